This is an optimization exercise on Yosys and OpenROAD, whose aim is small area, not a production implementation. Where RTL was checked, it was by simulation tests only, not by an equivalence proof against the original. The runs stand in the order in which they began. Some may have run side by side, so a run need not build on the results above it, and the first need not be the original design. The series may have gaps, and a smaller design here may also do less where the tests do not look. The RTL of runs 3 to 13 was laid out without a check of its function. The clock cells of runs 16 to 23 come from the design's own scripts or RTL, not from TritonCTS. The clock input has no modelled driver; a real chip could not lean on it and would need a root buffer or a full tree. No activity file was given, so power comes from the tool's default toggle rates.

===== config.mk =====
export PLATFORM = sky130hd
export DESIGN_NAME = RainbowRGB
export DESIGN_NICKNAME = RainbowRGB
export VERILOG_FILES = /design/flow/design.v
export SDC_FILE = /design/flow/constraint.sdc
export NUM_CORES = 4
export LEC_CHECK = 0
export CAP_MARGIN = 20
export CORE_MARGIN = 2
export CORE_UTILIZATION = 40
export SLEW_MARGIN = 20

===== constraint.sdc =====
create_clock -name core_clock -period 10.0 [get_ports {CLK}]
set_input_delay 2.0000 -clock core_clock [delete_from_list [all_inputs] [get_ports {CLK}]]
set_output_delay 2.0000 -clock core_clock [all_outputs]
set_load 0.01 [all_outputs]

===== design.v =====
module PWM
(input CLK
,input RST 
,input FLAG 
,output STT 
,output STR 
,output PWM
);
reg[12:0]cnt1;
reg[12:0]cnt2;
parameter[12:0]freq=13'd300; 
reg stt;
always@(posedge CLK)
	if(RST)
		stt<=1'b0;
	else if(cnt2==freq-1'b1)
		stt<=1'b1;
	else
		stt<=1'b0;
assign STT=stt;
assign STR=(cnt2==freq-1'b1)&&!stt;
always@(posedge CLK)
	if(RST)
		cnt1<=1'b0;
	else if(cnt1>=freq-1'b1)
		cnt1<=1'b0;
	else
		cnt1<=cnt1+1'b1;
always@(posedge CLK)
	if(RST)
		cnt2<=1'b0;
	else if(cnt1==freq-1'b1)
		if(FLAG)
			if(cnt2>=freq-1'b1)
				cnt2<=1'b0;
			else
				cnt2<=cnt2+1'b1;
		else
			if(cnt2<=0)
				cnt2<=freq-1'b1;
			else
				cnt2<=cnt2-1'b1;
	else
		cnt2<=cnt2;
assign PWM=(cnt1<cnt2)?1'b0:1'b1;
endmodule
module DBC
(input CLK
,input RST 
,input KEY 
,output KP 
,output KR 
);
reg[18:0]cnt_h; 
reg[18:0]cnt_l; 
reg kp;
always @(posedge CLK)
	if(RST)
		cnt_l<=0;
	else if(!KEY)
		cnt_l<=cnt_l+1'b1;
	else
		cnt_l<=0;
always@(posedge CLK)
	if(RST)
		cnt_h<=0;
	else if(KEY)
		cnt_h<=cnt_h+1'b1;
	else
		cnt_h<= 0;
always@(posedge CLK)
	if(RST)
		kp<=0;
	else if(cnt_h==19'h00bb8)
		kp<=1;
	else if(cnt_l==19'h00bb8)
		kp<=0;
	else
		kp<=kp;
assign KP=kp;
assign KR=(cnt_h==19'h00bb8)&&!kp;
endmodule
module LED(input CLK,input RST,input[2:0]FLAG,output LED);
wire UP;
wire DW;
wire STT0;
wire STT1;
wire STR0;
wire STR1;
PWM up(CLK,RST,1'b1,STT0,STR0,UP);
PWM dw(CLK,RST,1'b0,STT1,STR1,DW);
reg[2:0]flag;
reg E;
always@(posedge CLK)
	if(RST)begin
		flag<=FLAG;
		E<=1'b0;
	end
	else if(STR0)
		if(!E)begin
			flag<=FLAG;
			E<=1'b1;
		end
		else if(flag==3'b111)
			flag<=1'b0;
		else
			flag<=flag+1'b1;
assign LED=(flag==3'b000)?UP:((flag==3'b001)?DW:1'b1);
endmodule
module RGB(input CLK,input RST,input[1:0]FLAG,output LED);
wire UP;
wire DW;
wire STT0;
wire STT1;
wire STR0;
wire STR1;
PWM up(CLK,RST,1'b1,STT0,STR0,UP);
PWM dw(CLK,RST,1'b0,STT1,STR1,DW);
reg[1:0]flag;
reg E;
always@(posedge CLK)
	if(RST)begin
		flag<=FLAG;
		E<=1'b0;
	end
	else if(STR0)
		if(!E)begin
			flag<=FLAG;
			E<=1'b1;
		end
		else if(flag==2'b10)
			flag<=1'b0;
		else
			flag<=flag+1'b1;
assign LED=(flag==2'b00)?UP:((flag==2'b01)?DW:1'b1);
endmodule
module RainbowRGB
(input CLK
,input RST
,input BTN
,output[7:0]LED
,output[2:0]RGB
);
wire BP;
wire BR;
DBC i0(CLK,RST,BTN,BP,BR);
reg E;
always@(posedge CLK)
	if(RST)
		E<=1'b0;
	else if(BR)
		E<=~E;
wire[7:0]led;
LED i1(CLK,RST,3'b000,led[0]);
LED i2(CLK,RST,3'b001,led[1]);
LED i3(CLK,RST,3'b010,led[2]);
LED i4(CLK,RST,3'b011,led[3]);
LED i5(CLK,RST,3'b100,led[4]);
LED i6(CLK,RST,3'b101,led[5]);
LED i7(CLK,RST,3'b110,led[6]);
LED i8(CLK,RST,3'b111,led[7]);
assign LED=(E==1)?led:8'b1111_1111;
wire[2:0]rgb;
RGB i9(CLK,RST,2'b00,rgb[0]);
RGB i10(CLK,RST,2'b01,rgb[1]);
RGB i11(CLK,RST,2'b10,rgb[2]);
assign RGB=(E==0)?rgb:3'b111;
endmodule

===== run.sh =====
#!/bin/bash
# synth_recipe.tcl (not shown) runs the flow's synth.tcl, then flattens the netlist and writes it again
# the make line also repeats each setting of config.mk as NAME=value (left out here)
make -C /OpenROAD-flow-scripts/flow DESIGN_CONFIG=/design/flow/config.mk WORK_HOME=/design/flow/orfs CLKGATE_MAP_FILE= SYNTH_SCRIPT=/design/flow/synth_recipe.tcl finish

==> results of run 1 <==
report_power, final:
group          total [mW]  switching (mW)  internal (mW)
Sequential           2.68          0.0142           2.67
Combinational       0.112          0.0764         0.0361
Clock                3.05            1.16           1.89
Total                5.84            1.25           4.59
cell usage in the layout (no fill, tap or decap), types with 20 or more instances in the layout:
| cell | instances |
|---|---|
| dfxtp_1 | 663 |
| nor2_1 | 511 |
| ha_1 | 344 |
| inv_1 | 339 |
| a21oi_1 | 249 |
| nand2_1 | 240 |
| nand3_1 | 218 |
| xnor2_1 | 160 |
| o21ai_0 | 147 |
| nor3_1 | 118 |
| nand4_1 | 99 |
| conb_1 | 88 |
| and3_1 | 84 |
| clkbuf_16 | 81 |
| xor2_1 | 76 |
| nor4_1 | 64 |
| or4_1 | 63 |
| a211oi_1 | 38 |
| or3_1 | 36 |
| o31ai_1 | 36 |
| nand2b_1 | 33 |
| a31oi_1 | 33 |
| nor4bb_1 | 28 |
| o211ai_1 | 25 |
| nor2b_1 | 23 |
| a21o_1 | 23 |
| o22ai_1 | 21 |
| a211o_1 | 20 |
| clkbuf_8 | 20 |
through the flow:
step / instance area (um2) / utilization, % / setup WS (ps) / hold slack [ps]
finish: 39100 / 45.7 / 4770 / 456
global route: 39100 / 45.7 / 4650 / 472
CTS: 39100 / 45.7 / 4670 / 458
detailed placement: 36300 / 42.4 / 5320 / 445
global placement: 36300 / 42.4 / 5310 / 440
floorplan: 35000 / - / 6340 / 421
critical path, stage by stage (launching register included):
cell             delay (ps)
dfxtp_1                 420
inv_1                   120
ha_1                    310
a21o_1                  110
a31oi_1                  40
o21ai_0                 300
nand3_1                 180
a211oi_1                500
clkdlybuf4s50_1         640
worst min path at each step:
stage / end / slack (ps) / depth (start not counted)
after floorplan: i4.up.cnt1[0]$_SDFF_PP0_ / 420 / 1
after global placement: i0.cnt_h[0]$_SDFF_PP0_ / 440 / 1
after detailed placement: i0.cnt_h[0]$_SDFF_PP0_ / 450 / 1
after CTS: i0.cnt_h[0]$_SDFF_PP0_ / 460 / 1
after global routing: i0.cnt_h[0]$_SDFF_PP0_ / 470 / 1
final: i4.up.cnt1[0]$_SDFF_PP0_ / 460 / 1
per-layer routing:
layer | wire, um | track usage [%] | share of wire [%]
met1 | 36100 | 21.9 | 51
met2 | 31300 | 25.3 | 44
met3 | 2230 | 2.60 | 3.1
met4 | 1410 | 3.92 | 2.0
met5 | 0 | 0 | 0
area by class of cell:
type                    count  area, um2  area share, %
clock buffers             110       2330           5.95
clock inverters            30        465           1.19
inverters                 340       1280           3.26
multi-input cells        3063      20100           51.4
flip-flops and latches    664      13300           34.0
well taps                1144       1430           3.66
repair buffers             23        209          0.534
kinds of logic (layout without fill, tap and decap cells):
| family | Yosys count | after routing | synth area share, % |
|---|---|---|---|
| AND/OR/NAND/NOR | 1650 | 1650 | 24.9 |
| multiplexers | 19 | 19 | 0.563 |
| buffers and inverters | 420 | 503 | 4.64 |
| XOR/XNOR | 236 | 236 | 5.96 |
| other | 1 | 88 | 0.0108 |
| adder cells (fa/ha/maj) | 344 | 344 | 12.4 |
| flip-flops | 664 | 664 | 38.3 |
| AO/OA/AOI/OAI | 726 | 726 | 13.1 |
==> impl_metrics.json, run 1 <==
{
  "ys_warn_count": 5,
  "syn_area_per_cell_um2": 8.54,
  "rsz0062_at_grt": "false",
  "drt_iter0_markers": 1384,
  "final_cells": 5374,
  "synthToLayoutAreaGrowth_pct": 12.8,
  "cts.sinks": 664,
  "crit_required_ps": 8000,
  "cts_setup_buffers": 0,
  "fin_crit_sh_pct": 52.3,
  "synth-edff-count": 0,
  "r2r_slack_ps": 7160,
  "antenna_found_initial": 0,
  "ys.flop_type": "dfxtp_1",
  "yosysSeqAreaShare_pct": 38.3,
  "cts.clk_slew.worst_paths_ps": 60,
  "synth_top_area_share_pct": 38.3,
  "r2r-start": "i8.dw.cnt1[10]$_SDFF_PP0_",
  "maxSlewViolCount": 0,
  "reg2reg_depth": 5,
  "total_power_mw": 5.84,
  "first_global_vias": 26100,
  "nets": 4518,
  "fp.dieArea_um2": 89000,
  "insertion_delay_ps": 640,
  "leakage_nw": 14.8,
  "hold_class": "flop to flop",
  "drc_errors": 0,
  "grt_pass1_wl_um": 123000,
  "synth_area_um2": 34700,
  "numPortBuffers": 13,
  "cts_tree": "built",
  "firstDrtPassIters": 5,
  "fp.dieW_um": 298,
  "hpwl_um": 49900,
  "fin_tns_setup_ps": 0,
  "via_per_inst": 5.24,
  "crit_start": "i11.up.cnt2[2]$_SDFFE_PP0P_",
  "endpoint": "RGB[2]",
  "grt_max_degree": 71,
  "synth_common_cells": "dfxtp_1 (664), nor2_1 (511), ha_1 (344)",
  "slew_headroom_pct": 28.5,
  "grt_overflow": 0,
  "drtAntennaViolNets": 0,
  "report.final.setup_viol": 0,
  "drive_gt1_share_pct": 4.63,
  "tightestPinTransition_ps": 1060,
  "arrival_ps": 3230,
  "async_flop_share_pct": 0,
  "dieHeight_um": 298,
  "synth.most_common_cell": "dfxtp_1",
  "coreArea_um2": 85500,
  "hold_violations": 0,
  "cts_buffer_depth": 3,
  "largestRegisters": "i0.cnt_h x19, i0.cnt_l x19",
  "place_inst": 5234,
  "num_vias": 28200,
  "synthTopCellsByArea": "dfxtp_1 (38%), ha_1 (12%), nor2_1 (5.5%), xnor2_1 (4.0%), inv_1 (3.7%)",
  "powerDensity_nw_per_um2": 149,
  "end_kind": "output pin",
  "cts_resized": 0,
  "worstSetupStartpointType": "flop",
  "synthDistinctLibCells": 92,
  "grt_use_total_pct": 15.8,
  "hp-start": "i4.up.cnt1[0]$_SDFF_PP0_",
  "skew_ps": 25.0,
  "avgRoutedWirePerCell_um": 13.2,
  "yosys.area.top_type": "dfxtp_1",
  "cap_viol_max_count": 0,
  "vdd_drop_max_mv": 0.113,
  "routabilityCongestion": 0.808,
  "h-tree-depth": 3,
  "critPathMaxFanout": 6,
  "criticalPathCategory": "flop to output pin",
  "totalWireLength_um": 71100,
  "period_minus_slack_ps": 5230,
  "cts-buffers-inserted": 79,
  "start_util_pct": 40.5,
  "fmax_mhz": 191,
  "netlist_instances": 4060,
  "n_fill_cell": 8324,
  "fp-row-count": 107,
  "num_antenna_cells": 0,
  "ctsHoldBuffers": 0,
  "r2r-end": "i8.dw.cnt2[2]$_SDFFE_PP0P_",
  "clock-root-buffer": "clkbuf_16",
  "status": "complete, no violations",
  "io_pins": 14,
  "ys_seq_elements": 664
}
==> run 2: changes to the inputs <==
==> design.v (replaced) <==
module RainbowRGB
(input CLK
,input RST
,input BTN
,output[7:0]LED
,output[2:0]RGB
);
reg[8:0]c;    
reg[8:0]u;    
wire cw=c[8]&c[5]&c[3]&c[1]&c[0];    
wire uw=u[8]&u[5]&u[3]&u[1]&u[0];    
always@(posedge CLK)
	if(RST)
		c<=9'd0;
	else if(cw)
		c<=9'd0;
	else
		c<=c+1'b1;
always@(posedge CLK)
	if(RST)
		u<=9'd0;
	else if(cw)
		u<=uw?9'd0:u+1'b1;
wire up_low=c<u;
wire dw_low=(u!=9'd0)&&({1'b0,c}+{1'b0,u}<10'd300);
wire ramp=uw&&(c==9'd0);    
reg[2:0]k8;   
reg[1:0]k3;   
always@(posedge CLK)
	if(RST)begin
		k8<=3'd0;
		k3<=2'd3;
	end
	else if(ramp)begin
		if(k3==2'd3)
			k3<=2'd0;
		else begin
			k8<=k8+1'b1;
			k3<=(k3==2'd2)?2'd0:k3+1'b1;
		end
	end
reg b;           
reg[11:0]s;      
reg kp;          
reg sel;         
wire D=s[11]&s[10];    
always@(posedge CLK)
	b<=BTN;
always@(posedge CLK)
	if(RST)
		s<=12'd72;
	else if(BTN!=b)
		s<=12'd73;
	else
		s<=s+1'b1;
always@(posedge CLK)
	if(RST)
		kp<=1'b0;
	else if(D)
		kp<=b;
always@(posedge CLK)
	if(RST)
		sel<=1'b0;
	else if(D&&b&&!kp)
		sel<=~sel;
wire[2:0]k3e={1'b0,(k3==2'd3)?2'd0:k3};
genvar i;
generate
for(i=0;i<8;i=i+1)begin:gl
	wire[2:0]ph=k8+i;
	assign LED[i]=~(sel&&((ph==3'd0&&up_low)||(ph==3'd1&&dw_low)));
end
for(i=0;i<3;i=i+1)begin:gr
	wire[2:0]ph=(k3e+i>=3)?k3e+i-3:k3e+i;
	assign RGB[i]=~(!sel&&((ph==3'd0&&up_low)||(ph==3'd1&&dw_low)));
end
endgenerate
endmodule
==> impl_metrics.json, run 2 <==
{
  "cts.clk_slew.worst_paths_ps": 80,
  "totalWireLength_um": 5010,
  "cts_tree": "built",
  "num_antenna_cells": 0,
  "synthToLayoutAreaGrowth_pct": 11.6,
  "ctsHoldBuffers": 0,
  "cts_setup_buffers": 0,
  "avgRoutedWirePerCell_um": 12.4,
  "synthDistinctLibCells": 49,
  "end_kind": "output pin",
  "tightestPinTransition_ps": 737,
  "rsz0062_at_grt": "false",
  "fin_area_um2": 2870,
  "crit_required_ps": 8000,
  "synthTopCellsByArea": "dfxtp_1 (30%), ha_1 (16%), nor2_1 (6.9%), xnor2_1 (6.8%), xor2_1 (4.8%)",
  "mostFrequentLayoutCells": "nor2_1 (47), dfxtp_1 (38), ha_1 (32), inv_1 (26), xnor2_1 (20)",
  "arrival_ps": 3420,
  "final_common_cell": "nor2_1",
  "grt_pass1_wl_um": 8770,
  "numPortBuffers": 13,
  "hold_class": "flop to flop",
  "first_global_vias": 1916,
  "vdd_drop_max_mv": 0.0742,
  "largest_reg_flops": 12,
  "fmax_mhz": 185,
  "num_vias": 2064,
  "ys_seq_elements": 38,
  "grt_overflow": 0,
  "drc_errors": 0,
  "nets": 361,
  "synth_top_area_share_pct": 29.5,
  "cts_resized": 0,
  "firstDrtPassIters": 5,
  "place_area_um2": 2780,
  "io_pins": 14,
  "fp-row-count": 29,
  "worstSetupStartpointType": "flop",
  "powerDensity_nw_per_um2": 98.3,
  "maxSlewViolCount": 0,
  "criticalPathCategory": "flop to output pin",
  "cap_viol_max_count": 0,
  "yosysSeqAreaShare_pct": 29.5,
  "h-tree-depth": 2,
  "synth_common_cells": "nor2_1 (47), dfxtp_1 (38), ha_1 (32)",
  "largestRegisters": "s x12, c x9, u x9",
  "fp.dieW_um": 84.2,
  "leakage_nw": 1.10,
  "dieHeight_um": 84.2,
  "yosys.area.top_type": "dfxtp_1",
  "start_util_pct": 41.0,
  "grt_use_total_pct": 14.9,
  "hold_violations": 0,
  "ys_warn_count": 1,
  "fin_tns_setup_ps": 0,
  "drt_iter0_markers": 69,
  "clock-root-buffer": "clkbuf_8",
  "skew_ps": 3.98,
  "insertion_delay_ps": 290,
  "report.final.setup_viol": 0,
  "drtAntennaViolNets": 0,
  "fp.dieArea_um2": 7100,
  "routabilityCongestion": 0.863,
  "grt_max_degree": 15,
  "netlist_instances": 312,
  "via_per_inst": 5.11,
  "synth_area_um2": 2570,
  "async_flop_share_pct": 0,
  "hpwl_um": 3840,
  "period_minus_slack_ps": 5420,
  "syn_area_per_cell_um2": 8.25,
  "antenna_found_initial": 0,
  "drive_gt1_share_pct": 5.20,
  "coreArea_um2": 6280,
  "critPathMaxFanout": 7,
  "cts.sinks": 38,
  "cts-buffers-inserted": 5,
  "slew_headroom_pct": 50.5,
  "status": "complete, no violations",
  "ys.flop_type": "dfxtp_1",
  "regMostFlops": "s",
  "synth.most_common_cell": "nor2_1",
  "cts_buffer_depth": 2,
  "fin_crit_sh_pct": 54.2,
  "synth-edff-count": 0
}
## run 2: cell count changes in the layout (fill, tap and decap cells not counted), moves of 81 or more
cell / previous run / this run
a21oi_1: 249 / 6
clkbuf_16: 81 / 0
conb_1: 88 / 0
dfxtp_1: 663 / 38
ha_1: 344 / 32
inv_1: 339 / 26
nand2_1: 240 / 18
nand3_1: 218 / 14
nand4_1: 99 / 3
nor2_1: 511 / 47
nor3_1: 118 / 5
o21ai_0: 147 / 14
xnor2_1: 160 / 20
## run 2: path summary, 6_finish.rpt
check / slack, ps / to / from / depth (start not counted)
hold / removal: 470 / kp$_SDFFE_PP0P_ / kp$_SDFFE_PP0P_ / 2
setup / recovery: 4580 / LED[0] / u[2]$_SDFFE_PP0P_ / 9
hold reg to reg: 470 / kp$_SDFFE_PP0P_ / kp$_SDFFE_PP0P_ / 2
setup reg to reg: 8090 / k8[2]$_SDFFE_PP0P_ / c[0]$_SDFF_PP0_ / 8
## run 2: stage by stage
stage,std cells,utilization [%],hold slack (ps),setup WS (ps),power [mW]
global placement,396,44.2,439,5000,0.176
global route,404,45.8,504,4290,0.296
floorplan,312,-,431,5750,0.171
finish,404,45.8,468,4580,0.282
CTS,404,45.8,469,4510,0.287
detailed placement,396,44.2,455,4840,0.177
## run 2: kinds of logic (layout without fill, tap and decap cells)
kind of cell,count (synthesis),in the layout,share of synthesized area [%]
AO/OA/AOI/OAI,53,53,13.8
XOR/XNOR,34,34,11.6
adder cells (fa/ha/maj),32,32,15.5
buffers and inverters,32,47,4.71
flip-flops,38,38,29.5
multiplexers,2,2,0.777
AND/OR/NAND/NOR,121,121,24.0
## run 2: cell type report
| type | count | area, um2 |
|---|---|---|
| clock buffers | 6 | 82.6 |
| well taps | 77 | 96.3 |
| flip-flops and latches | 38 | 761 |
| repair buffers | 13 | 130 |
| fillers | 632 | 3400 |
| inverters | 26 | 97.6 |
| multi-input cells | 242 | 1690 |
| clock inverters | 2 | 12.5 |
## run 2: power by group
part           total (mW)  switching [mW]  internal [mW]
Clock               0.110          0.0541         0.0554
Combinational      0.0165         0.00962        0.00689
Sequential          0.156         0.00320          0.153
## run 2: layer usage
metal	track usage, %	wire length (um)	vias to the layer above
li1	-	-	1099
met1	20.2	2600	938
met2	23.4	2220	22
met3	2.85	118	5
met4	5.87	69	0
met5	0	0	-
## run 2: critical path: stages, from the launching register on
cell and delay, ps:
dfxtp_1 400, inv_1 100, ha_1 350, and4bb_1 320
o31ai_2 80, nor3b_2 190, o31ai_1 610, o21ai_0 260
o211ai_1 250, clkdlybuf4s50_1 570
==> run 3: changes to the inputs <==
==> design.v (replaced) <==
module RainbowRGB
(input CLK
,input RST
,input BTN
,output[7:0]LED
,output[2:0]RGB
);
reg[8:0]x;
reg[8:0]v;
wire xw=x[8]&x[7]&x[4]&x[2]&x[0];          
wire vw=v[8]&v[7]&v[4]&v[2]&v[0];          
wire x0=~(x[8]|x[7]|x[4]|x[2]|x[0]);       
wire v0=~(v[8]|v[7]|v[4]|v[2]|v[0]);       
always@(posedge CLK)
	if(RST|xw)
		x<=9'd106;
	else
		x<=x+1'b1;
always@(posedge CLK)
	if(RST)
		v<=9'd106;
	else if(xw)
		v<=vw?9'd106:v+1'b1;
wire up_low=x<v;
wire dw_low=!v0&&!(~x<v);
wire ramp=vw&&x0;    
reg[2:0]a;    
reg[1:0]q;    
always@(posedge CLK)
	if(RST)begin
		a<=3'd0;
		q<=2'd0;
	end
	else if(ramp)begin
		q<={q[1]^q[0],q[1]|~q[0]};
		if(q!=2'd0)
			a<=a-1'b1;
	end
reg b;           
reg[11:0]s;
reg kp;          
reg sel;         
wire D=s[11]&s[10]&!s[9]&!s[7]&s[6]&!s[5]&!s[4]&s[3]&!s[1];
always@(posedge CLK)
	b<=BTN;
always@(posedge CLK)
	if(RST)
		s<=12'h100;
	else if(BTN!=b)
		s<=12'h200;
	else
		s<={s[10:0],s[11]^s[10]};
always@(posedge CLK)
	if(RST)
		kp<=1'b0;
	else if(D)
		kp<=b;
always@(posedge CLK)
	if(RST)
		sel<=1'b0;
	else if(D&&b&&!kp)
		sel<=~sel;
wire U=up_low&&sel;
wire W=dw_low&&sel;
genvar i;
generate
for(i=0;i<8;i=i+1)begin:gl
	assign LED[i]=~((a==i&&U)||(a==((i+7)&7)&&W));
end
endgenerate
wire Ur=up_low&&!sel;
wire Wr=dw_low&&!sel;
assign RGB[0]=~((!q[1]&&Ur)||(q[1]&&!q[0]&&Wr));
assign RGB[1]=~((q[1]&&q[0]&&Ur)||(!q[1]&&Wr));
assign RGB[2]=~((q[1]&&!q[0]&&Ur)||(q[1]&&q[0]&&Wr));
endmodule
--- a/config.mk
+++ b/config.mk
@@ -5,6 +5,7 @@
 export SDC_FILE = /design/flow/constraint.sdc
 export NUM_CORES = 4
 export LEC_CHECK = 0
+export ABC_AREA = 1
 export CAP_MARGIN = 20
 export CORE_MARGIN = 2
 export CORE_UTILIZATION = 40
==> impl_metrics.json, run 3 <==
{
  "fp.dieW_um": 80.5,
  "cts.clk_slew.worst_paths_ps": 80,
  "drt_iter0_markers": 80,
  "fp.dieArea_um2": 6470,
  "synth.most_common_cell": "nor2_1",
  "skew_ps": 9.92,
  "ys_warn_count": 1,
  "dieHeight_um": 80.5,
  "maxSlewViolCount": 0,
  "grt_use_total_pct": 15.9,
  "vdd_drop_max_mv": 0.0690,
  "crit_start": "x[4]$_SDFF_PP0_",
  "fp-row-count": 27,
  "grt_pass1_wl_um": 8060,
  "ctsHoldBuffers": 0,
  "tightestPinTransition_ps": 358,
  "num_vias": 1953,
  "routabilityCongestion": 0.789,
  "largestRegisters": "s x12, v x9, x x9",
  "ys_seq_elements": 38,
  "end_kind": "output pin",
  "hp-start": "s[2]$_SDFF_PP0_",
  "hold_violations": 0,
  "num_antenna_cells": 0,
  "final_common_cell": "nor2_1",
  "grt_overflow": 0,
  "hpwl_um": 3640,
  "drc_errors": 0,
  "place_area_um2": 2550,
  "critPathMaxFanout": 8,
  "cts_tree": "built",
  "r2r-start": "v[0]$_SDFFE_PP0P_",
  "cts.sinks": 38,
  "period_minus_slack_ps": 4630,
  "first_global_vias": 1846,
  "avgRoutedWirePerCell_um": 10.8,
  "powerDensity_nw_per_um2": 126,
  "slew_headroom_pct": 76.1,
  "worstSetupStartpointType": "flop",
  "synthDistinctLibCells": 31,
  "drive_gt1_share_pct": 8.91,
  "fmax_mhz": 216,
  "synthToLayoutAreaGrowth_pct": 15.1,
  "arrival_ps": 2630,
  "report.final.setup_viol": 0,
  "drtAntennaViolNets": 0,
  "nets": 378,
  "cts-buffers-inserted": 5,
  "post-route-util_pct": 48.3,
  "cts_resized": 0,
  "synth-edff-count": 0,
  "synthTopCellsByArea": "dfxtp_1 (33%), ha_1 (15%), nor2_1 (9.8%), nand2_1 (9.1%), inv_1 (8.8%)",
  "yosys.area.top_type": "dfxtp_1",
  "clock-root-buffer": "clkbuf_8",
  "fin_tns_setup_ps": 0,
  "status": "complete, no violations",
  "totalWireLength_um": 4540,
  "regMostFlops": "s",
  "netlist_instances": 328,
  "io_pins": 14,
  "antenna_found_initial": 0,
  "yosysSeqAreaShare_pct": 32.5,
  "insertion_delay_ps": 290,
  "grt_max_degree": 14,
  "fin_crit_sh_pct": 46.3,
  "firstDrtPassIters": 4,
  "h-tree-depth": 2,
  "criticalPathCategory": "flop to output pin",
  "synth_top_area_share_pct": 32.5,
  "start_util_pct": 42.0,
  "numPortBuffers": 13,
  "hold_class": "flop to flop",
  "largest_reg_flops": 12,
  "hold_ws_ps": 412,
  "cap_viol_max_count": 0,
  "cts_setup_buffers": 0,
  "cts_buffer_depth": 2,
  "rsz0062_at_grt": "false",
  "synth_common_cells": "nor2_1 (61), nand2_1 (57), inv_1 (55)",
  "via_per_inst": 4.65,
  "syn_area_per_cell_um2": 7.13,
  "coreArea_um2": 5570,
  "synth_area_um2": 2340,
  "mostFrequentLayoutCells": "nor2_1 (61), nand2_1 (57), inv_1 (55), dfxtp_1 (38), ha_1 (28)",
  "ys.flop_type": "dfxtp_1",
  "crit_required_ps": 8000,
  "async_flop_share_pct": 0,
  "leakage_nw": 1.16,
  "fin_area_um2": 2690
}
run 3: cell types whose count changed after synthesis, sizes merged, moves of 5 or more:
cell / change
o211ai: -10
nor2: +19
nand3: +7
a21oi: +11
a211o: -5
inv: +32
xor2: -12
nand2: +41
nand2b: -6
xnor2: -20
run 3: power breakdown:
part | internal (mW) | leakage, nW | switching [mW]
sequential | 0.154 | 0.309 | 0.00314
clock | 0.100 | 0.0683 | 0.0579
combinational | 0.00947 | 0.784 | 0.0154
total | 0.263 | 1.16 | 0.0764
run 3: final timing paths:
kind,slack [ps],cells past startpoint,endpoint
worst max-delay path,5370,10,LED[3]
worst min-delay path,410,2,s[3]$_SDFF_PP0_
worst max register to register,8450,6,v[8]$_SDFFE_PP0P_
worst min register to register,410,2,s[3]$_SDFF_PP0_
run 3: critical path: stages, from the launching register on:
cell and delay, ps:
dfxtp_1 510, inv_1 110, ha_1 350, a21oi_1 190, nand2_1 80, nand2_1 50, nand3_1 90, nand3_1 250
nor2_1 70, nor2_1 90, clkdlybuf4s50_1 550
run 3: cells by family (layout without fill, tap and decap cells):
logic type               after synthesis  count (layout)  synth area share [%]
AO/OA/AOI/OAI                         34              34                  8.45
buffers and inverters                 60              80                  9.63
adder cells (fa/ha/maj)               28              28                  15.0
AND/OR/NAND/NOR                      166             166                  33.7
XOR/XNOR                               2               2                 0.749
flip-flops                            38              38                  32.5
run 3: through the flow:
| stage | worst slack (ps) | power (mW) | instances |
|---|---|---|---|
| floorplan | 6420 | 0.178 | 328 |
| global placement | 5710 | 0.185 | 412 |
| detailed placement | 5660 | 0.186 | 412 |
| CTS | 5330 | 0.345 | 420 |
| global route | 5130 | 0.355 | 420 |
| finish | 5370 | 0.340 | 420 |
run 3: layout make-up:
type / instances / area [um2]
fillers: 585 / 2880
inverters: 59 / 221
clock inverters: 3 / 68.8
multi-input cells: 230 / 1350
clock buffers: 5 / 68.8
well taps: 72 / 90.1
flip-flops and latches: 38 / 761
repair buffers: 13 / 130
run 3: routing by layer:
metal	global-route usage [%]	up-vias	routed length [um]
met3	3.60	5	137
met1	20.3	863	2280
met2	26.3	20	2090
met5	0	-	0
li1	-	1065	-
met4	5.42	0	36
==> run 4: changes to the inputs <==
--- a/config.mk
+++ b/config.mk
@@ -5,7 +5,6 @@
 export SDC_FILE = /design/flow/constraint.sdc
 export NUM_CORES = 4
 export LEC_CHECK = 0
-export ABC_AREA = 1
 export CAP_MARGIN = 20
 export CORE_MARGIN = 2
 export CORE_UTILIZATION = 40
==> impl_metrics.json, run 4 <==
{
  "maxSlewViolCount": 0,
  "totalWireLength_um": 4100,
  "largestRegisters": "s x12, v x9, x x9",
  "hold_violations": 0,
  "fp.dieArea_um2": 6080,
  "synth-edff-count": 0,
  "num_antenna_cells": 0,
  "fin_tns_setup_ps": 0,
  "fp-row-count": 26,
  "critPathMaxFanout": 11,
  "cts_buffer_depth": 2,
  "cts-buffers-inserted": 5,
  "post-route-util_pct": 47.6,
  "numPortBuffers": 13,
  "via_per_inst": 5.13,
  "report.final.setup_viol": 0,
  "fmax_mhz": 199,
  "synthTopCellsByArea": "dfxtp_1 (35%), ha_1 (16%), xnor2_1 (6.4%), nor2_1 (4.6%), a32oi_1 (4.4%)",
  "firstDrtPassIters": 5,
  "grt_max_degree": 19,
  "powerDensity_nw_per_um2": 127,
  "coreArea_um2": 5200,
  "num_vias": 1674,
  "grt_pass1_wl_um": 7090,
  "yosys.area.top_type": "dfxtp_1",
  "grt_overflow": 0,
  "cts.clk_slew.worst_paths_ps": 70,
  "synthToLayoutAreaGrowth_pct": 13.2,
  "cts_resized": 0,
  "regMostFlops": "s",
  "final_common_cell": "dfxtp_1",
  "drt_iter0_markers": 105,
  "cts_setup_buffers": 0,
  "status": "complete, no violations",
  "fin_area_um2": 2480,
  "hold_class": "flop to flop",
  "h-tree-depth": 2,
  "synth_common_cells": "dfxtp_1 (38), ha_1 (28), nor2_1 (27)",
  "clock-root-buffer": "clkbuf_8",
  "crit_required_ps": 8000,
  "leakage_nw": 1.03,
  "skew_ps": 4.21,
  "ctsHoldBuffers": 0,
  "worstSetupStartpointType": "flop",
  "avgRoutedWirePerCell_um": 12.6,
  "insertion_delay_ps": 290,
  "fin_crit_sh_pct": 50.3,
  "criticalPathCategory": "flop to output pin",
  "synthDistinctLibCells": 42,
  "nets": 287,
  "cts.sinks": 38,
  "fp.dieW_um": 78.0,
  "dieHeight_um": 78.0,
  "netlist_instances": 244,
  "arrival_ps": 3030,
  "syn_area_per_cell_um2": 8.97,
  "antenna_found_initial": 0,
  "tightestPinTransition_ps": 803,
  "grt_use_total_pct": 14.7,
  "ys_seq_elements": 38,
  "period_minus_slack_ps": 5030,
  "synth.most_common_cell": "dfxtp_1",
  "vdd_drop_max_mv": 0.0782,
  "slew_headroom_pct": 46.3,
  "io_pins": 14,
  "largest_reg_flops": 12,
  "hpwl_um": 3140,
  "place_area_um2": 2370,
  "drc_errors": 0,
  "mostFrequentLayoutCells": "dfxtp_1 (38), ha_1 (28), nor2_1 (27), inv_1 (23), xnor2_1 (16)",
  "drive_gt1_share_pct": 5.47,
  "rsz0062_at_grt": "false",
  "cts_tree": "built",
  "drtAntennaViolNets": 0,
  "ys.flop_type": "dfxtp_1",
  "routabilityCongestion": 0.841,
  "synth_top_area_share_pct": 34.7,
  "ys_warn_count": 1,
  "end_kind": "output pin",
  "first_global_vias": 1580,
  "synth_area_um2": 2190,
  "cap_viol_max_count": 0,
  "start_util_pct": 42.1,
  "yosysSeqAreaShare_pct": 34.7,
  "async_flop_share_pct": 0
}
[run 4: per-stage QoR]
stage               cells  hold slack (ps)  power (mW)  setup WS [ps]
finish                326              430       0.315           4970
global route          326              462       0.330           4710
CTS                   326              434       0.322           4840
detailed placement    319              416       0.187           5210
global placement      319              408       0.187           5270
floorplan             244              406       0.182           6090
[run 4: critical path, cell delays in order (launching register included)]
cell and delay (ps):
dfxtp_1 430, inv_1 90, ha_1 290, or2b_2 290
a31oi_1 160, o21bai_1 100, a311oi_2 660, a32oi_1 210
clkdlybuf4s50_1 520
[run 4: cells by family after synthesis]
group,Yosys count,share of synthesized area [%]
DFF,38,34.7
AOI/OAI and AO/OA,31,11.3
buffers and inverters,31,5.83
and+or+nand+nor,96,24.0
adders and majority gates,28,16.0
xor gates and xnor gates,18,7.20
muxes,2,0.914
[run 4: area by class of cell]
cell class	count	area (um2)
clock buffers	6	82.6
clock inverters	1	30.0
fillers	522	2730
inverters	23	86.3
multi-input cells	175	1300
flip-flops and latches	38	761
well taps	70	87.6
repair buffers	13	130
[run 4: worst paths after layout]
kind | slack (ps) | start | depth (start not counted) | end
setup / recovery | 4970 | v[1]$_SDFFE_PP1P_ | 8 | LED[1]
hold / removal | 430 | s[2]$_SDFF_PP0_ | 1 | s[3]$_SDFF_PP0_
setup reg to reg | 8150 | x[2]$_SDFF_PP0_ | 5 | v[5]$_SDFFE_PP1P_
hold reg to reg | 430 | s[2]$_SDFF_PP0_ | 1 | s[3]$_SDFF_PP0_
[run 4: routing by layer]
layer  part of all wire, %  vias to the layer above  GRT usage [%]  routed length [um]
met3                   3.9                        4           3.60                 161
met2                    45                       35           23.4                1840
met5                     0                        -              0                   0
met1                    50                      777           18.7                2030
li1                      -                      858              -                   -
met4                   1.6                        0           7.19                  67
[run 4: where the power goes]
part | leakage [nW] | internal (mW) | total, mW | switching, mW
clock | 0.0573 | 0.0798 | 0.132 | 0.0523
sequential | 0.309 | 0.154 | 0.158 | 0.00353
combinational | 0.667 | 0.0115 | 0.0255 | 0.0140
total | 1.03 | 0.246 | 0.315 | 0.0698
==> run 5: changes to the inputs <==
--- a/design.v
+++ b/design.v
@@ -5,24 +5,45 @@
 ,output[7:0]LED
 ,output[2:0]RGB
 );
-reg[8:0]x;
-reg[8:0]v;
-wire xw=x[8]&x[7]&x[4]&x[2]&x[0];          
-wire vw=v[8]&v[7]&v[4]&v[2]&v[0];          
-wire x0=~(x[8]|x[7]|x[4]|x[2]|x[0]);       
-wire v0=~(v[8]|v[7]|v[4]|v[2]|v[0]);       
-always@(posedge CLK)
-	if(RST|xw)
-		x<=9'd106;
-	else
-		x<=x+1'b1;
+function[9:0]nx;
+	input[9:0]s;
+	begin
+		nx={s[8:0],s[9]^~((s[0]&s[2])^(~s[6]&~s[8])^(s[4]?s[1]:~s[7]))};
+	end
+endfunction
+reg[9:0]x;
+reg[9:0]v;
+reg up_low;
+reg dw_low;
+wire xw=(x&10'h0d5)==10'h091;      
+wire x0=(x&10'h1aa)==10'h122;      
+wire vw=(v&10'h156)==10'h044;      
+wire[9:0]vm={~v[0],~v[1],~v[2],~v[3],~v[4],~v[5],~v[6],~v[7],~v[8],~v[9]};
 always@(posedge CLK)
 	if(RST)
-		v<=9'd106;
+		x<=10'h333;
+	else
+		x<=nx(x);
+always@(posedge CLK)
+	if(RST)
+		v<=10'h199;
 	else if(xw)
-		v<=vw?9'd106:v+1'b1;
-wire up_low=x<v;
-wire dw_low=!v0&&!(~x<v);
+		v<=nx(v);
+always@(posedge CLK)
+	if(RST)begin
+		up_low<=1'b0;
+		dw_low<=1'b0;
+	end
+	else if(xw)begin
+		up_low<=!vw;
+		dw_low<=!vw;
+	end
+	else begin
+		if(x==v)
+			up_low<=1'b0;
+		if(x==vm)
+			dw_low<=1'b0;
+	end
 wire ramp=vw&&x0;    
 reg[2:0]a;    
 reg[1:0]q;    
==> flow/run.sh (new file) <==
#!/bin/bash
bash standard.sh ADDER_MAP_FILE= finish > standard.log 2>&1
==> standard.sh (new file) <==
#!/bin/bash
# synth_recipe.tcl (not shown) runs the flow's synth.tcl, then flattens the netlist and writes it again
# the make line also repeats each setting of config.mk as NAME=value (left out here)
make -C /OpenROAD-flow-scripts/flow DESIGN_CONFIG=/design/flow/config.mk WORK_HOME=/design/flow/orfs CLKGATE_MAP_FILE= SYNTH_SCRIPT=/design/flow/synth_recipe.tcl "${@:-finish}"
removed: run.sh
==> impl_metrics.json, run 5 <==
{
  "status": "complete, no violations",
  "n_fill_cell": 476,
  "netlist_instances": 226,
  "final_cells": 297,
  "grt_use_total_pct": 14.8,
  "fmax_mhz": 256,
  "io_pins": 14,
  "r2r-start": "v[2]$_SDFFE_PP0P_",
  "largest_reg_flops": 12,
  "synth_common_cells": "dfxtp_1 (42), nand2_1 (27), nor2_1 (14), xor2_1 (14)",
  "synth_top_area_share_pct": 42.4,
  "tightestPinTransition_ps": 801,
  "antenna_found_initial": 0,
  "syn_area_per_cell_um2": 8.77,
  "yosys.area.top_type": "dfxtp_1",
  "synth-edff-count": 0,
  "drc_errors": 0,
  "slew_headroom_pct": 46.5,
  "fin_crit_sh_pct": 39.1,
  "fp.dieArea_um2": 5530,
  "nets": 232,
  "maxSlewViolCount": 0,
  "powerDensity_nw_per_um2": 149,
  "largestRegisters": "s x12, v x10, x x10",
  "crit_required_ps": 8000,
  "cts.clk_slew.worst_paths_ps": 90,
  "avgRoutedWirePerCell_um": 12.1,
  "place_area_um2": 2120,
  "cts-buffers-inserted": 5,
  "period_minus_slack_ps": 3910,
  "r2r_slack_ps": 7750,
  "drt_iter0_markers": 101,
  "cts_resized": 0,
  "post-route-util_pct": 46.5,
  "cts_buffer_depth": 2,
  "ys_seq_elements": 42,
  "synthToLayoutAreaGrowth_pct": 11.6,
  "worstSetupStartpointType": "flop",
  "routabilityCongestion": 0.767,
  "skew_ps": 7.89,
  "criticalPathCategory": "flop to output pin",
  "total_power_mw": 0.329,
  "cts_tree": "built",
  "regMostFlops": "s",
  "worst_slack_ps": 6090,
  "totalWireLength_um": 3590,
  "vdd_drop_max_mv": 0.0549,
  "clock-root-buffer": "clkbuf_8",
  "num_antenna_cells": 0,
  "leakage_nw": 0.792,
  "ys.flop_type": "dfxtp_1",
  "synthDistinctLibCells": 43,
  "drive_gt1_share_pct": 8.26,
  "synth_area_um2": 1980,
  "numPortBuffers": 13,
  "hold_class": "flop to flop",
  "hpwl_um": 2480,
  "rsz0062_at_grt": "false",
  "cts.sinks": 42,
  "arrival_ps": 1910,
  "via_per_inst": 4.89,
  "synthTopCellsByArea": "dfxtp_1 (42%), xor2_1 (6.2%), nand2_1 (5.1%), xnor2_1 (4.4%), nand3b_1 (3.8%)",
  "fp-row-count": 25,
  "dieHeight_um": 74.4,
  "yosysSeqAreaShare_pct": 42.4,
  "report.final.setup_viol": 0,
  "grt_overflow": 0,
  "grt_max_degree": 39,
  "coreArea_um2": 4750,
  "drtAntennaViolNets": 0,
  "synth.most_common_cell": "dfxtp_1",
  "critPathMaxFanout": 9,
  "fp.dieW_um": 74.4,
  "num_vias": 1451,
  "insertion_delay_ps": 300,
  "multi_input_area_um2": 1050,
  "endpoint": "LED[7]",
  "final_common_cell": "dfxtp_1",
  "hold_ws_ps": 439,
  "mostFrequentLayoutCells": "dfxtp_1 (42), nand2_1 (27), nor2_1 (14), xor2_1 (14), clkdlybuf4s50_1 (13)",
  "reg2reg_depth": 4,
  "first_global_vias": 1300,
  "fin_tns_setup_ps": 0,
  "cap_viol_max_count": 0,
  "cts_setup_buffers": 0,
  "grt_pass1_wl_um": 6150,
  "dp_slack_ps": 6420,
  "seq_area_um2": 841,
  "h-tree-depth": 2,
  "async_flop_share_pct": 0,
  "hold_violations": 0,
  "ctsHoldBuffers": 0,
  "fin_area_um2": 2210,
  "firstDrtPassIters": 4,
  "crit_start": "a[0]$_SDFFE_PP0P_",
  "start_util_pct": 41.7,
  "end_kind": "output pin",
  "place_inst": 289,
  "r2r-end": "a[2]$_SDFFE_PP0P_",
  "ys_warn_count": 1
}
## run 5: where the power goes
part	leakage, nW	internal [mW]	total (mW)	switching (mW)
clock network	0.0495	0.0519	0.118	0.0662
logic	0.400	0.0156	0.0274	0.0118
registers	0.343	0.174	0.184	0.00991
## run 5: worst min path at each step
stage                                from         endpoint  cells past startpoint
after floorplan           s[0]$_SDFF_PP0_  s[1]$_SDFF_PP0_                      1
after global placement    s[0]$_SDFF_PP0_  s[1]$_SDFF_PP0_                      1
after detailed placement  s[2]$_SDFF_PP0_  s[3]$_SDFF_PP0_                      1
after CTS                 s[2]$_SDFF_PP0_  s[3]$_SDFF_PP0_                      1
after global routing      s[2]$_SDFF_PP0_  s[3]$_SDFF_PP0_                      1
final                     s[2]$_SDFF_PP0_  s[3]$_SDFF_PP0_                      1
## run 5: worst max-delay path, cell delays in order, from the launching register on
cell and delay (ps):
dfxtp_1 470, mux2_2 370, and2_1 170, nand3_1 70, clkdlybuf4s50_1 530
## run 5: layout make-up
class | count | area share, %
Inverter | 2 | 0.340
Timing Repair Buffer | 14 | 6.23
Sequential cell | 42 | 38.0
Clock buffer | 5 | 3.11
Clock inverter | 3 | 1.19
Multi-Input combinational cell | 164 | 47.3
Tap cell | 67 | 3.79
## run 5: logic make-up after synthesis
| family | Yosys count | share of synthesized area [%] |
|---|---|---|
| multiplexers | 5 | 2.90 |
| AND/OR/NAND/NOR | 109 | 30.4 |
| AO/OA/AOI/OAI | 25 | 7.77 |
| flip-flops | 42 | 42.4 |
| XOR/XNOR | 25 | 11.7 |
| buffers and inverters | 20 | 4.80 |
## run 5: layer usage
layer	wire length (um)	vias up	track usage (%)
met4	57	0	5.36
met2	1540	26	22.1
met1	1850	655	19.9
met3	144	7	4.88
li1	-	763	-
met5	0	-	0
==> run 6: changes to the inputs <==
--- a/design.v
+++ b/design.v
@@ -5,45 +5,24 @@
 ,output[7:0]LED
 ,output[2:0]RGB
 );
-function[9:0]nx;
-	input[9:0]s;
-	begin
-		nx={s[8:0],s[9]^~((s[0]&s[2])^(~s[6]&~s[8])^(s[4]?s[1]:~s[7]))};
-	end
-endfunction
-reg[9:0]x;
-reg[9:0]v;
-reg up_low;
-reg dw_low;
-wire xw=(x&10'h0d5)==10'h091;      
-wire x0=(x&10'h1aa)==10'h122;      
-wire vw=(v&10'h156)==10'h044;      
-wire[9:0]vm={~v[0],~v[1],~v[2],~v[3],~v[4],~v[5],~v[6],~v[7],~v[8],~v[9]};
+reg[8:0]x;
+reg[8:0]v;
+wire xw=x[8]&x[7]&x[4]&x[2]&x[0];          
+wire vw=v[8]&v[7]&v[4]&v[2]&v[0];          
+wire x0=~(x[8]|x[7]|x[4]|x[2]|x[0]);       
+wire v0=~(v[8]|v[7]|v[4]|v[2]|v[0]);       
+always@(posedge CLK)
+	if(RST|xw)
+		x<=9'd106;
+	else
+		x<=x+1'b1;
 always@(posedge CLK)
 	if(RST)
-		x<=10'h333;
-	else
-		x<=nx(x);
-always@(posedge CLK)
-	if(RST)
-		v<=10'h199;
+		v<=9'd106;
 	else if(xw)
-		v<=nx(v);
-always@(posedge CLK)
-	if(RST)begin
-		up_low<=1'b0;
-		dw_low<=1'b0;
-	end
-	else if(xw)begin
-		up_low<=!vw;
-		dw_low<=!vw;
-	end
-	else begin
-		if(x==v)
-			up_low<=1'b0;
-		if(x==vm)
-			dw_low<=1'b0;
-	end
+		v<=vw?9'd106:v+1'b1;
+wire up_low=x<v;
+wire dw_low=!v0&&!(~x<v);
 wire ramp=vw&&x0;    
 reg[2:0]a;    
 reg[1:0]q;    
==> impl_metrics.json, run 6 <==
{
  "cts.clk_slew.worst_paths_ps": 80,
  "worst_slack_ps": 5170,
  "seq_area_um2": 761,
  "critPathMaxFanout": 11,
  "coreArea_um2": 5010,
  "cp_slowest_stage_delay_ps": 610,
  "maxSlewViolCount": 0,
  "h-tree-depth": 2,
  "yosysSeqAreaShare_pct": 37.3,
  "grt_pass1_wl_um": 5780,
  "synth_area_um2": 2040,
  "synth_top_area_share_pct": 37.3,
  "ys.flop_type": "dfxtp_1",
  "slew_headroom_pct": 46.8,
  "grt_max_degree": 20,
  "antenna_found_initial": 0,
  "fp.dieW_um": 75.5,
  "numPortBuffers": 13,
  "rsz0062_at_grt": "false",
  "insertion_delay_ps": 280,
  "powerDensity_nw_per_um2": 138,
  "num_antenna_cells": 0,
  "hold_class": "flop to flop",
  "wl_met1_um": 1830,
  "path_common_cell": "maj3_2",
  "top_layer": "met4",
  "totalWireLength_um": 3520,
  "largestRegisters": "s x12, v x9, x x9",
  "drc_errors": 0,
  "skew_ps": 4.64,
  "status": "complete, no violations",
  "cts_tree": "built",
  "synth_common_cells": "dfxtp_1 (38), nor2_1 (32), nand2_1 (17)",
  "wl_met3_um": 139,
  "p_sw_share_pct": 22.1,
  "async_flop_share_pct": 0,
  "crit_path_top_delay_cell": "a221oi_2",
  "report.final.setup_viol": 0,
  "fin_tns_setup_ps": 0,
  "dp_slack_ps": 5490,
  "arrival_ps": 2830,
  "cp_top_family": "compound AO/OA/AOI/OAI gates",
  "dieHeight_um": 75.5,
  "hold_ws_ps": 431,
  "syn_area_per_cell_um2": 8.69,
  "drt_iter0_markers": 101,
  "end_kind": "output pin",
  "avgRoutedWirePerCell_um": 11.4,
  "n_fill_cell": 529,
  "leakage_nw": 0.772,
  "crit_required_ps": 8000,
  "grt_use_total_pct": 13.1,
  "nets": 239,
  "multi_input_area_um2": 1070,
  "criticalPathCategory": "flop to output pin",
  "regMostFlops": "s",
  "hold_violations": 0,
  "hpwl_um": 2550,
  "fmax_mhz": 207,
  "drive_gt1_share_pct": 6.75,
  "ctsHoldBuffers": 0,
  "ys_warn_count": 1,
  "vdd_drop_max_mv": 0.0676,
  "power_frac_clock_pct": 42.1,
  "largest_reg_flops": 12,
  "io_pins": 14,
  "crit_buf_inv": 1,
  "cts_buffer_depth": 2,
  "clock-root-buffer": "clkbuf_8",
  "cts-buffers-inserted": 5,
  "period_minus_slack_ps": 4830,
  "wl_met2_um": 1500,
  "tightestPinTransition_ps": 791,
  "p_seq_share_pct": 52.2,
  "via_per_inst": 4.95,
  "yosys.area.top_type": "dfxtp_1",
  "num_vias": 1521,
  "synth-edff-count": 0,
  "final_common_cell": "dfxtp_1",
  "netlist_instances": 235,
  "routabilityCongestion": 0.799,
  "path_cells": "nand2b_1 -> maj3_2 -> maj3_2 -> a221oi_2 -> a22oi_1 -> clkdlybuf4s50_1",
  "fp-row-count": 26,
  "synthDistinctLibCells": 52,
  "firstDrtPassIters": 4,
  "fp.dieArea_um2": 5690,
  "fin_crit_sh_pct": 48.3,
  "p_int_mw": 0.237,
  "ys_seq_elements": 38,
  "power_frac_comb_pct": 5.7,
  "start_util_pct": 40.8,
  "cts_resized": 0,
  "synthToLayoutAreaGrowth_pct": 7.54,
  "netSwitchingPower_mw": 0.0670,
  "grt_overflow": 0,
  "synth.most_common_cell": "dfxtp_1",
  "drtAntennaViolNets": 0,
  "first_global_vias": 1268,
  "worstSetupStartpointType": "flop",
  "cts_setup_buffers": 0,
  "cap_viol_max_count": 0,
  "cts.sinks": 38,
  "synthTopCellsByArea": "dfxtp_1 (37%), nor2_1 (5.9%), buf_6 (5.5%), xor2_1 (4.7%), a22oi_1 (4.4%)",
  "mostFrequentLayoutCells": "dfxtp_1 (38), nor2_1 (32), nand2_1 (17), clkdlybuf4s50_1 (13), a22oi_1 (12)"
}
[run 6: cell count changes in the layout (fill, tap and decap cells not counted), sizes merged, moves of 4 or more]
cell and change:
nand3b -8, a21oi -4, a22oi +12, nand2 -10, maj3 +6, dfxtp -4, nor2b -4, or2b +4
nor2 +18, or2 -5
[run 6: metal layers]
layer	vias to the layer above	global-route usage, %
li1	805	-
met1	684	18.8
met2	28	19.0
met3	4	3.57
met4	0	4.09
met5	-	0
[run 6: path summary, 6_finish.rpt]
path | slack [ps] | end | start | cells after the start
max | 5170 | RGB[2] | v[2]$_SDFFE_PP0P_ | 6
min | 430 | s[3]$_SDFF_PP0_ | s[2]$_SDFF_PP0_ | 1
max reg2reg | 7950 | v[7]$_SDFFE_PP0P_ | x[7]$_SDFF_PP0_ | 5
min reg2reg | 430 | s[3]$_SDFF_PP0_ | s[2]$_SDFF_PP0_ | 1
[run 6: logic make-up after synthesis]
family / synth area share [%]
AOI/OAI and AO/OA: 14.5
xor gates and xnor gates: 8.58
adders and majority gates: 3.19
buffers and inverters: 10.2
DFF: 37.3
muxes: 0.490
and+or+nand+nor: 25.8
[run 6: cell type report]
type	count	area share (%)
clock buffer	5	3.13
clock inverter	3	2.05
inverter	8	1.37
multi-input combinational	170	48.9
sequential	38	34.6
tap	70	3.99
timing repair buffer	13	5.93
[run 6: through the flow]
stage / power [mW] / util [%] / cell area (um2) / std cells
floorplan: 0.178 / - / 2040 / 235
global placement: 0.180 / 41.6 / 2080 / 299
detailed placement: 0.180 / 41.6 / 2080 / 299
CTS: 0.309 / 43.8 / 2200 / 307
global route: 0.318 / 43.8 / 2200 / 307
finish: 0.304 / 43.8 / 2200 / 307
[run 6: power groups by stage]
| stage | registers [mW] | clock network [mW] | logic (mW) |
|---|---|---|---|
| global route | 0.159 | 0.139 | 0.0192 |
| detailed placement | 0.162 | 0 | 0.0173 |
| CTS | 0.159 | 0.133 | 0.0174 |
| global placement | 0.162 | 0 | 0.0175 |
| floorplan | 0.159 | 0 | 0.0191 |
| finish | 0.159 | 0.128 | 0.0173 |
==> run 7: changes to the inputs <==
==> flow/run.sh (replaced) <==
#!/bin/bash
bash standard.sh 'ADDER_MAP_FILE=' 'BUFFER_PORTS_ARGS=-buffer_cell sky130_fd_sc_hd__buf_1' finish > standard.log 2>&1
==> impl_metrics.json, run 7 <==
{
  "hold_class": "flop to flop",
  "total_power_mw": 0.284,
  "hold_ws_ps": 433,
  "h-tree-depth": 2,
  "ys_seq_elements": 38,
  "drt_iter0_markers": 124,
  "yosysSeqAreaShare_pct": 37.3,
  "cts_resized": 0,
  "fin_crit_sh_pct": 45.0,
  "grt_overflow": 0,
  "hpwl_um": 2630,
  "synth_area_um2": 2040,
  "place_area_um2": 2000,
  "dieHeight_um": 75.5,
  "hp-start": "s[2]$_SDFF_PP0_",
  "crit_required_ps": 8000,
  "maxSlewViolCount": 0,
  "numPortBuffers": 13,
  "cts_setup_buffers": 0,
  "insertion_delay_ps": 290,
  "tightestPinTransition_ps": 777,
  "synth_common_cells": "dfxtp_1 (38), nor2_1 (32), nand2_1 (17)",
  "leakage_nw": 0.728,
  "status": "complete, no violations",
  "routabilityCongestion": 0.784,
  "clock-root-buffer": "clkbuf_8",
  "vdd_drop_max_mv": 0.0694,
  "worst_slack_ps": 5500,
  "worstSetupStartpointType": "flop",
  "via_per_inst": 4.98,
  "fmax_mhz": 222,
  "mostFrequentLayoutCells": "dfxtp_1 (38), nor2_1 (32), nand2_1 (17), buf_1 (13), a22oi_1 (12)",
  "largestRegisters": "s x12, v x9, x x9",
  "crit_start": "v[2]$_SDFFE_PP0P_",
  "critPathMaxFanout": 11,
  "powerDensity_nw_per_um2": 135,
  "antenna_found_initial": 0,
  "criticalPathCategory": "flop to output pin",
  "rsz0062_at_grt": "false",
  "dp_slack_ps": 5830,
  "fp.dieW_um": 75.5,
  "fp.dieArea_um2": 5690,
  "fp-row-count": 26,
  "ctsHoldBuffers": 0,
  "fin_area_um2": 2100,
  "nets": 239,
  "drc_errors": 0,
  "grt_pass1_wl_um": 5830,
  "largest_reg_flops": 12,
  "report.final.setup_viol": 0,
  "totalWireLength_um": 3640,
  "regMostFlops": "s",
  "arrival_ps": 2500,
  "cts_buffer_depth": 2,
  "cts_tree": "built",
  "cts.sinks": 38,
  "num_vias": 1530,
  "io_pins": 14,
  "synth.most_common_cell": "dfxtp_1",
  "coreArea_um2": 5010,
  "slew_headroom_pct": 48.2,
  "fin_tns_setup_ps": 0,
  "final_cells": 307,
  "synth_top_area_share_pct": 37.3,
  "hold_violations": 0,
  "synthDistinctLibCells": 52,
  "avgRoutedWirePerCell_um": 11.8,
  "synthTopCellsByArea": "dfxtp_1 (37%), nor2_1 (5.9%), buf_6 (5.5%), xor2_1 (4.7%), a22oi_1 (4.4%)",
  "grt_use_total_pct": 13.4,
  "period_minus_slack_ps": 4500,
  "firstDrtPassIters": 4,
  "cts-buffers-inserted": 5,
  "synth-edff-count": 0,
  "num_antenna_cells": 0,
  "async_flop_share_pct": 0,
  "drive_gt1_share_pct": 6.75,
  "yosys.area.top_type": "dfxtp_1",
  "drtAntennaViolNets": 0,
  "syn_area_per_cell_um2": 8.69,
  "synthToLayoutAreaGrowth_pct": 2.63,
  "cap_viol_max_count": 0,
  "grt_max_degree": 20,
  "ys_warn_count": 1,
  "start_util_pct": 40.8,
  "r2r-start": "x[7]$_SDFF_PP0_",
  "skew_ps": 10.1,
  "final_common_cell": "dfxtp_1",
  "post-route-util_pct": 41.8,
  "netlist_instances": 235,
  "ys.flop_type": "dfxtp_1",
  "cts.clk_slew.worst_paths_ps": 80,
  "end_kind": "output pin",
  "place_inst": 299,
  "first_global_vias": 1295
}
run 7: cell counts after synthesis:
Identical to the previous run, type by type.
run 7: worst paths after layout:
| kind | endpoint | slack (ps) | cells after the start |
|---|---|---|---|
| setup reg to reg | v[7]$_SDFFE_PP0P_ | 7950 | 5 |
| hold / removal | s[3]$_SDFF_PP0_ | 430 | 1 |
| setup / recovery | RGB[2] | 5500 | 6 |
| hold reg to reg | s[3]$_SDFF_PP0_ | 430 | 1 |
run 7: cell type report:
cell class                      count  area (um2)
Tap cell                           70        87.6
Timing Repair Buffer               13        48.8
Multi-Input combinational cell    170        1070
Fill cell                         534        2910
Clock inverter                      2        12.5
Clock buffer                        6        82.6
Inverter                            8        30.0
Sequential cell                    38         761
run 7: critical path, stage by stage, from the launching register on:
cell and delay [ps]:
dfxtp_1 500, nand2b_1 100, maj3_2 310, maj3_2 310
a221oi_2 600, a22oi_1 210, buf_1 170
run 7: kinds of logic (layout without fill, tap and decap cells):
logic type / count (synthesis) / count (layout) / synth area share [%]
xor gates and xnor gates: 20 / 20 / 8.58
AOI/OAI and AO/OA: 42 / 42 / 14.5
buffers and inverters: 27 / 29 / 10.2
adders and majority gates: 6 / 6 / 3.19
muxes: 1 / 1 / 0.490
and+or+nand+nor: 101 / 101 / 25.8
DFF: 38 / 38 / 37.3
run 7: metal layers:
layer | global-route usage, % | wire length, um
met1 | 17.7 | 1850
met2 | 21.0 | 1600
met3 | 3.17 | 142
met4 | 5.26 | 44
met5 | 0 | 0
run 7: report_power, final:
part,internal (mW),switching (mW),leakage [nW]
clock network,0.0554,0.0538,0.0472
logic,0.00696,0.00904,0.372
registers,0.154,0.00441,0.309
==> run 8: changes to the inputs <==
==> flow/run.sh (replaced) <==
#!/bin/bash
bash standard.sh 'ADDER_MAP_FILE=' 'BUFFER_PORTS_ARGS=-buffer_cell sky130_fd_sc_hd__buf_1' 'CTS_ARGS=-sink_clustering_enable -repair_clock_nets -sink_clustering_size 40 -sink_clustering_max_diameter 200 -buf_list sky130_fd_sc_hd__clkbuf_4 sky130_fd_sc_hd__clkbuf_8 -dont_use_dummy_load' finish > standard.log 2>&1
==> impl_metrics.json, run 8 <==
{
  "synth_top_area_share_pct": 37.3,
  "place_inst": 299,
  "status": "did not finish",
  "synthTopCellsByArea": "dfxtp_1 (37%), nor2_1 (5.9%), buf_6 (5.5%), xor2_1 (4.7%), a22oi_1 (4.4%)",
  "fp-row-count": 26,
  "yosysSeqAreaShare_pct": 37.3,
  "synth.most_common_cell": "dfxtp_1",
  "dieHeight_um": 75.5,
  "ys_warn_count": 1,
  "yosys.area.top_type": "dfxtp_1",
  "hpwl_um": 2630,
  "io_pins": 14,
  "numPortBuffers": 13,
  "synth_common_cells": "dfxtp_1 (38), nor2_1 (32), nand2_1 (17)",
  "netlist_instances": 235,
  "syn_area_per_cell_um2": 8.69,
  "failing_step": "4_1_cts",
  "synth_area_um2": 2040,
  "async_flop_share_pct": 0,
  "ys.flop_type": "dfxtp_1",
  "fp.dieW_um": 75.5,
  "synthDistinctLibCells": 52,
  "start_util_pct": 40.8,
  "routabilityCongestion": 0.784,
  "synth-edff-count": 0,
  "ys_seq_elements": 38,
  "firstError": "[ERROR STA-0564] clock_tree_synthesis positional arguments not supported."
}
run 8: cells by family after synthesis:
group	synth area share, %
flops	37.3
mux	0.490
buf+inv	10.2
fa+ha+maj	3.19
simple gates	25.8
compound gates	14.5
xor+xnor	8.58
run 8: power groups by stage:
stage	logic (mW)	clock network (mW)	registers, mW
after floorplan	0.0191	0	0.159
after global placement	0.0159	0	0.162
after detailed placement	0.0161	0	0.162
run 8: worst max path at each step:
stage	from	endpoint	slack, ps	depth (start not counted)
3_5_place_dp	v[2]$_SDFFE_PP0P_	RGB[2]	5830	6
3_3_place_gp	v[2]$_SDFFE_PP0P_	RGB[2]	5890	6
2_1_floorplan	v[2]$_SDFFE_PP0P_	LED[1]	6250	7
run 8: through the flow:
stage,instance area (um2),power [mW],worst slack (ps)
3_5_place_dp,2000,0.178,5830
2_1_floorplan,2040,0.178,6250
3_3_place_gp,2000,0.178,5890
==> run 9: changes to the inputs <==
==> flow/run.sh (replaced) <==
#!/bin/bash
D=$(pwd)
bash standard.sh "SYNTH_SCRIPT=$D/flow/synth.tcl" 'ADDER_MAP_FILE=' 'BUFFER_PORTS_ARGS=-buffer_cell sky130_fd_sc_hd__buf_1' finish > standard.log 2>&1
==> flow/synth.tcl (new file) <==
proc synth {args} { yosys synth -nofsm -noshare {*}$args }
# The standard synthesis (synth_recipe.tcl), with abc given a different script.
proc abc {args} {
  set out {}
  set skip 0
  foreach a $args {
    if {$skip} { set skip 0; lappend out {+strash;dc2;dch -f;map -a;topo}; continue }
    if {$a eq "-script"} { set skip 1 }
    lappend out $a
  }
  yosys abc {*}$out
}
source $::env(SCRIPTS_DIR)/synth.tcl
# left out here: clear keep_hierarchy, flatten, clean up, hide names made inside functions, write 1_2_yosys.v
==> impl_metrics.json, run 9 <==
{
  "antenna_found_initial": 0,
  "regMostFlops": "s",
  "arrival_ps": 2440,
  "synthToLayoutAreaGrowth_pct": 14.7,
  "totalWireLength_um": 3580,
  "cts_resized": 0,
  "netlist_instances": 250,
  "start_util_pct": 42.3,
  "synthDistinctLibCells": 20,
  "ys_warn_count": 1,
  "total_power_mw": 0.333,
  "mostFrequentLayoutCells": "nor2_1 (67), clkinv_1 (44), dfxtp_1 (38), nand2_1 (20), o21ai_0 (18)",
  "skew_ps": 7.68,
  "drtAntennaViolNets": 0,
  "powerDensity_nw_per_um2": 168,
  "path_common_cell": "o21ai_0",
  "critPathMaxFanout": 8,
  "hold_class": "flop to flop",
  "fp.dieArea_um2": 4860,
  "grt_overflow": 0,
  "grt_max_degree": 13,
  "drc_errors": 0,
  "power_frac_comb_pct": 4.2,
  "maxSlewViolCount": 0,
  "async_flop_share_pct": 0,
  "vdd_drop_max_mv": 0.0838,
  "crit_required_ps": 8000,
  "syn_area_per_cell_um2": 6.91,
  "path_cells": "clkinv_1 -> nor2_1 -> o21ai_0 -> o21ai_0 -> a21oi_1 -> o21ai_0 -> a2111oi_0 -> or2_2 -> nor2_1 -> a32oi_1 -> buf_1",
  "fin_crit_sh_pct": 44.4,
  "largest_reg_flops": 12,
  "p_int_mw": 0.265,
  "end_kind": "output pin",
  "grt_pass1_wl_um": 6230,
  "place_inst": 313,
  "grt_use_total_pct": 15.7,
  "fin_tns_setup_ps": 0,
  "cts_tree": "built",
  "clock-root-buffer": "clkbuf_8",
  "fp-row-count": 23,
  "p_sw_share_pct": 20.3,
  "num_antenna_cells": 0,
  "cts_buffer_depth": 2,
  "coreArea_um2": 4090,
  "avgRoutedWirePerCell_um": 11.1,
  "io_pins": 14,
  "num_vias": 1601,
  "hp-start": "s[0]$_SDFF_PP0_",
  "yosys.area.top_type": "dfxtp_1",
  "hpwl_um": 2700,
  "synth_common_cells": "nor2_1 (67), clkinv_1 (44), dfxtp_1 (38)",
  "synth-edff-count": 0,
  "via_per_inst": 4.99,
  "tightestPinTransition_ps": 543,
  "insertion_delay_ps": 290,
  "period_minus_slack_ps": 4440,
  "criticalPathCategory": "flop to output pin",
  "final_common_cell": "nor2_1",
  "drt_iter0_markers": 58,
  "p_seq_share_pct": 47.0,
  "r2r-end": "v[8]$_SDFFE_PP0P_",
  "ys_seq_elements": 38,
  "yosysSeqAreaShare_pct": 44.0,
  "cap_viol_max_count": 0,
  "cts.sinks": 38,
  "cp_slowest_stage_delay_ps": 400,
  "nets": 273,
  "leakage_nw": 0.690,
  "r2r-start": "x[2]$_SDFF_PP0_",
  "h-tree-depth": 2,
  "seq_area_um2": 761,
  "synthTopCellsByArea": "dfxtp_1 (44%), nor2_1 (15%), clkinv_1 (9.6%), a22oi_1 (5.6%), o21ai_0 (5.2%)",
  "cts-buffers-inserted": 5,
  "firstDrtPassIters": 4,
  "crit_path_top_delay_cell": "dfxtp_1",
  "rsz0062_at_grt": "false",
  "place_area_um2": 1840,
  "fin_area_um2": 1980,
  "first_global_vias": 1405,
  "grt_busiest_layer": "met2",
  "netSwitchingPower_mw": 0.0677,
  "slew_headroom_pct": 63.8,
  "numPortBuffers": 13,
  "whs_path_depth": 2,
  "met3_usage_pct": 3.78,
  "drive_gt1_share_pct": 3.32,
  "min_to": "s[1]$_SDFF_PP0_",
  "grtUsageMet1_pct": 22.1,
  "r2r_slack_ps": 7880,
  "dieHeight_um": 69.7,
  "power_frac_clock_pct": 48.8,
  "final_cells": 321,
  "fmax_mhz": 225,
  "routabilityCongestion": 0.896,
  "hold_violations": 0,
  "multi_input_area_um2": 802,
  "largestRegisters": "s x12, v x9, x x9",
  "status": "complete, no violations",
  "report.final.setup_viol": 0,
  "n_fill_cell": 422,
  "synth_top_area_share_pct": 44.0,
  "synth.most_common_cell": "nor2_1",
  "ctsHoldBuffers": 0,
  "fp.dieW_um": 69.7,
  "cts.clk_slew.worst_paths_ps": 80,
  "worstSetupStartpointType": "flop",
  "use_met2_pct": 23.6,
  "reg2reg_depth": 12,
  "synth_area_um2": 1730,
  "cts_setup_buffers": 0,
  "ys.flop_type": "dfxtp_1"
}
[run 9: power by group through the flow]
stage | Combinational [mW] | Sequential (mW) | Clock [mW]
global route | 0.0163 | 0.157 | 0.172
CTS | 0.0140 | 0.156 | 0.165
detailed placement | 0.0138 | 0.160 | 0
floorplan | 0.0102 | 0.159 | 0
global placement | 0.0139 | 0.160 | 0
finish | 0.0140 | 0.156 | 0.162
[run 9: cell families after synthesis]
kind of cell	count (synthesis)	synth area share (%)
DFF	38	44.0
buffers and inverters	44	9.56
and+or+nand+nor	111	26.3
AOI/OAI and AO/OA	56	19.6
xor gates and xnor gates	1	0.507
[run 9: per-layer routing]
layer / share of wire, % / routed length (um)
met1: 53 / 1880
met2: 42 / 1500
met3: 4.9 / 177
met4: 0.56 / 20
met5: 0 / 0
[run 9: final cells by class]
class                   instances  share of cell area [%]
clock buffers                   6                    4.17
clock inverters                 2                    3.03
inverters                      44                    8.33
multi-input cells             168                    40.5
flip-flops and latches         38                    38.4
well taps                      50                    3.16
repair buffers                 13                    2.46
[run 9: worst max-delay path, delay by kind of cell, from the launching register on]
kind            cells  cell delay [ps]
flops               1              400
simple gates        3              790
compound gates      6              690
buf+inv             2              270
[run 9: worst max path at each step]
stage                      start  endpoint  slack [ps]  cells past startpoint
2_1_floorplan  v[0]$_SDFFE_PP0P_    LED[0]        6240                     10
3_3_place_gp   v[0]$_SDFFE_PP0P_    LED[0]        5950                     11
3_5_place_dp   v[0]$_SDFFE_PP0P_    LED[0]        5930                     11
4_1_cts        v[0]$_SDFFE_PP0P_    LED[0]        5580                     11
5_1_grt        v[0]$_SDFFE_PP0P_    LED[0]        5330                     11
6_report       v[0]$_SDFFE_PP0P_    LED[0]        5560                     11
[run 9: through the flow]
stage	util, %	hold WS (ps)	setup slack [ps]
after floorplan	-	388	6240
after global placement	45.0	391	5950
after detailed placement	45.0	396	5930
after CTS	48.5	407	5580
after global routing	48.5	427	5330
final	48.5	404	5560
==> run 10: changes to the inputs <==
==> flow/run.sh (replaced) <==
#!/bin/bash
D=$(pwd)
bash standard.sh "SYNTH_SCRIPT=$D/flow/synth.tcl" 'ADDER_MAP_FILE=' 'BUFFER_PORTS_ARGS=-buffer_cell sky130_fd_sc_hd__buf_1' 'CTS_ARGS=-sink_clustering_enable -repair_clock_nets -sink_clustering_size 40 -sink_clustering_max_diameter 200 -buf_list {sky130_fd_sc_hd__clkbuf_4 sky130_fd_sc_hd__clkbuf_8} -dont_use_dummy_load' finish > standard.log 2>&1
==> impl_metrics.json, run 10 <==
{
  "drtAntennaViolNets": 0,
  "grt_use_total_pct": 15.7,
  "insertion_delay_ps": 280,
  "clock-root-buffer": "clkbuf_8",
  "report.final.setup_viol": 0,
  "end_kind": "output pin",
  "hold_violations": 0,
  "cts.sinks": 38,
  "drive_gt1_share_pct": 2.24,
  "synthToLayoutAreaGrowth_pct": 10.4,
  "fin_crit_sh_pct": 43.9,
  "first_global_vias": 1392,
  "place_area_um2": 1840,
  "grt_max_degree": 13,
  "hold_class": "flop to flop",
  "largestRegisters": "s x12, v x9, x x9",
  "ctsHoldBuffers": 0,
  "powerDensity_nw_per_um2": 138,
  "tightestPinTransition_ps": 545,
  "yosys.area.top_type": "dfxtp_1",
  "multi_input_area_um2": 802,
  "hpwl_um": 2700,
  "n_fill_cell": 436,
  "firstDrtPassIters": 4,
  "total_power_mw": 0.263,
  "period_minus_slack_ps": 4390,
  "largest_reg_flops": 12,
  "cts_tree": "built",
  "cts-buffers-inserted": 5,
  "synthDistinctLibCells": 20,
  "antenna_found_initial": 0,
  "fp-row-count": 23,
  "mostFrequentLayoutCells": "nor2_1 (67), clkinv_1 (44), dfxtp_1 (38), nand2_1 (20), o21ai_0 (18)",
  "drc_errors": 0,
  "cap_viol_max_count": 0,
  "rsz0062_at_grt": "false",
  "skew_ps": 12.0,
  "grt_pass1_wl_um": 6220,
  "post-route-util_pct": 46.7,
  "nets": 273,
  "synth_common_cells": "nor2_1 (67), clkinv_1 (44), dfxtp_1 (38)",
  "numPortBuffers": 13,
  "totalWireLength_um": 3530,
  "avgRoutedWirePerCell_um": 11.1,
  "num_antenna_cells": 0,
  "seq_area_um2": 761,
  "start_util_pct": 42.3,
  "synth.most_common_cell": "nor2_1",
  "fmax_mhz": 228,
  "fin_area_um2": 1910,
  "criticalPathCategory": "flop to output pin",
  "leakage_nw": 0.654,
  "critPathMaxFanout": 8,
  "grt_overflow": 0,
  "slew_headroom_pct": 63.6,
  "fp.dieArea_um2": 4860,
  "via_per_inst": 5.08,
  "async_flop_share_pct": 0,
  "ys_warn_count": 1,
  "hold_ws_ps": 403,
  "fp.dieW_um": 69.7,
  "ys.flop_type": "dfxtp_1",
  "io_pins": 14,
  "final_common_cell": "nor2_1",
  "dieHeight_um": 69.7,
  "regMostFlops": "s",
  "status": "complete, no violations",
  "syn_area_per_cell_um2": 6.91,
  "drt_iter0_markers": 75,
  "num_vias": 1615,
  "vdd_drop_max_mv": 0.0749,
  "cts.clk_slew.worst_paths_ps": 70,
  "worstSetupStartpointType": "flop",
  "h-tree-depth": 2,
  "fin_tns_setup_ps": 0,
  "maxSlewViolCount": 0,
  "netlist_instances": 250,
  "cts_resized": 0,
  "crit_required_ps": 8000,
  "cts_setup_buffers": 0,
  "yosysSeqAreaShare_pct": 44.0,
  "cts_buffer_depth": 2,
  "synth_area_um2": 1730,
  "synth_top_area_share_pct": 44.0,
  "routabilityCongestion": 0.896,
  "coreArea_um2": 4090,
  "arrival_ps": 2390,
  "synthTopCellsByArea": "dfxtp_1 (44%), nor2_1 (15%), clkinv_1 (9.6%), a22oi_1 (5.6%), o21ai_0 (5.2%)",
  "ys_seq_elements": 38,
  "synth-edff-count": 0
}
## run 10: cell type report
type,instances,area share (%)
multi-input combinational,168,42.0
clock buffer,5,3.61
tap,50,3.28
inverter,44,8.66
sequential,38,39.9
timing repair buffer,13,2.56
## run 10: logic make-up after synthesis
group           count (synthesis)  synth area share, %
compound gates                 56                 19.6
xor+xnor                        1                0.507
buf+inv                        44                 9.56
flops                          38                 44.0
simple gates                  111                 26.3
## run 10: power by group
group | internal (mW) | switching (mW) | total (mW)
Clock | 0.0449 | 0.0480 | 0.0929
Combinational | 0.00486 | 0.00898 | 0.0138
Sequential | 0.154 | 0.00276 | 0.157
Total | 0.204 | 0.0598 | 0.263
## run 10: stage by stage
step	std cells	setup WS, ps
floorplan	250	6240
global placement	313	5950
detailed placement	313	5930
CTS	318	5610
global route	318	5360
finish	318	5610
## run 10: final timing paths
| check | startpoint | endpoint | slack, ps | cells past startpoint |
|---|---|---|---|---|
| hold reg to reg | s[2]$_SDFF_PP0_ | s[3]$_SDFF_PP0_ | 400 | 2 |
| setup / recovery | v[0]$_SDFFE_PP0P_ | LED[0] | 5610 | 11 |
| hold / removal | s[2]$_SDFF_PP0_ | s[3]$_SDFF_PP0_ | 400 | 2 |
| setup reg to reg | x[2]$_SDFF_PP0_ | v[7]$_SDFFE_PP0P_ | 7880 | 11 |
## run 10: worst max-delay path, stage by stage (launching register included)
cell	delay, ps
dfxtp_1	390
clkinv_1	110
nor2_1	120
o21ai_0	90
o21ai_0	80
a21oi_1	80
o21ai_0	140
a2111oi_0	120
or2_2	300
nor2_1	370
a32oi_1	160
buf_1	160
## run 10: layer usage
metal  wire length, um  GRT usage, %  share of wire, %  vias to the layer above
met5                 0             0                 0                        -
met1              1780          22.1                50                      702
li1                  -             -                 -                      873
met2              1510          23.1                43                       38
met3               234          5.52               6.6                        2
met4                 8          3.85              0.23                        0
==> run 11: changes to the inputs <==
==> flow/run.sh (replaced) <==
#!/bin/bash
D=$(pwd)
bash standard.sh "SYNTH_SCRIPT=$D/flow/synth.tcl" 'ADDER_MAP_FILE=' 'BUFFER_PORTS_ARGS=-buffer_cell sky130_fd_sc_hd__buf_1' 'CTS_ARGS=-repair_clock_nets -buf_list {sky130_fd_sc_hd__clkbuf_16} -root_buf sky130_fd_sc_hd__clkbuf_16 -dont_use_dummy_load' finish > standard.log 2>&1
==> impl_metrics.json, run 11 <==
{
  "post-route-util_pct": 48.1,
  "grt_max_degree": 13,
  "h-tree-depth": 2,
  "largestRegisters": "s x12, v x9, x x9",
  "routabilityCongestion": 0.896,
  "rsz0062_at_grt": "false",
  "reg2reg_depth": 12,
  "num_antenna_cells": 0,
  "wl_met3_um": 206,
  "syn_area_per_cell_um2": 6.91,
  "period_minus_slack_ps": 4410,
  "io_pins": 14,
  "wl_met1_um": 1850,
  "synth_common_cells": "nor2_1 (67), clkinv_1 (44), dfxtp_1 (38)",
  "nets": 273,
  "report.final.setup_viol": 0,
  "clock-root-buffer": "clkbuf_16",
  "status": "complete, no violations",
  "worstSetupStartpointType": "flop",
  "critPathMaxFanout": 8,
  "yosys.area.top_type": "dfxtp_1",
  "hold_class": "flop to flop",
  "muxShareOfSynthArea_pct": 0,
  "firstDrtPassIters": 4,
  "place_inst": 313,
  "fin_tns_setup_ps": 0,
  "hpwl_um": 2700,
  "fp.dieArea_um2": 4860,
  "numPortBuffers": 13,
  "wl_met2_um": 1480,
  "synthTopCellsByArea": "dfxtp_1 (44%), nor2_1 (15%), clkinv_1 (9.6%), a22oi_1 (5.6%), o21ai_0 (5.2%)",
  "maxSlewViolCount": 0,
  "r2r_slack_ps": 7870,
  "synth_area_um2": 1730,
  "worst_slack_ps": 5590,
  "top_layer": "met4",
  "synth_top_area_share_pct": 44.0,
  "via_per_inst": 5.06,
  "crit_required_ps": 8000,
  "final_common_cell": "nor2_1",
  "fp-row-count": 23,
  "synth.most_common_cell": "nor2_1",
  "avgRoutedWirePerCell_um": 11.2,
  "drc_errors": 0,
  "mostFrequentLayoutCells": "nor2_1 (67), clkinv_1 (44), dfxtp_1 (38), nand2_1 (20), o21ai_0 (18)",
  "cts_resized": 0,
  "async_flop_share_pct": 0,
  "grt_pass1_wl_um": 6250,
  "dieHeight_um": 69.7,
  "totalWireLength_um": 3570,
  "endpoint": "LED[0]",
  "hold_violations": 0,
  "synth_compound_area_share_pct": 19.6,
  "slew_headroom_pct": 63.3,
  "vdd_drop_max_mv": 0.0873,
  "synthToLayoutAreaGrowth_pct": 13.7,
  "start_util_pct": 42.3,
  "cts_setup_buffers": 0,
  "fmax_mhz": 227,
  "cts-buffers-inserted": 5,
  "drtAntennaViolNets": 0,
  "ys_warn_count": 1,
  "total_power_mw": 0.314,
  "arrival_ps": 2410,
  "ys_seq_elements": 38,
  "hold_ws_ps": 401,
  "fin_crit_sh_pct": 44.1,
  "cts.sinks": 38,
  "cap_viol_max_count": 0,
  "antenna_found_initial": 0,
  "yosys.area_share.adder_pct": 0,
  "grt_overflow": 0,
  "criticalPathCategory": "flop to output pin",
  "synth_top_family_by_area": "simple AND/OR/NAND/NOR gates",
  "num_vias": 1610,
  "fp.dieW_um": 69.7,
  "regMostFlops": "s",
  "synth_xor_area_share_pct": 0.507,
  "drive_gt1_share_pct": 2.24,
  "n_fill_cell": 429,
  "grt_use_total_pct": 15.7,
  "crit_start": "v[0]$_SDFFE_PP0P_",
  "ctsHoldBuffers": 0,
  "yosys.area_share.simple_pct": 26.3,
  "cts.clk_slew.worst_paths_ps": 60,
  "leakage_nw": 0.680,
  "dp_slack_ps": 5930,
  "synth-edff-count": 0,
  "coreArea_um2": 4090,
  "powerDensity_nw_per_um2": 160,
  "netlist_instances": 250,
  "skew_ps": 7.27,
  "synthDistinctLibCells": 20,
  "place_area_um2": 1840,
  "insertion_delay_ps": 270,
  "ys.flop_type": "dfxtp_1",
  "fin_area_um2": 1960,
  "cts_tree": "built",
  "first_global_vias": 1407,
  "end_kind": "output pin",
  "r2r-start": "x[2]$_SDFF_PP0_",
  "drt_iter0_markers": 79,
  "r2r-end": "v[8]$_SDFFE_PP0P_",
  "tightestPinTransition_ps": 550,
  "cts_buffer_depth": 2,
  "yosysSeqAreaShare_pct": 44.0,
  "final_cells": 318,
  "largest_reg_flops": 12
}
## run 11: cell type report
cell class                      instances  area [um2]  area share [%]
Timing Repair Buffer                   13        48.8            2.48
Clock buffer                            5         125            6.37
Tap cell                               50        62.6            3.18
Sequential cell                        38         761            38.7
Multi-Input combinational cell        168         802            40.8
Inverter                               44         165            8.41
## run 11: critical path, stage by stage (launching register included)
cell and delay [ps]:
dfxtp_1 390, clkinv_1 110, nor2_1 120, o21ai_0 90, o21ai_0 80, a21oi_1 80
o21ai_0 150, a2111oi_0 130, or2_2 300, nor2_1 380, a32oi_1 160, buf_1 160
## run 11: kinds of logic after synthesis
kind of cell	after synthesis
simple gates	111
compound gates	56
buf+inv	44
flops	38
xor+xnor	1
## run 11: routing by layer
metal | up-vias | global-route usage, %
met2 | 36 | 23.7
li1 | 880 | -
met4 | 0 | 3.85
met1 | 690 | 22.3
met5 | - | 0
met3 | 4 | 4.22
## run 11: worst min path at each step
stage                     cells after the start              end             from  slack [ps]
after floorplan                               2  s[1]$_SDFF_PP0_  s[0]$_SDFF_PP0_         390
after global placement                        2  s[3]$_SDFF_PP0_  s[2]$_SDFF_PP0_         390
after detailed placement                      2  s[1]$_SDFF_PP0_  s[0]$_SDFF_PP0_         400
after CTS                                     2  s[1]$_SDFF_PP0_  s[0]$_SDFF_PP0_         400
after global routing                          2  s[1]$_SDFF_PP0_  s[0]$_SDFF_PP0_         420
final                                         2  s[1]$_SDFF_PP0_  s[0]$_SDFF_PP0_         400
## run 11: power by group
group	switching (mW)	leakage (nW)	internal, mW
sequential	0.00277	0.309	0.154
clock	0.0549	0.0616	0.0880
combinational	0.00918	0.310	0.00486
total	0.0669	0.680	0.247
==> run 12: changes to the inputs <==
==> flow/run.sh (replaced) <==
#!/bin/bash
D=$(pwd)
bash standard.sh "SYNTH_SCRIPT=$D/flow/synth.tcl" 'ADDER_MAP_FILE=' 'BUFFER_PORTS_ARGS=-buffer_cell sky130_fd_sc_hd__buf_1' 'CTS_ARGS=-sink_clustering_enable -repair_clock_nets -sink_clustering_size 50 -sink_clustering_max_diameter 1000 -sink_buffer_max_cap_derate 1.0 -buf_list {sky130_fd_sc_hd__clkbuf_8 sky130_fd_sc_hd__clkbuf_16} -root_buf sky130_fd_sc_hd__clkbuf_8 -dont_use_dummy_load' finish > standard.log 2>&1
==> impl_metrics.json, run 12 <==
{
  "netSwitchingPower_mw": 0.0598,
  "grt_overflow": 0,
  "criticalPathCategory": "flop to output pin",
  "num_vias": 1615,
  "powerDensity_nw_per_um2": 138,
  "place_inst": 313,
  "synthDistinctLibCells": 20,
  "num_antenna_cells": 0,
  "antenna_found_initial": 0,
  "maxSlewViolCount": 0,
  "coreArea_um2": 4090,
  "fp.dieArea_um2": 4860,
  "slew_headroom_pct": 63.6,
  "post-route-util_pct": 46.7,
  "fin_crit_sh_pct": 43.9,
  "firstDrtPassIters": 4,
  "drc_errors": 0,
  "grt_max_degree": 13,
  "power_frac_comb_pct": 5.3,
  "fmax_mhz": 228,
  "cts_resized": 0,
  "h-tree-depth": 2,
  "power_frac_clock_pct": 35.3,
  "hold_class": "flop to flop",
  "yosys.area.top_type": "dfxtp_1",
  "fin_tns_setup_ps": 0,
  "grt_pass1_wl_um": 6220,
  "leakage_nw": 0.654,
  "crit_required_ps": 8000,
  "netlist_instances": 250,
  "critPathMaxFanout": 8,
  "start_util_pct": 42.3,
  "cts-buffers-inserted": 5,
  "largestRegisters": "s x12, v x9, x x9",
  "p_int_mw": 0.204,
  "numPortBuffers": 13,
  "cts.sinks": 38,
  "synth.most_common_cell": "nor2_1",
  "mostFrequentLayoutCells": "nor2_1 (67), clkinv_1 (44), dfxtp_1 (38), nand2_1 (20), o21ai_0 (18)",
  "ys_warn_count": 1,
  "cts_tree": "built",
  "final_cells": 318,
  "io_pins": 14,
  "first_global_vias": 1392,
  "arrival_ps": 2390,
  "ys_seq_elements": 38,
  "drive_gt1_share_pct": 2.24,
  "skew_ps": 12.0,
  "grt_use_total_pct": 15.7,
  "syn_area_per_cell_um2": 6.91,
  "synthToLayoutAreaGrowth_pct": 10.4,
  "synth_top_area_share_pct": 44.0,
  "dieHeight_um": 69.7,
  "cts_buffer_depth": 2,
  "hpwl_um": 2700,
  "fp.dieW_um": 69.7,
  "async_flop_share_pct": 0,
  "cts_setup_buffers": 0,
  "clock-root-buffer": "clkbuf_8",
  "synth-edff-count": 0,
  "synth_common_cells": "nor2_1 (67), clkinv_1 (44), dfxtp_1 (38)",
  "cap_viol_max_count": 0,
  "period_minus_slack_ps": 4390,
  "status": "complete, no violations",
  "ctsHoldBuffers": 0,
  "hold_ws_ps": 403,
  "report.final.setup_viol": 0,
  "ys.flop_type": "dfxtp_1",
  "final_common_cell": "nor2_1",
  "end_kind": "output pin",
  "p_seq_share_pct": 59.5,
  "via_per_inst": 5.08,
  "synth_area_um2": 1730,
  "drtAntennaViolNets": 0,
  "tightestPinTransition_ps": 545,
  "nets": 273,
  "largest_reg_flops": 12,
  "rsz0062_at_grt": "false",
  "p_sw_share_pct": 22.7,
  "yosysSeqAreaShare_pct": 44.0,
  "worstSetupStartpointType": "flop",
  "fin_area_um2": 1910,
  "routabilityCongestion": 0.896,
  "place_area_um2": 1840,
  "totalWireLength_um": 3530,
  "insertion_delay_ps": 280,
  "hold_violations": 0,
  "vdd_drop_max_mv": 0.0749,
  "synthTopCellsByArea": "dfxtp_1 (44%), nor2_1 (15%), clkinv_1 (9.6%), a22oi_1 (5.6%), o21ai_0 (5.2%)",
  "regMostFlops": "s",
  "avgRoutedWirePerCell_um": 11.1,
  "cts.clk_slew.worst_paths_ps": 70,
  "drt_iter0_markers": 75,
  "fp-row-count": 23
}
==> run 12: cell counts after synthesis <==
Identical to the previous run, type by type.
==> run 12: area by class of cell <==
type | count | area, um2
inverters | 44 | 165
fillers | 436 | 2180
well taps | 50 | 62.6
repair buffers | 13 | 48.8
flip-flops and latches | 38 | 761
clock buffers | 5 | 68.8
multi-input cells | 168 | 802
==> run 12: power groups by stage <==
stage	clock network, mW	logic, mW	registers [mW]
global route	0.105	0.0162	0.157
floorplan	0	0.0102	0.159
global placement	0	0.0139	0.160
finish	0.0929	0.0138	0.157
detailed placement	0	0.0138	0.160
CTS	0.0977	0.0139	0.156
==> run 12: kinds of logic after synthesis <==
logic type / count (synthesis) / share of synthesized area [%]
buf+inv: 44 / 9.56
xor+xnor: 1 / 0.507
flops: 38 / 44.0
simple gates: 111 / 26.3
compound gates: 56 / 19.6
==> run 12: stage by stage <==
stage | total power [mW] | setup slack [ps]
after floorplan | 0.169 | 6240
after global placement | 0.174 | 5950
after detailed placement | 0.174 | 5930
after CTS | 0.268 | 5610
after global routing | 0.278 | 5360
final | 0.263 | 5610
==> run 12: final timing paths <==
check	start	to	slack, ps	cells past startpoint
hold reg to reg	s[2]$_SDFF_PP0_	s[3]$_SDFF_PP0_	400	2
hold / removal	s[2]$_SDFF_PP0_	s[3]$_SDFF_PP0_	400	2
setup reg to reg	x[2]$_SDFF_PP0_	v[7]$_SDFFE_PP0P_	7880	11
setup / recovery	v[0]$_SDFFE_PP0P_	LED[0]	5610	11
==> run 12: critical path: stages, from the launching register on <==
cell	delay, ps
dfxtp_1	390
clkinv_1	110
nor2_1	120
o21ai_0	90
o21ai_0	80
a21oi_1	80
o21ai_0	140
a2111oi_0	120
or2_2	300
nor2_1	370
a32oi_1	160
buf_1	160
==> run 12: routing by layer <==
layer	vias to the layer above	global-route usage [%]	routed length (um)
met5	-	0	0
met4	0	3.85	8
met3	2	5.52	234
met2	38	23.1	1510
met1	702	22.1	1780
li1	873	-	-
==> run 13: changes to the inputs <==
==> flow/run.sh (replaced) <==
#!/bin/bash
D=$(pwd)
bash standard.sh "SYNTH_SCRIPT=$D/flow/synth.tcl" 'ADDER_MAP_FILE=' 'BUFFER_PORTS_ARGS=-buffer_cell sky130_fd_sc_hd__buf_1' 'CTS_ARGS=-sink_clustering_enable -repair_clock_nets -buf_list {sky130_fd_sc_hd__clkbuf_4} -root_buf sky130_fd_sc_hd__clkbuf_4 -dont_use_dummy_load' finish > standard.log 2>&1
==> impl_metrics.json, run 13 <==
{
  "firstDrtPassIters": 4,
  "synth_area_um2": 1730,
  "synth-edff-count": 0,
  "path_cells": "clkinv_1 -> nor2_1 -> o21ai_0 -> o21ai_0 -> a21oi_1 -> o21ai_0 -> a2111oi_0 -> or2_2 -> nor2_1 -> a32oi_1 -> buf_1",
  "via_per_inst": 5.02,
  "largestRegisters": "s x12, v x9, x x9",
  "synth_top_area_share_pct": 44.0,
  "yosys.area.top_type": "dfxtp_1",
  "drt_iter0_markers": 84,
  "cts_tree": "built",
  "critPathMaxFanout": 8,
  "largest_reg_flops": 12,
  "ys_warn_count": 1,
  "fin_tns_setup_ps": 0,
  "crit_required_ps": 8000,
  "cts_buffer_depth": 2,
  "cts_setup_buffers": 0,
  "final_cells": 318,
  "ctsHoldBuffers": 0,
  "leakage_nw": 0.641,
  "grt_pass1_wl_um": 6200,
  "drtAntennaViolNets": 0,
  "dieHeight_um": 69.7,
  "cp_slowest_stage_delay_ps": 410,
  "fp-row-count": 23,
  "vdd_drop_max_mv": 0.0700,
  "fmax_mhz": 224,
  "io_pins": 14,
  "cts-buffers-inserted": 5,
  "synthDistinctLibCells": 20,
  "criticalPathCategory": "flop to output pin",
  "routabilityCongestion": 0.896,
  "num_vias": 1596,
  "hold_violations": 0,
  "path_common_cell": "o21ai_0",
  "start_util_pct": 42.3,
  "yosys.area_share.adder_pct": 0,
  "ys.flop_type": "dfxtp_1",
  "place_inst": 313,
  "h-tree-depth": 2,
  "cts_resized": 0,
  "cts.clk_slew.worst_paths_ps": 110,
  "crit_path_top_delay_cell": "dfxtp_1",
  "grt_max_degree": 13,
  "regMostFlops": "s",
  "status": "complete, no violations",
  "num_antenna_cells": 0,
  "synth_top_family_by_area": "simple AND/OR/NAND/NOR gates",
  "grt_use_total_pct": 15.8,
  "muxShareOfSynthArea_pct": 0,
  "async_flop_share_pct": 0,
  "arrival_ps": 2460,
  "synth.most_common_cell": "nor2_1",
  "synthTopCellsByArea": "dfxtp_1 (44%), nor2_1 (15%), clkinv_1 (9.6%), a22oi_1 (5.6%), o21ai_0 (5.2%)",
  "synth_xor_area_share_pct": 0.507,
  "cap_viol_max_count": 0,
  "tightestPinTransition_ps": 544,
  "coreArea_um2": 4090,
  "hpwl_um": 2700,
  "synth_common_cells": "nor2_1 (67), clkinv_1 (44), dfxtp_1 (38)",
  "report.final.setup_viol": 0,
  "end_kind": "output pin",
  "synth_compound_area_share_pct": 19.6,
  "avgRoutedWirePerCell_um": 11.2,
  "fin_crit_sh_pct": 44.6,
  "total_power_mw": 0.241,
  "slew_headroom_pct": 63.7,
  "final_common_cell": "nor2_1",
  "maxSlewViolCount": 0,
  "hold_class": "flop to flop",
  "clock-root-buffer": "clkbuf_4",
  "rsz0062_at_grt": "false",
  "yosysSeqAreaShare_pct": 44.0,
  "first_global_vias": 1414,
  "synthToLayoutAreaGrowth_pct": 8.62,
  "nets": 273,
  "ys_seq_elements": 38,
  "numPortBuffers": 13,
  "period_minus_slack_ps": 4460,
  "totalWireLength_um": 3550,
  "drive_gt1_share_pct": 2.24,
  "syn_area_per_cell_um2": 6.91,
  "fp.dieArea_um2": 4860,
  "netlist_instances": 250,
  "hold_ws_ps": 409,
  "drc_errors": 0,
  "cts.sinks": 38,
  "post-route-util_pct": 45.9,
  "mostFrequentLayoutCells": "nor2_1 (67), clkinv_1 (44), dfxtp_1 (38), nand2_1 (20), o21ai_0 (18)",
  "grt_overflow": 0,
  "skew_ps": 18.0,
  "antenna_found_initial": 0,
  "powerDensity_nw_per_um2": 128,
  "worstSetupStartpointType": "flop",
  "fp.dieW_um": 69.7,
  "insertion_delay_ps": 340,
  "yosys.area_share.simple_pct": 26.3
}
## run 13: cells by family (layout without fill, tap and decap cells)
| kind of cell | count (synthesis) | count (layout) |
|---|---|---|
| DFF | 38 | 38 |
| xor gates and xnor gates | 1 | 1 |
| AOI/OAI and AO/OA | 56 | 56 |
| buffers and inverters | 44 | 62 |
| and+or+nand+nor | 111 | 111 |
## run 13: power breakdown
group / switching [mW] / internal, mW / total [mW]
combinational: 0.00901 / 0.00486 / 0.0139
clock: 0.0465 / 0.0236 / 0.0701
sequential: 0.00279 / 0.154 / 0.157
total: 0.0583 / 0.182 / 0.241
## run 13: path summary, 6_finish.rpt
path                      from           endpoint  slack [ps]  depth (start not counted)
min reg2reg    s[2]$_SDFF_PP0_    s[3]$_SDFF_PP0_         410                          2
max reg2reg    x[2]$_SDFF_PP0_  v[8]$_SDFFE_PP0P_        7860                         12
min            s[2]$_SDFF_PP0_    s[3]$_SDFF_PP0_         410                          2
max          v[0]$_SDFFE_PP0P_             LED[0]        5540                         11
## run 13: cell type report
cell class	count	area, um2
clock buffer	5	37.5
tap	50	62.6
fill	438	2210
multi-input combinational	168	802
inverter	44	165
timing repair buffer	13	48.8
sequential	38	761
## run 13: layer usage
layer / track usage, % / up-vias / share of wire (%)
met5: 0 / - / 0
met4: 7.05 / 0 / 0.51
met3: 3.78 / 2 / 5.1
met2: 23.0 / 37 / 42
met1: 22.0 / 683 / 53
li1: - / 874 / -
## run 13: critical path, delay by kind of cell (launching register included)
family | cells | cell delay, ps
and+or+nand+nor | 3 | 790
AOI/OAI and AO/OA | 6 | 670
DFF | 1 | 410
buffers and inverters | 2 | 270
## run 13: per-stage QoR
step,cell area [um2],setup slack [ps]
after floorplan,1730,6240
after global placement,1840,5950
after detailed placement,1840,5930
after CTS,1880,5540
after global routing,1880,5300
final,1880,5540
==> run 14: changes to the inputs <==
--- a/design.v
+++ b/design.v
@@ -37,7 +37,8 @@
 			a<=a-1'b1;
 	end
 reg b;           
-reg[11:0]s;
+reg[11:0]sr;     
+wire[11:0]s=sr^12'haaa;
 reg kp;          
 reg sel;         
 wire D=s[11]&s[10]&!s[9]&!s[7]&s[6]&!s[5]&!s[4]&s[3]&!s[1];
@@ -45,11 +46,11 @@
 	b<=BTN;
 always@(posedge CLK)
 	if(RST)
-		s<=12'h100;
+		sr<=12'h100^12'haaa;
 	else if(BTN!=b)
-		s<=12'h200;
+		sr<=12'h200^12'haaa;
 	else
-		s<={s[10:0],s[11]^s[10]};
+		sr<={s[10:0],s[11]^s[10]}^12'haaa;
 always@(posedge CLK)
 	if(RST)
 		kp<=1'b0;
@@ -62,10 +63,15 @@
 		sel<=~sel;
 wire U=up_low&&sel;
 wire W=dw_low&&sel;
-genvar i;
+wire U0=U&&!a[0];
+wire W1=W&&a[0];
+wire M=a[0]?U:W;
+wire[3:0]d={a[2:1]==2'd3,a[2:1]==2'd2,a[2:1]==2'd1,a[2:1]==2'd0};
+genvar j;
 generate
-for(i=0;i<8;i=i+1)begin:gl
-	assign LED[i]=~((a==i&&U)||(a==((i+7)&7)&&W));
+for(j=0;j<4;j=j+1)begin:gl
+	assign LED[2*j]=~((d[j]&&U0)||(d[(j+3)%4]&&W1));
+	assign LED[2*j+1]=~(d[j]&&M);
 end
 endgenerate
 wire Ur=up_low&&!sel;
==> impl_metrics.json, run 14 <==
{
  "yosys.area.top_type": "dfxtp_1",
  "yosysSeqAreaShare_pct": 45.4,
  "cts-buffers-inserted": 5,
  "cts_tree": "built",
  "grt_pass1_wl_um": 5490,
  "cap_viol_max_count": 0,
  "num_antenna_cells": 0,
  "antenna_found_initial": 0,
  "crit_path_top_delay_cell": "dfxtp_1",
  "worstSetupStartpointType": "flop",
  "min_to": "sr[3]$_SDFF_PP1_",
  "place_inst": 299,
  "drive_gt1_share_pct": 3.94,
  "firstDrtPassIters": 4,
  "synth_common_cells": "nor2_1 (47), clkinv_1 (40), dfxtp_1 (38)",
  "regMostFlops": "sr",
  "arrival_ps": 2320,
  "r2r-end": "v[8]$_SDFFE_PP0P_",
  "critPathMaxFanout": 4,
  "cp_top_family": "compound AO/OA/AOI/OAI gates",
  "io_pins": 14,
  "tightestPinTransition_ps": 482,
  "hold_class": "flop to flop",
  "first_global_vias": 1238,
  "powerDensity_nw_per_um2": 130,
  "dieHeight_um": 68.7,
  "path_common_cell": "o221ai_1",
  "synth_top_area_share_pct": 45.4,
  "totalWireLength_um": 3370,
  "largestRegisters": "sr x12, v x9, x x9",
  "ys_warn_count": 1,
  "ctsHoldBuffers": 0,
  "avgRoutedWirePerCell_um": 11.1,
  "maxSlewViolCount": 0,
  "grt_max_degree": 14,
  "clock-root-buffer": "clkbuf_4",
  "end_kind": "output pin",
  "routabilityCongestion": 0.948,
  "final_cells": 304,
  "cts_setup_buffers": 0,
  "r2r-start": "x[4]$_SDFF_PP0_",
  "synthDistinctLibCells": 19,
  "criticalPathCategory": "flop to output pin",
  "coreArea_um2": 4030,
  "via_per_inst": 5.16,
  "report.final.setup_viol": 0,
  "fp-row-count": 23,
  "whs_path_depth": 1,
  "grt_use_total_pct": 15.7,
  "multi_input_area_um2": 764,
  "mostFrequentLayoutCells": "nor2_1 (47), clkinv_1 (40), dfxtp_1 (38), nand2_1 (36), o21ai_0 (25)",
  "cts_buffer_depth": 2,
  "drc_errors": 0,
  "largest_reg_flops": 12,
  "syn_area_per_cell_um2": 7.10,
  "skew_ps": 35.1,
  "hpwl_um": 2520,
  "final_common_cell": "nor2_1",
  "h-tree-depth": 2,
  "insertion_delay_ps": 350,
  "dp_slack_ps": 6030,
  "seq_area_um2": 761,
  "drt_iter0_markers": 91,
  "fp.dieArea_um2": 4720,
  "numPortBuffers": 13,
  "crit_buf_inv": 2,
  "synth_area_um2": 1680,
  "hold_violations": 0,
  "fmax_mhz": 232,
  "slew_headroom_pct": 67.7,
  "cts.clk_slew.worst_paths_ps": 120,
  "crit_required_ps": 8000,
  "period_minus_slack_ps": 4320,
  "netlist_instances": 236,
  "cts_resized": 0,
  "drtAntennaViolNets": 0,
  "r2r_slack_ps": 7770,
  "synth-edff-count": 0,
  "synth.most_common_cell": "nor2_1",
  "fin_crit_sh_pct": 43.2,
  "status": "complete, no violations",
  "start_util_pct": 41.6,
  "cts.sinks": 38,
  "n_fill_cell": 401,
  "synthTopCellsByArea": "dfxtp_1 (45%), nor2_1 (11%), clkinv_1 (9.0%), nand2_1 (8.1%), o21ai_0 (7.5%)",
  "hp-start": "sr[2]$_SDFF_PP0_",
  "synthToLayoutAreaGrowth_pct": 8.89,
  "vdd_drop_max_mv": 0.0662,
  "reg2reg_depth": 14,
  "fin_tns_setup_ps": 0,
  "fp.dieW_um": 68.7,
  "path_cells": "clkinv_1 -> o21ai_0 -> o221ai_1 -> o221ai_1 -> o221ai_1 -> a21oi_1 -> o221ai_1 -> o21ai_0 -> nor2_1 -> nand2_1 -> o22a_2 -> buf_1",
  "leakage_nw": 0.637,
  "async_flop_share_pct": 0,
  "rsz0062_at_grt": "false",
  "ys_seq_elements": 38,
  "nets": 259,
  "ys.flop_type": "dfxtp_1",
  "num_vias": 1568,
  "cp_slowest_stage_delay_ps": 400,
  "worst_slack_ps": 5680,
  "grt_overflow": 0
}
-- run 14: cell types whose count changed after synthesis, moves of 4 or more --
cell,previous run,this run
a22oi_1,13,7
clkinv_1,44,40
nand2_1,20,36
nor2_1,67,47
nor3_1,15,5
o21ai_0,18,25
o221ai_1,0,4
o22a_2,0,4
-- run 14: area by class of cell --
cell class / count / area share, %
inverters: 40 / 8.23
clock buffers: 5 / 2.06
repair buffers: 13 / 2.67
well taps: 50 / 3.43
flip-flops and latches: 38 / 41.7
multi-input cells: 158 / 41.9
-- run 14: worst max-delay path by stage --
stage / start / endpoint / slack [ps] / cells after the start
global route: v[0]$_SDFFE_PP0P_ / LED[1] / 5420 / 13
finish: x[0]$_SDFF_PP0_ / LED[0] / 5680 / 12
global placement: v[0]$_SDFFE_PP0P_ / LED[4] / 6060 / 12
floorplan: x[0]$_SDFF_PP0_ / RGB[0] / 6400 / 10
CTS: x[0]$_SDFF_PP0_ / LED[0] / 5660 / 12
detailed placement: x[0]$_SDFF_PP0_ / LED[0] / 6030 / 12
-- run 14: per-stage QoR --
step                instance area [um2]  power, mW  utilization (%)  hold WS (ps)
finish                             1820      0.238             45.3           383
global route                       1820      0.249             45.3           399
CTS                                1820      0.241             45.3           386
detailed placement                 1790      0.173             44.3           356
global placement                   1790      0.173             44.3           354
floorplan                          1680      0.169                -           352
-- run 14: logic make-up after synthesis --
| family | count (synthesis) | synth area share, % |
|---|---|---|
| and+or+nand+nor | 98 | 23.5 |
| AOI/OAI and AO/OA | 59 | 21.6 |
| xor gates and xnor gates | 1 | 0.523 |
| buffers and inverters | 40 | 8.96 |
| DFF | 38 | 45.4 |
-- run 14: metal layers --
| layer | vias up | GRT usage [%] | wire length [um] |
|---|---|---|---|
| li1 | 824 | - | - |
| met1 | 697 | 20.9 | 1690 |
| met2 | 38 | 23.3 | 1420 |
| met3 | 9 | 5.84 | 199 |
| met4 | 0 | 5.39 | 64 |
| met5 | - | 0 | 0 |
-- run 14: power by group --
| group | total, mW | internal (mW) | switching, mW |
|---|---|---|---|
| logic | 0.0129 | 0.00444 | 0.00848 |
| clock network | 0.0682 | 0.0235 | 0.0447 |
| registers | 0.156 | 0.154 | 0.00258 |
| total | 0.238 | 0.182 | 0.0557 |
==> run 15: changes to the inputs <==
--- a/flow/synth.tcl
+++ b/flow/synth.tcl
@@ -4,7 +4,7 @@
   set out {}
   set skip 0
   foreach a $args {
-    if {$skip} { set skip 0; lappend out {+strash;dc2;dch -f;map -a;topo}; continue }
+    if {$skip} { set skip 0; lappend out {+strash;dc2;dch -f;map -a;strash;dc2;dch -f;map -a;strash;dc2;dch -f;map -a;strash;dc2;dch -f;map -a;topo}; continue }
     if {$a eq "-script"} { set skip 1 }
     lappend out $a
   }
==> impl_metrics.json, run 15 <==
{
  "fin_crit_sh_pct": 47.1,
  "drc_errors": 0,
  "n_fill_cell": 428,
  "synth_common_cells": "nor2_1 (50), dfxtp_1 (38), clkinv_1 (36)",
  "report.final.setup_viol": 0,
  "place_inst": 292,
  "ys_warn_count": 1,
  "yosys.area.top_type": "dfxtp_1",
  "fp-row-count": 23,
  "cts.sinks": 38,
  "cts_setup_buffers": 0,
  "grt_use_total_pct": 16.5,
  "slew_headroom_pct": 69.4,
  "muxShareOfSynthArea_pct": 0,
  "cts_tree": "built",
  "skew_ps": 14.0,
  "cts_buffer_depth": 2,
  "grt_max_degree": 13,
  "critPathMaxFanout": 4,
  "synth_top_family_by_area": "simple AND/OR/NAND/NOR gates",
  "yosys.area_share.adder_pct": 0.612,
  "avgRoutedWirePerCell_um": 11.4,
  "grt_overflow": 0,
  "final_common_cell": "nor2_1",
  "synthToLayoutAreaGrowth_pct": 9.10,
  "fp.dieArea_um2": 4620,
  "drive_gt1_share_pct": 2.43,
  "cap_viol_max_count": 0,
  "leakage_nw": 0.623,
  "ys.flop_type": "dfxtp_1",
  "hold_class": "flop to flop",
  "powerDensity_nw_per_um2": 134,
  "rsz0062_at_grt": "false",
  "synthTopCellsByArea": "dfxtp_1 (47%), nor2_1 (11%), clkinv_1 (8.3%), o21ai_0 (7.0%), nand2_1 (6.7%)",
  "status": "complete, no violations",
  "ys_seq_elements": 38,
  "crit_required_ps": 8000,
  "largestRegisters": "sr x12, v x9, x x9",
  "h-tree-depth": 2,
  "drt_iter0_markers": 124,
  "tightestPinTransition_ps": 458,
  "maxSlewViolCount": 0,
  "criticalPathCategory": "flop to output pin",
  "io_pins": 14,
  "totalWireLength_um": 3380,
  "place_area_um2": 1750,
  "insertion_delay_ps": 340,
  "arrival_ps": 2710,
  "synth_compound_area_share_pct": 20.7,
  "post-route-util_pct": 44.9,
  "syn_area_per_cell_um2": 7.14,
  "end_kind": "output pin",
  "ctsHoldBuffers": 0,
  "largest_reg_flops": 12,
  "grt_pass1_wl_um": 5660,
  "start_util_pct": 41.2,
  "period_minus_slack_ps": 4710,
  "numPortBuffers": 13,
  "hpwl_um": 2570,
  "fp.dieW_um": 67.9,
  "hold_violations": 0,
  "cts_resized": 0,
  "path_cells": "clkinv_1 -> a22oi_1 -> a221oi_1 -> a221oi_1 -> o22ai_1 -> maj3_1 -> a21oi_1 -> o21ai_0 -> o21ai_0 -> or2_2 -> nor2_1 -> nand2_1 -> o21ai_0 -> nand2_1 -> buf_1",
  "worstSetupStartpointType": "flop",
  "synth-edff-count": 0,
  "async_flop_share_pct": 0,
  "cts-buffers-inserted": 5,
  "synth_xor_area_share_pct": 0.536,
  "mostFrequentLayoutCells": "nor2_1 (50), dfxtp_1 (38), clkinv_1 (36), nand2_1 (29), o21ai_0 (23)",
  "routabilityCongestion": 0.886,
  "fin_area_um2": 1780,
  "dieHeight_um": 67.9,
  "fmax_mhz": 212,
  "clock-root-buffer": "clkbuf_4",
  "synthDistinctLibCells": 18,
  "vdd_drop_max_mv": 0.0486,
  "netlist_instances": 229,
  "path_common_cell": "o21ai_0",
  "cp_slowest_stage_delay_ps": 390,
  "fin_tns_setup_ps": 0,
  "firstDrtPassIters": 4,
  "final_cells": 297,
  "synth_top_area_share_pct": 46.5,
  "num_antenna_cells": 0,
  "yosysSeqAreaShare_pct": 46.5,
  "cts.clk_slew.worst_paths_ps": 110,
  "coreArea_um2": 3970,
  "via_per_inst": 5.09,
  "synth_area_um2": 1640,
  "first_global_vias": 1287,
  "synth.most_common_cell": "nor2_1",
  "nets": 252,
  "num_vias": 1513,
  "regMostFlops": "sr",
  "antenna_found_initial": 0,
  "crit_path_top_delay_cell": "dfxtp_1",
  "yosys.area_share.simple_pct": 23.4,
  "drtAntennaViolNets": 0
}
[run 15: cell types whose count changed after synthesis, moves of 2 or more]
cell | previous run | this run
o22a_2 | 4 | 0
nor2_1 | 47 | 50
o21ai_0 | 25 | 23
nor3_1 | 5 | 7
clkinv_1 | 40 | 36
a221oi_1 | 1 | 3
o221ai_1 | 4 | 0
a31oi_1 | 0 | 2
o22ai_1 | 3 | 6
nand2_1 | 36 | 29
[run 15: final timing paths]
kind | from | to | slack [ps] | cells after the start
setup / recovery | x[0]$_SDFF_PP0_ | LED[2] | 5290 | 15
hold / removal | sr[2]$_SDFF_PP0_ | sr[3]$_SDFF_PP1_ | 380 | 1
setup reg to reg | x[4]$_SDFF_PP0_ | v[7]$_SDFFE_PP0P_ | 7940 | 14
hold reg to reg | sr[2]$_SDFF_PP0_ | sr[3]$_SDFF_PP1_ | 380 | 1
[run 15: cells by family after synthesis]
group	after synthesis
xor gates and xnor gates	1
adders and majority gates	1
and+or+nand+nor	95
AOI/OAI and AO/OA	58
DFF	38
buffers and inverters	36
[run 15: worst max-delay path: cells and delay by family, from the launching register on]
family | cells | cell delay (ps)
buffers and inverters | 2 | 290
AOI/OAI and AO/OA | 8 | 1000
and+or+nand+nor | 4 | 370
adders and majority gates | 1 | 330
DFF | 1 | 390
[run 15: routing by layer]
metal	track usage, %	share of wire (%)
met1	21.9	51
met2	24.9	41
met3	4.44	6.3
met4	7.50	1.9
met5	0	0
[run 15: report_power, final]
part | leakage (nW) | internal (mW) | switching (mW) | total [mW]
clock network | 0.0230 | 0.0235 | 0.0454 | 0.0689
logic | 0.292 | 0.00470 | 0.00880 | 0.0135
registers | 0.309 | 0.154 | 0.00245 | 0.156
total | 0.623 | 0.182 | 0.0567 | 0.239
[run 15: layout make-up]
class                   count  area, um2  area share [%]
repair buffers             13       48.8            2.73
flip-flops and latches     38        761            42.6
inverters                  36        135            7.57
well taps                  50       62.6            3.51
clock buffers               5       37.5            2.10
multi-input cells         155        739            41.4
[run 15: per-stage QoR]
step / hold slack [ps] / power (mW) / setup slack [ps]
2_1_floorplan: 352 / 0.169 / 6000
3_3_place_gp: 353 / 0.173 / 5690
3_5_place_dp: 364 / 0.173 / 5690
4_1_cts: 387 / 0.242 / 5300
5_1_grt: 419 / 0.251 / 4960
6_report: 384 / 0.239 / 5290
==> run 16: changes to the inputs <==
==> flow/run.sh (replaced) <==
#!/bin/bash
D=$(pwd)
export CTS_SINGLE_BUF=sky130_fd_sc_hd__clkbuf_8
export CTS_NBUF=2
export POST_CTS_TCL=$D/flow/cts_post.tcl
bash standard.sh "SYNTH_SCRIPT=$D/flow/synth.tcl" "POST_CTS_TCL=$D/flow/cts_post.tcl" 'ADDER_MAP_FILE=' 'BUFFER_PORTS_ARGS=-buffer_cell sky130_fd_sc_hd__buf_1' 'CTS_ARGS=-sink_clustering_enable -repair_clock_nets -buf_list {sky130_fd_sc_hd__clkbuf_4} -root_buf sky130_fd_sc_hd__clkbuf_4 -dont_use_dummy_load' finish > standard.log 2>&1
==> flow/cts_post.tcl (new file) <==
# POST_CTS hook: replace the clock tree that CTS built with CTS_NBUF clock
# buffers of type CTS_SINGLE_BUF, all driven by the CLK port, each driving
# an equal share of the register clock pins (split by position).
set db [ord::get_db]
set block [ord::get_db_block]
set master [$db findMaster $::env(CTS_SINGLE_BUF)]
set nbuf $::env(CTS_NBUF)
set port_net [[$block findBTerm CLK] getNet]
set tree_insts {}
set tree_nets {}
set sinks {}
set todo [list $port_net]
while { [llength $todo] } {
  set net [lindex $todo 0]
  set todo [lrange $todo 1 end]
  foreach it [$net getITerms] {
    if { [$it getIoType] ne "INPUT" } { continue }
    set inst [$it getInst]
    set mname [[$inst getMaster] getName]
    if { [string match "*__clkbuf_*" $mname] || [string match "*__buf_*" $mname] } {
      lappend tree_insts $inst
      foreach o [$inst getITerms] {
        if { [$o getIoType] eq "OUTPUT" && [$o getNet] ne "NULL" } {
          lappend tree_nets [$o getNet]
          lappend todo [$o getNet]
        }
      }
    } else {
      set b [$inst getBBox]
      lappend sinks [list [expr {([$b xMin] + [$b xMax]) / 2}] [expr {([$b yMin] + [$b yMax]) / 2}] $it]
    }
  }
}
puts "cts_post: [llength $tree_insts] tree cells, [llength $sinks] sinks, $nbuf new buffers"
foreach s $sinks { [lindex $s 2] disconnect }
foreach inst $tree_insts { odb::dbInst_destroy $inst }
foreach net $tree_nets { odb::dbNet_destroy $net }
# split along the longer side of the sink region
set xs [lmap s $sinks {lindex $s 0}]
set ys [lmap s $sinks {lindex $s 1}]
set w [expr {[tcl::mathfunc::max {*}$xs] - [tcl::mathfunc::min {*}$xs]}]
set h [expr {[tcl::mathfunc::max {*}$ys] - [tcl::mathfunc::min {*}$ys]}]
set key [expr {$w >= $h ? 0 : 1}]
set sinks [lsort -integer -index $key $sinks]
set n [llength $sinks]
for {set k 0} {$k < $nbuf} {incr k} {
  set lo [expr {$k * $n / $nbuf}]
  set hi [expr {($k + 1) * $n / $nbuf - 1}]
  set grp [lrange $sinks $lo $hi]
  set buf [odb::dbInst_create $block $master clkbuf_root_$k]
  set cnet [odb::dbNet_create $block clknet_root_$k]
  $cnet setSigType CLOCK
  [$buf findITerm A] connect $port_net
  [$buf findITerm X] connect $cnet
  set sx 0; set sy 0
  foreach s $grp {
    [lindex $s 2] connect $cnet
    set sx [expr {$sx + [lindex $s 0]}]
    set sy [expr {$sy + [lindex $s 1]}]
  }
  $buf setLocation [expr {$sx / [llength $grp]}] [expr {$sy / [llength $grp]}]
  $buf setPlacementStatus PLACED
}
detailed_placement
check_placement -verbose
estimate_parasitics -placement
report_clock_skew
report_check_types -max_slew -max_capacitance
==> impl_metrics.json, run 16 <==
{
  "coreArea_um2": 3970,
  "hold_class": "flop to flop",
  "synth_top_area_share_pct": 46.5,
  "drtAntennaViolNets": 0,
  "hold_violations": 0,
  "synth.most_common_cell": "nor2_1",
  "regMostFlops": "sr",
  "skew_ps": 4.29,
  "crit_required_ps": 8000,
  "yosysSeqAreaShare_pct": 46.5,
  "largestRegisters": "sr x12, v x9, x x9",
  "async_flop_share_pct": 0,
  "r2r_slack_ps": 7930,
  "vdd_drop_max_mv": 0.0654,
  "path_common_cell": "o21ai_0",
  "final_cells": 294,
  "netlist_instances": 229,
  "largest_reg_flops": 12,
  "first_global_vias": 1253,
  "via_per_inst": 5.00,
  "fin_crit_sh_pct": 45.2,
  "grt_pass1_wl_um": 5550,
  "synth-edff-count": 0,
  "num_antenna_cells": 0,
  "maxSlewViolCount": 0,
  "place_area_um2": 1750,
  "synthToLayoutAreaGrowth_pct": 8.49,
  "end_kind": "output pin",
  "drive_gt1_share_pct": 1.23,
  "leakage_nw": 0.615,
  "fp.dieArea_um2": 4620,
  "fmax_mhz": 221,
  "synthTopCellsByArea": "dfxtp_1 (47%), nor2_1 (11%), clkinv_1 (8.3%), o21ai_0 (7.0%), nand2_1 (6.7%)",
  "powerDensity_nw_per_um2": 128,
  "status": "complete, no violations",
  "synth_area_um2": 1640,
  "totalWireLength_um": 3300,
  "grt_max_degree": 20,
  "numPortBuffers": 13,
  "yosys.area.top_type": "dfxtp_1",
  "mostFrequentLayoutCells": "nor2_1 (50), dfxtp_1 (38), clkinv_1 (36), nand2_1 (29), o21ai_0 (23)",
  "drt_iter0_markers": 114,
  "fin_tns_setup_ps": 0,
  "endpoint": "LED[2]",
  "hpwl_um": 2570,
  "final_common_cell": "nor2_1",
  "cts.sinks": 38,
  "antenna_found_initial": 0,
  "cp_slowest_stage_delay_ps": 400,
  "synth_common_cells": "nor2_1 (50), dfxtp_1 (38), clkinv_1 (36)",
  "start_util_pct": 41.2,
  "ys.flop_type": "dfxtp_1",
  "num_vias": 1469,
  "routabilityCongestion": 0.886,
  "ys_warn_count": 1,
  "seq_area_um2": 761,
  "grt_use_total_pct": 15.7,
  "arrival_ps": 2520,
  "multi_input_area_um2": 739,
  "avgRoutedWirePerCell_um": 11.2,
  "nets": 249,
  "cap_viol_max_count": 0,
  "synthDistinctLibCells": 18,
  "syn_area_per_cell_um2": 7.14,
  "ys_seq_elements": 38,
  "period_minus_slack_ps": 4520,
  "dieHeight_um": 67.9,
  "rsz0062_at_grt": "false",
  "path_cells": "clkinv_1 -> a22oi_1 -> a221oi_1 -> a221oi_1 -> o22ai_1 -> maj3_1 -> a21oi_1 -> o21ai_0 -> o21ai_0 -> or2_2 -> nor2_1 -> nand2_1 -> o21ai_0 -> nand2_1 -> buf_1",
  "fin_area_um2": 1770,
  "worstSetupStartpointType": "flop",
  "criticalPathCategory": "flop to output pin",
  "cts.clk_slew.worst_paths_ps": 110,
  "place_inst": 292,
  "firstDrtPassIters": 4,
  "io_pins": 14,
  "insertion_delay_ps": 170,
  "grt_overflow": 0,
  "r2r-start": "x[4]$_SDFF_PP0_",
  "n_fill_cell": 428,
  "fp.dieW_um": 67.9,
  "drc_errors": 0,
  "report.final.setup_viol": 0,
  "crit_start": "x[0]$_SDFF_PP0_",
  "fp-row-count": 23,
  "reg2reg_depth": 14,
  "tightestPinTransition_ps": 468,
  "crit_path_top_delay_cell": "dfxtp_1",
  "critPathMaxFanout": 4,
  "r2r-end": "v[7]$_SDFFE_PP0P_",
  "slew_headroom_pct": 68.7
}
## run 16: cell counts after synthesis
Identical to the previous run, type by type.
## run 16: metrics by stage
stage	power (mW)	hold slack [ps]	utilization (%)	setup WS, ps
after floorplan	0.169	352	-	6000
after global placement	0.173	353	44.0	5690
after detailed placement	0.173	364	44.0	5690
after global routing	0.237	419	44.7	5120
final	0.226	385	44.7	5480
## run 16: routing by layer
| layer | share of wire (%) | GRT usage, % |
|---|---|---|
| met1 | 52 | 22.3 |
| met2 | 41 | 24.0 |
| met3 | 5.6 | 2.47 |
| met4 | 1.3 | 5.25 |
| met5 | 0 | 0 |
## run 16: layout make-up
cell class | count | share of cell area [%]
multi-input combinational | 155 | 41.7
inverter | 36 | 7.62
timing repair buffer | 13 | 2.75
tap | 50 | 3.53
sequential | 38 | 42.9
buffer | 2 | 1.55
## run 16: worst min path at each step
stage               cells past startpoint  slack, ps                to        startpoint
global route                            1        420  sr[3]$_SDFF_PP1_  sr[2]$_SDFF_PP0_
floorplan                               1        350  sr[1]$_SDFF_PP1_  sr[0]$_SDFF_PP0_
detailed placement                      1        360  sr[3]$_SDFF_PP1_  sr[2]$_SDFF_PP0_
global placement                        1        350  sr[3]$_SDFF_PP1_  sr[2]$_SDFF_PP0_
finish                                  1        380  sr[3]$_SDFF_PP1_  sr[2]$_SDFF_PP0_
## run 16: power by group
group / leakage (nW) / internal (mW) / switching [mW]
Clock: 0.0144 / 0.0187 / 0.0379
Sequential: 0.309 / 0.154 / 0.00245
Combinational: 0.292 / 0.00470 / 0.00877
Total: 0.615 / 0.177 / 0.0491
## run 16: cells by family (layout without fill, tap and decap cells)
group	count (synthesis)	in the layout	share of synthesized area, %
flip-flops	38	38	46.5
XOR/XNOR	1	1	0.536
AO/OA/AOI/OAI	58	58	20.7
AND/OR/NAND/NOR	95	95	23.4
buffers and inverters	36	51	8.26
adder cells (fa/ha/maj)	1	1	0.612
## run 16: critical path: cells and delay by family (launching register included)
kind | cells | cell delay (ps)
buf+inv | 2 | 290
fa+ha+maj | 1 | 330
simple gates | 4 | 370
compound gates | 8 | 980
flops | 1 | 400
==> run 17: changes to the inputs <==
==> flow/run.sh (replaced) <==
#!/bin/bash
D=$(pwd)
export CTS_SINGLE_BUF=sky130_fd_sc_hd__clkbuf_4
export CTS_NBUF=3
export POST_CTS_TCL=$D/flow/cts_post.tcl
bash standard.sh "SYNTH_SCRIPT=$D/flow/synth.tcl" "POST_CTS_TCL=$D/flow/cts_post.tcl" 'ADDER_MAP_FILE=' 'BUFFER_PORTS_ARGS=-buffer_cell sky130_fd_sc_hd__buf_1' 'CTS_ARGS=-sink_clustering_enable -repair_clock_nets -buf_list {sky130_fd_sc_hd__clkbuf_4} -root_buf sky130_fd_sc_hd__clkbuf_4 -dont_use_dummy_load' finish > standard.log 2>&1
--- a/flow/cts_post.tcl
+++ b/flow/cts_post.tcl
@@ -35,7 +35,7 @@
 foreach s $sinks { [lindex $s 2] disconnect }
 foreach inst $tree_insts { odb::dbInst_destroy $inst }
 foreach net $tree_nets { odb::dbNet_destroy $net }
-# split along the longer side of the sink region
+# k-means on sink positions, started from strips along the longer side
 set xs [lmap s $sinks {lindex $s 0}]
 set ys [lmap s $sinks {lindex $s 1}]
 set w [expr {[tcl::mathfunc::max {*}$xs] - [tcl::mathfunc::min {*}$xs]}]
@@ -43,10 +43,36 @@
 set key [expr {$w >= $h ? 0 : 1}]
 set sinks [lsort -integer -index $key $sinks]
 set n [llength $sinks]
+set assign {}
+for {set i 0} {$i < $n} {incr i} { lappend assign [expr {$i * $nbuf / $n}] }
+for {set iter 0} {$iter < 20} {incr iter} {
+  set cx {}; set cy {}
+  for {set k 0} {$k < $nbuf} {incr k} {
+    set sx 0.0; set sy 0.0; set c 0
+    foreach s $sinks g $assign { if {$g == $k} { set sx [expr {$sx + [lindex $s 0]}]; set sy [expr {$sy + [lindex $s 1]}]; incr c } }
+    if {$c == 0} { set c 1 }
+    lappend cx [expr {$sx / $c}]; lappend cy [expr {$sy / $c}]
+  }
+  set new {}
+  foreach s $sinks {
+    set best 0; set bd 1e30
+    for {set k 0} {$k < $nbuf} {incr k} {
+      set d [expr {abs([lindex $s 0] - [lindex $cx $k]) + abs([lindex $s 1] - [lindex $cy $k])}]
+      if {$d < $bd} { set bd $d; set best $k }
+    }
+    lappend new $best
+  }
+  set assign $new
+}
+set groups {}
 for {set k 0} {$k < $nbuf} {incr k} {
-  set lo [expr {$k * $n / $nbuf}]
-  set hi [expr {($k + 1) * $n / $nbuf - 1}]
-  set grp [lrange $sinks $lo $hi]
+  set g {}
+  foreach s $sinks a $assign { if {$a == $k} { lappend g $s } }
+  lappend groups $g
+  puts "cts_post: group $k has [llength $g] sinks"
+}
+for {set k 0} {$k < $nbuf} {incr k} {
+  set grp [lindex $groups $k]
   set buf [odb::dbInst_create $block $master clkbuf_root_$k]
   set cnet [odb::dbNet_create $block clknet_root_$k]
   $cnet setSigType CLOCK
--- a/flow/synth.tcl
+++ b/flow/synth.tcl
@@ -4,7 +4,7 @@
   set out {}
   set skip 0
   foreach a $args {
-    if {$skip} { set skip 0; lappend out {+strash;dc2;dch -f;map -a;strash;dc2;dch -f;map -a;strash;dc2;dch -f;map -a;strash;dc2;dch -f;map -a;topo}; continue }
+    if {$skip} { set skip 0; lappend out {+strash;dc2;dch -f;map -a;strash;dc2;dch -f;map -a;strash;&get -n;&if -K 4 -a;&put;mfs;strash;dc2;dch -f;map -a;topo}; continue }
     if {$a eq "-script"} { set skip 1 }
     lappend out $a
   }
==> impl_metrics.json, run 17 <==
{
  "n_fill_cell": 429,
  "drt_iter0_markers": 61,
  "maxSlewViolCount": 0,
  "first_global_vias": 1235,
  "firstDrtPassIters": 4,
  "coreArea_um2": 3970,
  "powerDensity_nw_per_um2": 125,
  "status": "complete, no violations",
  "report.final.setup_viol": 0,
  "yosys.area.top_type": "dfxtp_1",
  "async_flop_share_pct": 0,
  "dieHeight_um": 67.8,
  "worst_slack_ps": 5420,
  "totalWireLength_um": 3240,
  "io_pins": 14,
  "insertion_delay_ps": 180,
  "slew_headroom_pct": 70.2,
  "largest_reg_flops": 12,
  "crit_path_top_delay_cell": "dfxtp_1",
  "fp.dieArea_um2": 4600,
  "worstSetupStartpointType": "flop",
  "synthTopCellsByArea": "dfxtp_1 (47%), nor2_1 (11%), clkinv_1 (8.3%), o21ai_0 (6.8%), nand2_1 (6.4%)",
  "critPathMaxFanout": 5,
  "synthDistinctLibCells": 19,
  "final_common_cell": "nor2_1",
  "grt_max_degree": 14,
  "period_minus_slack_ps": 4580,
  "synthToLayoutAreaGrowth_pct": 8.21,
  "hold_violations": 0,
  "tightestPinTransition_ps": 446,
  "cts.sinks": 38,
  "synth-edff-count": 0,
  "syn_area_per_cell_um2": 7.18,
  "power_frac_clock_pct": 23.2,
  "p_seq_share_pct": 70.9,
  "vdd_drop_max_mv": 0.0450,
  "leakage_nw": 0.611,
  "ys_seq_elements": 38,
  "netSwitchingPower_mw": 0.0483,
  "criticalPathCategory": "flop to output pin",
  "ys_warn_count": 1,
  "drc_errors": 0,
  "start_util_pct": 41.1,
  "hold_class": "flop to flop",
  "grt_use_total_pct": 15.4,
  "path_cells": "clkinv_1 -> a22oi_1 -> a21oi_1 -> a221oi_1 -> a221oi_1 -> o22ai_1 -> o21ai_0 -> nand2_1 -> o21ai_0 -> or2_2 -> nor2_1 -> nand2_1 -> o21ai_0 -> nand2_1 -> buf_1",
  "cap_viol_max_count": 0,
  "arrival_ps": 2580,
  "fp-row-count": 23,
  "grt_pass1_wl_um": 5340,
  "rsz0062_at_grt": "false",
  "cp_slowest_stage_delay_ps": 400,
  "p_int_mw": 0.173,
  "synth.most_common_cell": "nor2_1",
  "yosysSeqAreaShare_pct": 46.7,
  "netlist_instances": 227,
  "grt_overflow": 0,
  "cts.clk_slew.worst_paths_ps": 130,
  "end_kind": "output pin",
  "dp_slack_ps": 5650,
  "crit_required_ps": 8000,
  "numPortBuffers": 13,
  "antenna_found_initial": 0,
  "mostFrequentLayoutCells": "nor2_1 (48), dfxtp_1 (38), clkinv_1 (36), nand2_1 (28), o21ai_0 (22)",
  "synth_area_um2": 1630,
  "fin_tns_setup_ps": 0,
  "r2r_slack_ps": 7820,
  "fmax_mhz": 219,
  "synth_common_cells": "nor2_1 (48), dfxtp_1 (38), clkinv_1 (36)",
  "num_vias": 1489,
  "drtAntennaViolNets": 0,
  "hold_ws_ps": 382,
  "fp.dieW_um": 67.8,
  "num_antenna_cells": 0,
  "nets": 248,
  "power_frac_comb_pct": 5.9,
  "routabilityCongestion": 0.887,
  "avgRoutedWirePerCell_um": 11.1,
  "via_per_inst": 5.08,
  "hpwl_um": 2560,
  "largestRegisters": "sr x12, v x9, x x9",
  "ys.flop_type": "dfxtp_1",
  "skew_ps": 6.02,
  "drive_gt1_share_pct": 1.65,
  "synth_top_area_share_pct": 46.7,
  "p_sw_share_pct": 21.8,
  "regMostFlops": "sr",
  "fin_crit_sh_pct": 45.8
}
==> run 17: cell families after synthesis <==
kind of cell              count (synthesis)  synth area share [%]
buffers and inverters                    36                  8.29
xor gates and xnor gates                  1                 0.537
AOI/OAI and AO/OA                        59                  21.3
and+or+nand+nor                          93                  23.3
DFF                                      38                  46.7
==> run 17: power groups by stage <==
stage	clock, mW	sequential, mW	combinational (mW)
6_report	0.0513	0.157	0.0130
3_5_place_dp	0	0.160	0.0131
3_3_place_gp	0	0.160	0.0131
2_1_floorplan	0	0.159	0.00955
5_1_grt	0.0597	0.158	0.0151
==> run 17: worst max-delay path: cells and delay by family, from the launching register on <==
kind            cells  cell delay (ps)
flops               1              400
buf+inv             2              290
simple gates        5              670
compound gates      8             1030
==> run 17: stage by stage <==
step	total power [mW]	std cells	area [um2]	util, %
after floorplan	0.169	227	1630	-
after global placement	0.173	290	1740	43.9
after detailed placement	0.173	290	1740	43.9
after global routing	0.232	293	1760	44.4
final	0.221	293	1760	44.4
==> run 17: area by class of cell <==
class	count	area [um2]	area share, %
inverters	36	135	7.66
multi-input cells	153	734	41.6
repair buffers	13	48.8	2.77
well taps	50	62.6	3.55
flip-flops and latches	38	761	43.1
plain buffers	3	22.5	1.28
==> run 17: worst paths after layout <==
| path | startpoint | depth (start not counted) | to |
|---|---|---|---|
| worst min-delay path | sr[2]$_SDFF_PP0_ | 1 | sr[3]$_SDFF_PP1_ |
| worst max-delay path | v[2]$_SDFFE_PP0P_ | 15 | LED[2] |
| worst max register to register | x[0]$_SDFF_PP0_ | 13 | v[7]$_SDFFE_PP0P_ |
| worst min register to register | sr[2]$_SDFF_PP0_ | 1 | sr[3]$_SDFF_PP1_ |
==> run 17: layer usage <==
metal / vias up / part of all wire (%) / global-route usage, %
li1: 807 / - / -
met1: 652 / 52 / 20.4
met2: 27 / 43 / 24.4
met3: 3 / 3.9 / 3.45
met4: 0 / 1.4 / 5.75
met5: - / 0 / 0
==> run 18: changes to the inputs <==
==> flow/run.sh (replaced) <==
#!/bin/bash
D=$(pwd)
export CTS_SINGLE_BUF=sky130_fd_sc_hd__clkbuf_8
export CTS_NBUF=2
export POST_CTS_TCL=$D/flow/cts_post.tcl
bash standard.sh "SYNTH_SCRIPT=$D/flow/synth.tcl" "POST_CTS_TCL=$D/flow/cts_post.tcl" 'ADDER_MAP_FILE=' 'BUFFER_PORTS_ARGS=-buffer_cell sky130_fd_sc_hd__buf_1' 'CTS_ARGS=-sink_clustering_enable -repair_clock_nets -buf_list {sky130_fd_sc_hd__clkbuf_4} -root_buf sky130_fd_sc_hd__clkbuf_4 -dont_use_dummy_load' finish > standard.log 2>&1
--- a/flow/cts_post.tcl
+++ b/flow/cts_post.tcl
@@ -35,7 +35,7 @@
 foreach s $sinks { [lindex $s 2] disconnect }
 foreach inst $tree_insts { odb::dbInst_destroy $inst }
 foreach net $tree_nets { odb::dbNet_destroy $net }
-# k-means on sink positions, started from strips along the longer side
+# split along the longer side of the sink region
 set xs [lmap s $sinks {lindex $s 0}]
 set ys [lmap s $sinks {lindex $s 1}]
 set w [expr {[tcl::mathfunc::max {*}$xs] - [tcl::mathfunc::min {*}$xs]}]
@@ -43,36 +43,10 @@
 set key [expr {$w >= $h ? 0 : 1}]
 set sinks [lsort -integer -index $key $sinks]
 set n [llength $sinks]
-set assign {}
-for {set i 0} {$i < $n} {incr i} { lappend assign [expr {$i * $nbuf / $n}] }
-for {set iter 0} {$iter < 20} {incr iter} {
-  set cx {}; set cy {}
-  for {set k 0} {$k < $nbuf} {incr k} {
-    set sx 0.0; set sy 0.0; set c 0
-    foreach s $sinks g $assign { if {$g == $k} { set sx [expr {$sx + [lindex $s 0]}]; set sy [expr {$sy + [lindex $s 1]}]; incr c } }
-    if {$c == 0} { set c 1 }
-    lappend cx [expr {$sx / $c}]; lappend cy [expr {$sy / $c}]
-  }
-  set new {}
-  foreach s $sinks {
-    set best 0; set bd 1e30
-    for {set k 0} {$k < $nbuf} {incr k} {
-      set d [expr {abs([lindex $s 0] - [lindex $cx $k]) + abs([lindex $s 1] - [lindex $cy $k])}]
-      if {$d < $bd} { set bd $d; set best $k }
-    }
-    lappend new $best
-  }
-  set assign $new
-}
-set groups {}
 for {set k 0} {$k < $nbuf} {incr k} {
-  set g {}
-  foreach s $sinks a $assign { if {$a == $k} { lappend g $s } }
-  lappend groups $g
-  puts "cts_post: group $k has [llength $g] sinks"
-}
-for {set k 0} {$k < $nbuf} {incr k} {
-  set grp [lindex $groups $k]
+  set lo [expr {$k * $n / $nbuf}]
+  set hi [expr {($k + 1) * $n / $nbuf - 1}]
+  set grp [lrange $sinks $lo $hi]
   set buf [odb::dbInst_create $block $master clkbuf_root_$k]
   set cnet [odb::dbNet_create $block clknet_root_$k]
   $cnet setSigType CLOCK
==> impl_metrics.json, run 18 <==
{
  "status": "complete, no violations",
  "nets": 247,
  "grt_overflow": 0,
  "ys_seq_elements": 38,
  "grt_max_degree": 20,
  "yosysSeqAreaShare_pct": 46.7,
  "hold_violations": 0,
  "place_area_um2": 1740,
  "dp_slack_ps": 5650,
  "start_util_pct": 41.1,
  "synth_common_cells": "nor2_1 (48), dfxtp_1 (38), clkinv_1 (36)",
  "largest_reg_flops": 12,
  "via_per_inst": 5.09,
  "drt_iter0_markers": 109,
  "avgRoutedWirePerCell_um": 11.2,
  "period_minus_slack_ps": 4580,
  "critPathMaxFanout": 5,
  "routabilityCongestion": 0.887,
  "fin_crit_sh_pct": 45.8,
  "r2r_slack_ps": 7830,
  "leakage_nw": 0.611,
  "vdd_drop_max_mv": 0.0512,
  "largestRegisters": "sr x12, v x9, x x9",
  "rsz0062_at_grt": "false",
  "path_cells": "clkinv_1 -> a22oi_1 -> a21oi_1 -> a221oi_1 -> a221oi_1 -> o22ai_1 -> o21ai_0 -> nand2_1 -> o21ai_0 -> or2_2 -> nor2_1 -> nand2_1 -> o21ai_0 -> nand2_1 -> buf_1",
  "whs_path_depth": 1,
  "hold_class": "flop to flop",
  "insertion_delay_ps": 170,
  "ys_warn_count": 1,
  "num_vias": 1485,
  "end_kind": "output pin",
  "io_pins": 14,
  "maxSlewViolCount": 0,
  "synth_area_um2": 1630,
  "coreArea_um2": 3970,
  "synth_top_area_share_pct": 46.7,
  "totalWireLength_um": 3260,
  "r2r-start": "x[4]$_SDFF_PP0_",
  "cts.clk_slew.worst_paths_ps": 110,
  "dieHeight_um": 67.8,
  "synth.most_common_cell": "nor2_1",
  "cts.sinks": 38,
  "final_cells": 292,
  "netlist_instances": 227,
  "hp-start": "sr[2]$_SDFF_PP0_",
  "min_to": "sr[3]$_SDFF_PP1_",
  "reg2reg_depth": 13,
  "final_common_cell": "nor2_1",
  "synthToLayoutAreaGrowth_pct": 8.52,
  "arrival_ps": 2580,
  "criticalPathCategory": "flop to output pin",
  "drc_errors": 0,
  "slew_headroom_pct": 69.2,
  "cp_slowest_stage_delay_ps": 400,
  "numPortBuffers": 13,
  "worstSetupStartpointType": "flop",
  "tightestPinTransition_ps": 463,
  "cap_viol_max_count": 0,
  "fin_tns_setup_ps": 0,
  "fp.dieArea_um2": 4600,
  "fmax_mhz": 218,
  "report.final.setup_viol": 0,
  "drtAntennaViolNets": 0,
  "mostFrequentLayoutCells": "nor2_1 (48), dfxtp_1 (38), clkinv_1 (36), nand2_1 (28), o21ai_0 (22)",
  "synth-edff-count": 0,
  "syn_area_per_cell_um2": 7.18,
  "crit_required_ps": 8000,
  "synthDistinctLibCells": 19,
  "first_global_vias": 1222,
  "worst_slack_ps": 5420,
  "antenna_found_initial": 0,
  "regMostFlops": "sr",
  "r2r-end": "v[7]$_SDFFE_PP0P_",
  "fp-row-count": 23,
  "fin_area_um2": 1770,
  "hold_ws_ps": 380,
  "powerDensity_nw_per_um2": 128,
  "fp.dieW_um": 67.8,
  "grt_use_total_pct": 15.2,
  "crit_path_top_delay_cell": "dfxtp_1",
  "hpwl_um": 2560,
  "ys.flop_type": "dfxtp_1",
  "place_inst": 290,
  "drive_gt1_share_pct": 1.24,
  "skew_ps": 4.05,
  "grt_pass1_wl_um": 5370,
  "yosys.area.top_type": "dfxtp_1",
  "num_antenna_cells": 0,
  "async_flop_share_pct": 0,
  "firstDrtPassIters": 4,
  "synthTopCellsByArea": "dfxtp_1 (47%), nor2_1 (11%), clkinv_1 (8.3%), o21ai_0 (6.8%), nand2_1 (6.4%)"
}
-- run 18: cell counts after synthesis --
Identical to the previous run, type by type.
-- run 18: cell type report --
cell class | instances | area [um2]
Timing Repair Buffer | 13 | 48.8
Sequential cell | 38 | 761
Inverter | 36 | 135
Buffer | 2 | 27.5
Tap cell | 50 | 62.6
Multi-Input combinational cell | 153 | 734
Fill cell | 423 | 2200
-- run 18: per-stage QoR --
step                      total power, mW  util [%]
after floorplan                     0.169         -
after global placement              0.173      43.9
after detailed placement            0.173      43.9
after global routing                0.237      44.5
final                               0.227      44.5
-- run 18: how the worst max path moves through the flow --
stage / start / endpoint / depth (start not counted)
after floorplan: v[2]$_SDFFE_PP0P_ / LED[2] / 14
after global placement: v[2]$_SDFFE_PP0P_ / LED[6] / 15
after detailed placement: v[2]$_SDFFE_PP0P_ / LED[2] / 15
after global routing: v[2]$_SDFFE_PP0P_ / LED[6] / 15
final: v[2]$_SDFFE_PP0P_ / LED[2] / 15
-- run 18: logic make-up after synthesis --
kind of cell	after synthesis	synth area share (%)
AO/OA/AOI/OAI	59	21.3
XOR/XNOR	1	0.537
buffers and inverters	36	8.29
flip-flops	38	46.7
AND/OR/NAND/NOR	93	23.3
-- run 18: worst max-delay path, delay by kind of cell (launching register included) --
family	cells	cell delay [ps]
simple gates	5	680
flops	1	400
compound gates	8	1040
buf+inv	2	290
-- run 18: power by group --
part	switching, mW	internal, mW
Clock	0.0384	0.0187
Sequential	0.00295	0.154
Combinational	0.00862	0.00452
-- run 18: routing by layer --
layer	vias to the layer above	share of wire, %	routed length (um)	track usage [%]
met5	-	0	0	0
met4	0	1.2	38	5.00
met3	2	3.5	115	2.47
met2	28	44	1420	24.3
met1	657	52	1680	20.9
li1	798	-	-	-
==> run 19: changes to the inputs <==
--- a/design.v
+++ b/design.v
@@ -61,12 +61,10 @@
 		sel<=1'b0;
 	else if(D&&b&&!kp)
 		sel<=~sel;
-wire U=up_low&&sel;
-wire W=dw_low&&sel;
-wire U0=U&&!a[0];
-wire W1=W&&a[0];
-wire M=a[0]?U:W;
-wire[3:0]d={a[2:1]==2'd3,a[2:1]==2'd2,a[2:1]==2'd1,a[2:1]==2'd0};
+wire U0=up_low&&!a[0];
+wire W1=dw_low&&a[0];
+wire M=a[0]?up_low:dw_low;
+wire[3:0]d={sel&&a[2:1]==2'd3,sel&&a[2:1]==2'd2,sel&&a[2:1]==2'd1,sel&&a[2:1]==2'd0};
 genvar j;
 generate
 for(j=0;j<4;j=j+1)begin:gl
--- a/flow/synth.tcl
+++ b/flow/synth.tcl
@@ -4,7 +4,7 @@
   set out {}
   set skip 0
   foreach a $args {
-    if {$skip} { set skip 0; lappend out {+strash;dc2;dch -f;map -a;strash;dc2;dch -f;map -a;strash;&get -n;&if -K 4 -a;&put;mfs;strash;dc2;dch -f;map -a;topo}; continue }
+    if {$skip} { set skip 0; lappend out {+strash;dc2;dch -f;map -a;strash;dc2;dch -f;map -a;strash;dc2;dch -f;map -a;topo}; continue }
     if {$a eq "-script"} { set skip 1 }
     lappend out $a
   }
==> impl_metrics.json, run 19 <==
{
  "status": "complete, no violations",
  "synth_area_um2": 1630,
  "r2r-start": "x[7]$_SDFF_PP0_",
  "firstDrtPassIters": 4,
  "num_antenna_cells": 0,
  "nets": 247,
  "place_inst": 290,
  "period_minus_slack_ps": 4380,
  "mostFrequentLayoutCells": "nor2_1 (50), clkinv_1 (39), dfxtp_1 (38), nand2_1 (27), o21ai_0 (18)",
  "grt_overflow": 0,
  "slew_headroom_pct": 70.7,
  "vdd_drop_max_mv": 0.0638,
  "powerDensity_nw_per_um2": 129,
  "report.final.setup_viol": 0,
  "path_cells": "clkinv_1 -> nor2_1 -> a21oi_1 -> a221oi_1 -> a221oi_1 -> a221oi_1 -> a221oi_1 -> nor2_1 -> a21oi_1 -> a21oi_1 -> o22ai_1 -> mux2i_1 -> nand2_1 -> buf_1",
  "async_flop_share_pct": 0,
  "path_common_cell": "a221oi_1",
  "synth_common_cells": "nor2_1 (50), clkinv_1 (39), dfxtp_1 (38)",
  "num_vias": 1459,
  "synthDistinctLibCells": 17,
  "crit_start": "v[0]$_SDFFE_PP0P_",
  "hp-start": "sr[0]$_SDFF_PP0_",
  "synth_top_area_share_pct": 46.8,
  "final_common_cell": "nor2_1",
  "dieHeight_um": 67.8,
  "tightestPinTransition_ps": 439,
  "synth.most_common_cell": "nor2_1",
  "rsz0062_at_grt": "false",
  "end_kind": "output pin",
  "n_fill_cell": 409,
  "antenna_found_initial": 0,
  "routabilityCongestion": 0.793,
  "fp.dieW_um": 67.8,
  "insertion_delay_ps": 170,
  "yosysSeqAreaShare_pct": 46.8,
  "coreArea_um2": 3940,
  "netlist_instances": 227,
  "ys.flop_type": "dfxtp_1",
  "ys_warn_count": 1,
  "via_per_inst": 5.00,
  "post-route-util_pct": 44.8,
  "start_util_pct": 41.3,
  "syn_area_per_cell_um2": 7.17,
  "leakage_nw": 0.609,
  "largestRegisters": "sr x12, v x9, x x9",
  "cts.sinks": 38,
  "hold_violations": 0,
  "totalWireLength_um": 3140,
  "worstSetupStartpointType": "flop",
  "cap_viol_max_count": 0,
  "synthTopCellsByArea": "dfxtp_1 (47%), nor2_1 (12%), clkinv_1 (9.0%), nand2_1 (6.2%), o21ai_0 (5.5%)",
  "crit_required_ps": 8000,
  "drt_iter0_markers": 68,
  "grt_max_degree": 20,
  "cp_top_family": "compound AO/OA/AOI/OAI gates",
  "largest_reg_flops": 12,
  "fp.dieArea_um2": 4590,
  "critPathMaxFanout": 5,
  "ys_seq_elements": 38,
  "arrival_ps": 2380,
  "maxSlewViolCount": 0,
  "fin_area_um2": 1770,
  "crit_buf_inv": 2,
  "regMostFlops": "sr",
  "drive_gt1_share_pct": 0.826,
  "crit_path_top_delay_cell": "dfxtp_1",
  "fin_crit_sh_pct": 43.8,
  "synthToLayoutAreaGrowth_pct": 8.54,
  "synth-edff-count": 0,
  "criticalPathCategory": "flop to output pin",
  "fin_tns_setup_ps": 0,
  "fmax_mhz": 228,
  "hpwl_um": 2480,
  "io_pins": 14,
  "numPortBuffers": 13,
  "first_global_vias": 1161,
  "skew_ps": 8.18,
  "cp_slowest_stage_delay_ps": 350,
  "final_cells": 292,
  "drc_errors": 0,
  "avgRoutedWirePerCell_um": 10.8,
  "yosys.area.top_type": "dfxtp_1",
  "grt_use_total_pct": 14.5,
  "drtAntennaViolNets": 0,
  "fp-row-count": 23,
  "place_area_um2": 1740,
  "cts.clk_slew.worst_paths_ps": 120,
  "hold_class": "flop to flop",
  "grt_pass1_wl_um": 5100
}
-- run 19: power breakdown --
| part | switching, mW | internal, mW | total, mW |
|---|---|---|---|
| Sequential | 0.00262 | 0.154 | 0.157 |
| Clock | 0.0384 | 0.0187 | 0.0572 |
| Combinational | 0.00924 | 0.00482 | 0.0141 |
-- run 19: cell families after synthesis --
family          count (synthesis)  synth area share [%]
simple gates                   94                  23.3
compound gates                 54                  19.8
buf+inv                        39                  9.00
flops                          38                  46.8
xor+xnor                        1                 0.539
mux                             1                 0.615
-- run 19: worst paths after layout --
check | endpoint | slack, ps | cells after the start
worst max-delay path | LED[7] | 5620 | 14
worst min-delay path | sr[1]$_SDFF_PP1_ | 380 | 1
worst max register to register | v[8]$_SDFFE_PP0P_ | 7720 | 12
worst min register to register | sr[1]$_SDFF_PP1_ | 380 | 1
-- run 19: through the flow --
stage	setup slack [ps]	total power, mW	hold slack (ps)
2_1_floorplan	6180	0.170	352
3_3_place_gp	5880	0.174	358
3_5_place_dp	5830	0.174	361
5_1_grt	5270	0.238	402
6_report	5620	0.228	383
-- run 19: area by class of cell --
cell class | instances | area, um2 | share of cell area [%]
Tap cell | 50 | 62.6 | 3.54
Buffer | 2 | 27.5 | 1.56
Sequential cell | 38 | 761 | 43.1
Inverter | 39 | 146 | 8.29
Multi-Input combinational cell | 150 | 719 | 40.8
Timing Repair Buffer | 13 | 48.8 | 2.76
-- run 19: layer usage --
layer  track usage, %  part of all wire, %  vias up
met1             21.2                   52      634
li1                 -                    -      794
met2             22.3                   42       29
met5                0                    0        -
met3             2.00                  5.1        2
met4             3.75                 0.96        0
-- run 19: worst reg2reg max path, delay by kind of cell (launching register included) --
kind | cells | cell delay, ps
AND/OR/NAND/NOR | 11 | 1560
flip-flops | 1 | 480
buffers and inverters | 1 | 190
==> run 20: changes to the inputs <==
--- a/flow/synth.tcl
+++ b/flow/synth.tcl
@@ -4,7 +4,7 @@
   set out {}
   set skip 0
   foreach a $args {
-    if {$skip} { set skip 0; lappend out {+strash;dc2;dch -f;map -a;strash;dc2;dch -f;map -a;strash;dc2;dch -f;map -a;topo}; continue }
+    if {$skip} { set skip 0; lappend out {+strash;dc2;dch -f;map -a;strash;dc2;dch -f;map -a;strash;&get -n;&if -K 4 -a;&put;mfs;strash;dc2;dch -f;map -a;topo}; continue }
     if {$a eq "-script"} { set skip 1 }
     lappend out $a
   }
==> impl_metrics.json, run 20 <==
{
  "vdd_drop_max_mv": 0.0511,
  "mostFrequentLayoutCells": "nor2_1 (52), clkinv_1 (39), dfxtp_1 (38), nand2_1 (26), o21ai_0 (17)",
  "drive_gt1_share_pct": 0.826,
  "dp_slack_ps": 5790,
  "final_common_cell": "nor2_1",
  "coreArea_um2": 3970,
  "tightestPinTransition_ps": 457,
  "fin_crit_sh_pct": 44.9,
  "total_power_mw": 0.228,
  "synth_common_cells": "nor2_1 (52), clkinv_1 (39), dfxtp_1 (38)",
  "min_to": "sr[3]$_SDFF_PP1_",
  "powerDensity_nw_per_um2": 129,
  "reg2reg_depth": 12,
  "grt_overflow": 0,
  "worst_slack_ps": 5510,
  "leakage_nw": 0.603,
  "drt_iter0_markers": 49,
  "ys_seq_elements": 38,
  "synthToLayoutAreaGrowth_pct": 8.53,
  "async_flop_share_pct": 0,
  "largest_reg_flops": 12,
  "cts.sinks": 38,
  "fp.dieW_um": 67.8,
  "largestRegisters": "sr x12, v x9, x x9",
  "fin_tns_setup_ps": 0,
  "synth_area_um2": 1630,
  "whs_path_depth": 1,
  "status": "complete, no violations",
  "netSwitchingPower_mw": 0.0505,
  "ys.flop_type": "dfxtp_1",
  "synthTopCellsByArea": "dfxtp_1 (47%), nor2_1 (12%), clkinv_1 (9.0%), nand2_1 (6.0%), o21ai_0 (5.2%)",
  "skew_ps": 16.4,
  "maxSlewViolCount": 0,
  "worstSetupStartpointType": "flop",
  "yosys.area.top_type": "dfxtp_1",
  "hpwl_um": 2430,
  "rsz0062_at_grt": "false",
  "synth-edff-count": 0,
  "synthDistinctLibCells": 19,
  "routabilityCongestion": 0.853,
  "hp-start": "sr[2]$_SDFF_PP0_",
  "grt_max_degree": 20,
  "cts.clk_slew.worst_paths_ps": 120,
  "num_vias": 1458,
  "cap_viol_max_count": 0,
  "antenna_found_initial": 0,
  "r2r-start": "x[7]$_SDFF_PP0_",
  "fmax_mhz": 223,
  "fp.dieArea_um2": 4600,
  "synth_top_area_share_pct": 46.7,
  "slew_headroom_pct": 69.6,
  "dieHeight_um": 67.8,
  "ys_warn_count": 1,
  "r2r_slack_ps": 7770,
  "fin_area_um2": 1770,
  "drc_errors": 0,
  "numPortBuffers": 13,
  "grt_use_total_pct": 15.2,
  "place_area_um2": 1740,
  "totalWireLength_um": 3200,
  "drtAntennaViolNets": 0,
  "end_kind": "output pin",
  "first_global_vias": 1221,
  "hold_class": "flop to flop",
  "p_seq_share_pct": 68.8,
  "power_frac_comb_pct": 6.1,
  "via_per_inst": 4.99,
  "io_pins": 14,
  "hold_ws_ps": 381,
  "critPathMaxFanout": 5,
  "criticalPathCategory": "flop to output pin",
  "regMostFlops": "sr",
  "avgRoutedWirePerCell_um": 11.0,
  "fp-row-count": 23,
  "hold_violations": 0,
  "netlist_instances": 227,
  "num_antenna_cells": 0,
  "crit_required_ps": 8000,
  "power_frac_clock_pct": 25.1,
  "report.final.setup_viol": 0,
  "period_minus_slack_ps": 4490,
  "yosysSeqAreaShare_pct": 46.7,
  "firstDrtPassIters": 5,
  "syn_area_per_cell_um2": 7.17,
  "p_int_mw": 0.177,
  "insertion_delay_ps": 180,
  "grt_pass1_wl_um": 5330,
  "p_sw_share_pct": 22.2,
  "synth.most_common_cell": "nor2_1",
  "start_util_pct": 41.0,
  "r2r-end": "v[8]$_SDFFE_PP0P_",
  "nets": 247,
  "arrival_ps": 2490
}
[run 20: changes by cell type after synthesis]
cell / change
o21ai_0: -1
a211oi_1: +1
nor2_1: +2
o221ai_1: +1
nand2_1: -1
o22ai_1: -1
a22oi_1: -1
[run 20: layout make-up]
cell class | count | area, um2
inverters | 39 | 146
repair buffers | 13 | 48.8
multi-input cells | 150 | 721
plain buffers | 2 | 27.5
well taps | 50 | 62.6
fillers | 413 | 2200
flip-flops and latches | 38 | 761
[run 20: worst max path at each step]
stage | from | endpoint | slack [ps] | cells past startpoint
floorplan | v[0]$_SDFFE_PP0P_ | LED[1] | 6180 | 13
global placement | v[0]$_SDFFE_PP0P_ | LED[5] | 5760 | 14
detailed placement | v[0]$_SDFFE_PP0P_ | LED[1] | 5790 | 14
global route | v[0]$_SDFFE_PP0P_ | LED[7] | 5160 | 14
finish | v[0]$_SDFFE_PP0P_ | LED[5] | 5510 | 14
[run 20: cell families after synthesis]
family	count (synthesis)	synth area share, %
xor+xnor	1	0.538
mux	1	0.615
flops	38	46.7
buf+inv	39	8.99
compound gates	53	19.6
simple gates	95	23.5
[run 20: worst max-delay path, stage by stage (launching register included)]
cell and delay, ps:
dfxtp_1 360, clkinv_1 140, nor2_1 170, a21oi_1 70
a221oi_1 270, a211oi_1 80, a221oi_1 240, a221oi_1 80
nor2_1 110, a21oi_1 50, a21oi_1 130, o22ai_1 110
mux2i_1 290, nand2_1 80, buf_1 140
[run 20: metrics by stage]
stage | utilization, % | instances
after floorplan | - | 227
after global placement | 43.8 | 290
after detailed placement | 43.8 | 290
after global routing | 44.5 | 292
final | 44.5 | 292
[run 20: power groups by stage]
stage	Clock [mW]	Sequential (mW)	Combinational, mW
2_1_floorplan	0	0.159	0.0104
3_3_place_gp	0	0.160	0.0139
6_report	0.0572	0.157	0.0140
5_1_grt	0.0653	0.157	0.0162
3_5_place_dp	0	0.160	0.0138
[run 20: per-layer routing]
metal,share of wire [%],track usage [%],routed length (um),up-vias
li1,-,-,-,794
met1,51,20.5,1640,616
met2,42,24.9,1350,40
met3,4.9,2.33,158,8
met4,1.7,4.75,55,0
met5,0,0,0,-
==> run 21: changes to the inputs <==
--- a/flow/cts_post.tcl
+++ b/flow/cts_post.tcl
@@ -35,7 +35,7 @@
 foreach s $sinks { [lindex $s 2] disconnect }
 foreach inst $tree_insts { odb::dbInst_destroy $inst }
 foreach net $tree_nets { odb::dbNet_destroy $net }
-# split along the longer side of the sink region
+# k-means on sink positions, started from strips along the longer side
 set xs [lmap s $sinks {lindex $s 0}]
 set ys [lmap s $sinks {lindex $s 1}]
 set w [expr {[tcl::mathfunc::max {*}$xs] - [tcl::mathfunc::min {*}$xs]}]
@@ -43,10 +43,36 @@
 set key [expr {$w >= $h ? 0 : 1}]
 set sinks [lsort -integer -index $key $sinks]
 set n [llength $sinks]
+set assign {}
+for {set i 0} {$i < $n} {incr i} { lappend assign [expr {$i * $nbuf / $n}] }
+for {set iter 0} {$iter < 20} {incr iter} {
+  set cx {}; set cy {}
+  for {set k 0} {$k < $nbuf} {incr k} {
+    set sx 0.0; set sy 0.0; set c 0
+    foreach s $sinks g $assign { if {$g == $k} { set sx [expr {$sx + [lindex $s 0]}]; set sy [expr {$sy + [lindex $s 1]}]; incr c } }
+    if {$c == 0} { set c 1 }
+    lappend cx [expr {$sx / $c}]; lappend cy [expr {$sy / $c}]
+  }
+  set new {}
+  foreach s $sinks {
+    set best 0; set bd 1e30
+    for {set k 0} {$k < $nbuf} {incr k} {
+      set d [expr {abs([lindex $s 0] - [lindex $cx $k]) + abs([lindex $s 1] - [lindex $cy $k])}]
+      if {$d < $bd} { set bd $d; set best $k }
+    }
+    lappend new $best
+  }
+  set assign $new
+}
+set groups {}
 for {set k 0} {$k < $nbuf} {incr k} {
-  set lo [expr {$k * $n / $nbuf}]
-  set hi [expr {($k + 1) * $n / $nbuf - 1}]
-  set grp [lrange $sinks $lo $hi]
+  set g {}
+  foreach s $sinks a $assign { if {$a == $k} { lappend g $s } }
+  lappend groups $g
+  puts "cts_post: group $k has [llength $g] sinks"
+}
+for {set k 0} {$k < $nbuf} {incr k} {
+  set grp [lindex $groups $k]
   set buf [odb::dbInst_create $block $master clkbuf_root_$k]
   set cnet [odb::dbNet_create $block clknet_root_$k]
   $cnet setSigType CLOCK
==> impl_metrics.json, run 21 <==
{
  "status": "complete, no violations",
  "num_vias": 1432,
  "via_per_inst": 4.90,
  "io_pins": 14,
  "synthDistinctLibCells": 19,
  "synth_area_um2": 1630,
  "cts.clk_slew.worst_paths_ps": 130,
  "antenna_found_initial": 0,
  "start_util_pct": 41.0,
  "totalWireLength_um": 3190,
  "cts.sinks": 38,
  "synth-edff-count": 0,
  "min_to": "sr[3]$_SDFF_PP1_",
  "vdd_drop_max_mv": 0.0528,
  "r2r-start": "x[7]$_SDFF_PP0_",
  "syn_area_per_cell_um2": 7.17,
  "hp-start": "sr[2]$_SDFF_PP0_",
  "largest_reg_flops": 12,
  "drive_gt1_share_pct": 0.826,
  "hpwl_um": 2430,
  "grt_use_total_pct": 15.1,
  "criticalPathCategory": "flop to output pin",
  "reg2reg_depth": 11,
  "fmax_mhz": 224,
  "synth_common_cells": "nor2_1 (52), clkinv_1 (39), dfxtp_1 (38)",
  "netlist_instances": 227,
  "largestRegisters": "sr x12, v x9, x x9",
  "ys_warn_count": 1,
  "ys_seq_elements": 38,
  "worst_slack_ps": 5530,
  "drt_iter0_markers": 46,
  "cp_top_family": "compound AO/OA/AOI/OAI gates",
  "n_fill_cell": 415,
  "coreArea_um2": 3970,
  "crit_required_ps": 8000,
  "dieHeight_um": 67.8,
  "dp_slack_ps": 5790,
  "synth_top_area_share_pct": 46.7,
  "powerDensity_nw_per_um2": 129,
  "fin_crit_sh_pct": 44.7,
  "insertion_delay_ps": 180,
  "avgRoutedWirePerCell_um": 10.9,
  "routabilityCongestion": 0.853,
  "crit_buf_inv": 2,
  "ys.flop_type": "dfxtp_1",
  "mostFrequentLayoutCells": "nor2_1 (52), clkinv_1 (39), dfxtp_1 (38), nand2_1 (26), o21ai_0 (17)",
  "cap_viol_max_count": 0,
  "rsz0062_at_grt": "false",
  "whs_path_depth": 1,
  "end_kind": "output pin",
  "fp-row-count": 23,
  "leakage_nw": 0.603,
  "critPathMaxFanout": 5,
  "hold_ws_ps": 386,
  "r2r-end": "v[7]$_SDFFE_PP0P_",
  "worstSetupStartpointType": "flop",
  "firstDrtPassIters": 4,
  "crit_start": "v[0]$_SDFFE_PP0P_",
  "regMostFlops": "sr",
  "tightestPinTransition_ps": 443,
  "synthTopCellsByArea": "dfxtp_1 (47%), nor2_1 (12%), clkinv_1 (9.0%), nand2_1 (6.0%), o21ai_0 (5.2%)",
  "fp.dieArea_um2": 4600,
  "grt_max_degree": 23,
  "fin_tns_setup_ps": 0,
  "slew_headroom_pct": 70.5,
  "first_global_vias": 1220,
  "path_cells": "clkinv_1 -> nor2_1 -> a21oi_1 -> a221oi_1 -> a211oi_1 -> a221oi_1 -> a221oi_1 -> nor2_1 -> a21oi_1 -> a21oi_1 -> o22ai_1 -> mux2i_1 -> nand2_1 -> buf_1",
  "report.final.setup_viol": 0,
  "grt_overflow": 0,
  "yosysSeqAreaShare_pct": 46.7,
  "cp_slowest_stage_delay_ps": 350,
  "yosys.area.top_type": "dfxtp_1",
  "synth.most_common_cell": "nor2_1",
  "r2r_slack_ps": 7750,
  "arrival_ps": 2470,
  "synthToLayoutAreaGrowth_pct": 8.53,
  "numPortBuffers": 13,
  "drtAntennaViolNets": 0,
  "hold_violations": 0,
  "maxSlewViolCount": 0,
  "num_antenna_cells": 0,
  "cp_num_cells": 14,
  "fp.dieW_um": 67.8,
  "hold_class": "flop to flop",
  "async_flop_share_pct": 0,
  "grt_pass1_wl_um": 5260,
  "nets": 247,
  "crit_path_top_delay_cell": "dfxtp_1",
  "skew_ps": 18.7,
  "period_minus_slack_ps": 4470,
  "drc_errors": 0,
  "final_common_cell": "nor2_1"
}
run 21: cell counts after synthesis:
Identical to the previous run, type by type.
run 21: logic make-up (layout without fill, tap and decap cells):
kind of cell	count (synthesis)	count (layout)	synth area share [%]
xor gates and xnor gates	1	1	0.538
muxes	1	1	0.615
and+or+nand+nor	95	95	23.5
AOI/OAI and AO/OA	53	53	19.6
DFF	38	38	46.7
buffers and inverters	39	54	8.99
run 21: layout make-up:
| type | instances | area (um2) | area share (%) |
|---|---|---|---|
| multi-input cells | 150 | 721 | 40.8 |
| well taps | 50 | 62.6 | 3.54 |
| flip-flops and latches | 38 | 761 | 43.1 |
| inverters | 39 | 146 | 8.29 |
| plain buffers | 2 | 27.5 | 1.56 |
| repair buffers | 13 | 48.8 | 2.76 |
run 21: power breakdown:
part / total [mW] / switching [mW] / internal, mW
clock: 0.0581 / 0.0394 / 0.0188
sequential: 0.157 / 0.00270 / 0.154
combinational: 0.0140 / 0.00929 / 0.00468
total: 0.229 / 0.0513 / 0.177
run 21: how the worst max path moves through the flow:
stage	to	slack [ps]
after floorplan	LED[1]	6180
after global placement	LED[5]	5760
after detailed placement	LED[1]	5790
after global routing	LED[7]	5180
final	LED[5]	5530
run 21: metal layers:
metal / vias to the layer above / wire (um) / part of all wire (%) / global-route usage, %
met5: - / 0 / 0 / 0
met4: 0 / 61 / 1.9 / 4.75
met3: 7 / 98 / 3.1 / 2.83
met2: 22 / 1310 / 41 / 24.6
met1: 604 / 1720 / 54 / 20.1
li1: 799 / - / - / -
run 21: stage by stage:
step	area [um2]	cells	util, %	total power [mW]
2_1_floorplan	1630	227	-	0.170
3_5_place_dp	1740	290	43.8	0.174
3_3_place_gp	1740	290	43.8	0.174
5_1_grt	1770	292	44.5	0.237
6_report	1770	292	44.5	0.229
run 21: worst reg2reg max path, delay by kind of cell (launching register included):
| kind | cells | cell delay, ps |
|---|---|---|
| flops | 1 | 460 |
| buf+inv | 1 | 160 |
| simple gates | 10 | 1540 |
==> run 22: changes to the inputs <==
--- a/flow/synth.tcl
+++ b/flow/synth.tcl
@@ -4,7 +4,7 @@
   set out {}
   set skip 0
   foreach a $args {
-    if {$skip} { set skip 0; lappend out {+strash;dc2;dch -f;map -a;strash;dc2;dch -f;map -a;strash;&get -n;&if -K 4 -a;&put;mfs;strash;dc2;dch -f;map -a;topo}; continue }
+    if {$skip} { set skip 0; lappend out {+strash;dc2;dch -f;map -a;strash;dc2;dch -f;map -a;strash;dc2;dch -f;map -a;topo}; continue }
     if {$a eq "-script"} { set skip 1 }
     lappend out $a
   }
==> impl_metrics.json, run 22 <==
{
  "yosys.area_share.simple_pct": 23.3,
  "ys.flop_type": "dfxtp_1",
  "grt_pass1_wl_um": 5130,
  "yosys.area.top_type": "dfxtp_1",
  "totalWireLength_um": 3120,
  "maxSlewViolCount": 0,
  "fin_tns_setup_ps": 0,
  "drt_iter0_markers": 78,
  "ys_warn_count": 1,
  "via_per_inst": 4.95,
  "hpwl_um": 2480,
  "synth_common_cells": "nor2_1 (50), clkinv_1 (39), dfxtp_1 (38)",
  "rsz0062_at_grt": "false",
  "seq_area_um2": 761,
  "synth_compound_area_share_pct": 19.8,
  "num_antenna_cells": 0,
  "period_minus_slack_ps": 4340,
  "p_int_mw": 0.177,
  "final_cells": 292,
  "worstSetupStartpointType": "flop",
  "fin_area_um2": 1770,
  "hold_violations": 0,
  "mostFrequentLayoutCells": "nor2_1 (50), clkinv_1 (39), dfxtp_1 (38), nand2_1 (27), o21ai_0 (18)",
  "largest_reg_flops": 12,
  "fin_crit_sh_pct": 43.4,
  "multi_input_area_um2": 719,
  "avgRoutedWirePerCell_um": 10.7,
  "final_common_cell": "nor2_1",
  "drc_errors": 0,
  "cap_viol_max_count": 0,
  "p_sw_share_pct": 21.6,
  "grt_use_total_pct": 14.7,
  "crit_required_ps": 8000,
  "firstDrtPassIters": 4,
  "muxShareOfSynthArea_pct": 0.615,
  "synth_area_um2": 1630,
  "place_inst": 290,
  "io_pins": 14,
  "p_seq_share_pct": 69.1,
  "synthTopCellsByArea": "dfxtp_1 (47%), nor2_1 (12%), clkinv_1 (9.0%), nand2_1 (6.2%), o21ai_0 (5.5%)",
  "synth_top_family_by_area": "simple AND/OR/NAND/NOR gates",
  "routabilityCongestion": 0.793,
  "yosys.area_share.adder_pct": 0,
  "n_fill_cell": 406,
  "netSwitchingPower_mw": 0.0489,
  "cts.clk_slew.worst_paths_ps": 120,
  "hold_ws_ps": 385,
  "place_area_um2": 1740,
  "status": "complete, no violations",
  "regMostFlops": "sr",
  "powerDensity_nw_per_um2": 128,
  "synth-edff-count": 0,
  "drtAntennaViolNets": 0,
  "synth_top_area_share_pct": 46.8,
  "first_global_vias": 1175,
  "ys_seq_elements": 38,
  "num_vias": 1445,
  "tightestPinTransition_ps": 430,
  "fmax_mhz": 231,
  "fp.dieArea_um2": 4590,
  "async_flop_share_pct": 0,
  "hp-start": "sr[0]$_SDFF_PP0_",
  "synthToLayoutAreaGrowth_pct": 8.54,
  "hold_class": "flop to flop",
  "synth_xor_area_share_pct": 0.538,
  "grt_max_degree": 23,
  "dieHeight_um": 67.8,
  "drive_gt1_share_pct": 0.826,
  "syn_area_per_cell_um2": 7.17,
  "r2r-start": "x[7]$_SDFF_PP0_",
  "fp-row-count": 23,
  "cts.sinks": 38,
  "power_frac_clock_pct": 24.7,
  "crit_start": "v[0]$_SDFFE_PP0P_",
  "skew_ps": 13.3,
  "netlist_instances": 227,
  "largestRegisters": "sr x12, v x9, x x9",
  "leakage_nw": 0.609,
  "arrival_ps": 2340,
  "slew_headroom_pct": 71.4,
  "criticalPathCategory": "flop to output pin",
  "yosysSeqAreaShare_pct": 46.8,
  "antenna_found_initial": 0,
  "power_frac_comb_pct": 6.2,
  "report.final.setup_viol": 0,
  "nets": 247,
  "numPortBuffers": 13,
  "vdd_drop_max_mv": 0.0517,
  "synth.most_common_cell": "nor2_1",
  "end_kind": "output pin",
  "coreArea_um2": 3940,
  "fp.dieW_um": 67.8,
  "post-route-util_pct": 44.8,
  "start_util_pct": 41.3,
  "grt_overflow": 0,
  "critPathMaxFanout": 5,
  "synthDistinctLibCells": 17,
  "insertion_delay_ps": 170
}
==> run 22: cell types whose count changed after synthesis <==
cell,delta
a211oi_1,-1
a22oi_1,+1
nand2_1,+1
nor2_1,-2
o21ai_0,+1
o221ai_1,-1
o22ai_1,+1
==> run 22: kinds of logic after synthesis <==
group                     after synthesis
and+or+nand+nor                        94
AOI/OAI and AO/OA                      54
buffers and inverters                  39
DFF                                    38
xor gates and xnor gates                1
muxes                                   1
==> run 22: area by class of cell <==
cell class                 count  area share [%]
sequential                    38            43.1
buffer                         2            1.56
inverter                      39            8.29
timing repair buffer          13            2.76
multi-input combinational    150            40.8
tap                           50            3.54
==> run 22: path summary, 6_finish.rpt <==
check / end / slack (ps) / cells after the start
max: LED[7] / 5660 / 14
min reg2reg: sr[1]$_SDFF_PP1_ / 380 / 1
max reg2reg: v[8]$_SDFFE_PP0P_ / 7730 / 12
min: sr[1]$_SDFF_PP1_ / 380 / 1
==> run 22: power by group through the flow <==
stage	Sequential [mW]	Combinational, mW	Clock [mW]
detailed placement	0.160	0.0141	0
global placement	0.160	0.0141	0
floorplan	0.159	0.0107	0
global route	0.157	0.0163	0.0643
finish	0.157	0.0140	0.0558
==> run 22: metrics by stage <==
step	worst slack [ps]	power, mW
floorplan	6180	0.170
global placement	5880	0.174
detailed placement	5830	0.174
global route	5300	0.238
finish	5660	0.226
==> run 22: per-layer routing <==
layer  vias up  routed length (um)  GRT usage [%]  share of wire [%]
met3         3                 171           3.00                5.5
met5         -                   0              0                  0
met1       622                1630           20.6                 52
met2        31                1290           22.8                 41
met4         0                  41           4.50                1.3
li1        789                   -              -                  -
==> run 22: worst max-delay path: stages, from the launching register on <==
cell      delay [ps]
dfxtp_1          350
clkinv_1         140
nor2_1           160
a21oi_1           50
a221oi_1         200
a221oi_1          80
a221oi_1         220
a221oi_1          80
nor2_1            90
a21oi_1           50
a21oi_1          130
o22ai_1          110
mux2i_1          290
nand2_1           80
buf_1            140
==> run 23: changes to the inputs <==
--- a/flow/cts_post.tcl
+++ b/flow/cts_post.tcl
@@ -1,6 +1,6 @@
 # POST_CTS hook: replace the clock tree that CTS built with CTS_NBUF clock
 # buffers of type CTS_SINGLE_BUF, all driven by the CLK port, each driving
-# an equal share of the register clock pins (split by position).
+# one cluster of the register clock pins (k-means on their positions).
 set db [ord::get_db]
 set block [ord::get_db_block]
 set master [$db findMaster $::env(CTS_SINGLE_BUF)]
==> impl_metrics.json, run 23 <==
{
  "drc_errors": 0,
  "routabilityCongestion": 0.793,
  "report.final.setup_viol": 0,
  "fp.dieW_um": 67.8,
  "reg2reg_depth": 12,
  "totalWireLength_um": 3120,
  "synth-edff-count": 0,
  "leakage_nw": 0.609,
  "crit_required_ps": 8000,
  "drive_gt1_share_pct": 0.826,
  "synthDistinctLibCells": 17,
  "worstSetupStartpointType": "flop",
  "rsz0062_at_grt": "false",
  "final_common_cell": "nor2_1",
  "grt_busiest_layer": "met2",
  "hold_class": "flop to flop",
  "dieHeight_um": 67.8,
  "netlist_instances": 227,
  "powerDensity_nw_per_um2": 128,
  "cts.sinks": 38,
  "ys.flop_type": "dfxtp_1",
  "first_global_vias": 1175,
  "period_minus_slack_ps": 4340,
  "antenna_found_initial": 0,
  "drt_iter0_markers": 78,
  "grt_max_degree": 23,
  "slew_headroom_pct": 71.4,
  "fmax_mhz": 231,
  "synthToLayoutAreaGrowth_pct": 8.54,
  "numPortBuffers": 13,
  "hpwl_um": 2480,
  "synth.most_common_cell": "nor2_1",
  "fin_crit_sh_pct": 43.4,
  "grt_pass1_wl_um": 5130,
  "num_vias": 1445,
  "fp.dieArea_um2": 4590,
  "met3_usage_pct": 3.00,
  "total_power_mw": 0.226,
  "ys_seq_elements": 38,
  "largestRegisters": "sr x12, v x9, x x9",
  "end_kind": "output pin",
  "whs_path_depth": 1,
  "grtUsageMet1_pct": 20.6,
  "vdd_drop_max_mv": 0.0517,
  "ys_warn_count": 1,
  "async_flop_share_pct": 0,
  "hold_violations": 0,
  "synth_top_area_share_pct": 46.8,
  "maxSlewViolCount": 0,
  "insertion_delay_ps": 170,
  "drtAntennaViolNets": 0,
  "regMostFlops": "sr",
  "tightestPinTransition_ps": 430,
  "cts.clk_slew.worst_paths_ps": 120,
  "synthTopCellsByArea": "dfxtp_1 (47%), nor2_1 (12%), clkinv_1 (9.0%), nand2_1 (6.2%), o21ai_0 (5.5%)",
  "synth_common_cells": "nor2_1 (50), clkinv_1 (39), dfxtp_1 (38)",
  "start_util_pct": 41.3,
  "firstDrtPassIters": 4,
  "fp-row-count": 23,
  "criticalPathCategory": "flop to output pin",
  "fin_tns_setup_ps": 0,
  "grt_overflow": 0,
  "grt_use_total_pct": 14.7,
  "num_antenna_cells": 0,
  "critPathMaxFanout": 5,
  "mostFrequentLayoutCells": "nor2_1 (50), clkinv_1 (39), dfxtp_1 (38), nand2_1 (27), o21ai_0 (18)",
  "yosys.area.top_type": "dfxtp_1",
  "syn_area_per_cell_um2": 7.17,
  "use_met2_pct": 22.8,
  "synth_area_um2": 1630,
  "via_per_inst": 4.95,
  "status": "complete, no violations",
  "coreArea_um2": 3940,
  "io_pins": 14,
  "nets": 247,
  "largest_reg_flops": 12,
  "skew_ps": 13.3,
  "yosysSeqAreaShare_pct": 46.8,
  "arrival_ps": 2340,
  "avgRoutedWirePerCell_um": 10.7,
  "cap_viol_max_count": 0
}
## run 23: cell counts in the layout (fill, tap and decap cells not counted)
No cell type changed its count.
## run 23: kinds of logic (layout without fill, tap and decap cells)
| group | Yosys count | in the layout | share of synthesized area, % |
|---|---|---|---|
| and+or+nand+nor | 94 | 94 | 23.3 |
| AOI/OAI and AO/OA | 54 | 54 | 19.8 |
| buffers and inverters | 39 | 54 | 9.00 |
| DFF | 38 | 38 | 46.8 |
| xor gates and xnor gates | 1 | 1 | 0.539 |
| muxes | 1 | 1 | 0.615 |
## run 23: layout make-up
type	instances	area (um2)
Timing Repair Buffer	13	48.8
Sequential cell	38	761
Fill cell	406	2180
Buffer	2	27.5
Inverter	39	146
Tap cell	50	62.6
Multi-Input combinational cell	150	719
## run 23: per-layer routing
metal	share of wire, %	wire (um)
met5	0	0
met4	1.3	41
met3	5.5	171
met2	41	1290
met1	52	1630
## run 23: final timing paths
| check | startpoint | endpoint | slack, ps |
|---|---|---|---|
| hold / removal | sr[0]$_SDFF_PP0_ | sr[1]$_SDFF_PP1_ | 380 |
| setup reg to reg | x[7]$_SDFF_PP0_ | v[8]$_SDFFE_PP0P_ | 7730 |
| hold reg to reg | sr[0]$_SDFF_PP0_ | sr[1]$_SDFF_PP1_ | 380 |
| setup / recovery | v[0]$_SDFFE_PP0P_ | LED[7] | 5660 |
## run 23: power breakdown
group | switching [mW] | internal (mW) | total [mW]
Sequential | 0.00256 | 0.154 | 0.157
Clock | 0.0371 | 0.0187 | 0.0558
Combinational | 0.00923 | 0.00482 | 0.0140
## run 23: critical path, cell delays in order (launching register included)
cell	delay, ps
dfxtp_1	350
clkinv_1	140
nor2_1	160
a21oi_1	50
a221oi_1	200
a221oi_1	80
a221oi_1	220
a221oi_1	80
nor2_1	90
a21oi_1	50
a21oi_1	130
o22ai_1	110
mux2i_1	290
nand2_1	80
buf_1	140
## run 23: stage by stage
step,instances,instance area [um2],util [%],hold slack [ps],setup WS [ps]
6_report,292,1770,44.8,385,5660
3_5_place_dp,290,1740,44.1,361,5830
2_1_floorplan,227,1630,-,352,6180
5_1_grt,292,1770,44.8,404,5300
3_3_place_gp,290,1740,44.1,358,5880
==> run 24: changes to the inputs <==
==> run.sh (new file) <==
#!/bin/bash
# synth_recipe.tcl (not shown) runs the flow's synth.tcl, then flattens the netlist and writes it again
# the make line also repeats each setting of config.mk as NAME=value (left out here)
make -C /OpenROAD-flow-scripts/flow DESIGN_CONFIG=/design/flow/config.mk WORK_HOME=/design/flow/orfs CLKGATE_MAP_FILE= SYNTH_SCRIPT=/design/flow/synth_recipe.tcl finish
removed: flow/run.sh
removed: flow/cts_post.tcl
removed: flow/synth.tcl
removed: standard.sh
==> impl_metrics.json, run 24 <==
{
  "synth-edff-count": 0,
  "maxSlewViolCount": 0,
  "fin_crit_sh_pct": 49.9,
  "mostFrequentLayoutCells": "dfxtp_1 (38), nor2_1 (32), inv_1 (26), ha_1 (24), nand2_1 (17)",
  "first_global_vias": 1613,
  "final_common_cell": "dfxtp_1",
  "cts.sinks": 38,
  "avgRoutedWirePerCell_um": 12.8,
  "grt_use_total_pct": 15.6,
  "drtAntennaViolNets": 0,
  "skew_ps": 4.63,
  "criticalPathCategory": "flop to output pin",
  "ys.flop_type": "dfxtp_1",
  "cts_buffer_depth": 2,
  "fmax_mhz": 200,
  "post-route-util_pct": 47.8,
  "crit_required_ps": 8000,
  "tightestPinTransition_ps": 777,
  "grt_overflow": 0,
  "cts-buffers-inserted": 5,
  "cts_tree": "built",
  "cts_resized": 0,
  "status": "complete, no violations",
  "powerDensity_nw_per_um2": 139,
  "worstSetupStartpointType": "flop",
  "fin_tns_setup_ps": 0,
  "numPortBuffers": 13,
  "largestRegisters": "sr x12, v x9, x x9",
  "cts_setup_buffers": 0,
  "async_flop_share_pct": 0,
  "leakage_nw": 0.975,
  "ys_warn_count": 1,
  "num_vias": 1680,
  "worst_slack_ps": 5010,
  "synth.most_common_cell": "dfxtp_1",
  "h-tree-depth": 2,
  "hold_violations": 0,
  "report.final.setup_viol": 0,
  "synthTopCellsByArea": "dfxtp_1 (36%), ha_1 (14%), xnor2_1 (6.6%), nor2_1 (5.6%), inv_1 (4.6%)",
  "nets": 286,
  "slew_headroom_pct": 47.7,
  "grt_max_degree": 20,
  "synthToLayoutAreaGrowth_pct": 15.3,
  "antenna_found_initial": 0,
  "yosys.area.top_type": "dfxtp_1",
  "ctsHoldBuffers": 0,
  "clock-root-buffer": "clkbuf_8",
  "cts.clk_slew.worst_paths_ps": 80,
  "fp.dieW_um": 77.0,
  "vdd_drop_max_mv": 0.0757,
  "critPathMaxFanout": 5,
  "synth_top_area_share_pct": 35.7,
  "regMostFlops": "sr",
  "routabilityCongestion": 0.821,
  "io_pins": 14,
  "firstDrtPassIters": 4,
  "synth_area_um2": 2130,
  "period_minus_slack_ps": 4990,
  "netlist_instances": 246,
  "totalWireLength_um": 4240,
  "dp_slack_ps": 5360,
  "fp.dieArea_um2": 5930,
  "yosysSeqAreaShare_pct": 35.7,
  "syn_area_per_cell_um2": 8.67,
  "cap_viol_max_count": 0,
  "hpwl_um": 3130,
  "rsz0062_at_grt": "false",
  "num_antenna_cells": 0,
  "start_util_pct": 41.5,
  "synthDistinctLibCells": 42,
  "via_per_inst": 5.09,
  "insertion_delay_ps": 290,
  "grt_pass1_wl_um": 7470,
  "end_kind": "output pin",
  "arrival_ps": 2990,
  "synth_common_cells": "dfxtp_1 (38), nor2_1 (32), inv_1 (26)",
  "coreArea_um2": 5140,
  "drive_gt1_share_pct": 7.31,
  "largest_reg_flops": 12,
  "fp-row-count": 26,
  "drc_errors": 0,
  "ys_seq_elements": 38,
  "drt_iter0_markers": 81,
  "hold_ws_ps": 367,
  "dieHeight_um": 77.0,
  "hold_class": "flop to flop"
}
==> run 24: cell count changes in the layout (fill, tap and decap cells not counted), sizes merged, moves of 7 or more <==
cell           delta
clkinv           -38
inv              +26
ha               +24
nor2             -18
xnor2            +16
o21ai            -14
buf              -13
clkdlybuf4s50    +13
nand2            -10
nand4             +9
nor3              -8
a21oi             -7
==> run 24: cell type report <==
cell class,instances,area [um2]
fillers,526,2680
multi-input cells,175,1240
flip-flops and latches,38,761
repair buffers,13,130
inverters,26,97.6
well taps,70,87.6
clock buffers,5,68.8
clock inverters,3,68.8
==> run 24: path summary, 6_finish.rpt <==
kind	from	endpoint	slack (ps)	cells after the start
hold reg to reg	sr[0]$_SDFF_PP0_	sr[1]$_SDFF_PP1_	370	1
hold / removal	sr[0]$_SDFF_PP0_	sr[1]$_SDFF_PP1_	370	1
setup reg to reg	x[8]$_SDFF_PP0_	a[1]$_SDFFE_PP0P_	8190	5
setup / recovery	x[7]$_SDFF_PP0_	LED[5]	5010	6
==> run 24: per-stage QoR <==
| stage | total power [mW] | instances | cell area [um2] |
|---|---|---|---|
| 6_report | 0.342 | 330 | 2460 |
| 5_1_grt | 0.358 | 330 | 2460 |
| 4_1_cts | 0.347 | 330 | 2460 |
| 3_5_place_dp | 0.188 | 322 | 2320 |
| 3_3_place_gp | 0.188 | 322 | 2320 |
| 2_1_floorplan | 0.180 | 246 | 2130 |
==> run 24: cell families (layout without fill, tap and decap cells) <==
group / after synthesis / count (layout) / synth area share, %
xor+xnor: 19 / 19 / 7.81
mux: 2 / 2 / 0.939
simple gates: 94 / 94 / 23.0
buf+inv: 33 / 47 / 5.93
fa+ha+maj: 24 / 24 / 14.1
flops: 38 / 38 / 35.7
compound gates: 36 / 36 / 12.6
==> run 24: where the power goes <==
part	internal [mW]	switching, mW
clock	0.100	0.0573
sequential	0.154	0.00418
combinational	0.0122	0.0142
==> run 24: per-layer routing <==
layer	global-route usage, %	vias up	part of all wire (%)
met3	3.41	13	3.6
met1	20.9	767	50
li1	-	868	-
met5	0	-	0
met2	23.8	32	44
met4	7.68	0	2.7
==> run 24: critical path, cell delays in order, from the launching register on <==
cell             delay [ps]
dfxtp_1                 440
inv_1                   100
ha_1                    350
nor4_1                  700
a211oi_1                260
o2111ai_1               270
clkdlybuf4s50_1         580

static timing again, ports no longer ideal:
No port has a modelled driver above. Below, the same layouts with a new extraction and two added sets of constraints.
Step 1, drivers: a clkbuf_16 drives CLK and a buf_2 each remaining input, both assumed.
Step 2 times the ports against the registers' clock, not the clock port: input delays grow and output delays shrink by t, the midpoint of the rising clock arrivals with the driver on.
Slacks: ideal / step 1 / step 2; pairs: ideal / step 1.
run | t, ns | setup slack, ns | worst hold slack (ns) | worst data-port slew with drivers (ns)
run 1 | 0.692 | 4.768 / 4.703 / 5.320 | 0.456 / 0.456 / 0.456 | 0.04
run 2 | 0.316 | 4.584 / 4.553 / 4.869 | 0.468 / 0.468 / 0.468 | 0.03
run 3 | 0.316 | 5.373 / 5.346 / 5.662 | 0.412 / 0.412 / 0.412 | 0.03
run 4 | 0.315 | 4.970 / 4.941 / 5.256 | 0.430 / 0.430 / 0.430 | 0.03
run 5 | 0.328 | 6.091 / 6.063 / 6.391 | 0.439 / 0.439 / 0.439 | 0.03
run 6 | 0.306 | 5.168 / 5.142 / 5.448 | 0.431 / 0.431 / 0.431 | 0.03
run 7 | 0.310 | 5.501 / 5.477 / 5.787 | 0.433 / 0.433 / 0.433 | 0.03
run 9 | 0.311 | 5.563 / 5.541 / 5.852 | 0.404 / 0.404 / 0.404 | 0.03
run 10 | 0.300 | 5.611 / 5.587 / 5.887 | 0.403 / 0.403 / 0.403 | 0.03
run 11 | 0.299 | 5.590 / 5.561 / 5.861 | 0.401 / 0.401 / 0.401 | 0.03
run 12 | 0.300 | 5.611 / 5.587 / 5.887 | 0.403 / 0.403 / 0.403 | 0.03
run 13 | 0.353 | 5.537 / 5.514 / 5.867 | 0.409 / 0.409 / 0.409 | 0.03
run 14 | 0.356 | 5.683 / 5.658 / 6.014 | 0.383 / 0.383 / 0.383 | 0.03
run 15 | 0.356 | 5.290 / 5.266 / 5.623 | 0.384 / 0.384 / 0.384 | 0.03
run 16 | 0.204 | 5.484 / 5.446 / 5.650 | 0.385 / 0.385 / 0.385 | 0.03
run 17 | 0.213 | 5.424 / 5.387 / 5.600 | 0.382 / 0.382 / 0.382 | 0.03
run 18 | 0.203 | 5.422 / 5.385 / 5.588 | 0.380 / 0.380 / 0.380 | 0.03
run 19 | 0.199 | 5.617 / 5.583 / 5.782 | 0.383 / 0.383 / 0.383 | 0.03
run 20 | 0.202 | 5.508 / 5.473 / 5.675 | 0.381 / 0.381 / 0.381 | 0.03
run 21 | 0.204 | 5.534 / 5.498 / 5.701 | 0.386 / 0.386 / 0.386 | 0.03
run 22 | 0.200 | 5.664 / 5.628 / 5.827 | 0.385 / 0.385 / 0.385 | 0.03
run 23 | 0.200 | 5.664 / 5.628 / 5.827 | 0.385 / 0.385 / 0.385 | 0.03
run 24 | 0.315 | 5.009 / 4.983 / 5.297 | 0.367 / 0.367 / 0.367 | 0.03
After both steps every run listed still meets setup and hold.
